Source: an optimization exercise on an open RTL-to-GDS flow (aim: small area, a short achievable clock period and few clock cycles). Production flows keep margins and buffers that such runs may drop.
At most, simulation tests tie the RTL to the original design; equivalence was not proved.
Order is by start time. A run may have started before the one above it ended, and the first run may already hold edits.
Not every run is shown, and edits may drop behaviour that the tests do not exercise.
Only the layout flow was run in runs 2 to 6, 9, 11 and 21 to 23; the RTL was not checked for function there.
No activity file was given, so power comes from the tool's default toggle rates.

--- flow/design.v ---
module cpu(input clk, reset, input [15:0] i_mem_rddata, output logic o_mem_rd, o_mem_wr, output logic [15:0] o_mem_addr, o_mem_wrdata);
	logic ld_pc, pc_inc, ldpc7, Ain, Gin, AddSub, ldnz, ld_ir, ld_addr, ld_data, done;
	logic Gout, pcout, out8, s8out, s11out, wr, n, z;
	logic [15:0] buswire, wA, wG, wPC, wr0, wr1, wr2, wr3, wr4, wr5, wr6, wr7, sext_imm8, sext_imm11, IR, addr, data, sum;
	logic [7:0] Xreg, Yreg, Rin, Rout;
	logic [12:0] Sel;
	logic [7:0] imm8;
	logic [10:0] imm11;
	logic [4:0] inst;
	enum int unsigned
	{
		INIT,
		T0,
		T1,
		T2,
		T3,
		T4,
		T5,
		T6
	} state, nextstate;
	always @(posedge clk)
		if (reset)
			state <= INIT;
		else
			state <= nextstate;	
	always @(state, done)
	begin
		case (state)
			INIT:
				nextstate = T0;
			T0:  
				nextstate = T1;
			T1: begin
 				if (done) nextstate = T0;
 				else nextstate = T2;
 			end
			T2: 
 			begin
 				if (done) nextstate = T0;
				else nextstate = T3;
			end
	 		T3:  
	 		begin
				if (done) nextstate = T0;
 				else nextstate = T4;
 			end
			T4:  
			begin
 				if (done) nextstate = T0;
 				else nextstate = T5;
 			end
			T5:  
			begin
 				if (done) nextstate = T0;
 				else nextstate = T6;
 			end
 			T6: nextstate = T0;
			default: nextstate = INIT;
		endcase
	end
	always @(*)
	begin
		parameter 
		mv = 5'b0, add = 5'b1, sub = 5'b10, cmp = 5'b11, ld = 5'b100, st = 5'b101, 
		mvi = 5'b10000, addi = 5'b10001, subi = 5'b10010, cmpi = 5'b10011, mvhi = 5'b10110,
		jr = 5'b1000, jzr = 5'b1001, jnr = 5'b1010, callr = 5'b1100, 
		j = 5'b11000, jz = 5'b11001, jn = 5'b11010, call = 5'b11100;
		ld_pc = 0; pc_inc = 0; ldpc7 = 0; out8 = 0; Ain = 0; Gin = 0; AddSub = 0; ldnz = 0; 
		ld_ir = 0; ld_addr = 0; ld_data = 0; done = 0;
		Gout = 0; pcout = 0; s8out = 0; s11out = 0;
		o_mem_rd = 0; o_mem_wr = 0; wr = 0;
		Rin = 0;
		Rout = 0;
		case (state)
			INIT: begin
				ld_addr = 1;
				o_mem_rd = 1;
			end
			T0:  
				begin
					ld_ir = 1;
					pc_inc = 1;  
				end
			T1:
				case (inst)
					mv:
					begin
						Rout = Yreg;
						Rin = Xreg;
						ld_addr = 1;
					end
					add, sub, cmp: begin
						Rout = Xreg;
						Ain = 1;
					end
					ld, st: begin
						Rout = Yreg;
						wr = 1;
						ld_addr = 1;
					end
					mvi: begin
						s8out = 1;
						Rin = Xreg;
						ld_addr = 1;
					end
					addi, subi, cmpi: begin
						Rout = Xreg;
						Ain = 1;
					end
					mvhi: begin
						out8 = 1;
						Rin = Xreg;
						ld_addr = 1;
					end
					jr: begin
						Rout = Xreg;
						ld_pc = 1;
					end
					jzr: begin
						if (z) begin
							Rout = Xreg;
							ld_pc = 1;
						end
						else begin
							ld_addr = 1;
						end
					end
					jnr: begin
						if (n) begin
							Rout = Xreg;
							ld_pc = 1;
						end
						else begin
							ld_addr = 1;
						end					
					end
					callr: begin
						pcout = 1;
						Rin = 8'b10000000;
						ldpc7 = 1;
					end
					j: begin
						s11out = 1;
						Ain = 1;
					end
					jz: begin
						if (z) begin
							s11out = 1;
							Ain = 1;
						end
						else begin
							ld_addr = 1;
						end
					end
					jn: begin
						if (n) begin
							s11out = 1;
							Ain = 1;
						end
						else begin
							ld_addr = 1;
						end					
					end
					call: begin
						pcout = 1;
						Rin = 8'b10000000;
						ldpc7 = 1;
					end
					default: ;
			   endcase
			T2:
				case (inst)
					mv, mvi, mvhi:
					begin
						done = 1;
						o_mem_rd = 1;
					end
					add: begin
						Rout = Yreg;
						Gin = 1;
					end
					sub, cmp: begin
						Rout = Yreg;
						Gin = 1;
						AddSub = 1;
					end
					ld: begin
						o_mem_rd = 1;
					end
					st: begin
						Rout = Xreg;
						wr = 1;
						ld_data = 1;
					end
					addi: begin
						s8out = 1;
						Gin = 1;
					end
					subi, cmpi: begin
						s8out = 1;
						Gin = 1;
						AddSub = 1;	
					end
					jr: begin
						ld_addr = 1;
					end
					jzr: begin
						if (z) begin
							ld_addr = 1;
						end
						else begin
							done = 1;
							o_mem_rd = 1;
						end
					end
					jnr: begin
						if (n) begin
							ld_addr = 1;
						end
						else begin
							done = 1;
							o_mem_rd = 1;
						end					
					end
					callr: begin
						Rout = Xreg;
						ld_pc = 1;
					end
					j: begin
						pcout = 1;
						Gin = 1;
					end
					jz: begin
						if (z) begin
							pcout = 1;
							Gin = 1;
						end
						else begin
							done = 1;
							o_mem_rd = 1;
						end
					end
					jn: begin
						if (n) begin
							pcout = 1;
							Gin = 1;
						end
						else begin
							done = 1;
							o_mem_rd = 1;
						end					
					end
					call: begin
						s11out = 1;
						Ain = 1;
					end
					default: ;
			   endcase
			T3:
				case (inst)
					add, sub: begin
						Gout = 1;
						Rin = Xreg;
						ldnz = 1;
						ld_addr = 1;
					end
					cmp: begin
						Gout = 1;
						ldnz = 1;
						ld_addr = 1;
					end
					ld: begin
						Rout = 0;
						Rin = Xreg;
						ld_addr = 1;
					end
					st: begin
						o_mem_wr = 1;
					end
					addi, subi: begin
						Gout = 1;
						Rin = Xreg;
						ldnz = 1;
						ld_addr = 1;
					end
					cmpi: begin
						Gout = 1;
						ldnz = 1;
						ld_addr = 1;
					end
					jr, jzr, jnr: begin
						done = 1;
						o_mem_rd = 1;
					end
					callr: begin
						ld_addr = 1;
					end
					j, jz, jn: begin
						Gout = 1;
						ld_pc = 1;
					end
					call: begin
						pcout = 1;
						Gin = 1;
					end
					default: ;
			   endcase
			T4:
				case (inst)
					add, sub, cmp, ld, addi, subi, cmpi, callr: begin
						done = 1;
						o_mem_rd = 1;
					end
					cmp: begin
						Gout = 1;
						ldnz = 1;
						ld_addr = 1;
					end
					st: begin
						ld_addr = 1;
					end
					j, jz, jn: begin
						ld_addr = 1;
					end
					call: begin
						Gout = 1;
						ld_pc = 1;
					end
					default: ;
			   endcase
			T5:
				case (inst)
					st, j, jz, jn: begin
						done = 1;
						o_mem_rd = 1;
					end
					call: begin
						ld_addr = 1;
					end
					default: ;
			   endcase
			T6:
				case (inst)
					call: begin
						done = 1;
						o_mem_rd = 1;
					end
					default: ;
			   endcase
			default: ;
		endcase
	end
	assign inst = IR[4:0];
	assign imm8 = IR[15:8];
	assign imm11 = IR[15:5];
	dec3to8 decX (IR[7:5], 1'b1, Xreg);
	dec3to8 decY (IR[10:8], 1'b1, Yreg);
	regn IRreg (i_mem_rddata, ld_ir, clk, IR);	
	genpurp r0 (buswire, Rin[0], out8, 1'b0, clk, reset, wr0);
	genpurp r1 (buswire, Rin[1], out8, 1'b0, clk, reset, wr1);
	genpurp r2 (buswire, Rin[2], out8, 1'b0, clk, reset, wr2);
	genpurp r3 (buswire, Rin[3], out8, 1'b0, clk, reset, wr3);
	genpurp r4 (buswire, Rin[4], out8, 1'b0, clk, reset, wr4);
	genpurp r5 (buswire, Rin[5], out8, 1'b0, clk, reset, wr5);
	genpurp r6 (buswire, Rin[6], out8, 1'b0, clk, reset, wr6);
	genpurp r7 (buswire, Rin[7], out8, ldpc7, clk, reset, wr7);  
	pc_count pc(buswire, reset, clk, ld_pc, pc_inc, wPC);
	regn rA (buswire, Ain, clk, wA);
	regn rG (sum, Gin, clk, wG);
	regn raddr (addr, ld_addr, clk, o_mem_addr);
	regn rdata (data, ld_data, clk, o_mem_wrdata);
	always @(posedge clk) begin
	 	if (reset) begin
	 		n = 0;
	 		z = 0;
	 	end
	 	if (ldnz) begin
	 		n = buswire[15];
	 		z = (buswire == 16'b0) ? 1 : 0;
	 	end
	end
	always @(AddSub or wA or buswire)
		begin
		if (!AddSub)
			sum = wA + buswire;
	    else
			sum = wA - buswire;
		end
	assign addr = (wr) ? buswire : wPC;
	assign data = (wr) ? buswire : 16'b0;
	assign Sel = {Rout, Gout, pcout, out8, s8out, s11out};
	always @(*)
	begin
		if (Sel == 13'b1000000000000)
			buswire = wr7;
   	else if (Sel == 13'b100000000000)
			buswire = wr6;
		else if (Sel == 13'b10000000000)
			buswire = wr5;
		else if (Sel == 13'b1000000000)
			buswire = wr4;
		else if (Sel == 13'b100000000)
			buswire = wr3;
		else if (Sel == 10'b10000000)
			buswire = wr2;
		else if (Sel == 10'b1000000)
			buswire = wr1;
		else if (Sel == 10'b100000)
			buswire = wr0;
		else if (Sel == 10'b10000)
			buswire = wG;
		else if (Sel == 10'b1000)
			buswire = wPC;
		else if (Sel == 10'b100)
			buswire = {imm8, 8'b0};  
		else if (Sel == 10'b10)
			buswire = {{8{imm8[7]}}, imm8};  
		else if (Sel == 10'b1)
			buswire = 2*{{4{imm11[10]}}, imm11};  
   		else buswire = i_mem_rddata;
	end
endmodule
module dec3to8(input [2:0] in, input enable, output logic [7:0] Y);
	always @(in or enable)
	begin
		if (enable)
			case (in)
				3'b000: Y = 8'b1;
	   	   		3'b001: Y = 8'b10;
				3'b010: Y = 8'b100;
				3'b011: Y = 8'b1000;
				3'b100: Y = 8'b10000;
				3'b101: Y = 8'b100000;
				3'b110: Y = 8'b1000000;
				3'b111: Y = 8'b10000000;
			endcase
		else 
			Y = 8'b0;
	end
endmodule
module genpurp(input [15:0] R, input Rin, out8, ldpc7, clk, reset, output logic [15:0] Q);
	always @(posedge clk)
	 	if (reset)
	 		Q <= 16'b0;
	 	else if (out8 & Rin)
			Q <= Q + R;
		else if (Rin) 
			Q <= R;  
		else if (ldpc7)
			Q <= R;  
endmodule
module pc_count(input [15:0] R, input reset, Clock, ld_pc, pc_inc, output logic [15:0] Q);
	always @(posedge Clock)
	 	if (reset)
			Q <= 16'b0;
		else if (ld_pc)
			Q <= R;
		else if (pc_inc)
			Q <= Q + 2'b10;  
endmodule
module regn(R, Rin, Clock, Q);
	parameter n = 16;
	input [n-1:0] R;
	input Rin, Clock;
	output [n-1:0] Q;
	reg [n-1:0] Q;
	always @(posedge Clock)
	 	if (Rin)
			Q <= R;
endmodule
--- flow/run.sh ---
#!/bin/bash
# synth_recipe.tcl (not shown) runs the flow's synth.tcl, then flattens the netlist and writes it again
# the make line also repeats each setting of config.mk as NAME=value (left out here)
make -C /OpenROAD-flow-scripts/flow DESIGN_CONFIG=/design/flow/config.mk WORK_HOME=/design/flow/orfs CLKGATE_MAP_FILE= SYNTH_SCRIPT=/design/flow/synth_recipe.tcl finish
--- flow/config.mk ---
export PLATFORM = sky130hd
export DESIGN_NAME = cpu
export DESIGN_NICKNAME = cpu
export VERILOG_FILES = /design/flow/design.v
export SDC_FILE = /design/flow/constraint.sdc
export NUM_CORES = 4
export LEC_CHECK = 0
export CAP_MARGIN = 20
export CORE_MARGIN = 2
export CORE_UTILIZATION = 40
export SLEW_MARGIN = 20
--- flow/constraint.sdc ---
create_clock -name core_clock -period 7.5 [get_ports {clk}]
set_input_delay 1.5000 -clock core_clock [delete_from_list [all_inputs] [get_ports {clk}]]
set_output_delay 1.5000 -clock core_clock [all_outputs]
set_load 0.01 [all_outputs]
==> results_dict.tcl, run 1 <==
set metrics [dict create \
    drt-total-wl_um 66490 \
    worst_setup_slack_final_ns 0.2752 \
    edff_count_synth 82 \
    area_delta_synth_final_pct 14.44 \
    synthesis_warnings 5 \
    cts.reportedPaths.clkPinSlew_ns 0.06 \
    worst-endpoint-required_ns 7.95 \
    dpl.cell_count 2836 \
    synthesis.nets 2381 \
    finalSetupTns_ns 0 \
    vias_per_cell 6.176 \
    worst_pin_slew_ns 1.270 \
    number_of_iterations_in_the_first_detailed_routing_pass 6 \
    status "no timing/DRC/antenna violations" \
    final.period_utilization_pct 96.33 \
    leakage_nw 8.214 \
    h-tree-depth 1 \
    floorplan.io_pins 52 \
    post_syn_area_per_cell_um2 8.350 \
    initial_antenna_violation_count 0 \
    hold_path.class "reg -> reg" \
    max-clock-path-buffers 3 \
    syn_inst 2215 \
    fin_worst_skew_ns 0.01076 \
    hold_viol_final 0 \
    fp-row-count 78 \
    first_global_vias 17099 \
    placed_area_mm2 0.01998 \
    netlist-cell-type-count 110 \
    cap_violations 0 \
    dp.final_hpwl_um 50380 \
    vias 17954 \
    fin_util_pct 46.54 \
    worst_hold_slack_ns 0.4841 \
    grt_setup_unrepaired "no" \
    final-instance-count-excl-fill 2907 \
    routedWlPerCell_um 22.87 \
    finalWorstPathRequiredPeriod_ns 7.225 \
    fill_cells 4480 \
    tritoncts.num_buffers 30 \
    number_of_antenna_violating_nets_in_the_routed_design 0 \
    fin_total_pwr_mw 4.124 \
    synth_seq_area_share_pct 31.28 \
    final_max_slew_viol_count 0 \
    clock-root-buffer "clkbuf_16" \
    gp_routability_congestion 1.023 \
    post_route_design_area_mm2 0.02117 \
    cp-end-kind "flip-flop" \
    drt-initial-drc-count 1799 \
    io_buffers 51 \
    dominantRegCellSynth "dfxtp_1" \
    async_flop_share_pct 0 \
    drc 0 \
    grt_first_pass_wirelength_um 101600 \
    dieArea_mm2 0.04797 \
    final_net_count 2449 \
    clock.fmax_mhz 138.4 \
    chipWidth_um 219.0 \
    height_of_the_chip_um 219.0 \
    critPathArrivalTime_ns 7.68 \
    finalSetupViolCount 0 \
    number_of_antenna_cells_inserted 0 \
    crit_type "reg -> reg" \
    synthesis.area_mm2 0.01850 \
    timing.max_slew.rel_slack_pct 13.14 \
    drive_gt1_share_pct 10.14 \
    clock_sinks 248 \
    placement.setup.worst_slack_ns -0.1633 \
    groute.usage.overall_pct 27.46 \
    grt_max_degree 56 \
    cts_tree "yes" \
    total_of_hold_buffers_inserted_after_clock_tree_synthesis 0 \
    synth_seq_cells 248 \
    floorplan.core_area_mm2 0.04548 \
    worst_skew_pair.late_latency_ns 0.58 \
    effective_utilization_at_floorplan_pct 40.67 \
    startpoint_type "flip-flop" \
    max_vdd_drop_v 0.0001756 \
    power_density_mw_per_mm2 194.8 \
    overflow 0 \
    crit_fanout 19 \
]
-- where the power goes --
group          total, mW  internal (mW)  switching (mW)
Combinational       1.03          0.390           0.643
Sequential          1.50           1.46          0.0464
Clock               1.59          0.955           0.632
-- flip-flops by register name (all words and copies together), names as in the netlist, named ones only --
name     cells
IRreg.Q     16
state        3
r5.Q        16
z            1
r6.Q        16
r3.Q        16
r1.Q        16
pc.Q        16
rdata.Q     16
rA.Q        16
r2.Q        16
raddr.Q     16
r0.Q        16
Xreg         8
n            1
rG.Q        16
r7.Q        16
Yreg         8
r4.Q        16
-- Yosys cell counts, types with 17 or more instances --
cell,instances,area (um2)
a311oi_1,25,219.0
ha_1,139,1739
o21bai_1,33,247.7
nand4_1,26,162.7
a211oi_1,77,578.1
xnor2_1,114,998.5
buf_2,22,110.1
nand3_1,31,155.2
a21oi_1,165,825.8
nor2_1,305,1145
inv_1,67,251.5
and2_1,17,106.4
edfxtp_1,82,2462
mux2i_1,18,180.2
a221oi_1,18,157.7
clkbuf_1,81,304.0
nand2_1,182,683.2
xor2_1,27,236.5
nor3_1,84,420.4
a2111oi_0,20,175.2
o21ai_0,78,390.4
dfxtp_1,166,3323
o21a_1,22,165.2
a21o_1,37,277.8
o211ai_1,35,262.8
o22ai_1,31,193.9
a31oi_1,29,181.4
-- cells by family (layout without fill, tap and decap cells) --
group                      count (synthesis)  count (layout)  share of synthesized area, %
adders and majority gates                148             148                         10.38
DFF                                      248             248                         31.28
xor gates and xnor gates                 142             142                         6.765
buffers and inverters                    198             290                         4.458
AOI/OAI and AO/OA                        699             699                         26.84
muxes                                     22              22                         1.218
and+or+nand+nor                          758             758                         19.06
-- worst max-delay path, cell delays in order, from the launching register on --
cell and delay [ns]:
edfxtp_1 0.53, buf_4 0.22, and4bb_1 0.25, nand3_1 0.21, o31a_1 0.45, mux2i_1 0.16, a2111oi_1 0.90, buf_4 0.23
a221oi_1 0.07, o21ai_0 0.23, a21o_1 0.28, and2_1 0.37, buf_12 0.21, ha_1 0.24, inv_1 0.10, o21bai_1 0.10
a21oi_1 0.28, nor2b_1 0.08, o21a_1 0.20, o31a_1 0.28, o41ai_1 0.32, buf_4 0.19, o21a_1 0.16, o21ai_0 0.28
nor3_1 0.24, a2111oi_0 0.10, a2111oi_0 0.41
-- routing by layer --
layer,vias to the layer above,GRT usage (%),wire length [um]
li1,8392,-,-
met5,-,0,0
met3,156,3.299,5121
met4,0,9.324,2470
met2,773,44.97,30060
met1,8633,37.41,28830
-- repair_timing --
action	CTS	global route
buffers inserted	0	15
resized for setup	0	7
endpoints found under the setup margin	0	13
-- path summary, 6_finish.rpt --
check                        start                     to  slack (ns)  cells after the start
max reg2reg   IRreg.Q[3]$_DFFE_PP_  r5.Q[15]$_SDFFE_PP0P_        0.28                     26
min reg2reg  r6.Q[11]$_SDFFE_PP0P_  r6.Q[11]$_SDFFE_PP0P_        0.48                      2
min          r6.Q[11]$_SDFFE_PP0P_  r6.Q[11]$_SDFFE_PP0P_        0.48                      2
max           IRreg.Q[3]$_DFFE_PP_  r5.Q[15]$_SDFFE_PP0P_        0.28                     26
-- layout by cell type, fill, tap and decap left out, drive strengths merged, types with 32 or more instances in the layout --
| cell | synthesis | layout |
|---|---|---|
| clkdlybuf4s50 | 0 | 50 |
| buf | 44 | 111 |
| a211oi | 79 | 79 |
| edfxtp | 82 | 82 |
| a31oi | 32 | 32 |
| o211ai | 37 | 37 |
| o21ai | 84 | 84 |
| a21o | 37 | 37 |
| clkbuf | 81 | 34 |
| nor2 | 313 | 313 |
| ha | 139 | 139 |
| o21bai | 33 | 33 |
| nor3 | 84 | 84 |
| nand2 | 183 | 183 |
| dfxtp | 166 | 166 |
| inv | 71 | 71 |
| xnor2 | 114 | 114 |
| o22ai | 32 | 32 |
| a21oi | 168 | 168 |
-- final cells by class --
type                            count  area (um2)  area share, %
Tap cell                          600       750.7          3.547
Inverter                           73       275.3          1.301
Timing Repair Buffer              161        1346          6.361
Sequential cell                   248        5786          27.34
Clock inverter                     22       262.8          1.241
Multi-Input combinational cell   1769       11960          56.50
Clock buffer                       34       787.0          3.718
Testbench counts, summed over its fixed seeds: cycles 249,582.
==> run 2, diff against run 1 <==
==> flow/design.v (replaced) <==
module cpu(input clk, reset, input [15:0] i_mem_rddata, output logic o_mem_rd, o_mem_wr, output logic [15:0] o_mem_addr, o_mem_wrdata);
	logic [15:0] r0, r1, r2, r3, r4, r5, r6, r7;
	logic n, z;
	logic [15:0] IR;      
	logic v;              
	logic s;              
	logic ldp;            
	logic [2:0] ldx;      
	logic [15:1] P;       
	wire [4:0] op = IR[4:0];
	wire [2:0] X = IR[7:5];
	wire [2:0] Y = IR[10:8];
	wire [7:0] imm8 = IR[15:8];
	wire [10:0] imm11 = IR[15:5];
	logic [15:0] rx, ry;
	always @(*) begin
		case (X)
			3'd0: rx = r0; 3'd1: rx = r1; 3'd2: rx = r2; 3'd3: rx = r3;
			3'd4: rx = r4; 3'd5: rx = r5; 3'd6: rx = r6; default: rx = r7;
		endcase
		case (Y)
			3'd0: ry = r0; 3'd1: ry = r1; 3'd2: ry = r2; 3'd3: ry = r3;
			3'd4: ry = r4; 3'd5: ry = r5; 3'd6: ry = r6; default: ry = r7;
		endcase
	end
	wire ex = v & ~s;
	wire jmp   = op[3];
	wire ldst  = ~op[4] & ~op[3] & op[2];
	wire isst  = op[0];
	wire mvhi  = op[4] & op[2];
	wire alu   = ~op[3] & ~ldst;
	wire domov = ~op[1] & ~op[0] & ~mvhi;           
	wire dosub = op[1] & ~mvhi;                     
	wire aluw  = alu & ~(op[1] & op[0]);            
	wire aluf  = alu & ~domov & ~mvhi;              
	wire link  = jmp & op[2];                       
	wire cond  = (~op[1] & ~op[0]) | (op[0] & z) | (op[1] & n);
	wire dacc = ex & ldst;
	wire tk   = ex & jmp & cond;
	logic [15:0] b;
	always @(*) begin
		if (~op[4]) b = ry;
		else if (op[2]) b = {imm8, 8'b0};
		else b = {{8{imm8[7]}}, imm8};
	end
	wire [15:0] a = domov ? 16'b0 : rx;
	wire [15:0] res = a + (dosub ? ~b : b) + {15'b0, dosub};
	wire [15:1] tgt = op[4] ? (P + {{4{imm11[10]}}, imm11}) :
	                  ((op[2] & (X == 3'd7)) ? P : rx[15:1]);
	wire [15:1] faddr = tk ? tgt : (P + {14'b0, ~s | v});
	always @(*) begin
		o_mem_wr = dacc & isst;
		o_mem_rd = ~o_mem_wr;
		o_mem_addr = dacc ? ry : {faddr, 1'b0};
		o_mem_wrdata = rx;
	end
	wire hit = (ry[15:1] == P);
	logic [15:0] wd;
	logic [2:0] wi;
	logic we;
	always @(*) begin
		if (ldp) begin
			wd = i_mem_rddata; wi = ldx; we = 1'b1;
		end else if (link) begin
			wd = {P, 1'b0}; wi = 3'd7; we = ex;
		end else begin
			wd = res; wi = X; we = ex & aluw;
		end
	end
	wire [15:0] wdr = reset ? 16'b0 : wd;
	wire [7:0] wen = {8{reset}} | ({7'b0, we} << wi);
	always @(posedge clk) begin
		if (wen[0]) r0 <= wdr;
		if (wen[1]) r1 <= wdr;
		if (wen[2]) r2 <= wdr;
		if (wen[3]) r3 <= wdr;
		if (wen[4]) r4 <= wdr;
		if (wen[5]) r5 <= wdr;
		if (wen[6]) r6 <= wdr;
		if (wen[7]) r7 <= wdr;
	end
	always @(posedge clk) begin
		if (reset) begin
			n <= 1'b0;
			z <= 1'b0;
		end else if (ex & aluf) begin
			n <= res[15];
			z <= (res == 16'b0);
		end
	end
	always @(posedge clk) begin
		if (reset) begin
			s <= 1'b1;
			v <= 1'b0;
			ldp <= 1'b0;
			P <= 15'b0;
		end else begin
			s <= dacc;
			v <= s ? v : ~(tk | (dacc & isst & hit));
			ldp <= dacc & ~isst;
			if (~dacc) P <= faddr;
		end
	end
	always @(posedge clk) begin
		if (~s) IR <= i_mem_rddata;
		ldx <= X;
	end
endmodule
==> run 2 against run 1 <==
Against the previous run: critical path type is now reg -> out; via count decreased by 48%; setup slack improved by 1.2 ns; largest power group is now sequential cells; total power decreased by 23%; critical endpoint is now o_mem_addr[13]; non-clock buffer count decreased by 88.
==> results_dict.tcl, run 2 <==
set metrics [dict create \
    status "no timing/DRC/antenna violations" \
    synth_seq_area_share_pct 44.57 \
    cp-end-kind "output pin" \
    power_density_mw_per_mm2 263.2 \
    finalSetupViolCount 0 \
    worst_hold_slack_ns 0.4975 \
    dominantRegCellSynth "edfxtp_1" \
    grt_first_pass_wirelength_um 55180 \
    cap_violations 0 \
    grt_setup_unrepaired "no" \
    adder_cell_share_of_the_synthesized_area_pct 3.869 \
    worst_skew_pair.late_latency_ns 0.45 \
    edff_count_synth 144 \
    finalSetupTns_ns 0 \
    fp-row-count 59 \
    drt-initial-drc-count 1296 \
    commonest_non_fill_non_tap_cell_in_the_layout "edfxtp_1" \
    chipWidth_um 167.8 \
    number_of_antenna_cells_inserted 0 \
    hold_viol_final 0 \
    post_synth_top_area_share_pct 40.28 \
    commonest_cells_after_routing_fill_and_taps_aside "edfxtp_1 (144), nand2_1 (121), nor2_1 (115), a21oi_1 (88), o21ai_0 (76)" \
    max-clock-path-buffers 2 \
    post-synth-top-count-cell "edfxtp_1" \
    synthesis_warnings 1 \
    cts_tree "yes" \
    synthesis.area_mm2 0.01074 \
    netlist-cell-type-count 71 \
    worst_pin_slew_ns 1.097 \
    drive_gt1_share_pct 8.399 \
    postCtsSetupBuffers 0 \
    initial_antenna_violation_count 0 \
    yosysTopAreaCell "edfxtp_1" \
    gp_routability_congestion 0.9955 \
    h-tree-depth 4 \
    largest_family_of_logic_cells_by_synthesized_area "compound AO/OA/AOI/OAI gates" \
    effective_utilization_at_floorplan_pct 40.96 \
    fin_worst_skew_ns 0.01857 \
    io_buffers 51 \
    syn_inst 1119 \
    placement.setup.worst_slack_ns 1.534 \
    final_max_slew_viol_count 0 \
    post_syn_area_per_cell_um2 9.594 \
    fin_util_pct 46.13 \
    first_global_vias 8782 \
    cts_repair_resize_count 0 \
    vias 9262 \
    dpl.cell_count 1443 \
    floorplan.io_pins 52 \
    number_of_iterations_in_the_first_detailed_routing_pass 6 \
    grt_max_degree 49 \
    worst_setup_slack_final_ns 1.428 \
    number_of_antenna_violating_nets_in_the_routed_design 0 \
    crit_fanout 7 \
    synth_seq_cells 167 \
    groute.usage.overall_pct 26.25 \
    final_net_count 1180 \
    floorplan.core_area_mm2 0.02621 \
    async_flop_share_pct 0 \
    final-instance-count-excl-fill 1478 \
    post_synth_main_area_contributors "edfxtp_1 (40%), dfxtp_1 (4.3%), nand2_1 (4.2%)" \
    timing.max_slew.rel_slack_pct 26.87 \
    critPathArrivalTime_ns 4.57 \
    synth_compound_gate_area_share_pct 18.90 \
    max_vdd_drop_v 0.0001590 \
    simple_gate_fraction_of_synth_area_pct 14.87 \
    vias_per_cell 6.267 \
    drc 0 \
    area_delta_synth_final_pct 12.60 \
    cts.reportedPaths.clkPinSlew_ns 0.07 \
    leakage_nw 4.565 \
    startpoint_type "flip-flop" \
    synth_xor_area_share_pct 4.977 \
    routedWlPerCell_um 24.87 \
    clock.fmax_mhz 164.7 \
    overflow 0 \
    post_synth_mux_area_share_pct 8.380 \
    dp.final_hpwl_um 25630 \
    finalWorstPathRequiredPeriod_ns 6.072 \
    worst-endpoint-required_ns 6.00 \
    clock-root-buffer "clkbuf_16" \
    drt-total-wl_um 36770 \
    final.period_utilization_pct 80.96 \
    synth_commonest_cells "edfxtp_1 (144), nand2_1 (121), nor2_1 (115)" \
    hold_path.class "reg -> reg" \
    crit_type "reg -> out" \
    clock_sinks 167 \
    synthesis.nets 1169 \
    height_of_the_chip_um 167.8 \
    dieArea_mm2 0.02817 \
    tritoncts.num_buffers 17 \
    total_of_hold_buffers_inserted_after_clock_tree_synthesis 0 \
]
==> run 2: cell count changes after synthesis, moves of 26 or more <==
cell | previous run | this run
nor2_1 | 305 | 115
dfxtp_1 | 166 | 23
ha_1 | 139 | 30
xnor2_1 | 114 | 32
a21oi_1 | 165 | 88
nor3_1 | 84 | 19
edfxtp_1 | 82 | 144
nand2_1 | 182 | 121
a211oi_1 | 77 | 19
inv_1 | 67 | 36
o21bai_1 | 33 | 2
clkbuf_1 | 81 | 55
==> run 2: path summary, 6_finish.rpt <==
path / start / end / slack, ns / cells past startpoint
min reg2reg: z$_SDFFE_PP0P_ / z$_SDFFE_PP0P_ / 0.50 / 2
min: z$_SDFFE_PP0P_ / z$_SDFFE_PP0P_ / 0.50 / 2
max: IR[6]$_DFFE_PN_ / o_mem_addr[13] / 1.43 / 13
max reg2reg: IR[8]$_DFFE_PN_ / r7[13]$_DFFE_PP_ / 1.61 / 17
==> run 2: where the power goes <==
group          switching [mW]  leakage (nW)  total, mW  internal [mW]
combinational           0.597          2.62      0.965          0.368
sequential             0.0990          1.65       1.32           1.22
clock                   0.424         0.286      0.898          0.475
total                    1.12          4.56       3.18           2.06
==> run 2: routing by layer <==
layer  vias to the layer above  wire length [um]  track usage, %
li1                       4149                 -               -
met1                      4464             15420           36.15
met2                       557             16150           39.29
met3                        92              3471           5.853
met4                         0              1718           12.67
met5                         -                 0               0
==> run 2: logic make-up after synthesis <==
logic type	after synthesis
compound gates	320
xor+xnor	61
fa+ha+maj	32
buf+inv	119
flops	167
mux	68
simple gates	352
==> run 2: cell type report <==
type	count	area, um2
Timing Repair Buffer	73	675.6
Multi-Input combinational cell	833	5475
Clock buffer	18	429.2
Inverter	38	142.6
Sequential cell	167	4785
Clock inverter	14	161.4
Tap cell	335	419.2
Fill cell	2435	14120
==> run 2: critical path: stages (launching register included) <==
cell and delay [ns]:
edfxtp_1 0.36, clkinv_1 0.49, fa_1 0.63, nor2b_1 0.17, o21ai_0 0.12, a21oi_1 0.18
o21ai_0 0.19, a21oi_1 0.30, o2111ai_1 0.18, a31oi_1 0.26, xor2_1 0.24, a211oi_1 0.10
o21ai_0 0.32, clkdlybuf4s50_1 0.60
==> run 2: per-stage QoR <==
| stage | power (mW) | cell area [um2] |
|---|---|---|
| finish | 3.182 | 12090 |
| global route | 3.313 | 12090 |
| CTS | 3.158 | 12070 |
| detailed placement | 2.264 | 11480 |
| global placement | 2.267 | 11480 |
| floorplan | 1.913 | 10740 |
==> run 3, diff against run 2 <==
--- a/flow/config.mk
+++ b/flow/config.mk
@@ -6,6 +6,8 @@
 export NUM_CORES = 4
 export LEC_CHECK = 0
+export ABC_AREA = 1
 export CAP_MARGIN = 20
 export CORE_MARGIN = 2
 export CORE_UTILIZATION = 40
+export SETUP_SLACK_MARGIN = 3.5
 export SLEW_MARGIN = 20
==> run 3 against run 2 <==
Against the previous run: via count increased by 18%; register-to-register slack better by 1.2 ns; die area shrank 3.2%; design area rose by 16%; still clean; critical path type unchanged; routed wire length up 17%; sequential share of layout area fell by 5.6 points; non-clock buffer count increased by 166; area after synthesis decreased by 3.3%; global-route usage up 4.7 points; synthesized cell count grew 7.5%; total power up 1.4%.
==> results_dict.tcl, run 3 <==
set metrics [dict create \
    post-synth-top-count-cell "inv_1" \
    async_flop_share_pct 0 \
    vias_per_cell 6.190 \
    hold_path.class "reg -> reg" \
    cts_tree "yes" \
    crit-reg2reg-launch "IR[5]$_DFFE_PN_" \
    status "no timing/DRC/antenna violations" \
    post_synth_main_area_contributors "edfxtp_1 (42%), inv_1 (5.9%), nand2_1 (5.4%)" \
    syn_inst 1203 \
    synth_seq_area_share_pct 46.08 \
    worst_pin_slew_ns 1.106 \
    leakage_nw 5.842 \
    grt_setup_unrepaired "yes" \
    clock-root-buffer "clkbuf_16" \
    fin_worst_skew_ns 0.01623 \
    dpl.cell_count 1554 \
    synthesis.nets 1253 \
    vias 10906 \
    fin_total_pwr_mw 3.227 \
    worst-endpoint-required_ns 6.00 \
    routedWlPerCell_um 24.48 \
    clock_sinks 167 \
    timing.max_slew.rel_slack_pct 26.20 \
    drt-total-wl_um 43130 \
    commonest_non_fill_non_tap_cell_in_the_layout "buf_4" \
    worst_skew_pair.late_latency_ns 0.45 \
    power.internal_mw 2.023 \
    h-tree-depth 4 \
    gp_routability_congestion 1.018 \
    p_sw_share_pct 37.30 \
    finalSetupViolCount 0 \
    placed_area_mm2 0.01124 \
    final_net_count 1469 \
    hold_viol_final 0 \
    finalSetupTns_ns 0 \
    fp-row-count 58 \
    crit_path_max_cell_delay_ns 0.43 \
    p_switching_mw 1.204 \
    finalWorstPathRequiredPeriod_ns 4.695 \
    worst_hold_path_startpoint "z$_SDFFE_PP0P_" \
    crit_path_cell_chain "ha_2, inv_2, fa_2, inv_2, nand3_2, nand2_2, a21oi_4, o21bai_4, a21boi_2, o21ai_2, nand4_1, nand3_1, nand2_1, o21ai_2, nand2_2, a21boi_2, buf_2" \
    post_route_design_area_mm2 0.01408 \
    dominantRegCellSynth "edfxtp_1" \
    drc 0 \
    placement.setup.worst_slack_ns 2.408 \
    fin_util_pct 55.60 \
    clock.fmax_mhz 213.0 \
    post_synth_top_area_share_pct 41.65 \
    power_density_mw_per_mm2 229.2 \
    final.period_utilization_pct 62.60 \
    cap_violations 0 \
    worst_setup_slack_final_ns 2.805 \
    crit_slowest_cell "edfxtp_1" \
    crit_type "reg -> out" \
    final-instance-count-excl-fill 1762 \
    chipWidth_um 165.1 \
    edff_count_synth 144 \
    synth_seq_cells 167 \
    cp-end-kind "output pin" \
    tritoncts.num_buffers 17 \
    timing.reg2reg.worst_path_depth 33 \
    combinational_share_of_power_pct 34.0 \
    max-clock-path-buffers 2 \
    startpoint_type "flip-flop" \
    netlist-cell-type-count 52 \
    first_global_vias 10099 \
    drive_gt1_share_pct 31.22 \
    number_of_iterations_in_the_first_detailed_routing_pass 7 \
    drt-initial-drc-count 1427 \
    floorplan.io_pins 52 \
    pwr-share-clk_pct 27.1 \
    hold_depth 2 \
    io_buffers 51 \
    yosysTopAreaCell "edfxtp_1" \
    effective_utilization_at_floorplan_pct 40.99 \
    final_max_slew_viol_count 0 \
    worstHoldEndpoint "z$_SDFFE_PP0P_" \
    grt_max_degree 34 \
    number_of_antenna_cells_inserted 0 \
    dieArea_mm2 0.02726 \
    commonest_cells_after_routing_fill_and_taps_aside "buf_4 (157), inv_1 (152), edfxtp_1 (144), nand2_1 (142), a21oi_1 (84)" \
    critPathArrivalTime_ns 3.19 \
    initial_antenna_violation_count 0 \
    floorplan.core_area_mm2 0.02533 \
    synthesis.area_mm2 0.01038 \
    max_vdd_drop_v 0.0001770 \
    crit_fanout 4 \
    area_delta_synth_final_pct 35.62 \
    post_syn_area_per_cell_um2 8.630 \
    overflow 0 \
    synthesis_warnings 1 \
    synth_commonest_cells "inv_1 (162), nand2_1 (150), edfxtp_1 (144)" \
    regToRegEndpoint "P[15]$_SDFFE_PP0N_" \
    power.share.sequential_pct 38.9 \
    worst_hold_slack_ns 0.4770 \
    groute.usage.overall_pct 30.95 \
    grt_first_pass_wirelength_um 61620 \
    height_of_the_chip_um 165.1 \
    dp.final_hpwl_um 28100 \
    cts.reportedPaths.clkPinSlew_ns 0.08 \
    rrSetupSlack_ns 2.83 \
    number_of_antenna_violating_nets_in_the_routed_design 0 \
]
run 3: critical path, delay by kind of cell, from the launching register on:
kind,cells,cell delay (ns)
flip-flops,1,0.43
adder cells (fa/ha/maj),2,0.57
buffers and inverters,3,0.28
AND/OR/NAND/NOR,6,0.62
AO/OA/AOI/OAI,6,0.86
run 3: power groups by stage:
stage	registers [mW]	logic, mW	clock network (mW)
final	1.26	1.10	0.875
after global routing	1.27	1.16	0.910
after CTS	1.25	0.954	0.877
after detailed placement	1.27	0.846	0
after global placement	1.27	0.850	0
after floorplan	1.24	0.536	0
run 3: worst max path at each step:
stage / start / endpoint / depth (start not counted)
3_3_place_gp: IR[5]$_DFFE_PN_ / o_mem_addr[15] / 17
6_report: IR[5]$_DFFE_PN_ / o_mem_addr[15] / 17
4_1_cts: IR[5]$_DFFE_PN_ / o_mem_addr[15] / 17
2_1_floorplan: IR[5]$_DFFE_PN_ / o_mem_addr[15] / 16
3_5_place_dp: IR[8]$_DFFE_PN_ / r6[14]$_DFFE_PP_ / 19
5_1_grt: IR[5]$_DFFE_PN_ / o_mem_addr[15] / 17
run 3: kinds of logic after synthesis:
| group | Yosys count | synth area share [%] |
|---|---|---|
| simple gates | 351 | 15.92 |
| compound gates | 385 | 21.73 |
| xor+xnor | 42 | 3.543 |
| fa+ha+maj | 32 | 4.001 |
| flops | 167 | 46.08 |
| buf+inv | 226 | 8.725 |
run 3: cell type report:
class,instances,area [um2]
multi-input combinational,812,5533
fill,2234,11250
timing repair buffer,239,2032
clock buffer,19,432.9
tap,330,412.9
inverter,180,732.0
clock inverter,13,137.6
sequential,167,4791
timing repair inverter,2,10.01
run 3: repair_timing:
action                                  CTS  global route
cloned                                    3             1
buffers inserted                        126            46
resized for setup                       206           140
pin swaps                                33            46
endpoints found under the setup margin  175           149
hold buffers                              0             0
run 3: per-layer routing:
layer	global-route usage (%)	vias to the layer above	wire, um	share of wire, %
met1	40.34	5238	16560	38
met3	7.093	177	4866	11
met5	0	-	0	0
met4	14.51	0	2581	6.0
li1	-	4714	-	-
met2	48.88	777	19120	44
==> run 4, diff against run 3 <==
--- a/flow/config.mk
+++ b/flow/config.mk
@@ -10,4 +10,3 @@
 export CORE_MARGIN = 2
 export CORE_UTILIZATION = 40
-export SETUP_SLACK_MARGIN = 3.5
 export SLEW_MARGIN = 20
==> run 4 against run 3 <==
Against the previous run: still clean on timing, DRC and antenna; first-iteration DRC count shrank 7.8%; routed wire length is 10% lower; fmax fell by 16%; clock-buffer cell count down 1; critical path depth decreased by 4; worst hold slack gained 0.0078 ns; register-to-register slack worse by 0.81 ns; design area is 16% lower; sequential power barely moved.
==> results_dict.tcl, run 4 <==
set metrics [dict create \
    critPathBufInv 2 \
    worst_setup_slack_final_ns 1.932 \
    edff_count_synth 144 \
    post-synth-top-count-cell "inv_1" \
    finalWorstPathRequiredPeriod_ns 5.568 \
    cts_tree "yes" \
    worst_pin_slew_ns 1.080 \
    floorplan.core_area_mm2 0.02533 \
    clock-root-buffer "clkbuf_16" \
    overflow 0 \
    dieArea_mm2 0.02726 \
    placement.setup.worst_slack_ns 2.309 \
    tritoncts.num_buffers 17 \
    leakage_nw 4.692 \
    multi_input_comb_area_mm2 0.004726 \
    number_of_antenna_violating_nets_in_the_routed_design 0 \
    post_synth_top_area_share_pct 41.65 \
    synth_seq_area_share_pct 46.08 \
    chipWidth_um 165.1 \
    dominantRegCellSynth "edfxtp_1" \
    final_max_slew_viol_count 0 \
    worst_skew_pair.late_latency_ns 0.44 \
    cell_class_contributing_the_biggest_share_of_worst_path_delay "compound AO/OA/AOI/OAI gates" \
    vias_per_cell 6.005 \
    yosysTopAreaCell "edfxtp_1" \
    synth_commonest_cells "inv_1 (162), nand2_1 (150), edfxtp_1 (144)" \
    rrSetupSlack_ns 2.02 \
    first_global_vias 8990 \
    commonest_non_fill_non_tap_cell_in_the_layout "inv_1" \
    synth_seq_cells 167 \
    grt_setup_unrepaired "no" \
    worst_path_most_repeated_cell "o21ai_0" \
    post_synth_main_area_contributors "edfxtp_1 (42%), inv_1 (5.9%), nand2_1 (5.4%)" \
    fin_total_pwr_mw 3.008 \
    final.period_utilization_pct 74.24 \
    crit_path_cell_chain "ha_1, a21oi_1, o21ai_0, inv_1, o21ai_0, a21boi_0, o21ai_0, a21oi_1, o21ai_0, nand3_1, nand2_1, o21ai_0, clkdlybuf4s50_1" \
    total_of_hold_buffers_inserted_after_clock_tree_synthesis 0 \
    dp.final_hpwl_um 27900 \
    clock_sinks 167 \
    number_of_antenna_cells_inserted 0 \
    final-seq-area_mm2 0.004785 \
    worst_hold_slack_ns 0.4848 \
    timing.max_slew.rel_slack_pct 27.67 \
    effective_utilization_at_floorplan_pct 40.99 \
    async_flop_share_pct 0 \
    power_density_mw_per_mm2 255.1 \
    grt_first_pass_wirelength_um 56140 \
    cap_violations 0 \
    netlist-cell-type-count 52 \
    synthesis.area_mm2 0.01038 \
    fin_worst_skew_ns 0.01257 \
    syn_inst 1203 \
    fill_cells 2422 \
    startpoint_type "flip-flop" \
    postCtsSetupBuffers 0 \
    fp-row-count 58 \
    post_syn_area_per_cell_um2 8.630 \
    floorplan.io_pins 52 \
    grt_max_degree 33 \
    synthesis.nets 1253 \
    io_buffers 51 \
    crit_path_max_cell_delay_ns 0.60 \
    hold_viol_final 0 \
    drc 0 \
    h-tree-depth 4 \
    drt-initial-drc-count 1316 \
    critPathArrivalTime_ns 4.07 \
    status "no timing/DRC/antenna violations" \
    hold_path.class "reg -> reg" \
    vias 9512 \
    cts_repair_resize_count 0 \
    area_delta_synth_final_pct 13.57 \
    crit_fanout 10 \
    gp_routability_congestion 0.9952 \
    crit_slowest_cell "edfxtp_1" \
    finalSetupTns_ns 0 \
    max-clock-path-buffers 2 \
    initial_antenna_violation_count 0 \
    worst-endpoint-required_ns 6.00 \
    cts.reportedPaths.clkPinSlew_ns 0.08 \
    synthesis_warnings 1 \
    commonest_cells_after_routing_fill_and_taps_aside "inv_1 (162), nand2_1 (150), edfxtp_1 (144), a21oi_1 (109), o21ai_0 (90)" \
    routedWlPerCell_um 24.42 \
    groute.usage.overall_pct 28.53 \
    clock.fmax_mhz 179.6 \
    max_vdd_drop_v 0.0001616 \
    drt-total-wl_um 38680 \
    cp-end-kind "output pin" \
    number_of_iterations_in_the_first_detailed_routing_pass 8 \
    finalSetupViolCount 0 \
    drive_gt1_share_pct 8.931 \
    crit_type "reg -> out" \
    fin_util_pct 46.56 \
    height_of_the_chip_um 165.1 \
    final_net_count 1291 \
]
[run 4: cell types whose count changed in the layout (fill, tap and decap cells not counted), moves of 15 or more]
cell | previous run | this run
buf_4 | 157 | 14
o21ai_0 | 50 | 90
clkdlybuf4s50_1 | 19 | 51
a21oi_1 | 84 | 109
o21ai_2 | 32 | 8
buf_6 | 21 | 0
a21oi_2 | 21 | 1
buf_2 | 15 | 0
[run 4: cells by family (layout without fill, tap and decap cells)]
| logic type | Yosys count | count (layout) | share of synthesized area [%] |
|---|---|---|---|
| compound gates | 385 | 385 | 21.73 |
| xor+xnor | 42 | 42 | 3.543 |
| fa+ha+maj | 32 | 32 | 4.001 |
| buf+inv | 226 | 277 | 8.725 |
| flops | 167 | 167 | 46.08 |
| simple gates | 351 | 351 | 15.92 |
[run 4: routing by layer]
metal | track usage (%) | wire, um | vias to the layer above
li1 | - | - | 4339
met5 | 0 | 0 | -
met2 | 45.00 | 17360 | 583
met1 | 38.61 | 16020 | 4492
met3 | 4.795 | 3524 | 98
met4 | 12.73 | 1776 | 0
[run 4: final timing paths]
kind / start / end / depth (start not counted)
max: IR[7]$_DFFE_PN_ / o_mem_addr[12] / 13
max reg2reg: IR[9]$_DFFE_PN_ / r3[14]$_DFFE_PP_ / 19
min: z$_SDFFE_PP0P_ / z$_SDFFE_PP0P_ / 2
min reg2reg: z$_SDFFE_PP0P_ / z$_SDFFE_PP0P_ / 2
[run 4: worst min-delay path: cells and delay by family, from the launching register on]
family	cells	cell delay (ns)
flip-flops	1	0.32
AND/OR/NAND/NOR	1	0.06
AO/OA/AOI/OAI	1	0.05
[run 4: area by class of cell]
cell class                      count  share of cell area, %
Sequential cell                   167                  40.58
Multi-Input combinational cell    810                  40.08
Inverter                          180                  5.730
Timing Repair Buffer               65                  5.221
Clock buffer                       18                  3.640
Tap cell                          330                  3.502
Clock inverter                     14                  1.252
[run 4: metrics by stage]
stage | std cells | instance area, um2
floorplan | 1203 | 10380
global placement | 1552 | 11210
detailed placement | 1552 | 11210
CTS | 1584 | 11790
global route | 1584 | 11790
finish | 1584 | 11790
[run 4: where the power goes]
part | total [mW] | internal [mW] | switching [mW]
Sequential | 1.25 | 1.19 | 0.0649
Combinational | 0.884 | 0.271 | 0.613
Clock | 0.873 | 0.445 | 0.428
Total | 3.01 | 1.90 | 1.11
==> run 5, diff against run 4 <==
==> flow/design.v (replaced) <==
module cpu(input clk, reset, input [15:0] i_mem_rddata, output logic o_mem_rd, o_mem_wr, output logic [15:0] o_mem_addr, o_mem_wrdata);
	logic [15:0] r0, r1, r2, r3, r4, r5, r6, r7;
	logic n, z;
	logic [15:0] A;       
	logic wr;             
	logic [15:0] wd;      
	logic ldc;            
	logic av;             
	logic [15:1] L;       
	logic lw;             
	logic [2:0] ldx;      
	wire [15:0] I = i_mem_rddata;
	wire [4:0] op = I[4:0];
	wire [2:0] X = I[7:5];
	wire [2:0] Y = I[10:8];
	wire [7:0] imm8 = I[15:8];
	wire [10:0] imm11 = I[15:5];
	logic [15:0] rx, ry;
	always @(*) begin
		case (X)
			3'd0: rx = r0; 3'd1: rx = r1; 3'd2: rx = r2; 3'd3: rx = r3;
			3'd4: rx = r4; 3'd5: rx = r5; 3'd6: rx = r6; default: rx = r7;
		endcase
		case (Y)
			3'd0: ry = r0; 3'd1: ry = r1; 3'd2: ry = r2; 3'd3: ry = r3;
			3'd4: ry = r4; 3'd5: ry = r5; 3'd6: ry = r6; default: ry = r7;
		endcase
	end
	wire jmp   = op[3];
	wire ldst  = ~op[4] & ~op[3] & op[2];
	wire isst  = op[0];
	wire mvhi  = op[4] & op[2];
	wire alu   = ~op[3] & ~ldst;
	wire domov = ~op[1] & ~op[0] & ~mvhi;           
	wire dosub = op[1] & ~mvhi;                     
	wire aluw  = alu & ~(op[1] & op[0]);            
	wire aluf  = alu & ~domov & ~mvhi;              
	wire link  = jmp & op[2];                       
	wire cond  = (~op[1] & ~op[0]) | (op[0] & z) | (op[1] & n);
	wire xrel  = ~(op[4] & op[3]);                  
	wire yrel  = ~op[4] & ~op[3];                   
	wire haz  = (ldc & ((xrel & (X == ldx)) | (yrel & (Y == ldx)) | (link & (ldx == 3'd7))))
	          | (wr & (A[15:1] == L));
	wire ex   = av & ~haz;
	wire dacc = ex & ldst;
	wire tk   = ex & jmp & cond;
	logic [15:0] b;
	always @(*) begin
		if (~op[4]) b = ry;
		else if (op[2]) b = {imm8, 8'b0};
		else b = {{8{imm8[7]}}, imm8};
	end
	wire [15:0] a = domov ? 16'b0 : rx;
	wire [15:0] res = a + (dosub ? ~b : b) + {15'b0, dosub};
	wire now_data = wr | ldc;
	wire [15:1] inc = (now_data ? L : A[15:1]) + 15'd1;   
	wire [15:1] pc2 = now_data ? inc : A[15:1];           
	wire [15:1] tgt = op[4] ? (L + {{4{imm11[10]}}, imm11} + 15'd1) :
	                  ((op[2] & (X == 3'd7)) ? pc2 : rx[15:1]);
	logic [15:0] A_n;
	always @(*) begin
		if (av & haz) A_n = {L, 1'b0};
		else if (dacc) A_n = ry;
		else if (tk) A_n = {tgt, 1'b0};
		else A_n = {inc, 1'b0};
	end
	always @(*) begin
		o_mem_addr = A;
		o_mem_wr = wr;
		o_mem_rd = ~wr;
		o_mem_wrdata = wd;
	end
	logic [15:0] wdat;
	logic [2:0] wi;
	logic we;
	always @(*) begin
		if (lw) begin
			wdat = I; wi = ldx; we = 1'b1;
		end else if (link) begin
			wdat = {pc2, 1'b0}; wi = 3'd7; we = ex;
		end else begin
			wdat = res; wi = X; we = ex & aluw;
		end
	end
	wire [15:0] wdr = reset ? 16'b0 : wdat;
	wire [7:0] wen = {8{reset}} | ({7'b0, we} << wi);
	always @(posedge clk) begin
		if (wen[0]) r0 <= wdr;
		if (wen[1]) r1 <= wdr;
		if (wen[2]) r2 <= wdr;
		if (wen[3]) r3 <= wdr;
		if (wen[4]) r4 <= wdr;
		if (wen[5]) r5 <= wdr;
		if (wen[6]) r6 <= wdr;
		if (wen[7]) r7 <= wdr;
	end
	always @(posedge clk) begin
		if (reset) begin
			n <= 1'b0;
			z <= 1'b0;
		end else if (ex & aluf) begin
			n <= res[15];
			z <= (res == 16'b0);
		end
	end
	always @(posedge clk) begin
		if (reset) begin
			A <= 16'b0;
			wr <= 1'b0;
			ldc <= 1'b0;
			av <= 1'b0;
			lw <= 1'b0;
		end else begin
			A <= A_n;
			wr <= dacc & isst;
			ldc <= dacc & ~isst;
			av <= ~now_data & ~tk;
			lw <= ldc;
		end
	end
	always @(posedge clk) begin
		wd <= rx;
		if (~now_data) L <= A[15:1];
		if (dacc) ldx <= X;
	end
endmodule
==> run 5 against run 4 <==
Against the previous run: still clean on timing, DRC and antenna; global-route usage fell by 0.16 points; clock skew rose by 0.0012 ns; total power rose by 12%; routed wire length rose by 11%; worst hold slack got worse by 0.0052 ns; first-iteration DRC count fell by 2.7%; sequential share of layout area fell by 2.3 points.
==> results_dict.tcl, run 5 <==
set metrics [dict create \
    io_buffers 51 \
    dominantRegCellSynth "edfxtp_1" \
    cts_tree "yes" \
    synthesis.area_mm2 0.01137 \
    gp_routability_congestion 0.9325 \
    critPathArrivalTime_ns 6.54 \
    drt-initial-drc-count 1280 \
    synth_commonest_cells "nand2_1 (222), inv_1 (167), edfxtp_1 (131)" \
    cts_repair_resize_count 0 \
    postCtsSetupBuffers 0 \
    grt_first_pass_wirelength_um 63550 \
    worst_pin_slew_ns 1.029 \
    groute.usage.overall_pct 28.37 \
    final.period_utilization_pct 85.21 \
    fin_worst_skew_ns 0.01373 \
    commonest_non_fill_non_tap_cell_in_the_layout "nand2_1" \
    drc 0 \
    h-tree-depth 4 \
    synthesis_warnings 1 \
    clock-root-buffer "clkbuf_16" \
    leakage_nw 5.336 \
    effective_utilization_at_floorplan_pct 40.82 \
    timing.max_slew.rel_slack_pct 31.17 \
    drive_gt1_share_pct 11.40 \
    vias 10743 \
    initial_antenna_violation_count 0 \
    synth_seq_area_share_pct 43.93 \
    final-instance-count-excl-fill 1817 \
    yosysTopAreaCell "edfxtp_1" \
    dpl.cell_count 1785 \
    finalSetupViolCount 0 \
    post-synth-top-count-cell "nand2_1" \
    area_delta_synth_final_pct 14.62 \
    grt_max_degree 34 \
    height_of_the_chip_um 172.6 \
    dp.final_hpwl_um 31470 \
    drt-total-wl_um 43050 \
    worst_hold_slack_ns 0.4796 \
    floorplan.io_pins 52 \
    post_syn_area_per_cell_um2 8.306 \
    fill_cells 2761 \
    power_density_mw_per_mm2 257.7 \
    dieArea_mm2 0.02979 \
    netlist-cell-type-count 57 \
    fp-row-count 61 \
    floorplan.core_area_mm2 0.02786 \
    grt_setup_unrepaired "no" \
    first_global_vias 10281 \
    cap_violations 0 \
    finalSetupTns_ns 0 \
    final_max_slew_viol_count 0 \
    routedWlPerCell_um 23.69 \
    final_net_count 1475 \
    max_vdd_drop_v 0.0001590 \
    tritoncts.num_buffers 17 \
    syn_inst 1369 \
    crit_type "in -> reg" \
    commonest_cells_after_routing_fill_and_taps_aside "nand2_1 (222), inv_1 (167), edfxtp_1 (131), o21ai_0 (112), a21oi_1 (107)" \
    startpoint_type "input pin" \
    cp-end-kind "flip-flop" \
    total_of_hold_buffers_inserted_after_clock_tree_synthesis 0 \
    fin_util_pct 46.79 \
    overflow 0 \
    hold_path.class "reg -> reg" \
    edff_count_synth 131 \
    cts.reportedPaths.clkPinSlew_ns 0.08 \
    clock.fmax_mhz 156.5 \
    post_synth_main_area_contributors "edfxtp_1 (35%), dfxtp_1 (9.3%), nand2_1 (7.3%)" \
    clock_sinks 184 \
    max-clock-path-buffers 2 \
    crit_fanout 9 \
    number_of_iterations_in_the_first_detailed_routing_pass 6 \
    worst-endpoint-required_ns 7.65 \
    worst_skew_pair.late_latency_ns 0.45 \
    hold_viol_final 0 \
    async_flop_share_pct 0 \
    number_of_antenna_violating_nets_in_the_routed_design 0 \
    chipWidth_um 172.6 \
    vias_per_cell 5.912 \
    synthesis.nets 1418 \
    post_synth_top_area_share_pct 34.60 \
    status "no timing/DRC/antenna violations" \
    finalWorstPathRequiredPeriod_ns 6.390 \
    synth_seq_cells 184 \
    number_of_antenna_cells_inserted 0 \
]
run 5: changes by cell type in the layout (fill, tap and decap cells not counted), sizes merged, moves of 7 or more:
cell / delta
o211ai: -11
edfxtp: -13
a221oi: +15
nor2: +30
xnor2: +7
nand4: +7
nand2: +91
xor2: -7
o21ai: +35
dfxtp: +30
o22ai: -36
buf: +21
inv: +7
run 5: cells by family after synthesis:
| logic type | share of synthesized area [%] |
|---|---|
| AO/OA/AOI/OAI | 20.83 |
| XOR/XNOR | 3.235 |
| adder cells (fa/ha/maj) | 3.543 |
| buffers and inverters | 8.550 |
| flip-flops | 43.93 |
| AND/OR/NAND/NOR | 19.92 |
run 5: metal layers:
metal | GRT usage, % | part of all wire, %
met4 | 16.20 | 6.2
met3 | 4.573 | 8.4
met5 | 0 | 0
met1 | 36.21 | 40
met2 | 45.82 | 45
run 5: final timing paths:
path / start / end / slack (ns) / cells after the start
setup / recovery: i_mem_rddata[8] / r7[12]$_DFFE_PP_ / 1.11 / 21
hold / removal: ldc$_SDFF_PP0_ / lw$_SDFF_PP0_ / 0.48 / 2
hold reg to reg: ldc$_SDFF_PP0_ / lw$_SDFF_PP0_ / 0.48 / 2
setup reg to reg: r5[2]$_DFFE_PP_ / r7[12]$_DFFE_PP_ / 3.35 / 19
run 5: power breakdown:
| group | internal, mW | switching (mW) | total (mW) | leakage [nW] |
|---|---|---|---|---|
| Clock | 0.471 | 0.527 | 0.998 | 0.308 |
| Combinational | 0.314 | 0.670 | 0.985 | 3.25 |
| Sequential | 1.30 | 0.0798 | 1.38 | 1.77 |
run 5: critical path: stages:
cell and delay, ns:
clkdlybuf4s50_1 0.71, inv_1 0.19, nand3_1 0.44, inv_1 0.29, a21oi_1 0.19, o221ai_1 0.13, o32ai_1 0.48, o21ai_0 0.17
xor2_1 0.17, ha_1 0.38, nand2_1 0.06, o21ai_0 0.36, nand2_1 0.09, nand2_1 0.09, nand2_1 0.06, nand2_1 0.06
a21oi_1 0.08, or2_2 0.29, nand3_1 0.09, a31oi_1 0.10, a21oi_1 0.57
run 5: cell type report:
type | instances | area [um2] | share of cell area [%]
Inverter | 187 | 719.4 | 5.520
Tap cell | 378 | 473.0 | 3.629
Clock buffer | 17 | 425.4 | 3.264
Timing Repair Buffer | 86 | 773.2 | 5.933
Sequential cell | 184 | 4995 | 38.32
Multi-Input combinational cell | 950 | 5430 | 41.66
Clock inverter | 15 | 217.7 | 1.670
run 5: through the flow:
stage	instance area, um2	setup slack [ns]	total power [mW]
6_report	13030	1.110	3.359
4_1_cts	13030	1.272	3.338
2_1_floorplan	11370	2.428	1.962
5_1_grt	13030	0.8141	3.486
3_3_place_gp	12390	0.9096	2.358
3_5_place_dp	12390	0.8034	2.350
==> run 6, diff against run 5 <==
--- a/flow/config.mk
+++ b/flow/config.mk
@@ -10,3 +10,4 @@
 export CORE_MARGIN = 2
 export CORE_UTILIZATION = 40
+export SETUP_SLACK_MARGIN = 4.0
 export SLEW_MARGIN = 20
==> run 6 against run 5 <==
Against the previous run: largest cell class unchanged; total power grew 19%; critical path type unchanged; still clean; sequential power is essentially flat; first-iteration DRC count grew 30%; via count grew 11%.
==> results_dict.tcl, run 6 <==
set metrics [dict create \
    status "no timing/DRC/antenna violations" \
    io_buffers 51 \
    clock-root-buffer "clkbuf_16" \
    clock.fmax_mhz 212.3 \
    hold_path.class "reg -> reg" \
    timing.reg2reg.worst_path_depth 21 \
    number_of_iterations_in_the_first_detailed_routing_pass 8 \
    grt_first_pass_wirelength_um 71250 \
    pwr-share-clk_pct 25.2 \
    combinational_share_of_power_pct 40.1 \
    dominantRegCellSynth "edfxtp_1" \
    tritoncts.num_buffers 17 \
    startpoint_type "input pin" \
    rrSetupSlack_ns 3.98 \
    met1Wirelength_um 18240 \
    synth_seq_area_share_pct 43.93 \
    floorplan.core_area_mm2 0.02786 \
    synth_seq_cells 184 \
    dp.final_hpwl_um 31490 \
    clock_sinks 184 \
    fill_cells 2376 \
    hold_depth 2 \
    synthesis.nets 1418 \
    dieArea_mm2 0.02979 \
    drt-total-wl_um 49810 \
    critPathBufInv 6 \
    fin_worst_skew_ns 0.01633 \
    cell_class_contributing_the_biggest_share_of_worst_path_delay "compound AO/OA/AOI/OAI gates" \
    crit_type "in -> reg" \
    floorplan.io_pins 52 \
    grt_setup_unrepaired "yes" \
    p_sw_share_pct 38.89 \
    cts.reportedPaths.clkPinSlew_ns 0.09 \
    final_max_slew_viol_count 0 \
    edff_count_synth 131 \
    crit-reg2reg-launch "r6[2]$_DFFE_PP_" \
    first_global_vias 11522 \
    timing.max_slew.rel_slack_pct 32.00 \
    met2_length_um 22350 \
    post_synth_top_area_share_pct 34.60 \
    placement.setup.worst_slack_ns 0.9635 \
    syn_inst 1369 \
    post_route_design_area_mm2 0.01624 \
    power.internal_mw 2.436 \
    h-tree-depth 4 \
    finalSetupTns_ns 0 \
    post-synth-top-count-cell "nand2_1" \
    cp-end-kind "flip-flop" \
    synth_commonest_cells "nand2_1 (222), inv_1 (167), edfxtp_1 (131)" \
    number_of_antenna_cells_inserted 0 \
    overflow 0 \
    groute.usage.overall_pct 31.72 \
    total_of_hold_buffers_inserted_after_clock_tree_synthesis 0 \
    dr.max_layer_used "met4" \
    routedWlPerCell_um 25.14 \
    finalSetupViolCount 0 \
    worstSetupStartpoint "i_mem_rddata[8]" \
    power_density_mw_per_mm2 245.4 \
    final-seq-area_mm2 0.004995 \
    fp-row-count 61 \
    drt-initial-drc-count 1664 \
    drive_gt1_share_pct 34.37 \
    finalWorstPathRequiredPeriod_ns 4.710 \
    max-clock-path-buffers 2 \
    commonest_cells_after_routing_fill_and_taps_aside "nand2_1 (182), inv_1 (148), buf_4 (136), edfxtp_1 (131), nor2_1 (85)" \
    worst-path-stages 25 \
    effective_utilization_at_floorplan_pct 40.82 \
    drc 0 \
    number_of_antenna_violating_nets_in_the_routed_design 0 \
    async_flop_share_pct 0 \
    p_switching_mw 1.550 \
    post_syn_area_per_cell_um2 8.306 \
    power.share.sequential_pct 34.8 \
    height_of_the_chip_um 172.6 \
    commonest_non_fill_non_tap_cell_in_the_layout "nand2_1" \
    leakage_nw 6.513 \
    vias 11954 \
    initial_antenna_violation_count 0 \
    gp_routability_congestion 0.9625 \
    cap_violations 0 \
    worst_path_most_repeated_cell "nand2_2" \
    synthesis_warnings 1 \
    worst_pin_slew_ns 1.019 \
    worst-endpoint-required_ns 7.70 \
    vias_per_cell 6.034 \
    crit_fanout 8 \
    crit_path_max_cell_delay_ns 0.33 \
    netlist-cell-type-count 57 \
    placed_area_mm2 0.01246 \
    hold_viol_final 0 \
    critPathArrivalTime_ns 4.91 \
    worst_skew_pair.late_latency_ns 0.45 \
    grt_max_degree 31 \
    synthesis.area_mm2 0.01137 \
    worst_setup_slack_final_ns 2.790 \
    final.period_utilization_pct 62.79 \
    yosysTopAreaCell "edfxtp_1" \
    chipWidth_um 172.6 \
    post_synth_main_area_contributors "edfxtp_1 (35%), dfxtp_1 (9.3%), nand2_1 (7.3%)" \
    route.met3.wl_um 5390 \
    cts_tree "yes" \
    final_net_count 1639 \
    crit_slowest_cell "a2111oi_4" \
    max_vdd_drop_v 0.0001675 \
    multi_input_comb_area_mm2 0.006835 \
    worst_hold_path_startpoint "L[12]$_DFF_P_" \
    area_delta_synth_final_pct 42.84 \
]
-- run 6: cell counts after synthesis --
No cell type changed its count.
-- run 6: path summary, 6_finish.rpt --
| check | endpoint |
|---|---|
| setup / recovery | r0[12]$_DFFE_PP_ |
| hold / removal | A[12]$_SDFF_PP0_ |
| hold reg to reg | A[12]$_SDFF_PP0_ |
| setup reg to reg | r0[12]$_DFFE_PP_ |
-- run 6: power groups by stage --
stage	registers [mW]	clock network, mW	logic, mW
floorplan	1.38	0	0.613
global placement	1.40	0	0.967
detailed placement	1.40	0	0.964
CTS	1.38	1.00	1.34
global route	1.40	1.04	1.67
finish	1.39	1.00	1.60
-- run 6: layout make-up --
| type | instances | share of cell area [%] |
|---|---|---|
| tap | 378 | 2.912 |
| clock buffer | 17 | 2.619 |
| inverter | 187 | 5.131 |
| sequential | 184 | 30.75 |
| timing repair buffer | 244 | 15.00 |
| multi-input combinational | 952 | 42.08 |
| clock inverter | 15 | 1.340 |
| timing repair inverter | 4 | 0.1618 |
-- run 6: worst min-delay path, stage by stage, from the launching register on --
cell     delay [ns]
dfxtp_1        0.34
nand2_1        0.07
a21oi_1        0.06
-- run 6: layer usage --
metal / global-route usage, % / vias to the layer above
met3: 6.948 / 256
met4: 18.30 / 0
met5: 0 / -
met2: 50.82 / 843
met1: 39.58 / 5623
li1: - / 5232
-- run 6: cells by family after synthesis --
family	share of synthesized area, %
DFF	43.93
xor gates and xnor gates	3.235
and+or+nand+nor	19.92
adders and majority gates	3.543
buffers and inverters	8.550
AOI/OAI and AO/OA	20.83
-- run 6: timing repair --
item                                   4_1_cts  5_1_grt
setup endpoints to repair                  284      273
endpoints found under the hold margin        0        0
gates cloned                                 4        3
setup buffers                              135       38
gates resized for setup                    261      158
pin swaps                                   83       84
-- run 6: through the flow --
stage	hold slack, ns	total power [mW]	util [%]	cells
3_5_place_dp	0.4628	2.359	44.74	1769
4_1_cts	0.5040	3.727	55.15	1940
3_3_place_gp	0.4607	2.363	44.74	1769
6_report	0.5045	3.985	58.30	1981
5_1_grt	0.5258	4.108	58.30	1981
2_1_floorplan	0.4489	1.992	-	1369
==> run 7, diff against run 6 <==
==> flow/design.v (replaced) <==
module cpu(input clk, reset, input [15:0] i_mem_rddata, output logic o_mem_rd, o_mem_wr, output logic [15:0] o_mem_addr, o_mem_wrdata);
	logic [15:0] r0, r1, r2, r3, r4, r5, r6, r7;
	logic n, z;
	logic [15:0] A;       
	logic wr;             
	logic ldc;            
	logic av;             
	logic [15:1] L;       
	logic lw;             
	logic [2:0] ldx;      
	logic [15:0] opA, opB;
	logic ecin, ewe, efl;
	logic [2:0] ed;
	wire [15:0] I = i_mem_rddata;
	wire [4:0] op = I[4:0];
	wire [2:0] X = I[7:5];
	wire [2:0] Y = I[10:8];
	wire [7:0] imm8 = I[15:8];
	wire [10:0] imm11 = I[15:5];
	wire [15:0] res = opA + opB + {15'b0, ecin};
	wire res_z = (opA[0] ^ opB[0]) == ecin &&
	             ((opA[15:1] ^ opB[15:1]) == (opA[14:0] | opB[14:0]));
	wire n_e = efl ? res[15] : n;
	wire z_e = efl ? res_z : z;
	wire [15:0] wdr = reset ? 16'b0 : res;
	wire [7:0] wen = {8{reset}} | ({7'b0, ewe} << ed);
	always @(posedge clk) begin
		if (wen[0]) r0 <= wdr;
		if (wen[1]) r1 <= wdr;
		if (wen[2]) r2 <= wdr;
		if (wen[3]) r3 <= wdr;
		if (wen[4]) r4 <= wdr;
		if (wen[5]) r5 <= wdr;
		if (wen[6]) r6 <= wdr;
		if (wen[7]) r7 <= wdr;
	end
	always @(posedge clk) begin
		if (reset) begin
			n <= 1'b0;
			z <= 1'b0;
		end else begin
			n <= n_e;
			z <= z_e;
		end
	end
	logic [15:0] rxf, ryf;
	always @(*) begin
		case (X)
			3'd0: rxf = r0; 3'd1: rxf = r1; 3'd2: rxf = r2; 3'd3: rxf = r3;
			3'd4: rxf = r4; 3'd5: rxf = r5; 3'd6: rxf = r6; default: rxf = r7;
		endcase
		case (Y)
			3'd0: ryf = r0; 3'd1: ryf = r1; 3'd2: ryf = r2; 3'd3: ryf = r3;
			3'd4: ryf = r4; 3'd5: ryf = r5; 3'd6: ryf = r6; default: ryf = r7;
		endcase
	end
	wire [15:0] rx = (ewe && ed == X) ? res : rxf;
	wire [15:0] ry = (ewe && ed == Y) ? res : ryf;
	wire jmp   = op[3];
	wire ldst  = ~op[4] & ~op[3] & op[2];
	wire isst  = op[0];
	wire mvhi  = op[4] & op[2];
	wire alu   = ~op[3] & ~ldst;
	wire domov = ~op[1] & ~op[0] & ~mvhi;           
	wire dosub = op[1] & ~mvhi;                     
	wire aluw  = alu & ~(op[1] & op[0]);            
	wire aluf  = alu & ~domov & ~mvhi;              
	wire link  = jmp & op[2];                       
	wire cond  = (~op[1] & ~op[0]) | (op[0] & z_e) | (op[1] & n_e);
	wire xrel  = ~(op[4] & op[3]);                  
	wire yrel  = ~op[4] & ~op[3];                   
	wire haz  = (ldc & ((xrel & (X == ldx)) | (yrel & (Y == ldx)) | (link & (ldx == 3'd7))))
	          | (wr & (A[15:1] == L));
	wire ex   = av & ~haz;
	wire dacc = ex & ldst;
	wire tk   = ex & jmp & cond;
	wire now_data = wr | ldc;
	wire [15:1] inc = (now_data ? L : A[15:1]) + 15'd1;   
	wire [15:1] pc2 = now_data ? inc : A[15:1];           
	wire [15:1] tgt = op[4] ? (L + {{4{imm11[10]}}, imm11} + 15'd1) :
	                  ((op[2] & (X == 3'd7)) ? pc2 : rx[15:1]);
	logic [15:0] A_n;
	always @(*) begin
		if (av & haz) A_n = {L, 1'b0};
		else if (dacc) A_n = ry;
		else if (tk) A_n = {tgt, 1'b0};
		else A_n = {inc, 1'b0};
	end
	logic [15:0] b;
	always @(*) begin
		if (~op[4]) b = ry;
		else if (op[2]) b = {imm8, 8'b0};
		else b = {{8{imm8[7]}}, imm8};
	end
	always @(posedge clk) begin
		if (lw) begin
			opA <= 16'b0;
			opB <= I;
			ecin <= 1'b0;
			ed <= ldx;
		end else if (link) begin
			opA <= {pc2, 1'b0};
			opB <= 16'b0;
			ecin <= 1'b0;
			ed <= 3'd7;
		end else begin
			opA <= domov ? 16'b0 : rx;
			opB <= dosub ? ~b : b;
			ecin <= dosub;
			ed <= X;
		end
	end
	always @(posedge clk) begin
		if (reset) begin
			A <= 16'b0;
			wr <= 1'b0;
			ldc <= 1'b0;
			av <= 1'b0;
			lw <= 1'b0;
			ewe <= 1'b0;
			efl <= 1'b0;
		end else begin
			A <= A_n;
			wr <= dacc & isst;
			ldc <= dacc & ~isst;
			av <= ~now_data & ~tk;
			lw <= ldc;
			ewe <= lw | (ex & (aluw | link));
			efl <= ex & aluf;
		end
	end
	always @(posedge clk) begin
		if (~now_data) L <= A[15:1];
		if (dacc) ldx <= X;
	end
	always @(*) begin
		o_mem_addr = A;
		o_mem_wr = wr;
		o_mem_rd = ~wr;
		o_mem_wrdata = opA;
	end
endmodule
--- a/flow/config.mk
+++ b/flow/config.mk
@@ -10,4 +10,4 @@
 export CORE_MARGIN = 2
 export CORE_UTILIZATION = 40
-export SETUP_SLACK_MARGIN = 4.0
+export SETUP_SLACK_MARGIN = 3.5
 export SLEW_MARGIN = 20
==> run 7 against run 6 <==
Against the previous run: worst hold slack got worse by 0.026 ns; final cell count increased by 9.7%; routed wire length decreased by 4.9%.
==> results_dict.tcl, run 7 <==
set metrics [dict create \
    status "no timing/DRC/antenna violations" \
    edff_count_synth 131 \
    cap_violations 0 \
    p_sw_share_pct 34.82 \
    synth_seq_cells 206 \
    fin_util_pct 46.29 \
    synthesis.nets 1743 \
    combinational_share_of_power_pct 27.1 \
    area_delta_synth_final_pct 13.33 \
    drt-initial-drc-count 1593 \
    dr.max_layer_used "met4" \
    initial_antenna_violation_count 0 \
    effective_utilization_at_floorplan_pct 40.84 \
    synth_compound_gate_area_share_pct 15.60 \
    async_flop_share_pct 0 \
    yosysTopAreaCell "edfxtp_1" \
    met2_length_um 20080 \
    syn_inst 1678 \
    final_max_slew_viol_count 0 \
    drive_gt1_share_pct 9.891 \
    worst-endpoint-required_ns 7.91 \
    worst-path-stages 12 \
    crit_type "in -> reg" \
    clock-root-buffer "clkbuf_16" \
    post_syn_area_per_cell_um2 7.740 \
    floorplan.io_pins 52 \
    groute.usage.overall_pct 27.77 \
    io_buffers 51 \
    dpl.cell_count 2128 \
    power_density_mw_per_mm2 247.1 \
    synth_seq_area_share_pct 41.85 \
    critPathArrivalTime_ns 4.33 \
    final-instance-count-excl-fill 2174 \
    commonest_cells_after_routing_fill_and_taps_aside "nand2_1 (357), inv_1 (226), nor2_1 (149), nand3_1 (131), edfxtp_1 (131)" \
    height_of_the_chip_um 184.2 \
    pwr-share-clk_pct 31.1 \
    post-synth-top-count-cell "nand2_1" \
    crit_fanout 14 \
    crit_path_max_cell_delay_ns 0.60 \
    max_vdd_drop_v 0.0001790 \
    power.share.sequential_pct 41.8 \
    adder_cell_share_of_the_synthesized_area_pct 4.701 \
    clock.fmax_mhz 255.4 \
    cts_tree "yes" \
    grt_first_pass_wirelength_um 70470 \
    crit_path_cell_chain "clkdlybuf4s15_1, inv_2, nand2_1, inv_2, nand2_1, o21ai_0, nor2_1, o2111ai_1, a22oi_1, nor2_1, nor2_1, a21oi_1" \
    dieArea_mm2 0.03393 \
    p_switching_mw 1.266 \
    largest_family_of_logic_cells_by_synthesized_area "simple AND/OR/NAND/NOR gates" \
    critPathBufInv 3 \
    commonest_non_fill_non_tap_cell_in_the_layout "nand2_1" \
    routedWlPerCell_um 21.80 \
    final.period_utilization_pct 52.21 \
    synth_xor_area_share_pct 2.351 \
    finalWorstPathRequiredPeriod_ns 3.915 \
    placed_area_mm2 0.01390 \
    drt-total-wl_um 47390 \
    post_synth_top_area_share_pct 30.29 \
    crit-reg2reg-launch "opA[0]$_SDFF_PP0_" \
    post_route_design_area_mm2 0.01472 \
    cts.reportedPaths.clkPinSlew_ns 0.06 \
    regToRegEndpoint "opB[6]$_DFF_P_" \
    max-clock-path-buffers 3 \
    route.met3.wl_um 5069 \
    vias_per_cell 5.701 \
    netlist-cell-type-count 59 \
    overflow 0 \
    timing.max_slew.rel_slack_pct 33.80 \
    final_net_count 1786 \
    critPathCapture "A[3]$_SDFF_PP0_" \
    synthesis_warnings 1 \
    fp-row-count 65 \
    worst_skew_pair.late_latency_ns 0.54 \
    timing.reg2reg.worst_path_depth 14 \
    cell_class_contributing_the_biggest_share_of_worst_path_delay "buffers and inverters" \
    worst_pin_slew_ns 0.9917 \
    cp-end-kind "flip-flop" \
    hold_path.class "reg -> reg" \
    synthesis.area_mm2 0.01299 \
    post_synth_main_area_contributors "edfxtp_1 (30%), dfxtp_1 (12%), nand2_1 (10%)" \
    worstSetupStartpoint "i_mem_rddata[10]" \
    rrSetupSlack_ns 4.33 \
    post_synth_mux_area_share_pct 0 \
    power.internal_mw 2.371 \
    grt_max_degree 36 \
    crit_slowest_cell "clkdlybuf4s15_1" \
    h-tree-depth 1 \
    dp.final_hpwl_um 34910 \
    worst_path_most_repeated_cell "nor2_1" \
    finalSetupTns_ns 0 \
    fin_worst_skew_ns 0.01279 \
    finalSetupViolCount 0 \
    vias 12395 \
    hold_viol_final 0 \
    drc 0 \
    number_of_antenna_violating_nets_in_the_routed_design 0 \
    chipWidth_um 184.2 \
    met1Wirelength_um 20910 \
    number_of_antenna_cells_inserted 0 \
    floorplan.core_area_mm2 0.03180 \
    dominantRegCellSynth "edfxtp_1" \
    number_of_iterations_in_the_first_detailed_routing_pass 8 \
    grt_setup_unrepaired "yes" \
    clock_sinks 206 \
    synth_commonest_cells "nand2_1 (360), inv_1 (227), nor2_1 (153)" \
    simple_gate_fraction_of_synth_area_pct 26.18 \
    gp_routability_congestion 0.9540 \
    startpoint_type "input pin" \
    tritoncts.num_buffers 24 \
    first_global_vias 11613 \
    leakage_nw 6.350 \
]
## run 7: logic make-up (layout without fill, tap and decap cells)
family,count (synthesis),count (layout)
simple gates,754,754
fa+ha+maj,47,47
compound gates,338,338
buf+inv,299,360
flops,206,206
xor+xnor,34,34
## run 7: final cells by class
class	count	area (um2)
fillers	3192	17080
multi-input cells	1173	6425
flip-flops and latches	206	5435
inverters	250	952.2
clock buffers	33	654.4
repair buffers	66	616.8
well taps	435	544.3
clock inverters	11	91.34
## run 7: worst min path at each step
| stage | slack [ns] | depth (start not counted) | start | end |
|---|---|---|---|---|
| after CTS | 0.48 | 2 | z$_SDFF_PP0_ | z$_SDFF_PP0_ |
| final | 0.48 | 2 | z$_SDFF_PP0_ | z$_SDFF_PP0_ |
| after global placement | 0.46 | 2 | z$_SDFF_PP0_ | z$_SDFF_PP0_ |
| after floorplan | 0.45 | 2 | z$_SDFF_PP0_ | z$_SDFF_PP0_ |
| after global routing | 0.49 | 2 | z$_SDFF_PP0_ | z$_SDFF_PP0_ |
| after detailed placement | 0.47 | 2 | z$_SDFF_PP0_ | z$_SDFF_PP0_ |
## run 7: repair_timing
action	4_1_cts	5_1_grt
setup buffers	2	0
hold endpoints to repair	0	0
pin swaps	2	0
gates resized for setup	17	12
hold buffers	0	0
setup endpoints to repair	40	23
## run 7: worst register-to-register path, stage by stage, from the launching register on
cell	delay, ns
dfxtp_1	0.46
fa_1	0.27
inv_1	0.06
fa_1	0.41
inv_1	0.08
nand3_1	0.06
nand2_1	0.22
nand2_1	0.09
nand2_1	0.15
xor2_1	0.40
nor2_1	0.09
a31oi_1	0.33
o21ai_0	0.17
a22oi_1	0.16
o21ai_0	0.11
## run 7: metrics by stage
| step | power, mW | hold slack [ns] | setup slack (ns) |
|---|---|---|---|
| after global routing | 3.784 | 0.4928 | 3.478 |
| after CTS | 3.614 | 0.4780 | 3.497 |
| after detailed placement | 2.488 | 0.4670 | 2.299 |
| after floorplan | 2.115 | 0.4511 | 4.269 |
| after global placement | 2.482 | 0.4619 | 2.348 |
| final | 3.637 | 0.4790 | 3.585 |
## run 7: power groups by stage
| stage | registers [mW] | logic (mW) | clock network [mW] |
|---|---|---|---|
| 6_report | 1.52 | 0.986 | 1.13 |
| 5_1_grt | 1.54 | 1.06 | 1.19 |
| 4_1_cts | 1.52 | 0.956 | 1.14 |
| 3_5_place_dp | 1.54 | 0.948 | 0 |
| 3_3_place_gp | 1.54 | 0.943 | 0 |
| 2_1_floorplan | 1.51 | 0.604 | 0 |
## run 7: per-layer routing
layer,global-route usage (%),vias to the layer above
met1,40.70,5843
met2,41.45,725
met3,5.295,105
met4,8.064,0
li1,-,5722
met5,0,-
Testbench counts for the RTL of run 7, summed over its fixed seeds: cycles 75,890.
==> run 8, diff against run 7 <==
--- a/flow/config.mk
+++ b/flow/config.mk
@@ -10,4 +10,4 @@
 export CORE_MARGIN = 2
 export CORE_UTILIZATION = 40
-export SETUP_SLACK_MARGIN = 3.5
+export SETUP_SLACK_MARGIN = 4.2
 export SLEW_MARGIN = 20
==> run 8 against run 7 <==
Against the previous run: setup slack improved by 0.62 ns; non-clock buffer count increased by 19; largest power group unchanged; first-iteration DRC count decreased by 1.9%; area after synthesis unchanged; clock power about the same; final cell count increased by 0.92%; largest cell class unchanged; core utilization increased by 1.5 points.
==> results_dict.tcl, run 8 <==
set metrics [dict create \
    height_of_the_chip_um 184.2 \
    grt_setup_unrepaired "yes" \
    startpoint_type "input pin" \
    cp-end-kind "flip-flop" \
    first_global_vias 11779 \
    h-tree-depth 1 \
    drc 0 \
    vias 12519 \
    fp-row-count 65 \
    gp_routability_congestion 0.9540 \
    cts_tree "yes" \
    status "no timing/DRC/antenna violations" \
    effective_utilization_at_floorplan_pct 40.84 \
    groute.usage.overall_pct 28.08 \
    final.period_utilization_pct 43.98 \
    floorplan.core_area_mm2 0.03180 \
    hold_path.class "reg -> reg" \
    finalSetupTns_ns 0 \
    worst_hold_slack_ns 0.4817 \
    syn_inst 1678 \
    grt_util_met3_pct 5.829 \
    synth_commonest_cells "nand2_1 (360), inv_1 (227), nor2_1 (153)" \
    synth_seq_cells 206 \
    critPathArrivalTime_ns 3.76 \
    max_vdd_drop_v 0.0001789 \
    final_net_count 1806 \
    cap_violations 0 \
    post-synth-top-count-cell "nand2_1" \
    overflow 0 \
    leakage_nw 6.499 \
    synth_xor_area_share_pct 2.351 \
    number_of_antenna_cells_inserted 0 \
    cts.reportedPaths.clkPinSlew_ns 0.06 \
    dominantRegCellSynth "edfxtp_1" \
    commonest_cells_after_routing_fill_and_taps_aside "nand2_1 (352), inv_1 (219), nor2_1 (144), edfxtp_1 (131), nand3_1 (129)" \
    number_of_antenna_violating_nets_in_the_routed_design 0 \
    crit_fanout 11 \
    number_of_iterations_in_the_first_detailed_routing_pass 6 \
    edff_count_synth 131 \
    worst_pin_slew_ns 0.9919 \
    clock.fmax_mhz 303.2 \
    grt_most_used_layer "met2" \
    post_synth_top_area_share_pct 30.29 \
    simple_gate_fraction_of_synth_area_pct 26.18 \
    drt-total-wl_um 48310 \
    finalWorstPathRequiredPeriod_ns 3.299 \
    routedWlPerCell_um 22.02 \
    chipWidth_um 184.2 \
    largest_family_of_logic_cells_by_synthesized_area "simple AND/OR/NAND/NOR gates" \
    post_syn_area_per_cell_um2 7.740 \
    clock_sinks 206 \
    max-clock-path-buffers 3 \
    area_delta_synth_final_pct 16.97 \
    synthesis_warnings 1 \
    fill_cells 3146 \
    crit_type "in -> reg" \
    timing.max_slew.rel_slack_pct 33.78 \
    use_met2_pct 41.81 \
    fin_worst_skew_ns 0.02019 \
    worst-endpoint-required_ns 7.96 \
    power_density_mw_per_mm2 242.1 \
    io_buffers 51 \
    met1_track_demand_over_resource_pct 40.92 \
    grt_first_pass_wirelength_um 71270 \
    grt_max_degree 36 \
    netlist-cell-type-count 59 \
    dp.final_hpwl_um 34910 \
    drt-initial-drc-count 1563 \
    synthesis.nets 1743 \
    fin_util_pct 47.77 \
    final_max_slew_viol_count 0 \
    worst_skew_pair.late_latency_ns 0.54 \
    hold_viol_final 0 \
    commonest_non_fill_non_tap_cell_in_the_layout "nand2_1" \
    drive_gt1_share_pct 13.25 \
    rrSetupSlack_ns 4.35 \
    finalSetupViolCount 0 \
    total_of_hold_buffers_inserted_after_clock_tree_synthesis 0 \
    clock-root-buffer "clkbuf_16" \
    floorplan.io_pins 52 \
    post_synth_main_area_contributors "edfxtp_1 (30%), dfxtp_1 (12%), nand2_1 (10%)" \
    initial_antenna_violation_count 0 \
    vias_per_cell 5.706 \
    adder_cell_share_of_the_synthesized_area_pct 4.701 \
    synthesis.area_mm2 0.01299 \
    yosysTopAreaCell "edfxtp_1" \
    tritoncts.num_buffers 24 \
    post_synth_mux_area_share_pct 0 \
    dieArea_mm2 0.03393 \
    async_flop_share_pct 0 \
    synth_compound_gate_area_share_pct 15.60 \
    synth_seq_area_share_pct 41.85 \
]
## run 8: cell counts after synthesis
No cell type changed its count.
## run 8: repair_timing
| action | CTS | global route |
|---|---|---|
| cloned | 2 | 0 |
| resized for setup | 92 | 50 |
| pin swaps | 4 | 3 |
| buffers inserted | 10 | 10 |
| setup endpoints to repair | 55 | 35 |
## run 8: kinds of logic (layout without fill, tap and decap cells)
| group | after synthesis | count (layout) |
|---|---|---|
| compound gates | 338 | 338 |
| xor+xnor | 34 | 34 |
| fa+ha+maj | 47 | 47 |
| buf+inv | 299 | 380 |
| flops | 206 | 206 |
| simple gates | 754 | 754 |
## run 8: report_power, final
part	switching (mW)	internal (mW)
sequential	0.101	1.42
clock	0.490	0.645
combinational	0.698	0.325
total	1.29	2.39
## run 8: path summary, 6_finish.rpt
path	startpoint	to	depth (start not counted)
hold / removal	z$_SDFF_PP0_	z$_SDFF_PP0_	2
setup / recovery	i_mem_rddata[9]	opB[7]$_DFF_P_	12
hold reg to reg	z$_SDFF_PP0_	z$_SDFF_PP0_	2
setup reg to reg	opA[0]$_SDFF_PP0_	opB[6]$_DFF_P_	14
## run 8: routing by layer
layer,share of wire [%],vias up
li1,-,5771
met1,44,5923
met2,43,718
met3,11,107
met4,2.8,0
met5,0,-
## run 8: stage by stage
stage               std cells  power [mW]  worst slack [ns]  cell area, um2
finish                   2194       3.677             4.201           15190
global route             2194       3.822             4.127           15190
CTS                      2184       3.631             4.153           14970
detailed placement       2128       2.488             2.299           13900
global placement         2128       2.482             2.348           13890
floorplan                1678       2.115             4.269           12990
## run 8: layout make-up
type	count	area, um2	area share, %
clock buffer	33	654.4	4.308
clock inverter	11	91.34	0.6013
inverter	250	999.7	6.581
multi-input combinational	1173	6674	43.93
sequential	206	5435	35.78
tap	435	544.3	3.583
timing repair buffer	85	788.3	5.189
timing repair inverter	1	3.754	0.02471
## run 8: critical path, cell delays in order
cell and delay (ns):
clkbuf_4 0.25, inv_2 0.15, nand3_1 0.10, buf_4 0.25
inv_1 0.20, nand2_1 0.10, o21ai_0 0.10, nor4_2 0.39
a22oi_1 0.20, o21ai_0 0.29, a22oi_1 0.11, o21ai_1 0.12
==> run 9, diff against run 8 <==
--- a/flow/design.v
+++ b/flow/design.v
@@ -18,7 +18,28 @@
 	wire [7:0] imm8 = I[15:8];
 	wire [10:0] imm11 = I[15:5];
-	wire [15:0] res = opA + opB + {15'b0, ecin};
-	wire res_z = (opA[0] ^ opB[0]) == ecin &&
-	             ((opA[15:1] ^ opB[15:1]) == (opA[14:0] | opB[14:0]));
+	function automatic [15:0] bkadd(input [15:0] x, input [15:0] y, input c0);
+		logic [15:0] g, p, G, P;
+		integer i, s;
+		begin
+			g = x & y;
+			p = x ^ y;
+			G = g;
+			P = p;
+			G[0] = g[0] | (p[0] & c0);
+			for (s = 1; s < 16; s = s * 2)
+				for (i = 2*s-1; i < 16; i = i + 2*s) begin
+					G[i] = G[i] | (P[i] & G[i-s]);
+					P[i] = P[i] & P[i-s];
+				end
+			for (s = 4; s >= 1; s = s / 2)
+				for (i = 3*s-1; i < 16; i = i + 2*s) begin
+					G[i] = G[i] | (P[i] & G[i-s]);
+					P[i] = P[i] & P[i-s];
+				end
+			bkadd = p ^ {G[14:0], c0};
+		end
+	endfunction
+	wire [15:0] res = bkadd(opA, opB ^ {16{ecin}}, ecin);
+	wire res_z = (res == 16'b0);
 	wire n_e = efl ? res[15] : n;
 	wire z_e = efl ? res_z : z;
@@ -76,5 +97,6 @@
 	wire tk   = ex & jmp & cond;
 	wire now_data = wr | ldc;
-	wire [15:1] inc = (now_data ? L : A[15:1]) + 15'd1;   
+	wire [15:0] incw = bkadd({1'b0, now_data ? L : A[15:1]}, 16'b0, 1'b1);
+	wire [15:1] inc = incw[14:0];                          
 	wire [15:1] pc2 = now_data ? inc : A[15:1];           
 	wire [15:1] tgt = op[4] ? (L + {{4{imm11[10]}}, imm11} + 15'd1) :
@@ -106,5 +128,5 @@
 		end else begin
 			opA <= domov ? 16'b0 : rx;
-			opB <= dosub ? ~b : b;
+			opB <= b;
 			ecin <= dosub;
 			ed <= X;
--- a/flow/config.mk
+++ b/flow/config.mk
@@ -10,4 +10,4 @@
 export CORE_MARGIN = 2
 export CORE_UTILIZATION = 40
-export SETUP_SLACK_MARGIN = 4.2
+export SETUP_SLACK_MARGIN = 4.6
 export SLEW_MARGIN = 20
==> run 9 against run 8 <==
Against the previous run: flip-flop and latch count is the same; highest routed layer unchanged; still clean on timing, DRC and antenna; combinational power grew 25%; first-iteration DRC count shrank 8.2%; core utilization grew 4.8 points; critical path depth grew 6; via count shrank 5.0%; final cell count shrank 8.8%; area after synthesis shrank 7.9%.
==> results_dict.tcl, run 9 <==
set metrics [dict create \
    syn_inst 1456 \
    drt-total-wl_um 46880 \
    grt_setup_unrepaired "yes" \
    pwr-share-clk_pct 28.7 \
    final-seq-area_mm2 0.005461 \
    commonest_cells_after_routing_fill_and_taps_aside "nand2_1 (214), inv_1 (180), nor2_1 (144), edfxtp_1 (131), a21oi_1 (91)" \
    fp-row-count 63 \
    synthesis_warnings 1 \
    io_buffers 51 \
    worst_pin_slew_ns 0.6886 \
    p_switching_mw 1.407 \
    post_route_design_area_mm2 0.01555 \
    edff_count_synth 131 \
    synthesis.area_mm2 0.01197 \
    multi_input_comb_area_mm2 0.006260 \
    routedWlPerCell_um 23.44 \
    critPathArrivalTime_ns 4.30 \
    synth_commonest_cells "nand2_1 (235), inv_1 (195), nor2_1 (160)" \
    tritoncts.num_buffers 24 \
    power.share.sequential_pct 39.6 \
    finalSetupViolCount 0 \
    async_flop_share_pct 0 \
    drt-initial-drc-count 1435 \
    chipWidth_um 177.0 \
    post_synth_top_area_share_pct 32.88 \
    number_of_antenna_cells_inserted 0 \
    cp-end-kind "flip-flop" \
    crit_fanout 6 \
    dieArea_mm2 0.03131 \
    worst-endpoint-required_ns 7.92 \
    hold_path.class "reg -> reg" \
    groute.usage.overall_pct 29.49 \
    crit_path_cell_chain "buf_8, xor2_1, ha_1, a21oi_2, nand2_2, buf_4, fa_1, xor2_4, nor3_1, nand3_2, o21bai_4, nand2_2, nand2_4, nand2_8, inv_6, nand3_1, nand3_1, a21oi_1" \
    finalWorstPathRequiredPeriod_ns 3.877 \
    max_vdd_drop_v 0.0001580 \
    number_of_iterations_in_the_first_detailed_routing_pass 6 \
    dp.final_hpwl_um 31670 \
    vias_per_cell 5.948 \
    grt_first_pass_wirelength_um 69200 \
    status "no timing/DRC/antenna violations" \
    max-clock-path-buffers 3 \
    timing.max_slew.rel_slack_pct 54.05 \
    placed_area_mm2 0.01286 \
    cap_violations 0 \
    crit_path_max_cell_delay_ns 0.48 \
    fin_total_pwr_mw 4.037 \
    p_sw_share_pct 34.84 \
    commonest_non_fill_non_tap_cell_in_the_layout "nand2_1" \
    final_net_count 1652 \
    netlist-cell-type-count 57 \
    cts_tree "yes" \
    final_max_slew_viol_count 0 \
    overflow 0 \
    vias 11896 \
    floorplan.io_pins 52 \
    synth_seq_cells 206 \
    initial_antenna_violation_count 0 \
    power_density_mw_per_mm2 259.6 \
    startpoint_type "flip-flop" \
    number_of_antenna_violating_nets_in_the_routed_design 0 \
    leakage_nw 6.630 \
    worst_skew_pair.late_latency_ns 0.53 \
    effective_utilization_at_floorplan_pct 40.48 \
    combinational_share_of_power_pct 31.7 \
    hold_viol_final 0 \
    clock-root-buffer "clkbuf_16" \
    first_global_vias 11304 \
    crit_slowest_cell "fa_1" \
    height_of_the_chip_um 177.0 \
    finalSetupTns_ns 0 \
    post_synth_main_area_contributors "edfxtp_1 (33%), dfxtp_1 (13%), nand2_1 (7.4%)" \
    post-synth-top-count-cell "nand2_1" \
    fill_cells 2735 \
    cts.reportedPaths.clkPinSlew_ns 0.06 \
    power.internal_mw 2.631 \
    yosysTopAreaCell "edfxtp_1" \
    clock_sinks 206 \
    post_syn_area_per_cell_um2 8.218 \
    floorplan.core_area_mm2 0.02956 \
    final.period_utilization_pct 51.70 \
    fin_worst_skew_ns 0.01417 \
    total_of_hold_buffers_inserted_after_clock_tree_synthesis 0 \
    synthesis.nets 1516 \
    drive_gt1_share_pct 22.24 \
    area_delta_synth_final_pct 29.97 \
    clock.fmax_mhz 257.9 \
    h-tree-depth 1 \
    dominantRegCellSynth "edfxtp_1" \
    grt_max_degree 31 \
    synth_seq_area_share_pct 45.43 \
    gp_routability_congestion 1.002 \
    crit_type "reg -> reg" \
    drc 0 \
]
==> run 9: changes by cell type in the layout (fill, tap and decap cells not counted), moves of 27 or more <==
cell,before,now
buf_4,30,76
clkdlybuf4s50_1,37,10
dlygate4sd2_1,5,32
inv_1,219,180
nand2_1,352,214
nand3_1,129,60
==> run 9: worst paths after layout <==
check	startpoint	to	slack, ns	cells past startpoint
max reg2reg	ecin$_SDFF_PP0_	A[2]$_SDFF_PP0_	3.62	18
min reg2reg	n$_SDFF_PP0_	n$_SDFF_PP0_	0.50	2
max	ecin$_SDFF_PP0_	A[2]$_SDFF_PP0_	3.62	18
min	n$_SDFF_PP0_	n$_SDFF_PP0_	0.50	2
==> run 9: logic make-up after synthesis <==
| group | after synthesis | synth area share [%] |
|---|---|---|
| flops | 206 | 45.43 |
| fa+ha+maj | 42 | 4.957 |
| xor+xnor | 43 | 3.273 |
| buf+inv | 268 | 9.254 |
| mux | 1 | 0.09411 |
| simple gates | 527 | 18.89 |
| compound gates | 369 | 18.11 |
==> run 9: what timing repair did <==
item	CTS	global route
gates resized for setup	239	99
buffers inserted	61	30
hold endpoints to repair	0	0
endpoints found under the setup margin	321	188
pin swaps	31	54
cloned	8	1
==> run 9: per-layer routing <==
layer	routed length (um)	vias to the layer above	share of wire, %	track usage, %
met5	0	-	0	0
met4	2379	0	5.1	12.43
met3	4737	176	10	4.918
met2	20670	820	44	45.96
met1	19090	5660	41	40.56
li1	-	5240	-	-
==> run 9: power groups by stage <==
| stage | logic (mW) | registers, mW | clock network, mW |
|---|---|---|---|
| 3_5_place_dp | 0.954 | 1.61 | 0 |
| 4_1_cts | 1.13 | 1.59 | 1.17 |
| 6_report | 1.28 | 1.60 | 1.16 |
| 3_3_place_gp | 0.948 | 1.61 | 0 |
| 2_1_floorplan | 0.607 | 1.58 | 0 |
| 5_1_grt | 1.36 | 1.62 | 1.21 |
==> run 9: worst max-delay path: cells and delay by family (launching register included) <==
family / cells / cell delay [ns]
AO/OA/AOI/OAI: 3 / 0.40
XOR/XNOR: 2 / 0.41
adder cells (fa/ha/maj): 2 / 0.77
buffers and inverters: 3 / 0.44
flip-flops: 1 / 0.43
AND/OR/NAND/NOR: 8 / 1.30
==> run 9: layout make-up <==
cell class | count | area share (%)
Timing Repair inverter | 5 | 0.2896
Inverter | 209 | 5.648
Clock inverter | 9 | 0.6034
Sequential cell | 206 | 35.12
Timing Repair Buffer | 162 | 10.68
Tap cell | 390 | 3.138
Clock buffer | 35 | 4.264
Multi-Input combinational cell | 984 | 40.25
==> run 9: metrics by stage <==
stage          hold WS, ns  std cells  util [%]  setup slack, ns
2_1_floorplan       0.4501       1456         -            3.915
3_3_place_gp        0.4960       1856     43.50            2.540
3_5_place_dp        0.4955       1856     43.50            2.516
4_1_cts             0.5093       1969     50.37            3.698
5_1_grt             0.5239       2000     52.61            3.468
6_report            0.5021       2000     52.61            3.623
==> run 10, diff against run 9 <==
--- a/flow/design.v
+++ b/flow/design.v
@@ -4,4 +4,5 @@
 	logic [15:0] A;       
 	logic wr;             
+	logic rd;             
 	logic ldc;            
 	logic av;             
@@ -40,6 +41,7 @@
 		end
 	endfunction
-	wire [15:0] res = bkadd(opA, opB ^ {16{ecin}}, ecin);
-	wire res_z = (res == 16'b0);
+	wire [15:0] res = opA + opB + {15'b0, ecin};
+	wire res_z = (opA[0] ^ opB[0]) == ecin &&
+	             ((opA[15:1] ^ opB[15:1]) == (opA[14:0] | opB[14:0]));
 	wire n_e = efl ? res[15] : n;
 	wire z_e = efl ? res_z : z;
@@ -128,5 +130,5 @@
 		end else begin
 			opA <= domov ? 16'b0 : rx;
-			opB <= b;
+			opB <= dosub ? ~b : b;
 			ecin <= dosub;
 			ed <= X;
@@ -137,4 +139,5 @@
 			A <= 16'b0;
 			wr <= 1'b0;
+			rd <= 1'b1;
 			ldc <= 1'b0;
 			av <= 1'b0;
@@ -145,4 +148,5 @@
 			A <= A_n;
 			wr <= dacc & isst;
+			rd <= ~(dacc & isst);
 			ldc <= dacc & ~isst;
 			av <= ~now_data & ~tk;
@@ -159,5 +163,5 @@
 		o_mem_addr = A;
 		o_mem_wr = wr;
-		o_mem_rd = ~wr;
+		o_mem_rd = rd;
 		o_mem_wrdata = opA;
 	end
--- a/flow/config.mk
+++ b/flow/config.mk
@@ -10,4 +10,4 @@
 export CORE_MARGIN = 2
 export CORE_UTILIZATION = 40
-export SETUP_SLACK_MARGIN = 4.6
+export SETUP_SLACK_MARGIN = 4.5
 export SLEW_MARGIN = 20
==> run 10 against run 9 <==
Against the previous run: clock power about the same; die area increased by 4.9%; sequential power decreased by 3%; register-to-register slack improved by 0.94 ns; critical path depth decreased by 7; flip-flop and latch count increased by 1; clock skew increased by 0.022 ns; fmax increased by 29%; sequential share of layout area about the same; worst hold slack got worse by 0.020 ns; via count increased by 7.8%; setup slack improved by 0.87 ns; critical endpoint is now opB[6]$_DFF_P_; largest power group unchanged; highest routed layer is now met5.
==> results_dict.tcl, run 10 <==
set metrics [dict create \
    status "no timing/DRC/antenna violations" \
    post_route_design_area_mm2 0.01559 \
    clock.fmax_mhz 333.0 \
    max-clock-path-buffers 3 \
    routedWlPerCell_um 23.96 \
    vias 12823 \
    drc 0 \
    clock_sinks 207 \
    effective_utilization_at_floorplan_pct 40.86 \
    grt_max_degree 31 \
    worst-endpoint-required_ns 7.92 \
    regToRegEndpoint "A[13]$_SDFF_PP0_" \
    leakage_nw 6.803 \
    clock-root-buffer "clkbuf_16" \
    cp-end-kind "flip-flop" \
    worstHoldEndpoint "z$_SDFF_PP0_" \
    max_vdd_drop_v 0.0001740 \
    power_density_mw_per_mm2 243.9 \
    area_delta_synth_final_pct 24.12 \
    height_of_the_chip_um 181.2 \
    placement.setup.worst_slack_ns 2.475 \
    post-synth-top-count-cell "nand2_1" \
    number_of_antenna_cells_inserted 0 \
    worst_pin_slew_ns 0.9208 \
    crit_type "in -> reg" \
    p_sw_share_pct 35.60 \
    dpl.cell_count 2030 \
    cap_violations 0 \
    placed_area_mm2 0.01354 \
    dominantRegCellSynth "edfxtp_1" \
    finalWorstPathRequiredPeriod_ns 3.003 \
    power.share.sequential_pct 40.8 \
    yosysTopAreaCell "edfxtp_1" \
    chipWidth_um 181.2 \
    crit_fanout 8 \
    edff_count_synth 131 \
    startpoint_type "input pin" \
    grt_first_pass_wirelength_um 74980 \
    drive_gt1_share_pct 17.26 \
    pwr-share-clk_pct 30.1 \
    vias_per_cell 5.961 \
    floorplan.io_pins 52 \
    worst_skew_pair.late_latency_ns 0.55 \
    fin_total_pwr_mw 3.803 \
    fp-row-count 64 \
    commonest_non_fill_non_tap_cell_in_the_layout "nand2_1" \
    post_syn_area_per_cell_um2 7.789 \
    hold_path.class "reg -> reg" \
    finalSetupTns_ns 0 \
    number_of_antenna_violating_nets_in_the_routed_design 0 \
    initial_antenna_violation_count 2 \
    number_of_iterations_in_the_first_detailed_routing_pass 6 \
    io_buffers 51 \
    hold_depth 2 \
    final-instance-count-excl-fill 2151 \
    crit_path_max_cell_delay_ns 0.26 \
    crit_slowest_cell "a22oi_1" \
    final.period_utilization_pct 40.04 \
    worst_setup_slack_final_ns 4.497 \
    drt-initial-drc-count 1805 \
    final_net_count 1809 \
    gp_routability_congestion 0.9766 \
    groute.usage.overall_pct 30.32 \
    timing.reg2reg.worst_path_depth 19 \
    dieArea_mm2 0.03284 \
    synthesis.nets 1684 \
    crit_path_cell_chain "buf_6, nand2_2, nor2_4, clkinvlp_4, buf_4, o22ai_1, nor4_1, a22oi_1, o21ai_0, a22oi_1, o21ai_0" \
    tritoncts.num_buffers 24 \
    critPathArrivalTime_ns 3.43 \
    synth_commonest_cells "nand2_1 (358), inv_1 (223), nor2_1 (145)" \
    dp.final_hpwl_um 36380 \
    hold_viol_final 0 \
    netlist-cell-type-count 52 \
    commonest_cells_after_routing_fill_and_taps_aside "nand2_1 (345), inv_1 (203), nor2_1 (137), edfxtp_1 (131), a21oi_1 (102)" \
    synth_seq_area_share_pct 43.42 \
    synth_seq_cells 207 \
    fin_worst_skew_ns 0.03577 \
    grt_setup_unrepaired "yes" \
    timing.max_slew.rel_slack_pct 38.18 \
    cts.reportedPaths.clkPinSlew_ns 0.06 \
    synthesis.area_mm2 0.01256 \
    worst_hold_path_startpoint "z$_SDFF_PP0_" \
    p_switching_mw 1.354 \
    async_flop_share_pct 0 \
    cts_tree "yes" \
    post_synth_top_area_share_pct 31.31 \
    finalSetupViolCount 0 \
    combinational_share_of_power_pct 29.1 \
    final_max_slew_viol_count 0 \
    post_synth_main_area_contributors "edfxtp_1 (31%), dfxtp_1 (12%), nand2_1 (11%)" \
    drt-total-wl_um 51540 \
    first_global_vias 12026 \
    synthesis_warnings 1 \
    power.internal_mw 2.449 \
    h-tree-depth 1 \
    overflow 0 \
    rrSetupSlack_ns 4.56 \
    syn_inst 1613 \
    floorplan.core_area_mm2 0.03075 \
    total_of_hold_buffers_inserted_after_clock_tree_synthesis 0 \
    crit-reg2reg-launch "ldc$_SDFF_PP0_" \
]
==> run 10: cell types whose count changed after synthesis, moves of 9 or more <==
cell / change
a21oi_1: +10
ha_1: +17
inv_1: +28
nand2_1: +123
nand3_1: +18
nor2_1: -15
o21ai_0: -20
o21ai_1: +9
o221ai_1: +10
o22ai_1: -11
xor2_1: -14
==> run 10: final cells by class <==
type	instances	area (um2)
fill	3020	15160
multi-input combinational	1115	6465
sequential	207	5483
timing repair buffer	144	1353
inverter	242	1010
clock buffer	34	665.6
tap	396	495.5
clock inverter	9	95.09
timing repair inverter	4	27.53
==> run 10: logic make-up (layout without fill, tap and decap cells) <==
logic type,count (synthesis),after routing,share of synthesized area (%)
flops,207,207,43.42
buf+inv,292,433,9.172
simple gates,660,661,22.14
fa+ha+maj,53,53,5.458
xor+xnor,35,35,2.500
compound gates,366,366,17.31
==> run 10: layer usage <==
layer	track usage [%]	part of all wire, %
met1	42.62	42
met2	45.76	42
met3	6.773	12
met4	10.93	3.9
met5	0	0.021
==> run 10: power groups by stage <==
stage / clock, mW / sequential (mW) / combinational, mW
floorplan: 0 / 1.53 / 0.617
CTS: 1.15 / 1.55 / 1.03
global placement: 0 / 1.57 / 0.993
global route: 1.19 / 1.56 / 1.19
detailed placement: 0 / 1.57 / 0.995
finish: 1.14 / 1.55 / 1.11
==> run 10: stage by stage <==
step / utilization (%) / hold slack [ns]
floorplan: - / 0.4511
global placement: 44.03 / 0.4747
detailed placement: 44.03 / 0.4737
CTS: 48.59 / 0.4863
global route: 50.71 / 0.5358
finish: 50.71 / 0.4817
==> run 10: timing repair <==
item	in CTS	in global routing
gates resized for setup	184	68
pin swaps	3	18
gates cloned	5	2
setup buffers	23	48
endpoints found under the setup margin	204	73
==> run 10: how the worst max path moves through the flow <==
| stage | start | endpoint | depth (start not counted) | slack (ns) |
|---|---|---|---|---|
| 5_1_grt | ldc$_SDFF_PP0_ | A[14]$_SDFF_PP0_ | 20 | 4.35 |
| 4_1_cts | i_mem_rddata[6] | A[13]$_SDFF_PP0_ | 15 | 4.49 |
| 6_report | i_mem_rddata[8] | opB[6]$_DFF_P_ | 11 | 4.50 |
| 3_3_place_gp | i_mem_rddata[2] | A[13]$_SDFF_PP0_ | 14 | 2.40 |
| 2_1_floorplan | i_mem_rddata[5] | A[15]$_SDFF_PP0_ | 17 | 4.29 |
| 3_5_place_dp | i_mem_rddata[2] | A[13]$_SDFF_PP0_ | 14 | 2.47 |
==> run 10: worst max-delay path: cells and delay by family <==
kind / cells / cell delay, ns
simple gates: 3 / 0.46
compound gates: 5 / 0.85
buf+inv: 3 / 0.58
Testbench counts for the RTL of run 10, summed over its fixed seeds: cycles 75,890.
==> run 11, diff against run 10 <==
--- a/flow/design.v
+++ b/flow/design.v
@@ -41,7 +41,8 @@
 		end
 	endfunction
-	wire [15:0] res = opA + opB + {15'b0, ecin};
-	wire res_z = (opA[0] ^ opB[0]) == ecin &&
-	             ((opA[15:1] ^ opB[15:1]) == (opA[14:0] | opB[14:0]));
+	wire [15:0] opBx = opB ^ {16{ecin}};
+	wire [15:0] res = opA + opBx + {15'b0, ecin};
+	wire res_z = (opA[0] ^ opBx[0]) == ecin &&
+	             ((opA[15:1] ^ opBx[15:1]) == (opA[14:0] | opBx[14:0]));
 	wire n_e = efl ? res[15] : n;
 	wire z_e = efl ? res_z : z;
@@ -130,5 +131,5 @@
 		end else begin
 			opA <= domov ? 16'b0 : rx;
-			opB <= dosub ? ~b : b;
+			opB <= b;
 			ecin <= dosub;
 			ed <= X;
==> run 11 against run 10 <==
Against the previous run: setup slack lost 0.028 ns; routed wire length shrank 2.6%; critical path type unchanged; non-clock buffer count grew 17; register-to-register slack is essentially flat; area after synthesis grew 1.1%; still clean on timing, DRC and antenna; largest power group unchanged; clock skew shrank 0.0099 ns; final cell count grew 0.51%.
==> results_dict.tcl, run 11 <==
set metrics [dict create \
    status "no timing/DRC/antenna violations" \
    initial_antenna_violation_count 0 \
    finalSetupTns_ns 0 \
    adder_cell_share_of_the_synthesized_area_pct 5.240 \
    final.period_utilization_pct 40.41 \
    floorplan.io_pins 52 \
    worst_setup_slack_final_ns 4.469 \
    critPathArrivalTime_ns 3.44 \
    post-synth-top-count-cell "nand2_1" \
    post_synth_mux_area_share_pct 0 \
    drc 0 \
    synth_seq_cells 207 \
    effective_utilization_at_floorplan_pct 40.46 \
    final-instance-count-excl-fill 2162 \
    crit_fanout 7 \
    grt_setup_unrepaired "yes" \
    worst_pin_slew_ns 0.9721 \
    drive_gt1_share_pct 20.91 \
    drt-initial-drc-count 1818 \
    synthesis.nets 1680 \
    async_flop_share_pct 0 \
    vias_per_cell 5.877 \
    floorplan.core_area_mm2 0.03139 \
    dpl.cell_count 2020 \
    fp-row-count 65 \
    synth_xor_area_share_pct 3.103 \
    routedWlPerCell_um 23.23 \
    chipWidth_um 182.2 \
    overflow 0 \
    total_of_hold_buffers_inserted_after_clock_tree_synthesis 0 \
    post_synth_main_area_contributors "edfxtp_1 (31%), dfxtp_1 (12%), nand2_1 (8.9%)" \
    post_syn_area_per_cell_um2 7.890 \
    drt-total-wl_um 50220 \
    synth_commonest_cells "nand2_1 (301), inv_1 (251), edfxtp_1 (131), o21ai_0 (131), nor2_1 (127)" \
    final_max_slew_viol_count 0 \
    number_of_iterations_in_the_first_detailed_routing_pass 7 \
    synthesis.area_mm2 0.01270 \
    largest_family_of_logic_cells_by_synthesized_area "simple AND/OR/NAND/NOR gates" \
    dieArea_mm2 0.03320 \
    clock-root-buffer "clkbuf_16" \
    height_of_the_chip_um 182.2 \
    post_synth_top_area_share_pct 30.97 \
    final_net_count 1814 \
    hold_path.class "reg -> reg" \
    netlist-cell-type-count 57 \
    number_of_antenna_cells_inserted 0 \
    worst-endpoint-required_ns 7.91 \
    timing.max_slew.rel_slack_pct 35.12 \
    cp-end-kind "flip-flop" \
    commonest_cells_after_routing_fill_and_taps_aside "nand2_1 (283), inv_1 (229), edfxtp_1 (131), nor2_1 (121), o21ai_0 (98)" \
    crit_type "in -> reg" \
    syn_inst 1610 \
    first_global_vias 11768 \
    grt_first_pass_wirelength_um 73490 \
    worst_hold_slack_ns 0.4891 \
    max_vdd_drop_v 0.0001957 \
    cts.reportedPaths.clkPinSlew_ns 0.06 \
    vias 12707 \
    cap_violations 0 \
    yosysTopAreaCell "edfxtp_1" \
    synthesis_warnings 1 \
    leakage_nw 6.946 \
    finalWorstPathRequiredPeriod_ns 3.031 \
    clock.fmax_mhz 330.0 \
    worst_skew_pair.late_latency_ns 0.55 \
    number_of_antenna_violating_nets_in_the_routed_design 0 \
    dominantRegCellSynth "edfxtp_1" \
    simple_gate_fraction_of_synth_area_pct 20.53 \
    fin_util_pct 51.34 \
    io_buffers 51 \
    commonest_non_fill_non_tap_cell_in_the_layout "nand2_1" \
    dp.final_hpwl_um 34560 \
    power_density_mw_per_mm2 249.7 \
    gp_routability_congestion 1.046 \
    tritoncts.num_buffers 23 \
    edff_count_synth 131 \
    synth_seq_area_share_pct 42.95 \
    placement.setup.worst_slack_ns 1.990 \
    fin_worst_skew_ns 0.02586 \
    area_delta_synth_final_pct 26.89 \
    hold_viol_final 0 \
    groute.usage.overall_pct 29.28 \
    h-tree-depth 1 \
    cts_tree "yes" \
    startpoint_type "input pin" \
    clock_sinks 207 \
    max-clock-path-buffers 3 \
    finalSetupViolCount 0 \
    synth_compound_gate_area_share_pct 18.11 \
    grt_max_degree 33 \
    fill_cells 2992 \
]
[run 11: changes by cell type after synthesis, moves of 18 or more]
cell     before  now
nand2_1     358  301
o21ai_0      92  131
inv_1       223  251
o21ai_1      23    2
o22ai_1      50   69
nor2_1      145  127
[run 11: kinds of logic after synthesis]
logic type | Yosys count
simple gates | 601
compound gates | 390
buf+inv | 315
flops | 207
fa+ha+maj | 52
xor+xnor | 45
[run 11: what timing repair did]
item,4_1_cts,5_1_grt
setup endpoints to repair,307,158
gates resized for setup,187,124
cloned,5,3
pin swaps,15,34
setup buffers,57,36
[run 11: worst max-delay path: stages]
cell	delay [ns]
clkdlybuf4s50_1	0.59
nor2_1	0.35
nand2_1	0.16
nand2_1	0.15
nor2_4	0.09
inv_1	0.20
a21oi_1	0.06
or2_2	0.32
[run 11: metal layers]
layer  up-vias  wire length (um)  GRT usage, %
li1       5742                 -             -
met1      5978             20240         39.65
met2       804             21990         45.83
met3       183              4857         4.111
met4         0              3135         14.94
met5         -                 0             0
[run 11: worst paths after layout]
path                   endpoint            start  cells after the start  slack (ns)
max          opA[15]$_SDFF_PP0_  i_mem_rddata[1]                      8        4.47
min reg2reg        z$_SDFF_PP0_     z$_SDFF_PP0_                      2        0.49
max reg2reg    A[12]$_SDFF_PP0_   ldc$_SDFF_PP0_                     19        4.57
min                z$_SDFF_PP0_     z$_SDFF_PP0_                      2        0.49
[run 11: final cells by class]
| type | count | area (um2) | share of cell area, % |
|---|---|---|---|
| multi-input cells | 1093 | 6797 | 42.17 |
| repair inverters | 1 | 7.507 | 0.04658 |
| well taps | 402 | 503.0 | 3.121 |
| repair buffers | 161 | 1545 | 9.587 |
| inverters | 257 | 1060 | 6.575 |
| clock inverters | 6 | 53.80 | 0.3338 |
| clock buffers | 35 | 670.6 | 4.161 |
| flip-flops and latches | 207 | 5482 | 34.01 |
[run 11: where the power goes]
part           switching (mW)  internal [mW]  total (mW)
Combinational           0.881          0.450        1.33
Sequential              0.117           1.47        1.59
Clock                   0.484          0.621        1.10
[run 11: metrics by stage]
step           cell area (um2)  power (mW)
6_report                 16120       4.025
5_1_grt                  16120       4.190
4_1_cts                  15280       3.897
3_5_place_dp             13560       2.733
3_3_place_gp             13560       2.729
2_1_floorplan            12770       2.293
==> run 12, diff against run 11 <==
--- a/flow/design.v
+++ b/flow/design.v
@@ -41,8 +41,7 @@
 		end
 	endfunction
-	wire [15:0] opBx = opB ^ {16{ecin}};
-	wire [15:0] res = opA + opBx + {15'b0, ecin};
-	wire res_z = (opA[0] ^ opBx[0]) == ecin &&
-	             ((opA[15:1] ^ opBx[15:1]) == (opA[14:0] | opBx[14:0]));
+	wire [15:0] res = opA + opB + {15'b0, ecin};
+	wire res_z = (opA[0] ^ opB[0]) == ecin &&
+	             ((opA[15:1] ^ opB[15:1]) == (opA[14:0] | opB[14:0]));
 	wire n_e = efl ? res[15] : n;
 	wire z_e = efl ? res_z : z;
@@ -131,5 +130,5 @@
 		end else begin
 			opA <= domov ? 16'b0 : rx;
-			opB <= b;
+			opB <= dosub ? ~b : b;
 			ecin <= dosub;
 			ed <= X;
==> flow/flow/run.sh (new file) <==
#!/bin/bash
# The standard layout, with one change: Yosys's ABC step maps the logic with
# flow/abc.script (area-oriented mapping) instead of ORFS's abc_area.script.
# Everything before ABC (including flip-flop mapping) and after it is the
# standard synthesis, so the registers keep their names and cell types.
set -euo pipefail
W=$PWD
cat > "$W/synth_abc.tcl" <<EOT
proc abc {args} {
  set i [lsearch \$args -script]
  lset args [expr {\$i + 1}] $W/flow/abc.script
  yosys abc {*}\$args
}
source $W/synth_recipe.tcl
EOT
bash "$W/standard.sh" SYNTH_SCRIPT="$W/synth_abc.tcl" finish > "$W/standard.log" 2>&1
==> flow/flow/abc.script (new file) <==
strash
dch
map -a
topo
stime -c
==> flow/standard.sh (new file) <==
#!/bin/bash
# synth_recipe.tcl (not shown) runs the flow's synth.tcl, then flattens the netlist and writes it again
# the make line also repeats each setting of config.mk as NAME=value (left out here)
make -C /OpenROAD-flow-scripts/flow DESIGN_CONFIG=/design/flow/config.mk WORK_HOME=/design/flow/orfs CLKGATE_MAP_FILE= SYNTH_SCRIPT=/design/flow/synth_recipe.tcl "${@:-finish}"
removed: flow/run.sh
==> run 12 against run 11 <==
Against the previous run: area after synthesis is 11% lower; flip-flop and latch count stayed put; critical path type unchanged; synthesized cell count is 21% lower; critical path depth is 12 higher; routed wire length is 9.8% lower; fmax is 9.0% lower; die area is 11% lower.
==> results_dict.tcl, run 12 <==
set metrics [dict create \
    final.period_utilization_pct 44.42 \
    effective_utilization_at_floorplan_pct 40.69 \
    adder_cell_share_of_the_synthesized_area_pct 6.049 \
    edff_count_synth 131 \
    p_sw_share_pct 34.77 \
    post_route_design_area_mm2 0.01595 \
    final_max_slew_viol_count 0 \
    chipWidth_um 172.3 \
    synth_seq_cells 207 \
    post-synth-top-count-cell "clkinv_1" \
    grt_first_pass_wirelength_um 65960 \
    fp-row-count 61 \
    commonest_non_fill_non_tap_cell_in_the_layout "nand2_1" \
    commonest_cells_after_routing_fill_and_taps_aside "nand2_1 (155), clkinv_1 (141), edfxtp_1 (131), buf_4 (110), a21oi_1 (101)" \
    critPathBufInv 4 \
    cap_violations 0 \
    drt-initial-drc-count 1688 \
    post_synth_top_area_share_pct 34.70 \
    critPathArrivalTime_ns 3.73 \
    yosysTopAreaCell "edfxtp_1" \
    leakage_nw 6.100 \
    fin_worst_skew_ns 0.01407 \
    post_synth_mux_area_share_pct 0.08830 \
    p_switching_mw 1.390 \
    floorplan.core_area_mm2 0.02786 \
    crit_path_max_cell_delay_ns 0.36 \
    grt_max_degree 34 \
    clock_sinks 207 \
    grt_setup_unrepaired "yes" \
    pwr-share-clk_pct 30.1 \
    netlist-cell-type-count 36 \
    dominantRegCellSynth "edfxtp_1" \
    finalWorstPathRequiredPeriod_ns 3.332 \
    synthesis_warnings 1 \
    vias_per_cell 6.141 \
    worst_pin_slew_ns 0.7920 \
    worst_skew_pair.late_latency_ns 0.54 \
    max-clock-path-buffers 3 \
    number_of_antenna_violating_nets_in_the_routed_design 0 \
    hold_path.class "reg -> reg" \
    cts_tree "yes" \
    drt-total-wl_um 45310 \
    number_of_antenna_cells_inserted 0 \
    initial_antenna_violation_count 0 \
    synthesis.area_mm2 0.01134 \
    power_density_mw_per_mm2 250.6 \
    h-tree-depth 1 \
    placed_area_mm2 0.01274 \
    fin_total_pwr_mw 3.998 \
    routedWlPerCell_um 24.09 \
    syn_inst 1269 \
    simple_gate_fraction_of_synth_area_pct 12.76 \
    finalSetupTns_ns 0 \
    async_flop_share_pct 0 \
    crit_fanout 3 \
    cts.reportedPaths.clkPinSlew_ns 0.06 \
    gp_routability_congestion 0.9123 \
    hold_viol_final 0 \
    number_of_iterations_in_the_first_detailed_routing_pass 6 \
    timing.max_slew.rel_slack_pct 47.00 \
    clock-root-buffer "clkbuf_16" \
    drive_gt1_share_pct 29.08 \
    crit_path_cell_chain "buf_12, clkinv_16, ha_4, clkinv_4, fa_2, a21oi_4, o21bai_1, nand3_1, nand2_2, nand3_2, nand2_2, nand3_2, nand2_4, a41oi_2, buf_4, a21oi_2, a21oi_1, o21ai_1, o21ai_1, a21oi_1" \
    synth_xor_area_share_pct 3.400 \
    groute.usage.overall_pct 29.78 \
    io_buffers 51 \
    fin_util_pct 57.27 \
    max_vdd_drop_v 0.0002517 \
    cell_class_contributing_the_biggest_share_of_worst_path_delay "compound AO/OA/AOI/OAI gates" \
    crit_slowest_cell "fa_2" \
    height_of_the_chip_um 172.3 \
    power.share.sequential_pct 39.3 \
    synth_commonest_cells "clkinv_1 (186), nand2_1 (172), edfxtp_1 (131)" \
    vias 11552 \
    floorplan.io_pins 52 \
    area_delta_synth_final_pct 40.74 \
    drc 0 \
    worst_hold_slack_ns 0.4886 \
    tritoncts.num_buffers 24 \
    cp-end-kind "flip-flop" \
    post_syn_area_per_cell_um2 8.933 \
    startpoint_type "input pin" \
    synth_seq_area_share_pct 48.12 \
    crit_type "in -> reg" \
    fill_cells 2338 \
    post_synth_main_area_contributors "edfxtp_1 (35%), dfxtp_1 (13%), clkinv_1 (6.2%)" \
    dieArea_mm2 0.02970 \
    synth_compound_gate_area_share_pct 23.42 \
    largest_family_of_logic_cells_by_synthesized_area "compound AO/OA/AOI/OAI gates" \
    final_net_count 1556 \
    dp.final_hpwl_um 29140 \
    status "no timing/DRC/antenna violations" \
    power.internal_mw 2.608 \
    overflow 0 \
    worst-endpoint-required_ns 7.90 \
    finalSetupViolCount 0 \
    synthesis.nets 1340 \
    combinational_share_of_power_pct 30.6 \
    clock.fmax_mhz 300.1 \
    first_global_vias 10695 \
]
[run 12: cell count changes in the layout (fill, tap and decap cells not counted), sizes merged, moves of 13 or more]
cell | previous run | this run
clkinvlp | 17 | 4
nand3 | 112 | 23
a22oi | 6 | 52
o22ai | 69 | 46
nand2 | 314 | 174
nor2 | 133 | 114
clkbuf | 37 | 24
inv | 240 | 17
buf | 116 | 143
a221oi | 7 | 28
clkinv | 7 | 184
o221ai | 4 | 24
o21ai | 137 | 108
[run 12: worst min-delay path, stage by stage, from the launching register on]
cell      delay, ns
dfxtp_2        0.36
clkinv_1       0.05
nor2_1         0.03
[run 12: per-layer routing]
layer	vias up	global-route usage [%]	wire length (um)
li1	5100	-	-
met5	-	0	0
met4	0	13.04	1942
met1	5581	42.58	18610
met3	131	5.539	5020
met2	740	43.93	19730
[run 12: timing repair]
item | CTS | global route
hold buffers | 0 | 0
pin swaps | 65 | 51
buffers inserted | 86 | 33
cloned | 5 | 0
endpoints found under the setup margin | 240 | 207
gates resized for setup | 285 | 143
[run 12: layout make-up]
type                       count  area [um2]  area share, %
clock inverter                20       202.7          1.270
inverter                     186       942.2          5.905
sequential                   207        5494          34.44
multi-input combinational    879        6464          40.51
tap                          378       473.0          2.964
timing repair buffer         185        1757          11.01
clock buffer                  24       600.6          3.764
timing repair inverter         2       21.27         0.1333
[run 12: path summary, 6_finish.rpt]
path                     start                to  slack, ns  cells after the start
max            i_mem_rddata[5]  A[15]$_SDFF_PP0_       4.17                     20
min             ldc$_SDFF_PP0_     lw$_SDFF_PP0_       0.49                      2
max reg2reg  opA[4]$_SDFF_PP0_   A[2]$_SDFF_PP0_       4.28                     18
min reg2reg     ldc$_SDFF_PP0_     lw$_SDFF_PP0_       0.49                      2
[run 12: stage by stage]
step | std cells | worst slack (ns)
global route | 1881 | 4.089
floorplan | 1269 | 4.017
detailed placement | 1713 | 2.034
CTS | 1848 | 4.156
finish | 1881 | 4.168
global placement | 1713 | 2.047
[run 12: power groups by stage]
stage	logic, mW	registers [mW]	clock network [mW]
detailed placement	0.878	1.58	0
finish	1.22	1.57	1.20
global route	1.29	1.59	1.26
floorplan	0.541	1.55	0
global placement	0.878	1.58	0
CTS	1.06	1.56	1.20
[run 12: cells by family (layout without fill, tap and decap cells)]
logic type               after synthesis  count (layout)
adder cells (fa/ha/maj)               53              53
AND/OR/NAND/NOR                      353             356
AO/OA/AOI/OAI                        425             425
multiplexers                           1               1
buffers and inverters                186             417
XOR/XNOR                              44              44
flip-flops                           207             207
Testbench counts for the RTL of run 12, summed over its fixed seeds: cycles 75,890.
==> run 13, diff against run 12 <==
==> flow/run.sh (new file) <==
#!/bin/bash
# synth_recipe.tcl (not shown) runs the flow's synth.tcl, then flattens the netlist and writes it again
# the make line also repeats each setting of config.mk as NAME=value (left out here)
make -C /OpenROAD-flow-scripts/flow DESIGN_CONFIG=/design/flow/config.mk WORK_HOME=/design/flow/orfs CLKGATE_MAP_FILE= SYNTH_SCRIPT=/design/flow/synth_recipe.tcl finish
--- a/flow/config.mk
+++ b/flow/config.mk
@@ -10,4 +10,4 @@
 export CORE_MARGIN = 2
 export CORE_UTILIZATION = 40
-export SETUP_SLACK_MARGIN = 4.5
+export SETUP_SLACK_MARGIN = 4.35
 export SLEW_MARGIN = 20
removed: flow/flow/run.sh
removed: flow/flow/abc.script
removed: flow/standard.sh
==> run 13 against run 12 <==
Against the previous run: still clean; setup slack better by 0.19 ns; fmax is 6.1% higher; first-iteration DRC count is 13% higher; global-route usage is 0.42 points higher; total power is 3.1% lower; final cell count is 14% higher; combinational power is 9.8% lower; critical path type unchanged.
==> results_dict.tcl, run 13 <==
set metrics [dict create \
    hold_viol_final 0 \
    groute.usage.overall_pct 30.21 \
    worst_skew_pair.late_latency_ns 0.55 \
    floorplan.core_area_mm2 0.03075 \
    finalSetupTns_ns 0 \
    clock_sinks 207 \
    placement.setup.worst_slack_ns 2.442 \
    area_delta_synth_final_pct 23.40 \
    drc 0 \
    crit_path_max_cell_delay_ns 0.25 \
    dp.final_hpwl_um 35850 \
    first_global_vias 11935 \
    drive_gt1_share_pct 15.63 \
    tritoncts.num_buffers 24 \
    gp_routability_congestion 0.9654 \
    p_sw_share_pct 34.95 \
    io_buffers 51 \
    post_syn_area_per_cell_um2 7.789 \
    final_max_slew_viol_count 0 \
    worst_pin_slew_ns 0.8858 \
    netlist-cell-type-count 52 \
    height_of_the_chip_um 181.2 \
    dieArea_mm2 0.03284 \
    fin_total_pwr_mw 3.875 \
    post_synth_top_area_share_pct 31.31 \
    clock-root-buffer "clkbuf_16" \
    floorplan.io_pins 52 \
    worst_setup_slack_final_ns 4.359 \
    vias_per_cell 5.993 \
    commonest_non_fill_non_tap_cell_in_the_layout "nand2_1" \
    dominantRegCellSynth "edfxtp_1" \
    cts.reportedPaths.clkPinSlew_ns 0.06 \
    fin_worst_skew_ns 0.03386 \
    synthesis.nets 1684 \
    synth_commonest_cells "nand2_1 (358), inv_1 (223), nor2_1 (145)" \
    grt_first_pass_wirelength_um 74480 \
    async_flop_share_pct 0 \
    drt-initial-drc-count 1912 \
    grt_max_degree 31 \
    startpoint_type "input pin" \
    effective_utilization_at_floorplan_pct 40.86 \
    number_of_antenna_cells_inserted 0 \
    crit_slowest_cell "clkdlybuf4s15_2" \
    leakage_nw 6.662 \
    crit_fanout 21 \
    post-synth-top-count-cell "nand2_1" \
    synthesis.area_mm2 0.01256 \
    final.period_utilization_pct 41.88 \
    finalSetupViolCount 0 \
    timing.max_slew.rel_slack_pct 40.52 \
    cp-end-kind "flip-flop" \
    drt-total-wl_um 50480 \
    edff_count_synth 131 \
    synthesis_warnings 1 \
    critPathArrivalTime_ns 3.60 \
    routedWlPerCell_um 23.63 \
    overflow 0 \
    yosysTopAreaCell "edfxtp_1" \
    power.internal_mw 2.521 \
    fin_util_pct 50.42 \
    cap_violations 0 \
    chipWidth_um 181.2 \
    synth_seq_area_share_pct 43.42 \
    power.share.sequential_pct 40.0 \
    syn_inst 1613 \
    number_of_antenna_violating_nets_in_the_routed_design 0 \
    initial_antenna_violation_count 1 \
    post_synth_main_area_contributors "edfxtp_1 (31%), dfxtp_1 (12%), nand2_1 (11%)" \
    max-clock-path-buffers 3 \
    clock.fmax_mhz 318.4 \
    finalWorstPathRequiredPeriod_ns 3.141 \
    p_switching_mw 1.354 \
    number_of_iterations_in_the_first_detailed_routing_pass 6 \
    power_density_mw_per_mm2 249.9 \
    max_vdd_drop_v 0.0002047 \
    status "no timing/DRC/antenna violations" \
    pwr-share-clk_pct 31.5 \
    synth_seq_cells 207 \
    fp-row-count 64 \
    commonest_cells_after_routing_fill_and_taps_aside "nand2_1 (347), inv_1 (211), nor2_1 (138), edfxtp_1 (131), a21oi_1 (101)" \
    final_net_count 1794 \
    h-tree-depth 1 \
    crit_path_cell_chain "clkdlybuf4s15_2, buf_12, inv_16, nand2_2, a21oi_2, nand3_1, nand3_2, nand2_1, nand2_2, inv_2, nand3_4, buf_12, inv_4, a21oi_4, nand2_1, a21oi_1" \
    grt_setup_unrepaired "yes" \
    crit_type "in -> reg" \
    worst-endpoint-required_ns 7.96 \
    combinational_share_of_power_pct 28.5 \
    hold_path.class "reg -> reg" \
    cts_tree "yes" \
    vias 12800 \
]
[run 13: critical path: cells and delay by family]
kind / cells / cell delay [ns]
and+or+nand+nor: 7 / 0.65
AOI/OAI and AO/OA: 3 / 0.49
buffers and inverters: 6 / 0.90
[run 13: path summary, 6_finish.rpt]
path,from,endpoint,slack [ns],cells past startpoint
worst max-delay path,i_mem_rddata[4],A[13]$_SDFF_PP0_,4.36,16
worst min-delay path,z$_SDFF_PP0_,z$_SDFF_PP0_,0.49,2
worst max register to register,opA[0]$_SDFF_PP0_,r3[8]$_DFFE_PP_,4.40,12
worst min register to register,z$_SDFF_PP0_,z$_SDFF_PP0_,0.49,2
[run 13: cell type report]
class	instances	area, um2
Timing Repair inverter	3	23.77
Sequential cell	207	5461
Multi-Input combinational cell	1115	6436
Fill cell	2960	15250
Tap cell	396	495.5
Clock inverter	15	182.7
Inverter	242	1005
Clock buffer	28	645.6
Timing Repair Buffer	130	1254
[run 13: per-stage QoR]
stage / hold slack [ns] / instance area, um2 / cells
6_report: 0.4882 / 15500 / 2136
5_1_grt: 0.5187 / 15500 / 2136
4_1_cts: 0.4907 / 15190 / 2117
3_5_place_dp: 0.4777 / 13560 / 2032
3_3_place_gp: 0.4734 / 13560 / 2032
2_1_floorplan: 0.4511 / 12630 / 1613
[run 13: repair_timing]
action | CTS | global route
resized for setup | 144 | 55
pin swaps | 12 | 6
cloned | 5 | 1
setup endpoints to repair | 152 | 57
hold buffers | 0 | 0
buffers inserted | 37 | 18
[run 13: cells by family (layout without fill, tap and decap cells)]
logic type,after synthesis,in the layout,share of synthesized area [%]
adder cells (fa/ha/maj),53,53,5.458
AO/OA/AOI/OAI,366,366,17.31
flip-flops,207,207,43.42
buffers and inverters,292,418,9.172
XOR/XNOR,35,35,2.500
AND/OR/NAND/NOR,660,661,22.14
[run 13: metal layers]
layer  part of all wire [%]  global-route usage, %  routed length (um)  up-vias
met4                    4.5                  12.16                2281        2
met1                     40                  42.26               20360     6017
met3                     13                  7.357                6490      169
met5                  0.036                      0                  18        -
met2                     42                  44.75               21330      949
li1                       -                      -                   -     5663
[run 13: power by group through the flow]
stage | combinational, mW | clock [mW] | sequential [mW]
after floorplan | 0.616 | 0 | 1.53
final | 1.10 | 1.22 | 1.55
after global placement | 0.985 | 0 | 1.57
after detailed placement | 0.986 | 0 | 1.57
after global routing | 1.19 | 1.28 | 1.57
after CTS | 1.04 | 1.23 | 1.55
==> run 14, diff against run 13 <==
--- a/flow/config.mk
+++ b/flow/config.mk
@@ -10,4 +10,6 @@
 export CORE_MARGIN = 2
 export CORE_UTILIZATION = 40
-export SETUP_SLACK_MARGIN = 4.35
+export CTS_CLUSTER_DIAMETER = 60
+export CTS_CLUSTER_SIZE = 30
+export SETUP_SLACK_MARGIN = 4.5
 export SLEW_MARGIN = 20
==> run 14 against run 13 <==
Against the previous run: setup slack better by 0.14 ns; first-iteration DRC count down 3.1%; critical path type unchanged; non-clock buffer count rose by 26; largest cell class unchanged; core utilization is 0.94 points higher; die area unchanged; area after synthesis is the same; routed wire length grew 2.4%; sequential power is essentially flat; synthesized cell count did not move; worst hold slack worse by 0.0049 ns.
==> results_dict.tcl, run 14 <==
set metrics [dict create \
    area_delta_synth_final_pct 25.69 \
    worst_skew_pair.late_latency_ns 0.56 \
    number_of_iterations_in_the_first_detailed_routing_pass 6 \
    crit_fanout 10 \
    synth_seq_cells 207 \
    timing.max_slew.rel_slack_pct 36.30 \
    drc 0 \
    synth_commonest_cells "nand2_1 (358), inv_1 (223), nor2_1 (145)" \
    pwr-share-clk_pct 31.1 \
    synthesis.nets 1684 \
    floorplan.core_area_mm2 0.03075 \
    groute.usage.overall_pct 30.15 \
    max_vdd_drop_v 0.0001720 \
    clock.fmax_mhz 333.0 \
    grt_setup_unrepaired "yes" \
    vias_per_cell 6.011 \
    hold_viol_final 0 \
    post_synth_mux_area_share_pct 0 \
    critPathArrivalTime_ns 3.41 \
    cap_violations 0 \
    async_flop_share_pct 0 \
    effective_utilization_at_floorplan_pct 40.86 \
    worst_path_most_repeated_cell "nand2_1" \
    worst_hold_slack_ns 0.4833 \
    worst-endpoint-required_ns 7.90 \
    yosysTopAreaCell "edfxtp_1" \
    final_net_count 1820 \
    routedWlPerCell_um 23.91 \
    commonest_non_fill_non_tap_cell_in_the_layout "nand2_1" \
    drive_gt1_share_pct 18.70 \
    edff_count_synth 131 \
    crit-reg2reg-launch "wr$_SDFF_PP0_" \
    chipWidth_um 181.2 \
    cts_tree "yes" \
    post-synth-top-count-cell "nand2_1" \
    overflow 0 \
    netlist-cell-type-count 52 \
    cell_class_contributing_the_biggest_share_of_worst_path_delay "simple AND/OR/NAND/NOR gates" \
    drt-initial-drc-count 1852 \
    gp_routability_congestion 0.9766 \
    synth_xor_area_share_pct 2.500 \
    post_synth_top_area_share_pct 31.31 \
    clock_sinks 207 \
    synthesis.area_mm2 0.01256 \
    max-clock-path-buffers 3 \
    finalSetupViolCount 0 \
    synthesis_warnings 1 \
    synth_compound_gate_area_share_pct 17.31 \
    worst_hold_path_startpoint "z$_SDFF_PP0_" \
    post_synth_main_area_contributors "edfxtp_1 (31%), dfxtp_1 (12%), nand2_1 (11%)" \
    post_syn_area_per_cell_um2 7.789 \
    io_buffers 51 \
    finalSetupTns_ns 0 \
    dominantRegCellSynth "edfxtp_1" \
    crit_slowest_cell "a221oi_2" \
    syn_inst 1613 \
    status "no timing/DRC/antenna violations" \
    final_max_slew_viol_count 0 \
    hold_path.class "reg -> reg" \
    first_global_vias 11982 \
    worstSetupStartpoint "i_mem_rddata[6]" \
    dieArea_mm2 0.03284 \
    finalWorstPathRequiredPeriod_ns 3.003 \
    cp-end-kind "flip-flop" \
    grt_max_degree 31 \
    number_of_antenna_violating_nets_in_the_routed_design 0 \
    combinational_share_of_power_pct 28.9 \
    clock-root-buffer "clkbuf_16" \
    height_of_the_chip_um 181.2 \
    h-tree-depth 1 \
    critPathBufInv 5 \
    leakage_nw 6.924 \
    floorplan.io_pins 52 \
    worst_pin_slew_ns 0.9488 \
    crit_path_cell_chain "buf_8, inv_4, nand3_1, buf_6, clkinvlp_4, buf_4, a221oi_2, nand2_1, nand2_1, nand3_1, nand2_1, nand2_1, nand2_1, nand3_1, nand2_1, a21oi_1" \
    fin_worst_skew_ns 0.04405 \
    synth_seq_area_share_pct 43.42 \
    p_sw_share_pct 37.07 \
    number_of_antenna_cells_inserted 0 \
    largest_family_of_logic_cells_by_synthesized_area "simple AND/OR/NAND/NOR gates" \
    fill_cells 2993 \
    fp-row-count 64 \
    power_density_mw_per_mm2 245.3 \
    tritoncts.num_buffers 23 \
    simple_gate_fraction_of_synth_area_pct 22.14 \
    p_switching_mw 1.436 \
    crit_type "in -> reg" \
    vias 12990 \
    drt-total-wl_um 51680 \
    dp.final_hpwl_um 36380 \
    crit_path_max_cell_delay_ns 0.23 \
    startpoint_type "input pin" \
    adder_cell_share_of_the_synthesized_area_pct 5.458 \
    final.period_utilization_pct 40.04 \
    initial_antenna_violation_count 2 \
    power.internal_mw 2.437 \
    cts.reportedPaths.clkPinSlew_ns 0.07 \
    power.share.sequential_pct 40.1 \
    commonest_cells_after_routing_fill_and_taps_aside "nand2_1 (344), inv_1 (203), nor2_1 (136), edfxtp_1 (131), a21oi_1 (103)" \
    grt_first_pass_wirelength_um 74710 \
]
-- run 14: stage by stage --
stage                     cell area (um2)  worst slack (ns)  total power, mW  util [%]  instances
after detailed placement            13540             2.475            2.561     44.03       2030
after CTS                           14940             4.475            3.783     48.60       2094
after global placement              13540             2.399            2.560     44.03       2030
final                               15790             4.497            3.873     51.36       2161
after floorplan                     12630             4.286            2.143         -       1613
after global routing                15790             4.366            4.021     51.36       2161
-- run 14: cell families after synthesis --
| group | count (synthesis) |
|---|---|
| DFF | 207 |
| xor gates and xnor gates | 35 |
| buffers and inverters | 292 |
| AOI/OAI and AO/OA | 366 |
| adders and majority gates | 53 |
| and+or+nand+nor | 660 |
-- run 14: timing repair --
item / 4_1_cts / 5_1_grt
pin swaps: 3 / 28
hold buffers: 0 / 0
buffers inserted: 18 / 64
cloned: 5 / 3
gates resized for setup: 187 / 81
endpoints found under the setup margin: 207 / 82
endpoints found under the hold margin: 0 / 0
-- run 14: path summary, 6_finish.rpt --
| kind | slack (ns) | cells after the start | to |
|---|---|---|---|
| max | 4.50 | 16 | A[13]$_SDFF_PP0_ |
| min | 0.48 | 2 | z$_SDFF_PP0_ |
| max reg2reg | 4.55 | 20 | A[14]$_SDFF_PP0_ |
| min reg2reg | 0.48 | 2 | z$_SDFF_PP0_ |
-- run 14: per-layer routing --
layer / global-route usage [%] / wire length [um] / part of all wire, %
met5: 0 / 0 / 0
met4: 10.57 / 2059 / 4.0
met3: 6.329 / 6554 / 13
met2: 45.70 / 22050 / 43
met1: 42.60 / 21010 / 41
-- run 14: layout make-up --
| class | count | area, um2 | share of cell area (%) |
|---|---|---|---|
| timing repair buffer | 156 | 1424 | 9.017 |
| multi-input combinational | 1116 | 6558 | 41.53 |
| tap | 396 | 495.5 | 3.138 |
| sequential | 207 | 5484 | 34.73 |
| clock buffer | 25 | 583.1 | 3.692 |
| timing repair inverter | 3 | 18.77 | 0.1188 |
| clock inverter | 16 | 212.7 | 1.347 |
| inverter | 242 | 1016 | 6.434 |
-- run 14: worst reg2reg max path: cells and delay by family, from the launching register on --
kind | cells | cell delay (ns)
and+or+nand+nor | 9 | 0.96
AOI/OAI and AO/OA | 5 | 0.52
adders and majority gates | 2 | 0.45
DFF | 1 | 0.41
buffers and inverters | 3 | 0.31
xor gates and xnor gates | 1 | 0.16
-- run 14: power by group through the flow --
stage	registers (mW)	logic, mW	clock network [mW]
after floorplan	1.53	0.617	0
after global placement	1.57	0.993	0
after detailed placement	1.57	0.995	0
after CTS	1.54	1.03	1.21
after global routing	1.56	1.20	1.25
final	1.55	1.12	1.20
==> run 15, diff against run 14 <==
--- a/flow/config.mk
+++ b/flow/config.mk
@@ -10,6 +10,5 @@
 export CORE_MARGIN = 2
 export CORE_UTILIZATION = 40
-export CTS_CLUSTER_DIAMETER = 60
-export CTS_CLUSTER_SIZE = 30
 export SETUP_SLACK_MARGIN = 4.5
 export SLEW_MARGIN = 20
+export TNS_END_PERCENT = 0
==> run 15 against run 14 <==
Against the previous run: setup slack worse by 0.055 ns; area after synthesis stayed put; clock-buffer cell count increased by 2; core utilization is 0.68 points lower; clock skew down 0.013 ns; final cell count down 0.69%; combinational power about the same; critical path depth down 15; sequential power about the same.
==> results_dict.tcl, run 15 <==
set metrics [dict create \
    status "no timing/DRC/antenna violations" \
    io_buffers 51 \
    drive_gt1_share_pct 16.64 \
    synthesis_warnings 1 \
    first_global_vias 11713 \
    cp-end-kind "output pin" \
    placement.setup.worst_slack_ns 2.355 \
    netlist-cell-type-count 52 \
    dieArea_mm2 0.03284 \
    effective_utilization_at_floorplan_pct 40.86 \
    power_density_mw_per_mm2 251.2 \
    worst-endpoint-required_ns 6.00 \
    crit_slowest_cell "clkdlybuf4s50_1" \
    crit_path_max_cell_delay_ns 0.58 \
    regToRegEndpoint "A[14]$_SDFF_PP0_" \
    number_of_antenna_violating_nets_in_the_routed_design 0 \
    vias_per_cell 5.866 \
    drc 0 \
    worst_skew_pair.late_latency_ns 0.56 \
    chipWidth_um 181.2 \
    critPathArrivalTime_ns 1.56 \
    crit_path_cell_chain "clkdlybuf4s50_1" \
    gp_routability_congestion 0.9729 \
    clock_sinks 207 \
    clock.fmax_mhz 327.0 \
    timing.reg2reg.worst_path_depth 19 \
    floorplan.core_area_mm2 0.03075 \
    tritoncts.num_buffers 24 \
    area_delta_synth_final_pct 24.02 \
    critPathBufInv 1 \
    finalWorstPathRequiredPeriod_ns 3.058 \
    yosysTopAreaCell "edfxtp_1" \
    crit-reg2reg-launch "ldc$_SDFF_PP0_" \
    groute.usage.overall_pct 28.88 \
    dominantRegCellSynth "edfxtp_1" \
    rrSetupSlack_ns 4.64 \
    overflow 0 \
    critPathCapture "o_mem_wrdata[6]" \
    cts.reportedPaths.clkPinSlew_ns 0.06 \
    final-instance-count-excl-fill 2146 \
    total_of_hold_buffers_inserted_after_clock_tree_synthesis 0 \
    final_net_count 1804 \
    grt_max_degree 31 \
    max-clock-path-buffers 3 \
    fin_util_pct 50.67 \
    worst_pin_slew_ns 1.011 \
    drt-total-wl_um 48650 \
    synth_commonest_cells "nand2_1 (358), inv_1 (223), nor2_1 (145)" \
    grt_first_pass_wirelength_um 72170 \
    post_synth_main_area_contributors "edfxtp_1 (31%), dfxtp_1 (12%), nand2_1 (11%)" \
    commonest_cells_after_routing_fill_and_taps_aside "nand2_1 (344), inv_1 (210), nor2_1 (137), edfxtp_1 (131), a21oi_1 (103)" \
    post-synth-top-count-cell "nand2_1" \
    leakage_nw 6.670 \
    cell_class_contributing_the_biggest_share_of_worst_path_delay "buffers and inverters" \
    startpoint_type "flip-flop" \
    fill_cells 2943 \
    hold_path.class "reg -> reg" \
    floorplan.io_pins 52 \
    worst-path-stages 1 \
    dp.final_hpwl_um 34730 \
    fp-row-count 64 \
    drt-initial-drc-count 1862 \
    grt_setup_unrepaired "yes" \
    worst_setup_slack_final_ns 4.442 \
    finalSetupTns_ns 0 \
    cts_tree "yes" \
    clock-root-buffer "clkbuf_16" \
    finalSetupViolCount 0 \
    hold_viol_final 0 \
    vias 12589 \
    crit_fanout 3 \
    cap_violations 0 \
    timing.max_slew.rel_slack_pct 32.59 \
    synth_seq_cells 207 \
    synthesis.area_mm2 0.01256 \
    height_of_the_chip_um 181.2 \
    final_max_slew_viol_count 0 \
    final.period_utilization_pct 40.77 \
    synth_seq_area_share_pct 43.42 \
    max_vdd_drop_v 0.0001869 \
    routedWlPerCell_um 22.67 \
    fin_worst_skew_ns 0.03134 \
    h-tree-depth 1 \
    commonest_non_fill_non_tap_cell_in_the_layout "nand2_1" \
    post_syn_area_per_cell_um2 7.789 \
    syn_inst 1613 \
    async_flop_share_pct 0 \
    worstSetupStartpoint "opA[6]$_SDFF_PP0_" \
    initial_antenna_violation_count 1 \
    edff_count_synth 131 \
    dpl.cell_count 2030 \
    post_synth_top_area_share_pct 31.31 \
    number_of_iterations_in_the_first_detailed_routing_pass 6 \
    crit_type "reg -> out" \
    synthesis.nets 1684 \
]
==> run 15: worst min-delay path by stage <==
stage	startpoint	end	slack, ns	cells after the start
5_1_grt	z$_SDFF_PP0_	z$_SDFF_PP0_	0.52	2
4_1_cts	z$_SDFF_PP0_	z$_SDFF_PP0_	0.49	2
6_report	z$_SDFF_PP0_	z$_SDFF_PP0_	0.49	2
3_3_place_gp	z$_SDFF_PP0_	z$_SDFF_PP0_	0.47	2
3_5_place_dp	z$_SDFF_PP0_	z$_SDFF_PP0_	0.48	2
2_1_floorplan	z$_SDFF_PP0_	z$_SDFF_PP0_	0.45	2
==> run 15: power by group <==
| group | switching, mW | total [mW] | internal, mW |
|---|---|---|---|
| sequential | 0.114 | 1.55 | 1.43 |
| clock | 0.502 | 1.28 | 0.773 |
| combinational | 0.726 | 1.09 | 0.368 |
==> run 15: repair_timing <==
action	CTS	global route
setup buffers	12	58
setup endpoints to repair	197	213
resized for setup	74	156
pin swaps	2	25
cloned	3	0
==> run 15: per-stage QoR <==
step	hold slack, ns	instance area, um2	total power, mW
after detailed placement	0.4814	13540	2.532
after CTS	0.4932	14640	3.803
after floorplan	0.4511	12610	2.141
after global routing	0.5188	15580	4.068
final	0.4877	15580	3.914
after global placement	0.4742	13540	2.531
==> run 15: layout make-up <==
cell class              count  area [um2]  share of cell area, %
clock inverters            15       232.7                  1.494
flip-flops and latches    207        5466                  35.08
repair buffers            141        1255                  8.054
multi-input cells        1115        6481                  41.60
diodes                      1       2.502                0.01606
repair inverters            2       15.01                0.09636
inverters                 242        1011                  6.488
clock buffers              27       621.8                  3.991
well taps                 396       495.5                  3.180
==> run 15: layer usage <==
layer  routed length [um]  part of all wire (%)  up-vias  global-route usage [%]
met1                20250                    42     5923                   40.47
li1                     -                     -     5700                       -
met3                 5520                    11      151                   5.866
met2                20850                    43      815                   43.52
met4                 2037                   4.2        0                   11.77
met5                    0                     0        -                       0
==> run 15: kinds of logic (layout without fill, tap and decap cells) <==
| logic type | Yosys count | in the layout | synth area share (%) |
|---|---|---|---|
| buffers and inverters | 292 | 427 | 9.172 |
| AOI/OAI and AO/OA | 366 | 366 | 17.31 |
| adders and majority gates | 53 | 53 | 5.458 |
| other | 0 | 1 | 0 |
| DFF | 207 | 207 | 43.42 |
| xor gates and xnor gates | 35 | 35 | 2.500 |
| and+or+nand+nor | 660 | 661 | 22.14 |
==> run 15: worst register-to-register path: cells and delay by family (launching register included) <==
kind | cells | cell delay, ns
compound gates | 5 | 0.60
flops | 1 | 0.38
simple gates | 9 | 0.93
buf+inv | 2 | 0.23
fa+ha+maj | 2 | 0.42
xor+xnor | 1 | 0.16
==> run 16, diff against run 15 <==
--- a/flow/config.mk
+++ b/flow/config.mk
@@ -10,5 +10,5 @@
 export CORE_MARGIN = 2
 export CORE_UTILIZATION = 40
+export CTS_BUF_LIST = sky130_fd_sc_hd__clkbuf_4 sky130_fd_sc_hd__clkbuf_8
 export SETUP_SLACK_MARGIN = 4.5
 export SLEW_MARGIN = 20
-export TNS_END_PERCENT = 0
==> run 16 against run 15 <==
Against the previous run: sequential share of layout area grew 0.22 points; clock skew grew 0.014 ns; critical path depth rose by 10; combinational power is essentially flat; still clean on timing, DRC and antenna; global-route usage rose by 1.2 points; critical path type is now in -> reg; die area is the same; routed wire length grew 5.9%; area after synthesis unchanged; fmax up 0.41%; flip-flop and latch count did not move; final cell count up 0.79%; worst hold slack worse by 0.0068 ns.
==> results_dict.tcl, run 16 <==
set metrics [dict create \
    status "no timing/DRC/antenna violations" \
    grt_first_pass_wirelength_um 74540 \
    async_flop_share_pct 0 \
    cts.reportedPaths.clkPinSlew_ns 0.06 \
    groute.usage.overall_pct 30.11 \
    post_syn_area_per_cell_um2 7.789 \
    dominantRegCellSynth "edfxtp_1" \
    crit_type "in -> reg" \
    tritoncts.num_buffers 37 \
    clock_sinks 207 \
    first_global_vias 12023 \
    worstHoldEndpoint "z$_SDFF_PP0_" \
    worst_hold_slack_ns 0.4809 \
    final-instance-count-excl-fill 2163 \
    fill_cells 3051 \
    chipWidth_um 181.2 \
    worst_hold_path_startpoint "z$_SDFF_PP0_" \
    netlist-cell-type-count 52 \
    finalSetupViolCount 0 \
    number_of_antenna_violating_nets_in_the_routed_design 0 \
    clock-root-buffer "clkbuf_8" \
    effective_utilization_at_floorplan_pct 40.86 \
    timing.reg2reg.worst_path_depth 13 \
    timing.max_slew.rel_slack_pct 40.93 \
    io_buffers 51 \
    cell_class_contributing_the_biggest_share_of_worst_path_delay "compound AO/OA/AOI/OAI gates" \
    synthesis_warnings 1 \
    vias_per_cell 5.965 \
    worst-endpoint-required_ns 7.94 \
    dpl.cell_count 2030 \
    crit_path_max_cell_delay_ns 0.25 \
    cap_violations 0 \
    h-tree-depth 2 \
    final_max_slew_viol_count 0 \
    post_synth_top_area_share_pct 31.31 \
    dp.final_hpwl_um 36380 \
    finalWorstPathRequiredPeriod_ns 3.046 \
    number_of_antenna_cells_inserted 0 \
    regToRegEndpoint "opB[6]$_DFF_P_" \
    vias 12903 \
    synthesis.area_mm2 0.01256 \
    overflow 0 \
    hold_depth 2 \
    crit-reg2reg-launch "opA[0]$_SDFF_PP0_" \
    max_vdd_drop_v 0.0001388 \
    fin_worst_skew_ns 0.04566 \
    number_of_iterations_in_the_first_detailed_routing_pass 8 \
    drt-initial-drc-count 1838 \
    area_delta_synth_final_pct 23.51 \
    synth_commonest_cells "nand2_1 (358), inv_1 (223), nor2_1 (145)" \
    critPathArrivalTime_ns 3.48 \
    crit_fanout 8 \
    fp-row-count 64 \
    drc 0 \
    cp-end-kind "flip-flop" \
    grt_setup_unrepaired "yes" \
    hold_viol_final 0 \
    commonest_non_fill_non_tap_cell_in_the_layout "nand2_1" \
    post-synth-top-count-cell "nand2_1" \
    final.period_utilization_pct 40.61 \
    worst_skew_pair.late_latency_ns 0.56 \
    floorplan.io_pins 52 \
    yosysTopAreaCell "edfxtp_1" \
    crit_path_cell_chain "buf_4, nand2_2, nor2_4, clkinvlp_4, buf_4, o22ai_1, nor4_1, a22oi_1, o21ai_0, a22oi_1, o21ai_0" \
    routedWlPerCell_um 23.82 \
    crit_slowest_cell "a22oi_1" \
    power_density_mw_per_mm2 241.9 \
    cts_tree "yes" \
    critPathBufInv 3 \
    floorplan.core_area_mm2 0.03075 \
    synth_seq_cells 207 \
    leakage_nw 6.782 \
    hold_path.class "reg -> reg" \
    grt_max_degree 36 \
    final_net_count 1811 \
    dieArea_mm2 0.03284 \
    clock.fmax_mhz 328.3 \
    post_synth_main_area_contributors "edfxtp_1 (31%), dfxtp_1 (12%), nand2_1 (11%)" \
    rrSetupSlack_ns 4.45 \
    drive_gt1_share_pct 17.77 \
    drt-total-wl_um 51530 \
    placed_area_mm2 0.01354 \
    commonest_cells_after_routing_fill_and_taps_aside "nand2_1 (345), inv_1 (204), nor2_1 (136), edfxtp_1 (131), a21oi_1 (103)" \
    syn_inst 1613 \
    synth_seq_area_share_pct 43.42 \
    startpoint_type "input pin" \
    max-clock-path-buffers 3 \
    height_of_the_chip_um 181.2 \
    gp_routability_congestion 0.9766 \
    post_route_design_area_mm2 0.01552 \
    finalSetupTns_ns 0 \
    synthesis.nets 1684 \
    worst_pin_slew_ns 0.8797 \
    initial_antenna_violation_count 4 \
    edff_count_synth 131 \
]
## run 16: cell counts after synthesis
Identical to the previous run, type by type.
## run 16: where the power goes
part / switching, mW / internal [mW]
clock network: 0.507 / 0.599
logic: 0.747 / 0.350
registers: 0.118 / 1.43
## run 16: layer usage
layer	track usage [%]	share of wire (%)
met5	0	0.049
met3	5.684	12
met4	11.28	3.9
met2	45.32	43
met1	42.93	42
## run 16: what timing repair did
item / in CTS / in global routing
hold buffers: 0 / 0
pin swaps: 2 / 20
cloned: 4 / 4
endpoints found under the setup margin: 210 / 67
resized for setup: 182 / 84
setup buffers: 16 / 43
## run 16: layout make-up
type,instances,area (um2),area share [%]
repair inverters,4,27.53,0.1774
well taps,396,495.5,3.193
inverters,242,1006,6.483
clock inverters,15,113.9,0.7338
repair buffers,133,1226,7.902
flip-flops and latches,207,5478,35.30
multi-input cells,1115,6525,42.05
clock buffers,51,645.6,4.161
## run 16: tightest hold or removal path, stage by stage, from the launching register on
cell	delay, ns
dfxtp_1	0.30
nand2_1	0.07
a21oi_1	0.06
## run 16: how the worst max path moves through the flow
| stage | start | endpoint | slack, ns | cells past startpoint |
|---|---|---|---|---|
| finish | i_mem_rddata[8] | opB[6]$_DFF_P_ | 4.45 | 11 |
| global route | i_mem_rddata[8] | opB[6]$_DFF_P_ | 4.42 | 11 |
| CTS | i_mem_rddata[9] | A[12]$_SDFF_PP0_ | 4.48 | 12 |
| detailed placement | i_mem_rddata[2] | A[13]$_SDFF_PP0_ | 2.47 | 14 |
| global placement | i_mem_rddata[2] | A[13]$_SDFF_PP0_ | 2.40 | 14 |
| floorplan | i_mem_rddata[5] | A[15]$_SDFF_PP0_ | 4.29 | 17 |
## run 16: cell families (layout without fill, tap and decap cells)
logic type | after synthesis | count (layout) | synth area share, %
fa+ha+maj | 53 | 53 | 5.458
simple gates | 660 | 661 | 22.14
flops | 207 | 207 | 43.42
buf+inv | 292 | 445 | 9.172
compound gates | 366 | 366 | 17.31
xor+xnor | 35 | 35 | 2.500
## run 16: per-stage QoR
step | util [%] | worst slack (ns) | power [mW]
global placement | 44.03 | 2.399 | 2.560
floorplan | - | 4.286 | 2.143
CTS | 48.15 | 4.478 | 3.674
detailed placement | 44.03 | 2.475 | 2.561
finish | 50.46 | 4.454 | 3.753
global route | 50.46 | 4.421 | 3.901
==> run 17, diff against run 16 <==
--- a/flow/config.mk
+++ b/flow/config.mk
@@ -10,5 +10,5 @@
 export CORE_MARGIN = 2
 export CORE_UTILIZATION = 40
-export CTS_BUF_LIST = sky130_fd_sc_hd__clkbuf_4 sky130_fd_sc_hd__clkbuf_8
+export CTS_BUF_LIST = sky130_fd_sc_hd__clkbuf_8
 export SETUP_SLACK_MARGIN = 4.5
 export SLEW_MARGIN = 20
==> run 17 against run 16 <==
Against the previous run: final cell count unchanged; synthesized cell count unchanged; area after synthesis stayed put; design area down 0.22%; total power is 1.2% lower; critical endpoint unchanged; largest cell class unchanged.
==> results_dict.tcl, run 17 <==
set metrics [dict create \
    worst_skew_pair.late_latency_ns 0.57 \
    commonest_cells_after_routing_fill_and_taps_aside "nand2_1 (345), inv_1 (213), nor2_1 (136), edfxtp_1 (131), a21oi_1 (103)" \
    clock-root-buffer "clkbuf_8" \
    worst_setup_slack_final_ns 4.421 \
    floorplan.core_area_mm2 0.03075 \
    dieArea_mm2 0.03284 \
    async_flop_share_pct 0 \
    crit-reg2reg-launch "opA[0]$_SDFF_PP0_" \
    groute.usage.overall_pct 30.12 \
    critPathArrivalTime_ns 3.52 \
    routedWlPerCell_um 23.84 \
    gp_routability_congestion 0.9766 \
    post_synth_main_area_contributors "edfxtp_1 (31%), dfxtp_1 (12%), nand2_1 (11%)" \
    placement.setup.worst_slack_ns 2.475 \
    final_net_count 1811 \
    tritoncts.num_buffers 37 \
    chipWidth_um 181.2 \
    timing.reg2reg.worst_path_depth 13 \
    max_vdd_drop_v 0.0001382 \
    final-seq-area_mm2 0.005478 \
    synthesis_warnings 1 \
    dpl.cell_count 2030 \
    cts.reportedPaths.clkPinSlew_ns 0.06 \
    first_global_vias 12027 \
    cts_tree "yes" \
    timing.max_slew.rel_slack_pct 38.76 \
    synth_seq_cells 207 \
    area_delta_synth_final_pct 23.24 \
    grt_max_degree 36 \
    height_of_the_chip_um 181.2 \
    power_density_mw_per_mm2 239.5 \
    worst_pin_slew_ns 0.9121 \
    final_max_slew_viol_count 0 \
    status "no timing/DRC/antenna violations" \
    drive_gt1_share_pct 17.26 \
    overflow 0 \
    post_synth_top_area_share_pct 31.31 \
    startpoint_type "input pin" \
    multi_input_comb_area_mm2 0.006525 \
    final-instance-count-excl-fill 2163 \
    post_syn_area_per_cell_um2 7.789 \
    syn_inst 1613 \
    io_buffers 51 \
    vias 12901 \
    hold_path.class "reg -> reg" \
    number_of_antenna_cells_inserted 0 \
    dominantRegCellSynth "edfxtp_1" \
    synth_seq_area_share_pct 43.42 \
    initial_antenna_violation_count 4 \
    cap_violations 0 \
    vias_per_cell 5.964 \
    commonest_non_fill_non_tap_cell_in_the_layout "nand2_1" \
    h-tree-depth 2 \
    effective_utilization_at_floorplan_pct 40.86 \
    leakage_nw 6.789 \
    max-clock-path-buffers 3 \
    drc 0 \
    finalWorstPathRequiredPeriod_ns 3.079 \
    dp.final_hpwl_um 36380 \
    total_of_hold_buffers_inserted_after_clock_tree_synthesis 0 \
    finalSetupTns_ns 0 \
    finalSetupViolCount 0 \
    clock.fmax_mhz 324.8 \
    floorplan.io_pins 52 \
    worstSetupStartpoint "i_mem_rddata[8]" \
    netlist-cell-type-count 52 \
    synthesis.nets 1684 \
    yosysTopAreaCell "edfxtp_1" \
    regToRegEndpoint "opB[6]$_DFF_P_" \
    post-synth-top-count-cell "nand2_1" \
    rrSetupSlack_ns 4.47 \
    clock_sinks 207 \
    critPathCapture "opB[6]$_DFF_P_" \
    number_of_antenna_violating_nets_in_the_routed_design 0 \
    crit_fanout 8 \
    worst-endpoint-required_ns 7.94 \
    fin_worst_skew_ns 0.05053 \
    grt_first_pass_wirelength_um 74550 \
    drt-total-wl_um 51580 \
    cp-end-kind "flip-flop" \
    crit_type "in -> reg" \
    edff_count_synth 131 \
    final.period_utilization_pct 41.06 \
    grt_setup_unrepaired "yes" \
    fill_cells 3056 \
    synthesis.area_mm2 0.01256 \
    fp-row-count 64 \
    drt-initial-drc-count 1742 \
    hold_viol_final 0 \
    number_of_iterations_in_the_first_detailed_routing_pass 7 \
    synth_commonest_cells "nand2_1 (358), inv_1 (223), nor2_1 (145)" \
]
-- run 17: worst min path at each step --
| stage | start | endpoint | slack [ns] | depth (start not counted) |
|---|---|---|---|---|
| 2_1_floorplan | z$_SDFF_PP0_ | z$_SDFF_PP0_ | 0.45 | 2 |
| 3_5_place_dp | z$_SDFF_PP0_ | z$_SDFF_PP0_ | 0.47 | 2 |
| 5_1_grt | z$_SDFF_PP0_ | z$_SDFF_PP0_ | 0.54 | 2 |
| 4_1_cts | z$_SDFF_PP0_ | z$_SDFF_PP0_ | 0.49 | 2 |
| 3_3_place_gp | z$_SDFF_PP0_ | z$_SDFF_PP0_ | 0.47 | 2 |
| 6_report | z$_SDFF_PP0_ | z$_SDFF_PP0_ | 0.48 | 2 |
-- run 17: worst max-delay path, cell delays in order --
cell and delay (ns):
buf_4 0.22, nand2_2 0.15, nor2_4 0.25, clkinvlp_4 0.25, buf_4 0.20, o22ai_1 0.16, nor4_1 0.08, a22oi_1 0.25
o21ai_0 0.15, a22oi_1 0.16, o21ai_0 0.12
-- run 17: per-stage QoR --
step | instance area, um2 | util, % | hold slack, ns | power (mW)
finish | 15480 | 50.35 | 0.4810 | 3.708
global route | 15480 | 50.35 | 0.5351 | 3.857
CTS | 14770 | 48.04 | 0.4863 | 3.630
detailed placement | 13540 | 44.03 | 0.4737 | 2.561
global placement | 13540 | 44.03 | 0.4747 | 2.560
floorplan | 12630 | - | 0.4511 | 2.143
-- run 17: cells by family (layout without fill, tap and decap cells) --
group                      after synthesis  after routing  synth area share (%)
and+or+nand+nor                        660            661                 22.14
DFF                                    207            207                 43.42
xor gates and xnor gates                35             35                 2.500
buffers and inverters                  292            445                 9.172
AOI/OAI and AO/OA                      366            366                 17.31
adders and majority gates               53             53                 5.458
-- run 17: final cells by class --
| class | instances | share of cell area [%] |
|---|---|---|
| inverters | 242 | 6.497 |
| repair buffers | 133 | 7.919 |
| repair inverters | 4 | 0.1778 |
| flip-flops and latches | 207 | 35.38 |
| multi-input cells | 1115 | 42.14 |
| clock buffers | 42 | 3.733 |
| clock inverters | 24 | 0.9535 |
| well taps | 396 | 3.200 |
-- run 17: routing by layer --
layer	share of wire [%]	up-vias	GRT usage [%]
met5	0.056	-	0
met4	4.0	4	11.28
met3	13	176	5.684
met2	42	914	45.33
met1	41	6095	42.93
li1	-	5712	-
-- run 17: repair_timing --
action | CTS | global route
gates cloned | 4 | 4
gates resized for setup | 182 | 84
setup endpoints to repair | 210 | 67
pin swaps | 2 | 20
buffers inserted | 16 | 43
-- run 17: report_power, final --
| part | leakage, nW | internal (mW) | switching (mW) |
|---|---|---|---|
| clock | 0.410 | 0.554 | 0.507 |
| sequential | 1.97 | 1.43 | 0.118 |
| combinational | 4.41 | 0.350 | 0.746 |
| total | 6.79 | 2.34 | 1.37 |
==> run 18, diff against run 17 <==
--- a/flow/config.mk
+++ b/flow/config.mk
@@ -9,6 +9,6 @@
 export CAP_MARGIN = 20
 export CORE_MARGIN = 2
-export CORE_UTILIZATION = 40
-export CTS_BUF_LIST = sky130_fd_sc_hd__clkbuf_8
+export CORE_UTILIZATION = 45
+export PLACE_DENSITY = 0.75
 export SETUP_SLACK_MARGIN = 4.5
 export SLEW_MARGIN = 20
==> run 18 against run 17 <==
Against the previous run: still clean; non-clock buffer count is 22 higher; fmax increased by 0.98%; clock-buffer cell count down 16; routed wire length fell by 4.7%; flip-flop and latch count stayed put; first-iteration DRC count rose by 44%; sequential share of layout area shrank 0.67 points; clock power rose by 14%; synthesized cell count unchanged; area after synthesis is the same; critical path depth grew 3; design area is 1.9% higher; critical path type unchanged; critical endpoint is now opB[9]$_DFF_P_.
==> results_dict.tcl, run 18 <==
set metrics [dict create \
    io_buffers 51 \
    status "no timing/DRC/antenna violations" \
    grt_util_met3_pct 7.819 \
    finalSetupViolCount 0 \
    dpl.cell_count 2009 \
    initial_antenna_violation_count 1 \
    grt_most_used_layer "met2" \
    fin_worst_skew_ns 0.02792 \
    netlist-cell-type-count 52 \
    vias 13062 \
    grt_first_pass_wirelength_um 71180 \
    grt_max_degree 31 \
    height_of_the_chip_um 171.1 \
    crit_type "in -> reg" \
    startpoint_type "input pin" \
    post_synth_top_area_share_pct 31.31 \
    commonest_cells_after_routing_fill_and_taps_aside "nand2_1 (341), inv_1 (206), nor2_1 (136), edfxtp_1 (131), a21oi_1 (102)" \
    leakage_nw 6.967 \
    tritoncts.num_buffers 23 \
    final.period_utilization_pct 40.66 \
    number_of_iterations_in_the_first_detailed_routing_pass 9 \
    drt-initial-drc-count 2510 \
    clock.fmax_mhz 328.0 \
    h-tree-depth 1 \
    syn_inst 1613 \
    drive_gt1_share_pct 18.08 \
    crit_fanout 8 \
    number_of_antenna_cells_inserted 0 \
    floorplan.io_pins 52 \
    fin_util_pct 57.09 \
    crit_path_max_cell_delay_ns 0.21 \
    synthesis_warnings 1 \
    overflow 0 \
    power_density_mw_per_mm2 245.1 \
    dp.final_hpwl_um 34030 \
    worst-endpoint-required_ns 7.87 \
    drc 0 \
    cts_tree "yes" \
    p_switching_mw 1.343 \
    clock_sinks 207 \
    p_sw_share_pct 34.72 \
    hold_path.class "reg -> reg" \
    use_met2_pct 48.42 \
    grt_setup_unrepaired "yes" \
    met1_track_demand_over_resource_pct 44.34 \
    synth_commonest_cells "nand2_1 (358), inv_1 (223), nor2_1 (145)" \
    timing.max_slew.rel_slack_pct 33.68 \
    crit_path_cell_chain "buf_4, nor2_1, nand2_4, clkinvlp_4, nand2_1, nand2_1, nor2_1, o2111ai_1, o21ai_1, nand2_1, o21ai_2, a21oi_1, nand2_1, o221ai_1" \
    post_route_design_area_mm2 0.01577 \
    commonest_non_fill_non_tap_cell_in_the_layout "nand2_1" \
    cts.reportedPaths.clkPinSlew_ns 0.06 \
    synth_seq_cells 207 \
    chipWidth_um 171.1 \
    yosysTopAreaCell "edfxtp_1" \
    critPathArrivalTime_ns 3.42 \
    worst_skew_pair.late_latency_ns 0.54 \
    post_syn_area_per_cell_um2 7.789 \
    final_max_slew_viol_count 0 \
    placed_area_mm2 0.01349 \
    fp-row-count 61 \
    first_global_vias 11882 \
    hold_viol_final 0 \
    synth_seq_area_share_pct 43.42 \
    effective_utilization_at_floorplan_pct 45.47 \
    post-synth-top-count-cell "nand2_1" \
    number_of_antenna_violating_nets_in_the_routed_design 0 \
    post_synth_main_area_contributors "edfxtp_1 (31%), dfxtp_1 (12%), nand2_1 (11%)" \
    gp_routability_congestion 1.015 \
    worst_pin_slew_ns 0.9947 \
    finalSetupTns_ns 0 \
    max-clock-path-buffers 3 \
    dieArea_mm2 0.02927 \
    cp-end-kind "flip-flop" \
    pwr-share-clk_pct 31.4 \
    routedWlPerCell_um 22.95 \
    power.internal_mw 2.524 \
    worst_hold_slack_ns 0.4768 \
    groute.usage.overall_pct 32.50 \
    finalWorstPathRequiredPeriod_ns 3.049 \
    clock-root-buffer "clkbuf_16" \
    combinational_share_of_power_pct 28.6 \
    synthesis.nets 1684 \
    drt-total-wl_um 49160 \
    worst_path_most_repeated_cell "nand2_1" \
    edff_count_synth 131 \
    vias_per_cell 6.098 \
    final-instance-count-excl-fill 2142 \
    power.share.sequential_pct 40.0 \
    synthesis.area_mm2 0.01256 \
    async_flop_share_pct 0 \
    final_net_count 1819 \
    floorplan.core_area_mm2 0.02763 \
    dominantRegCellSynth "edfxtp_1" \
    crit_slowest_cell "buf_4" \
    cap_violations 0 \
    area_delta_synth_final_pct 25.56 \
    max_vdd_drop_v 0.0002038 \
]
[run 18: changes by cell type in the layout (fill, tap and decap cells not counted), moves of 5 or more]
cell and change:
inv_2 -5, clkdlybuf4s50_1 +12, clkbuf_8 -40, buf_6 +5
inv_1 -7, buf_4 +20, clkbuf_16 +22, dlygate4sd2_1 -20
dlymetal6s2s_1 +8
[run 18: logic make-up after synthesis]
| family | count (synthesis) | synth area share, % |
|---|---|---|
| AND/OR/NAND/NOR | 660 | 22.14 |
| buffers and inverters | 292 | 9.172 |
| XOR/XNOR | 35 | 2.500 |
| adder cells (fa/ha/maj) | 53 | 5.458 |
| flip-flops | 207 | 43.42 |
| AO/OA/AOI/OAI | 366 | 17.31 |
[run 18: layout make-up]
cell class	count	area, um2
clock buffer	26	608.1
clock inverter	15	196.4
fill	2462	11860
inverter	242	1021
multi-input combinational	1115	6539
sequential	207	5475
tap	378	473.0
timing repair buffer	155	1433
timing repair inverter	4	28.78
[run 18: worst paths after layout]
| check | startpoint | to | slack [ns] | cells after the start |
|---|---|---|---|---|
| hold reg to reg | z$_SDFF_PP0_ | z$_SDFF_PP0_ | 0.48 | 2 |
| setup / recovery | i_mem_rddata[8] | opB[9]$_DFF_P_ | 4.45 | 14 |
| hold / removal | z$_SDFF_PP0_ | z$_SDFF_PP0_ | 0.48 | 2 |
| setup reg to reg | opA[2]$_SDFF_PP0_ | r7[15]$_DFFE_PP_ | 4.61 | 9 |
[run 18: routing by layer]
metal	vias to the layer above	share of wire [%]	routed length, um
li1	5727	-	-
met5	-	0	0
met3	235	14	7028
met2	1077	43	20900
met4	0	5.6	2754
met1	6023	38	18470
[run 18: stage by stage]
step,power (mW),setup slack [ns]
finish,3.866,4.451
CTS,3.768,4.462
global placement,2.511,2.522
global route,3.995,4.411
floorplan,2.143,4.286
detailed placement,2.525,2.548
[run 18: power groups by stage]
stage / combinational [mW] / clock [mW] / sequential, mW
finish: 1.11 / 1.21 / 1.55
global route: 1.18 / 1.26 / 1.56
CTS: 1.01 / 1.21 / 1.54
detailed placement: 0.965 / 0 / 1.56
global placement: 0.954 / 0 / 1.56
floorplan: 0.617 / 0 / 1.53
[run 18: repair_timing]
item / in CTS / in global routing
endpoints found under the setup margin: 196 / 93
setup buffers: 37 / 47
hold buffers: 0 / 0
cloned: 5 / 3
pin swaps: 6 / 15
resized for setup: 169 / 89
[run 18: worst max-delay path: cells and delay by family]
kind,cells,cell delay [ns]
AOI/OAI and AO/OA,5,0.70
buffers and inverters,2,0.42
and+or+nand+nor,7,0.78
==> run 19, diff against run 18 <==
--- a/flow/design.v
+++ b/flow/design.v
@@ -7,5 +7,5 @@
 	logic ldc;            
 	logic av;             
-	logic [15:1] L;       
+	logic nd;             
 	logic lw;             
 	logic [2:0] ldx;      
@@ -94,13 +94,14 @@
 	wire yrel  = ~op[4] & ~op[3];                   
 	wire haz  = (ldc & ((xrel & (X == ldx)) | (yrel & (Y == ldx)) | (link & (ldx == 3'd7))))
-	          | (wr & (A[15:1] == L));
+	          | (wr & (A[8:1] == L[8:1]));    
 	wire ex   = av & ~haz;
 	wire dacc = ex & ldst;
 	wire tk   = ex & jmp & cond;
-	wire now_data = wr | ldc;
+	wire now_data = nd;
+	wire [15:1] L = opB[15:1];
 	wire [15:0] incw = bkadd({1'b0, now_data ? L : A[15:1]}, 16'b0, 1'b1);
 	wire [15:1] inc = incw[14:0];                          
 	wire [15:1] pc2 = now_data ? inc : A[15:1];           
-	wire [15:1] tgt = op[4] ? (L + {{4{imm11[10]}}, imm11} + 15'd1) :
+	wire [15:1] tgt = op[4] ? ((now_data ? L : A[15:1]) + {{4{imm11[10]}}, imm11} + {14'b0, now_data}) :
 	                  ((op[2] & (X == 3'd7)) ? pc2 : rx[15:1]);
 	logic [15:0] A_n;
@@ -113,5 +114,6 @@
 	logic [15:0] b;
 	always @(*) begin
-		if (~op[4]) b = ry;
+		if (ldst) b = {now_data ? L : A[15:1], 1'b0};    
+		else if (~op[4]) b = ry;
 		else if (op[2]) b = {imm8, 8'b0};
 		else b = {{8{imm8[7]}}, imm8};
@@ -139,4 +141,5 @@
 			A <= 16'b0;
 			wr <= 1'b0;
+			nd <= 1'b0;
 			rd <= 1'b1;
 			ldc <= 1'b0;
@@ -148,4 +151,5 @@
 			A <= A_n;
 			wr <= dacc & isst;
+			nd <= dacc;
 			rd <= ~(dacc & isst);
 			ldc <= dacc & ~isst;
@@ -157,5 +161,4 @@
 	end
 	always @(posedge clk) begin
-		if (~now_data) L <= A[15:1];
 		if (dacc) ldx <= X;
 	end
--- a/flow/config.mk
+++ b/flow/config.mk
@@ -9,6 +9,5 @@
 export CAP_MARGIN = 20
 export CORE_MARGIN = 2
-export CORE_UTILIZATION = 45
-export PLACE_DENSITY = 0.75
+export CORE_UTILIZATION = 40
 export SETUP_SLACK_MARGIN = 4.5
 export SLEW_MARGIN = 20
==> run 19 against run 18 <==
Against the previous run: area after synthesis fell by 0.69%; critical endpoint is now A[13]$_SDFF_PP0_; final cell count rose by 0.28%; sequential power fell by 6%; non-clock buffer count rose by 6; routed wire length rose by 5.4%; global-route usage fell by 1.5 points; register-to-register slack got worse by 0.11 ns; still clean; total power fell by 7.9%; worst hold slack got worse by 0.036 ns.
==> results_dict.tcl, run 19 <==
set metrics [dict create \
    finalSetupTns_ns 0 \
    final_net_count 1810 \
    clock.fmax_mhz 329.4 \
    final.period_utilization_pct 40.48 \
    leakage_nw 6.637 \
    adder_cell_share_of_the_synthesized_area_pct 5.556 \
    timing.reg2reg.worst_path_depth 10 \
    crit_type "in -> reg" \
    critPathBufInv 3 \
    worst-path-stages 13 \
    cap_violations 0 \
    hold_depth 2 \
    crit_fanout 5 \
    synth_seq_cells 193 \
    fp-row-count 64 \
    worst_skew_pair.late_latency_ns 0.46 \
    chipWidth_um 180.6 \
    status "no timing/DRC/antenna violations" \
    overflow 0 \
    clock-root-buffer "clkbuf_16" \
    post_synth_mux_area_share_pct 0 \
    hold_viol_final 0 \
    finalWorstPathRequiredPeriod_ns 3.036 \
    fin_worst_skew_ns 0.01422 \
    crit_path_cell_chain "buf_12, inv_12, fa_2, fa_2, inv_2, nand3_2, nand3_4, a31o_4, nand2_1, nand2_1, o21ai_1, o21ai_1, a21oi_1" \
    number_of_antenna_cells_inserted 0 \
    cts_tree "yes" \
    initial_antenna_violation_count 0 \
    placed_area_mm2 0.01333 \
    synthesis_warnings 1 \
    post_synth_top_area_share_pct 31.53 \
    finalSetupViolCount 0 \
    fill_cells 2987 \
    floorplan.core_area_mm2 0.03067 \
    vias_per_cell 5.872 \
    synth_xor_area_share_pct 2.316 \
    groute.usage.overall_pct 30.97 \
    worst_setup_slack_final_ns 4.464 \
    netlist-cell-type-count 53 \
    tritoncts.num_buffers 17 \
    placement.setup.worst_slack_ns 2.625 \
    number_of_antenna_violating_nets_in_the_routed_design 0 \
    regToRegEndpoint "r3[6]$_DFFE_PP_" \
    synth_compound_gate_area_share_pct 17.89 \
    final_max_slew_viol_count 0 \
    startpoint_type "input pin" \
    simple_gate_fraction_of_synth_area_pct 23.15 \
    critPathArrivalTime_ns 3.37 \
    power_density_mw_per_mm2 229.4 \
    first_global_vias 11999 \
    crit_path_max_cell_delay_ns 0.41 \
    vias 12612 \
    syn_inst 1614 \
    fin_util_pct 50.63 \
    dieArea_mm2 0.03262 \
    synthesis.area_mm2 0.01248 \
    cp-end-kind "flip-flop" \
    synthesis.nets 1685 \
    rrSetupSlack_ns 4.50 \
    routedWlPerCell_um 24.12 \
    post_route_design_area_mm2 0.01553 \
    drive_gt1_share_pct 19.52 \
    async_flop_share_pct 0 \
    post-synth-top-count-cell "nand2_1" \
    crit_slowest_cell "fa_2" \
    drt-total-wl_um 51820 \
    gp_routability_congestion 1.011 \
    io_buffers 51 \
    drt-initial-drc-count 1852 \
    cts.reportedPaths.clkPinSlew_ns 0.08 \
    commonest_cells_after_routing_fill_and_taps_aside "nand2_1 (328), inv_1 (203), edfxtp_1 (131), nor2_1 (118)" \
    effective_utilization_at_floorplan_pct 40.68 \
    hold_path.class "reg -> reg" \
    dp.final_hpwl_um 36280 \
    height_of_the_chip_um 180.6 \
    edff_count_synth 131 \
    max-clock-path-buffers 2 \
    worst_pin_slew_ns 0.7908 \
    grt_first_pass_wirelength_um 75730 \
    timing.max_slew.rel_slack_pct 47.21 \
    dominantRegCellSynth "edfxtp_1" \
    total_of_hold_buffers_inserted_after_clock_tree_synthesis 0 \
    max_vdd_drop_v 0.0001980 \
    h-tree-depth 4 \
    synth_seq_area_share_pct 41.48 \
    crit-reg2reg-launch "opA[0]$_SDFF_PP0_" \
    number_of_iterations_in_the_first_detailed_routing_pass 6 \
    synth_commonest_cells "nand2_1 (345), inv_1 (221), edfxtp_1 (131)" \
    post_syn_area_per_cell_um2 7.730 \
    grt_max_degree 30 \
    floorplan.io_pins 52 \
    post_synth_main_area_contributors "edfxtp_1 (32%), nand2_1 (10%), dfxtp_1 (9.9%)" \
    drc 0 \
    worstSetupStartpoint "i_mem_rddata[5]" \
    yosysTopAreaCell "edfxtp_1" \
    cell_class_contributing_the_biggest_share_of_worst_path_delay "adder cells" \
    grt_setup_unrepaired "yes" \
    fin_total_pwr_mw 3.562 \
    worst-endpoint-required_ns 7.84 \
    clock_sinks 193 \
    largest_family_of_logic_cells_by_synthesized_area "simple AND/OR/NAND/NOR gates" \
    critPathCapture "A[13]$_SDFF_PP0_" \
    area_delta_synth_final_pct 24.46 \
    commonest_non_fill_non_tap_cell_in_the_layout "nand2_1" \
]
==> run 19: cell types whose count changed after synthesis, moves of 7 or more <==
cell and change:
nand2_1 -13, o21ai_0 +18, nand3_1 +11, buf_2 -7, nor2_1 -18, xnor2_1 -10
xor2_1 +9, dfxtp_1 -14, and2_1 +8
==> run 19: cell families (layout without fill, tap and decap cells) <==
kind of cell | Yosys count | count (layout)
adder cells (fa/ha/maj) | 53 | 53
XOR/XNOR | 33 | 33
AND/OR/NAND/NOR | 662 | 663
flip-flops | 193 | 193
AO/OA/AOI/OAI | 378 | 378
buffers and inverters | 295 | 432
==> run 19: report_power, final <==
group	total [mW]	internal [mW]	switching (mW)
clock	0.957	0.478	0.479
combinational	1.14	0.378	0.762
sequential	1.46	1.35	0.115
==> run 19: worst register-to-register path, delay by kind of cell, from the launching register on <==
kind / cells / cell delay, ns
xor+xnor: 1 / 0.48
buf+inv: 2 / 0.18
fa+ha+maj: 2 / 0.61
flops: 1 / 0.39
simple gates: 5 / 1.04
==> run 19: how the worst min path moves through the flow <==
stage	startpoint	slack [ns]	end
global placement	ldc$_SDFF_PP0_	0.42	lw$_SDFF_PP0_
finish	ldc$_SDFF_PP0_	0.44	lw$_SDFF_PP0_
CTS	ldc$_SDFF_PP0_	0.44	lw$_SDFF_PP0_
detailed placement	ldc$_SDFF_PP0_	0.41	lw$_SDFF_PP0_
global route	ldc$_SDFF_PP0_	0.48	lw$_SDFF_PP0_
floorplan	ldc$_SDFF_PP0_	0.40	lw$_SDFF_PP0_
==> run 19: repair_timing <==
action,CTS,global route
pin swaps,16,42
hold endpoints to repair,0,0
gates cloned,4,2
setup endpoints to repair,204,46
buffers inserted,49,41
resized for setup,173,117
==> run 19: final cells by class <==
class	count	area (um2)	area share (%)
multi-input cells	1127	6729	43.33
flip-flops and latches	193	5185	33.39
repair buffers	161	1489	9.588
inverters	237	1021	6.575
well taps	396	495.5	3.191
clock buffers	18	429.2	2.764
clock inverters	14	170.2	1.096
repair inverters	2	10.01	0.06446
==> run 19: layer usage <==
| metal | up-vias | track usage [%] | part of all wire (%) |
|---|---|---|---|
| met5 | - | 0 | 0 |
| met4 | 0 | 19.58 | 7.7 |
| met3 | 200 | 5.558 | 9.1 |
| met2 | 775 | 48.81 | 45 |
| met1 | 5928 | 39.34 | 38 |
| li1 | 5709 | - | - |
==> run 19: per-stage QoR <==
step | cells | hold WS (ns)
floorplan | 1614 | 0.4031
global placement | 2020 | 0.4172
detailed placement | 2020 | 0.4115
CTS | 2105 | 0.4407
global route | 2148 | 0.4821
finish | 2148 | 0.4407
Testbench counts for the RTL of run 19, summed over its fixed seeds: cycles 75,905.
==> run 20, diff against run 19 <==
--- a/flow/config.mk
+++ b/flow/config.mk
@@ -10,4 +10,4 @@
 export CORE_MARGIN = 2
 export CORE_UTILIZATION = 40
-export SETUP_SLACK_MARGIN = 4.5
+export SETUP_SLACK_MARGIN = 4.6
 export SLEW_MARGIN = 20
==> run 20 against run 19 <==
Against the previous run: still clean on timing, DRC and antenna; core utilization increased by 1.5 points; flip-flop and latch count stayed put; clock power decreased by 3.4%; setup slack worse by 0.21 ns; register-to-register slack better by 0.07 ns; critical path depth down 3; synthesized cell count unchanged; non-clock buffer count grew 16; via count is 2.2% higher; critical endpoint is now opB[6]$_DFF_P_; largest cell class unchanged; largest power group unchanged.
==> results_dict.tcl, run 20 <==
set metrics [dict create \
    status "no timing/DRC/antenna violations" \
    synth_commonest_cells "nand2_1 (345), inv_1 (221), edfxtp_1 (131)" \
    synthesis.nets 1685 \
    gp_routability_congestion 0.9753 \
    syn_inst 1614 \
    hold_path.class "reg -> reg" \
    h-tree-depth 4 \
    async_flop_share_pct 0 \
    grt_first_pass_wirelength_um 75380 \
    post_syn_area_per_cell_um2 7.730 \
    final-seq-area_mm2 0.005205 \
    yosysTopAreaCell "edfxtp_1" \
    first_global_vias 12042 \
    fin_worst_skew_ns 0.02762 \
    dieArea_mm2 0.03262 \
    vias_per_cell 5.942 \
    cts.reportedPaths.clkPinSlew_ns 0.08 \
    commonest_cells_after_routing_fill_and_taps_aside "nand2_1 (322), inv_1 (200), edfxtp_1 (131), nor2_1 (116), buf_4 (100)" \
    number_of_iterations_in_the_first_detailed_routing_pass 8 \
    crit_fanout 11 \
    vias 12894 \
    fill_cells 2862 \
    timing.max_slew.rel_slack_pct 47.36 \
    finalSetupViolCount 0 \
    startpoint_type "input pin" \
    leakage_nw 6.895 \
    cap_violations 0 \
    final_max_slew_viol_count 0 \
    post_synth_main_area_contributors "edfxtp_1 (32%), nand2_1 (10%), dfxtp_1 (9.9%)" \
    floorplan.io_pins 52 \
    effective_utilization_at_floorplan_pct 40.68 \
    drc 0 \
    critPathArrivalTime_ns 3.57 \
    floorplan.core_area_mm2 0.03067 \
    multi_input_comb_area_mm2 0.006910 \
    worst_skew_pair.late_latency_ns 0.47 \
    routedWlPerCell_um 24.27 \
    final.period_utilization_pct 43.23 \
    io_buffers 51 \
    max_vdd_drop_v 0.0001521 \
    clock_sinks 193 \
    synth_seq_area_share_pct 41.48 \
    chipWidth_um 180.6 \
    drive_gt1_share_pct 23.00 \
    fin_total_pwr_mw 3.568 \
    tritoncts.num_buffers 17 \
    initial_antenna_violation_count 0 \
    post_synth_top_area_share_pct 31.53 \
    worst-endpoint-required_ns 7.83 \
    hold_viol_final 0 \
    grt_max_degree 30 \
    crit_type "in -> reg" \
    overflow 0 \
    groute.usage.overall_pct 30.76 \
    max-clock-path-buffers 2 \
    grt_setup_unrepaired "yes" \
    area_delta_synth_final_pct 28.09 \
    commonest_non_fill_non_tap_cell_in_the_layout "nand2_1" \
    finalSetupTns_ns 0 \
    cp-end-kind "flip-flop" \
    cts_tree "yes" \
    number_of_antenna_violating_nets_in_the_routed_design 0 \
    clock-root-buffer "clkbuf_16" \
    height_of_the_chip_um 180.6 \
    clock.fmax_mhz 308.4 \
    post-synth-top-count-cell "nand2_1" \
    worst_pin_slew_ns 0.7885 \
    dp.final_hpwl_um 35570 \
    final_net_count 1832 \
    total_of_hold_buffers_inserted_after_clock_tree_synthesis 0 \
    synthesis_warnings 1 \
    power_density_mw_per_mm2 223.3 \
    drt-total-wl_um 52680 \
    finalWorstPathRequiredPeriod_ns 3.242 \
    drt-initial-drc-count 1669 \
    number_of_antenna_cells_inserted 0 \
    dominantRegCellSynth "edfxtp_1" \
    edff_count_synth 131 \
    synth_seq_cells 193 \
    netlist-cell-type-count 53 \
    fp-row-count 64 \
    synthesis.area_mm2 0.01248 \
]
[run 20: kinds of logic after synthesis]
family	count (synthesis)	synth area share, %
AOI/OAI and AO/OA	378	17.89
buffers and inverters	295	9.607
and+or+nand+nor	662	23.15
DFF	193	41.48
adders and majority gates	53	5.556
xor gates and xnor gates	33	2.317
[run 20: worst paths after layout]
| path | end | slack [ns] | cells after the start | start |
|---|---|---|---|---|
| worst max-delay path | opB[6]$_DFF_P_ | 4.26 | 10 | i_mem_rddata[9] |
| worst min-delay path | lw$_SDFF_PP0_ | 0.44 | 2 | ldc$_SDFF_PP0_ |
| worst max register to register | r0[6]$_DFFE_PP_ | 4.57 | 10 | opB[0]$_DFF_P_ |
| worst min register to register | lw$_SDFF_PP0_ | 0.44 | 2 | ldc$_SDFF_PP0_ |
[run 20: metrics by stage]
stage / hold WS [ns] / instance area, um2 / util, % / std cells / setup WS (ns)
finish: 0.4437 / 15980 / 52.11 / 2170 / 4.258
global placement: 0.4216 / 13400 / 43.70 / 2015 / 2.569
CTS: 0.4309 / 15020 / 48.98 / 2109 / 4.488
global route: 0.4884 / 15980 / 52.11 / 2170 / 4.295
floorplan: 0.4031 / 12640 / - / 1614 / 4.410
detailed placement: 0.4241 / 13400 / 43.70 / 2015 / 2.459
[run 20: power breakdown]
group	total [mW]	switching [mW]	internal (mW)
clock network	0.924	0.479	0.445
logic	1.18	0.787	0.394
registers	1.46	0.111	1.35
[run 20: critical path, cell delays in order]
cell and delay (ns):
buf_16 0.14, xor2_1 0.54, a21oi_2 0.09, and2_4 0.24, a21oi_1 0.25, o2111ai_1 0.31
o21ai_2 0.21, o21bai_1 0.11, nand3_1 0.08, o211ai_1 0.09
[run 20: cell type report]
class	instances	area share [%]
Timing Repair Buffer	177	10.92
Timing Repair inverter	4	0.1722
Sequential cell	193	32.57
Tap cell	396	3.100
Clock buffer	18	2.685
Clock inverter	14	0.8612
Inverter	237	6.451
Multi-Input combinational cell	1131	43.24
[run 20: what timing repair did]
item                       CTS  global route
resized for setup          221           152
setup endpoints to repair  233           181
pin swaps                   19            63
hold endpoints to repair     0             0
cloned                       7             6
buffers inserted            55            55
[run 20: routing by layer]
layer  track usage, %  vias up  routed length (um)
li1                 -     5752                   -
met1            38.89     6037               19760
met2            48.69      846               23380
met3            5.457      259                5454
met4            19.52        0                4084
met5                0        -                   0
==> run 21, diff against run 20 <==
--- a/flow/design.v
+++ b/flow/design.v
@@ -41,5 +41,5 @@
 		end
 	endfunction
-	wire [15:0] res = opA + opB + {15'b0, ecin};
+	wire [15:0] res = bkadd(opA, opB, ecin);
 	wire res_z = (opA[0] ^ opB[0]) == ecin &&
 	             ((opA[15:1] ^ opB[15:1]) == (opA[14:0] | opB[14:0]));
--- a/flow/config.mk
+++ b/flow/config.mk
@@ -10,4 +10,4 @@
 export CORE_MARGIN = 2
 export CORE_UTILIZATION = 40
-export SETUP_SLACK_MARGIN = 4.6
+export SETUP_SLACK_MARGIN = 4.5
 export SLEW_MARGIN = 20
==> run 21 against run 20 <==
Against the previous run: setup slack got worse by 0.28 ns; sequential share of layout area barely moved; critical path depth up 12; combinational power grew about 10%; register-to-register slack lost 0.60 ns; clock skew is 0.014 ns lower; sequential power is essentially flat; critical endpoint is now A[8]$_SDFF_PP0_; largest power group unchanged.
==> results_dict.tcl, run 21 <==
set metrics [dict create \
    initial_antenna_violation_count 0 \
    drt-total-wl_um 50630 \
    height_of_the_chip_um 179.7 \
    multi_input_comb_area_mm2 0.006965 \
    clock.fmax_mhz 283.5 \
    drive_gt1_share_pct 20.87 \
    max_vdd_drop_v 0.0001611 \
    commonest_cells_after_routing_fill_and_taps_aside "nand2_1 (312), inv_1 (198), edfxtp_1 (131), nor2_1 (125), a21oi_1 (103)" \
    grt_util_met3_pct 5.450 \
    worst_path_most_repeated_cell "inv_2" \
    crit_type "reg -> reg" \
    finalSetupViolCount 0 \
    area_delta_synth_final_pct 28.94 \
    synth_seq_area_share_pct 41.90 \
    status "no timing/DRC/antenna violations" \
    synthesis.nets 1668 \
    synth_commonest_cells "nand2_1 (331), inv_1 (216), nor2_1 (143)" \
    hold_viol_final 0 \
    fin_worst_skew_ns 0.01368 \
    finalSetupTns_ns 0 \
    cts_tree "yes" \
    groute.usage.overall_pct 30.13 \
    number_of_iterations_in_the_first_detailed_routing_pass 9 \
    edff_count_synth 131 \
    post_synth_main_area_contributors "edfxtp_1 (32%), nand2_1 (10%), dfxtp_1 (10%)" \
    leakage_nw 6.792 \
    effective_utilization_at_floorplan_pct 40.48 \
    tritoncts.num_buffers 17 \
    power_density_mw_per_mm2 232.6 \
    crit_path_max_cell_delay_ns 0.38 \
    commonest_non_fill_non_tap_cell_in_the_layout "nand2_1" \
    drc 0 \
    drt-initial-drc-count 1789 \
    overflow 0 \
    gp_routability_congestion 0.9853 \
    worst_skew_pair.late_latency_ns 0.45 \
    routedWlPerCell_um 23.82 \
    crit_slowest_cell "fa_2" \
    vias 12572 \
    synthesis_warnings 1 \
    cap_violations 0 \
    worst_setup_slack_final_ns 3.973 \
    met1_track_demand_over_resource_pct 38.94 \
    io_buffers 51 \
    final_max_slew_viol_count 0 \
    chipWidth_um 179.7 \
    synthesis.area_mm2 0.01235 \
    dominantRegCellSynth "edfxtp_1" \
    dp.final_hpwl_um 34560 \
    async_flop_share_pct 0 \
    timing.max_slew.rel_slack_pct 49.31 \
    clock-root-buffer "clkbuf_16" \
    floorplan.core_area_mm2 0.03051 \
    yosysTopAreaCell "edfxtp_1" \
    cp-end-kind "flip-flop" \
    placement.setup.worst_slack_ns 2.628 \
    grt_setup_unrepaired "yes" \
    netlist-cell-type-count 53 \
    final.period_utilization_pct 47.03 \
    clock_sinks 193 \
    first_global_vias 11745 \
    crit_path_cell_chain "fa_2, inv_2, fa_2, inv_2, a31oi_4, inv_2, a21boi_2, inv_2, a221o_1, a31oi_2, fa_2, xnor2_4, o21ai_2, nand2_1, nand2_1, inv_2, nand2_4, buf_12, nand2_8, a21oi_1, o21ai_1, a21oi_1" \
    grt_first_pass_wirelength_um 73420 \
    grt_most_used_layer "met2" \
    hold_path.class "reg -> reg" \
    h-tree-depth 4 \
    cts.reportedPaths.clkPinSlew_ns 0.08 \
    post-synth-top-count-cell "nand2_1" \
    final-instance-count-excl-fill 2126 \
    syn_inst 1592 \
    floorplan.io_pins 52 \
    dpl.cell_count 2004 \
    post_syn_area_per_cell_um2 7.758 \
    finalWorstPathRequiredPeriod_ns 3.527 \
    synth_seq_cells 193 \
    vias_per_cell 5.913 \
    final_net_count 1793 \
    crit_fanout 4 \
    number_of_antenna_cells_inserted 0 \
    fp-row-count 64 \
    post_synth_top_area_share_pct 31.85 \
    fill_cells 2834 \
    max-clock-path-buffers 2 \
    use_met2_pct 46.93 \
    fin_total_pwr_mw 3.704 \
    worst-endpoint-required_ns 7.87 \
    final-seq-area_mm2 0.005194 \
    worst_hold_slack_ns 0.4732 \
    critPathArrivalTime_ns 3.90 \
    dieArea_mm2 0.03230 \
    number_of_antenna_violating_nets_in_the_routed_design 0 \
    worst_pin_slew_ns 0.7575 \
    grt_max_degree 33 \
    startpoint_type "flip-flop" \
]
==> run 21: cell count changes in the layout (fill, tap and decap cells not counted), moves of 12 or more <==
cell	delta
clkdlybuf4s50_1	+26
a21oi_1	+12
o21ai_1	-14
dlygate4sd2_1	-17
clkinvlp_4	-12
buf_4	-33
==> run 21: per-layer routing <==
layer	wire length [um]	up-vias
met3	4700	203
met4	3601	0
met1	19930	5925
met2	22410	838
met5	0	-
li1	-	5606
==> run 21: repair_timing <==
action / 4_1_cts / 5_1_grt
buffers inserted: 38 / 38
pin swaps: 37 / 46
endpoints found under the hold margin: 0 / 0
gates resized for setup: 205 / 139
endpoints found under the setup margin: 236 / 171
cloned: 10 / 4
hold buffers: 0 / 0
==> run 21: final timing paths <==
path	startpoint	endpoint	slack, ns	cells after the start
hold / removal	ldc$_SDFF_PP0_	lw$_SDFF_PP0_	0.47	2
setup reg to reg	ecin$_SDFF_PP0_	A[8]$_SDFF_PP0_	3.97	22
hold reg to reg	ldc$_SDFF_PP0_	lw$_SDFF_PP0_	0.47	2
setup / recovery	ecin$_SDFF_PP0_	A[8]$_SDFF_PP0_	3.97	22
==> run 21: layout make-up <==
cell class / count / area share (%)
clock buffer: 17 / 2.671
clock inverter: 15 / 1.029
inverter: 236 / 6.325
multi-input combinational: 1111 / 43.74
sequential: 193 / 32.61
tap: 396 / 3.111
timing repair buffer: 152 / 10.10
timing repair inverter: 6 / 0.4164
==> run 21: kinds of logic after synthesis <==
group | synth area share, %
and+or+nand+nor | 22.39
AOI/OAI and AO/OA | 17.03
buffers and inverters | 9.786
DFF | 41.90
adders and majority gates | 6.544
xor gates and xnor gates | 2.269
muxes | 0.08105
==> run 21: worst max-delay path: cells and delay by family, from the launching register on <==
family / cells / cell delay [ns]
AOI/OAI and AO/OA: 8 / 1.41
xor gates and xnor gates: 1 / 0.09
adders and majority gates: 3 / 0.88
buffers and inverters: 6 / 0.41
DFF: 1 / 0.33
and+or+nand+nor: 4 / 0.33
==> run 21: report_power, final <==
group          internal [mW]  switching [mW]
Combinational          0.471           0.827
Sequential              1.36          0.0998
Clock                  0.477           0.467
==> run 21: per-stage QoR <==
step | utilization, % | cell area (um2)
floorplan | - | 12450
global placement | 43.59 | 13300
detailed placement | 43.59 | 13300
CTS | 49.47 | 15090
global route | 52.20 | 15930
finish | 52.20 | 15930
==> run 22, diff against run 21 <==
--- a/flow/design.v
+++ b/flow/design.v
@@ -11,6 +11,6 @@
 	logic [2:0] ldx;      
 	logic [15:0] opA, opB;
-	logic ecin, ewe, efl;
-	logic [2:0] ed;
+	logic ecin, efl;
+	logic [7:0] edh;      
 	wire [15:0] I = i_mem_rddata;
 	wire [4:0] op = I[4:0];
@@ -41,5 +41,5 @@
 		end
 	endfunction
-	wire [15:0] res = bkadd(opA, opB, ecin);
+	wire [15:0] res = opA + opB + {15'b0, ecin};
 	wire res_z = (opA[0] ^ opB[0]) == ecin &&
 	             ((opA[15:1] ^ opB[15:1]) == (opA[14:0] | opB[14:0]));
@@ -47,5 +47,5 @@
 	wire z_e = efl ? res_z : z;
 	wire [15:0] wdr = reset ? 16'b0 : res;
-	wire [7:0] wen = {8{reset}} | ({7'b0, ewe} << ed);
+	wire [7:0] wen = {8{reset}} | edh;
 	always @(posedge clk) begin
 		if (wen[0]) r0 <= wdr;
@@ -78,6 +78,8 @@
 		endcase
 	end
-	wire [15:0] rx = (ewe && ed == X) ? res : rxf;
-	wire [15:0] ry = (ewe && ed == Y) ? res : ryf;
+	wire [7:0] xh = 8'b1 << X;
+	wire [7:0] yh = 8'b1 << Y;
+	wire [15:0] rx = |(edh & xh) ? res : rxf;
+	wire [15:0] ry = |(edh & yh) ? res : ryf;
 	wire jmp   = op[3];
 	wire ldst  = ~op[4] & ~op[3] & op[2];
@@ -124,15 +126,12 @@
 			opB <= I;
 			ecin <= 1'b0;
-			ed <= ldx;
 		end else if (link) begin
 			opA <= {pc2, 1'b0};
 			opB <= 16'b0;
 			ecin <= 1'b0;
-			ed <= 3'd7;
 		end else begin
 			opA <= domov ? 16'b0 : rx;
 			opB <= dosub ? ~b : b;
 			ecin <= dosub;
-			ed <= X;
 		end
 	end
@@ -146,5 +145,5 @@
 			av <= 1'b0;
 			lw <= 1'b0;
-			ewe <= 1'b0;
+			edh <= 8'b0;
 			efl <= 1'b0;
 		end else begin
@@ -156,5 +155,5 @@
 			av <= ~now_data & ~tk;
 			lw <= ldc;
-			ewe <= lw | (ex & (aluw | link));
+			edh <= {8{lw | (ex & (aluw | link))}} & (8'b1 << (lw ? ldx : (link ? 3'd7 : X)));
 			efl <= ex & aluf;
 		end
==> run 22 against run 21 <==
Against the previous run: combinational power down 9%; sequential power is essentially flat; critical path type is now in -> reg; flip-flop and latch count grew 4; final cell count rose by 5.1%; clock power grew 4.3%; clock-buffer cell count unchanged; synthesized cell count up 5.7%; largest power group unchanged; still clean on timing, DRC and antenna.
==> results_dict.tcl, run 22 <==
set metrics [dict create \
    status "no timing/DRC/antenna violations" \
    yosysTopAreaCell "edfxtp_1" \
    max_vdd_drop_v 0.0002636 \
    max-clock-path-buffers 2 \
    first_global_vias 12231 \
    clock-root-buffer "clkbuf_16" \
    effective_utilization_at_floorplan_pct 40.47 \
    startpoint_type "input pin" \
    adder_cell_share_of_the_synthesized_area_pct 5.457 \
    grt_setup_unrepaired "yes" \
    height_of_the_chip_um 182.2 \
    synth_compound_gate_area_share_pct 16.36 \
    dieArea_mm2 0.03320 \
    synthesis.nets 1754 \
    initial_antenna_violation_count 0 \
    final.period_utilization_pct 41.98 \
    total_of_hold_buffers_inserted_after_clock_tree_synthesis 0 \
    h-tree-depth 4 \
    io_buffers 51 \
    floorplan.io_pins 52 \
    largest_family_of_logic_cells_by_synthesized_area "simple AND/OR/NAND/NOR gates" \
    crit_fanout 4 \
    post_synth_top_area_share_pct 30.97 \
    drt-total-wl_um 52820 \
    async_flop_share_pct 0 \
    crit_path_max_cell_delay_ns 0.43 \
    drt-initial-drc-count 1626 \
    fill_cells 2960 \
    commonest_cells_after_routing_fill_and_taps_aside "nand2_1 (399), inv_1 (213), edfxtp_1 (131), nor2_1 (121), nand3_1 (110)" \
    fin_worst_skew_ns 0.01418 \
    post_syn_area_per_cell_um2 7.548 \
    post_synth_main_area_contributors "edfxtp_1 (31%), nand2_1 (13%), dfxtp_1 (10%)" \
    grt_max_degree 32 \
    final_max_slew_viol_count 0 \
    simple_gate_fraction_of_synth_area_pct 25.21 \
    crit_path_cell_chain "buf_12, inv_12, fa_2, fa_2, o21ai_4, a21boi_2, inv_2, buf_6, nand3_2, nand2_2, o21ai_2, a21oi_2, o21ai_1, a21oi_1" \
    synth_commonest_cells "nand2_1 (424), inv_1 (230), nor2_1 (134)" \
    clock_sinks 197 \
    power_density_mw_per_mm2 225.3 \
    hold_viol_final 0 \
    cp-end-kind "flip-flop" \
    finalWorstPathRequiredPeriod_ns 3.148 \
    leakage_nw 6.931 \
    worst_pin_slew_ns 0.8368 \
    timing.max_slew.rel_slack_pct 44.21 \
    post_synth_mux_area_share_pct 0 \
    synth_xor_area_share_pct 1.793 \
    hold_depth 2 \
    dp.final_hpwl_um 35380 \
    cts_tree "yes" \
    gp_routability_congestion 0.9929 \
    netlist-cell-type-count 54 \
    drc 0 \
    number_of_antenna_violating_nets_in_the_routed_design 0 \
    area_delta_synth_final_pct 27.23 \
    crit_type "in -> reg" \
    fp-row-count 65 \
    overflow 0 \
    synth_seq_area_share_pct 41.37 \
    tritoncts.num_buffers 17 \
    syn_inst 1683 \
    edff_count_synth 131 \
    worst_hold_slack_ns 0.4333 \
    finalSetupTns_ns 0 \
    synthesis.area_mm2 0.01270 \
    commonest_non_fill_non_tap_cell_in_the_layout "nand2_1" \
    number_of_antenna_cells_inserted 0 \
    crit_slowest_cell "fa_2" \
    routedWlPerCell_um 23.64 \
    synth_seq_cells 197 \
    floorplan.core_area_mm2 0.03139 \
    worst_path_most_repeated_cell "fa_2" \
    post-synth-top-count-cell "nand2_1" \
    worst_skew_pair.late_latency_ns 0.46 \
    synthesis_warnings 1 \
    worst-endpoint-required_ns 7.89 \
    critPathArrivalTime_ns 3.54 \
    final_net_count 1890 \
    cap_violations 0 \
    clock.fmax_mhz 317.6 \
    number_of_iterations_in_the_first_detailed_routing_pass 8 \
    grt_first_pass_wirelength_um 76210 \
    vias_per_cell 5.943 \
    cts.reportedPaths.clkPinSlew_ns 0.08 \
    chipWidth_um 182.2 \
    timing.reg2reg.worst_path_depth 19 \
    hold_path.class "reg -> reg" \
    vias 13277 \
    finalSetupViolCount 0 \
    dominantRegCellSynth "edfxtp_1" \
    groute.usage.overall_pct 30.98 \
    drive_gt1_share_pct 20.03 \
]
run 22: cell types whose count changed in the layout (fill, tap and decap cells not counted), sizes merged, moves of 7 or more:
cell | previous run | this run
o21ai | 121 | 109
xor2 | 17 | 10
fa | 11 | 4
buf | 100 | 119
nor2 | 152 | 134
clkinvlp | 7 | 18
nand3 | 119 | 132
nand2 | 342 | 440
a22oi | 11 | 3
o22ai | 48 | 73
run 22: power breakdown:
part           switching (mW)  internal, mW  leakage (nW)  total [mW]
clock                   0.500         0.485         0.299       0.985
sequential              0.103          1.37          1.88        1.47
combinational           0.792         0.391          4.75        1.18
run 22: routing by layer:
layer	routed length, um	track usage (%)	up-vias
met2	23250	49.07	902
met1	20710	40.47	6244
met3	5579	6.146	211
met5	0	0	-
met4	3275	15.55	0
li1	-	-	5920
run 22: final timing paths:
path	to	from	slack, ns
setup / recovery	A[11]$_SDFF_PP0_	i_mem_rddata[5]	4.35
hold / removal	lw$_SDFF_PP0_	ldc$_SDFF_PP0_	0.43
setup reg to reg	A[14]$_SDFF_PP0_	nd$_SDFF_PP0_	4.49
hold reg to reg	lw$_SDFF_PP0_	ldc$_SDFF_PP0_	0.43
run 22: cell families after synthesis:
kind of cell,Yosys count
AO/OA/AOI/OAI,353
XOR/XNOR,26
AND/OR/NAND/NOR,752
buffers and inverters,302
adder cells (fa/ha/maj),53
flip-flops,197
run 22: final cells by class:
cell class,count,area [um2],area share (%)
clock inverter,15,206.4,1.277
timing repair buffer,167,1772,10.96
clock buffer,17,425.4,2.632
multi-input combinational,1185,6895,42.66
tap,402,503.0,3.112
timing repair inverter,6,45.04,0.2787
sequential,197,5270,32.61
inverter,245,1046,6.472
run 22: per-stage QoR:
stage | cells | instance area [um2] | power [mW] | util (%) | setup slack [ns]
2_1_floorplan | 1683 | 12770 | 2.091 | - | 4.073
3_3_place_gp | 2088 | 13520 | 2.495 | 43.06 | 2.253
3_5_place_dp | 2088 | 13520 | 2.500 | 43.06 | 2.298
4_1_cts | 2193 | 15460 | 3.547 | 49.25 | 4.363
5_1_grt | 2234 | 16160 | 3.777 | 51.49 | 4.272
6_report | 2234 | 16160 | 3.641 | 51.49 | 4.352
run 22: repair_timing:
action / in CTS / in global routing
gates resized for setup: 204 / 103
setup buffers: 66 / 37
gates cloned: 7 / 4
endpoints found under the setup margin: 197 / 189
pin swaps: 26 / 40
run 22: worst max-delay path: cells and delay by family:
kind | cells | cell delay [ns]
buffers and inverters | 4 | 0.33
AND/OR/NAND/NOR | 2 | 0.15
adder cells (fa/ha/maj) | 2 | 0.79
AO/OA/AOI/OAI | 6 | 0.76
==> run 23, diff against run 22 <==
--- a/flow/design.v
+++ b/flow/design.v
@@ -11,6 +11,6 @@
 	logic [2:0] ldx;      
 	logic [15:0] opA, opB;
-	logic ecin, efl;
-	logic [7:0] edh;      
+	logic ecin, ewe, efl;
+	logic [2:0] ed;
 	wire [15:0] I = i_mem_rddata;
 	wire [4:0] op = I[4:0];
@@ -47,5 +47,5 @@
 	wire z_e = efl ? res_z : z;
 	wire [15:0] wdr = reset ? 16'b0 : res;
-	wire [7:0] wen = {8{reset}} | edh;
+	wire [7:0] wen = {8{reset}} | ({7'b0, ewe} << ed);
 	always @(posedge clk) begin
 		if (wen[0]) r0 <= wdr;
@@ -78,8 +78,6 @@
 		endcase
 	end
-	wire [7:0] xh = 8'b1 << X;
-	wire [7:0] yh = 8'b1 << Y;
-	wire [15:0] rx = |(edh & xh) ? res : rxf;
-	wire [15:0] ry = |(edh & yh) ? res : ryf;
+	wire [15:0] rx = (ewe && ed == X) ? res : rxf;
+	wire [15:0] ry = (ewe && ed == Y) ? res : ryf;
 	wire jmp   = op[3];
 	wire ldst  = ~op[4] & ~op[3] & op[2];
@@ -96,14 +94,17 @@
 	wire yrel  = ~op[4] & ~op[3];                   
 	wire haz  = (ldc & ((xrel & (X == ldx)) | (yrel & (Y == ldx)) | (link & (ldx == 3'd7))))
-	          | (wr & (A[8:1] == L[8:1]));    
+	          | (wr & (incA[8:1] == opB[8:1]));    
 	wire ex   = av & ~haz;
 	wire dacc = ex & ldst;
 	wire tk   = ex & jmp & cond;
 	wire now_data = nd;
-	wire [15:1] L = opB[15:1];
-	wire [15:0] incw = bkadd({1'b0, now_data ? L : A[15:1]}, 16'b0, 1'b1);
-	wire [15:1] inc = incw[14:0];                          
-	wire [15:1] pc2 = now_data ? inc : A[15:1];           
-	wire [15:1] tgt = op[4] ? ((now_data ? L : A[15:1]) + {{4{imm11[10]}}, imm11} + {14'b0, now_data}) :
+	wire [15:1] N = opB[15:1];
+	wire [15:0] incw = bkadd({1'b0, A[15:1]}, 16'b0, 1'b1);
+	wire [15:1] incA = incw[14:0];
+	wire [15:0] decw = bkadd({1'b0, N}, 16'h7fff, 1'b0);
+	wire [15:1] L = decw[14:0];                            
+	wire [15:1] seq = now_data ? N : incA;                
+	wire [15:1] pc2 = now_data ? N : A[15:1];             
+	wire [15:1] tgt = op[4] ? (pc2 + {{4{imm11[10]}}, imm11}) :
 	                  ((op[2] & (X == 3'd7)) ? pc2 : rx[15:1]);
 	logic [15:0] A_n;
@@ -112,9 +113,9 @@
 		else if (dacc) A_n = ry;
 		else if (tk) A_n = {tgt, 1'b0};
-		else A_n = {inc, 1'b0};
+		else A_n = {seq, 1'b0};
 	end
 	logic [15:0] b;
 	always @(*) begin
-		if (ldst) b = {now_data ? L : A[15:1], 1'b0};    
+		if (ldst) b = {seq, 1'b0};    
 		else if (~op[4]) b = ry;
 		else if (op[2]) b = {imm8, 8'b0};
@@ -126,12 +127,15 @@
 			opB <= I;
 			ecin <= 1'b0;
+			ed <= ldx;
 		end else if (link) begin
 			opA <= {pc2, 1'b0};
 			opB <= 16'b0;
 			ecin <= 1'b0;
+			ed <= 3'd7;
 		end else begin
 			opA <= domov ? 16'b0 : rx;
 			opB <= dosub ? ~b : b;
 			ecin <= dosub;
+			ed <= X;
 		end
 	end
@@ -145,5 +149,5 @@
 			av <= 1'b0;
 			lw <= 1'b0;
-			edh <= 8'b0;
+			ewe <= 1'b0;
 			efl <= 1'b0;
 		end else begin
@@ -155,5 +159,5 @@
 			av <= ~now_data & ~tk;
 			lw <= ldc;
-			edh <= {8{lw | (ex & (aluw | link))}} & (8'b1 << (lw ? ldx : (link ? 3'd7 : X)));
+			ewe <= lw | (ex & (aluw | link));
 			efl <= ex & aluf;
 		end
==> run 23 against run 22 <==
Against the previous run: fmax rose by 4.3%; routed wire length fell by 0.37%; area after synthesis rose by 3.1%; synthesized cell count rose by 5.1%; first-iteration DRC count rose by 1.5%; critical endpoint is now A[7]$_SDFF_PP0_.
==> results_dict.tcl, run 23 <==
set metrics [dict create \
    grt_first_pass_wirelength_um 75530 \
    max-clock-path-buffers 2 \
    height_of_the_chip_um 184.9 \
    tritoncts.num_buffers 17 \
    largest_family_of_logic_cells_by_synthesized_area "simple AND/OR/NAND/NOR gates" \
    first_global_vias 12212 \
    dpl.cell_count 2231 \
    cp-end-kind "flip-flop" \
    leakage_nw 7.045 \
    overflow 0 \
    worst-endpoint-required_ns 7.83 \
    dieArea_mm2 0.03419 \
    adder_cell_share_of_the_synthesized_area_pct 5.907 \
    finalSetupViolCount 0 \
    edff_count_synth 131 \
    groute.usage.overall_pct 30.31 \
    commonest_cells_after_routing_fill_and_taps_aside "nand2_1 (389), inv_1 (215), nor2_1 (181), edfxtp_1 (131), nand3_1 (123)" \
    synth_seq_cells 193 \
    area_delta_synth_final_pct 24.12 \
    synthesis.area_mm2 0.01309 \
    max_vdd_drop_v 0.0001699 \
    dominantRegCellSynth "edfxtp_1" \
    drive_gt1_share_pct 19.47 \
    worst_pin_slew_ns 0.7912 \
    post_synth_top_area_share_pct 30.05 \
    clock_sinks 193 \
    crit_fanout 13 \
    hold_path.class "reg -> reg" \
    synthesis.nets 1847 \
    status "no timing/DRC/antenna violations" \
    vias_per_cell 5.582 \
    critPathArrivalTime_ns 3.35 \
    grt_util_met3_pct 4.738 \
    synth_commonest_cells "nand2_1 (412), inv_1 (234), nor2_1 (197)" \
    routedWlPerCell_um 22.47 \
    clock-root-buffer "clkbuf_16" \
    crit_type "in -> reg" \
    post_route_design_area_mm2 0.01625 \
    finalSetupTns_ns 0 \
    drc 0 \
    final_net_count 1965 \
    io_buffers 51 \
    gp_routability_congestion 0.9797 \
    cts_tree "yes" \
    post-synth-top-count-cell "nand2_1" \
    netlist-cell-type-count 52 \
    grt_most_used_layer "met2" \
    syn_inst 1769 \
    cap_violations 0 \
    floorplan.core_area_mm2 0.03237 \
    initial_antenna_violation_count 0 \
    fin_worst_skew_ns 0.01415 \
    post_synth_mux_area_share_pct 0 \
    number_of_antenna_violating_nets_in_the_routed_design 0 \
    cts.reportedPaths.clkPinSlew_ns 0.08 \
    clock.fmax_mhz 331.4 \
    grt_setup_unrepaired "yes" \
    fp-row-count 66 \
    effective_utilization_at_floorplan_pct 40.44 \
    met1_track_demand_over_resource_pct 37.53 \
    final_max_slew_viol_count 0 \
    final.period_utilization_pct 40.23 \
    floorplan.io_pins 52 \
    finalWorstPathRequiredPeriod_ns 3.018 \
    drt-total-wl_um 52620 \
    use_met2_pct 50.73 \
    async_flop_share_pct 0 \
    hold_depth 2 \
    dp.final_hpwl_um 37790 \
    yosysTopAreaCell "edfxtp_1" \
    timing.reg2reg.worst_path_depth 22 \
    synth_seq_area_share_pct 39.53 \
    drt-initial-drc-count 1650 \
    hold_viol_final 0 \
    chipWidth_um 184.9 \
    h-tree-depth 4 \
    grt_max_degree 27 \
    final-instance-count-excl-fill 2342 \
    synthesis_warnings 1 \
    startpoint_type "input pin" \
    timing.max_slew.rel_slack_pct 46.69 \
    fill_cells 3244 \
    post_synth_main_area_contributors "edfxtp_1 (30%), nand2_1 (12%), dfxtp_1 (9.5%)" \
    worst_skew_pair.late_latency_ns 0.46 \
    post_syn_area_per_cell_um2 7.400 \
    synth_compound_gate_area_share_pct 13.97 \
    commonest_non_fill_non_tap_cell_in_the_layout "nand2_1" \
    simple_gate_fraction_of_synth_area_pct 28.99 \
    synth_xor_area_share_pct 2.265 \
    power_density_mw_per_mm2 226.7 \
    number_of_antenna_cells_inserted 0 \
    number_of_iterations_in_the_first_detailed_routing_pass 6 \
    vias 13072 \
    placed_area_mm2 0.01406 \
]
==> run 23: cell families after synthesis <==
group | Yosys count
buf+inv | 304
compound gates | 323
simple gates | 856
xor+xnor | 33
fa+ha+maj | 60
flops | 193
==> run 23: final timing paths <==
| check | from | end | slack [ns] |
|---|---|---|---|
| worst max-delay path | i_mem_rddata[8] | A[7]$_SDFF_PP0_ | 4.48 |
| worst min-delay path | z$_SDFF_PP0_ | z$_SDFF_PP0_ | 0.50 |
| worst max register to register | nd$_SDFF_PP0_ | A[11]$_SDFF_PP0_ | 4.59 |
| worst min register to register | z$_SDFF_PP0_ | z$_SDFF_PP0_ | 0.50 |
==> run 23: critical path, cell delays in order <==
cell        delay [ns]
buf_12            0.14
nor2_2            0.09
nand2_4           0.13
clkinvlp_4        0.25
nand2_1           0.12
o21ai_0           0.09
nor4_1            0.41
nand2_1           0.18
a31oi_2           0.33
a21oi_2           0.09
==> run 23: through the flow <==
step | worst slack [ns] | hold WS, ns | utilization, % | power [mW]
floorplan | 4.400 | 0.4031 | - | 2.136
global placement | 2.231 | 0.4847 | 43.43 | 2.568
detailed placement | 2.228 | 0.4918 | 43.43 | 2.573
CTS | 4.443 | 0.5034 | 47.73 | 3.597
global route | 4.451 | 0.5515 | 50.20 | 3.845
finish | 4.482 | 0.4997 | 50.20 | 3.684
==> run 23: area by class of cell <==
class	count	area (um2)	share of cell area, %
Multi-Input combinational cell	1274	7360	45.29
Timing Repair inverter	5	30.03	0.1848
Timing Repair Buffer	145	1466	9.024
Inverter	251	1030	6.337
Sequential cell	193	5192	31.96
Clock inverter	14	188.9	1.163
Tap cell	442	553.0	3.403
Clock buffer	18	429.2	2.641
==> run 23: per-layer routing <==
layer,share of wire (%),vias to the layer above
met4,5.7,0
met2,47,737
li1,-,6094
met1,39,6065
met5,0,-
met3,8.1,176
==> run 23: power by group <==
part / internal, mW / switching [mW]
registers: 1.35 / 0.112
clock network: 0.510 / 0.476
logic: 0.414 / 0.822
total: 2.27 / 1.41
==> run 23: repair_timing <==
action | in CTS | in global routing
hold buffers | 0 | 0
gates resized for setup | 155 | 135
gates cloned | 6 | 6
setup buffers | 32 | 35
pin swaps | 15 | 33
setup endpoints to repair | 187 | 80
==> run 24, diff against run 23 <==
--- a/flow/design.v
+++ b/flow/design.v
@@ -94,17 +94,14 @@
 	wire yrel  = ~op[4] & ~op[3];                   
 	wire haz  = (ldc & ((xrel & (X == ldx)) | (yrel & (Y == ldx)) | (link & (ldx == 3'd7))))
-	          | (wr & (incA[8:1] == opB[8:1]));    
+	          | (wr & (A[8:1] == L[8:1]));    
 	wire ex   = av & ~haz;
 	wire dacc = ex & ldst;
 	wire tk   = ex & jmp & cond;
 	wire now_data = nd;
-	wire [15:1] N = opB[15:1];
-	wire [15:0] incw = bkadd({1'b0, A[15:1]}, 16'b0, 1'b1);
-	wire [15:1] incA = incw[14:0];
-	wire [15:0] decw = bkadd({1'b0, N}, 16'h7fff, 1'b0);
-	wire [15:1] L = decw[14:0];                            
-	wire [15:1] seq = now_data ? N : incA;                
-	wire [15:1] pc2 = now_data ? N : A[15:1];             
-	wire [15:1] tgt = op[4] ? (pc2 + {{4{imm11[10]}}, imm11}) :
+	wire [15:1] L = opB[15:1];
+	wire [15:0] incw = bkadd({1'b0, now_data ? L : A[15:1]}, 16'b0, 1'b1);
+	wire [15:1] inc = incw[14:0];                          
+	wire [15:1] pc2 = now_data ? inc : A[15:1];           
+	wire [15:1] tgt = op[4] ? ((now_data ? L : A[15:1]) + {{4{imm11[10]}}, imm11} + {14'b0, now_data}) :
 	                  ((op[2] & (X == 3'd7)) ? pc2 : rx[15:1]);
 	logic [15:0] A_n;
@@ -113,9 +110,9 @@
 		else if (dacc) A_n = ry;
 		else if (tk) A_n = {tgt, 1'b0};
-		else A_n = {seq, 1'b0};
+		else A_n = {inc, 1'b0};
 	end
 	logic [15:0] b;
 	always @(*) begin
-		if (ldst) b = {seq, 1'b0};    
+		if (ldst) b = {now_data ? L : A[15:1], 1'b0};    
 		else if (~op[4]) b = ry;
 		else if (op[2]) b = {imm8, 8'b0};
--- a/flow/config.mk
+++ b/flow/config.mk
@@ -10,4 +10,4 @@
 export CORE_MARGIN = 2
 export CORE_UTILIZATION = 40
-export SETUP_SLACK_MARGIN = 4.5
+export SETUP_SLACK_MARGIN = 4.55
 export SLEW_MARGIN = 20
==> run 24 against run 23 <==
Against the previous run: highest routed layer unchanged; critical endpoint is now A[9]$_SDFF_PP0_; final cell count is 8.5% lower; still clean; non-clock buffer count is 6 higher; synthesized cell count is 8.8% lower.
==> results_dict.tcl, run 24 <==
set metrics [dict create \
    status "no timing/DRC/antenna violations" \
    worst_pin_slew_ns 0.7846 \
    hold_depth 2 \
    final_max_slew_viol_count 0 \
    routedWlPerCell_um 24.37 \
    clock.fmax_mhz 333.6 \
    area_delta_synth_final_pct 27.57 \
    worst_setup_slack_final_ns 4.502 \
    finalSetupTns_ns 0 \
    worst_skew_pair.late_latency_ns 0.46 \
    chipWidth_um 180.6 \
    route.met3.wl_um 4739 \
    synthesis.area_mm2 0.01248 \
    regToRegEndpoint "r3[6]$_DFFE_PP_" \
    final_net_count 1802 \
    startpoint_type "input pin" \
    hold_viol_final 0 \
    overflow 0 \
    clock_sinks 193 \
    synth_seq_area_share_pct 41.48 \
    drt-initial-drc-count 1682 \
    height_of_the_chip_um 180.6 \
    worst_hold_path_startpoint "ldc$_SDFF_PP0_" \
    grt_setup_unrepaired "yes" \
    vias_per_cell 5.921 \
    number_of_iterations_in_the_first_detailed_routing_pass 6 \
    grt_first_pass_wirelength_um 76190 \
    met1Wirelength_um 19990 \
    vias 12683 \
    drc 0 \
    synth_commonest_cells "nand2_1 (345), inv_1 (221), edfxtp_1 (131)" \
    dp.final_hpwl_um 35680 \
    final.period_utilization_pct 39.97 \
    groute.usage.overall_pct 31.17 \
    synthesis_warnings 1 \
    floorplan.io_pins 52 \
    dpl.cell_count 2017 \
    floorplan.core_area_mm2 0.03067 \
    number_of_antenna_violating_nets_in_the_routed_design 0 \
    clock-root-buffer "clkbuf_16" \
    placement.setup.worst_slack_ns 2.637 \
    met2_length_um 23660 \
    critPathArrivalTime_ns 3.39 \
    cp-end-kind "flip-flop" \
    post_syn_area_per_cell_um2 7.730 \
    h-tree-depth 4 \
    rrSetupSlack_ns 4.65 \
    tritoncts.num_buffers 17 \
    io_buffers 51 \
    netlist-cell-type-count 53 \
    worstSetupStartpoint "i_mem_rddata[5]" \
    synth_seq_cells 193 \
    cts_tree "yes" \
    placed_area_mm2 0.01332 \
    gp_routability_congestion 0.9882 \
    synthesis.nets 1685 \
    finalWorstPathRequiredPeriod_ns 2.998 \
    fp-row-count 64 \
    max-clock-path-buffers 2 \
    fill_cells 2883 \
    crit_type "in -> reg" \
    cts.reportedPaths.clkPinSlew_ns 0.08 \
    crit-reg2reg-launch "opB[3]$_DFF_P_" \
    commonest_non_fill_non_tap_cell_in_the_layout "nand2_1" \
    post_synth_main_area_contributors "edfxtp_1 (32%), nand2_1 (10%), dfxtp_1 (9.9%)" \
    cap_violations 0 \
    async_flop_share_pct 0 \
    timing.max_slew.rel_slack_pct 47.62 \
    timing.reg2reg.worst_path_depth 9 \
    leakage_nw 6.737 \
    yosysTopAreaCell "edfxtp_1" \
    dr.max_layer_used "met4" \
    syn_inst 1614 \
    dieArea_mm2 0.03262 \
    final-instance-count-excl-fill 2142 \
    drt-total-wl_um 52190 \
    edff_count_synth 131 \
    hold_path.class "reg -> reg" \
    worst-endpoint-required_ns 7.89 \
    grt_max_degree 30 \
    max_vdd_drop_v 0.0001558 \
    dominantRegCellSynth "edfxtp_1" \
    commonest_cells_after_routing_fill_and_taps_aside "nand2_1 (321), inv_1 (203), edfxtp_1 (131), nor2_1 (114), nand3_1 (87)" \
    power_density_mw_per_mm2 228.9 \
    drive_gt1_share_pct 21.85 \
    initial_antenna_violation_count 0 \
    total_of_hold_buffers_inserted_after_clock_tree_synthesis 0 \
    finalSetupViolCount 0 \
    post_synth_top_area_share_pct 31.53 \
    crit_fanout 5 \
    post-synth-top-count-cell "nand2_1" \
    fin_util_pct 51.90 \
    post_route_design_area_mm2 0.01592 \
    first_global_vias 11994 \
    effective_utilization_at_floorplan_pct 40.68 \
    fin_worst_skew_ns 0.02543 \
    critPathCapture "A[9]$_SDFF_PP0_" \
]
-- run 24: cell count changes in the layout (fill, tap and decap cells not counted), moves of 15 or more --
| cell | before | now |
|---|---|---|
| o21ai_1 | 18 | 33 |
| nand2_1 | 389 | 321 |
| o21ai_0 | 92 | 71 |
| nor2_1 | 181 | 114 |
| nand3_1 | 123 | 87 |
| o21ai_2 | 3 | 18 |
-- run 24: stage by stage --
stage / hold WS [ns] / power, mW
3_3_place_gp: 0.4299 / 2.463
3_5_place_dp: 0.4185 / 2.463
5_1_grt: 0.4630 / 3.780
2_1_floorplan: 0.4031 / 2.055
6_report: 0.4428 / 3.644
4_1_cts: 0.4322 / 3.550
-- run 24: worst min path at each step --
stage               endpoint  slack [ns]
2_1_floorplan  lw$_SDFF_PP0_        0.40
3_3_place_gp   lw$_SDFF_PP0_        0.43
3_5_place_dp   lw$_SDFF_PP0_        0.42
4_1_cts        lw$_SDFF_PP0_        0.43
5_1_grt        lw$_SDFF_PP0_        0.46
6_report       lw$_SDFF_PP0_        0.44
-- run 24: cells by family after synthesis --
group	synth area share, %
buffers and inverters	9.607
AOI/OAI and AO/OA	17.89
xor gates and xnor gates	2.317
adders and majority gates	5.556
DFF	41.48
and+or+nand+nor	23.15
-- run 24: critical path, stage by stage --
cell and delay [ns]:
buf_12 0.10, inv_12 0.03, fa_2 0.35, fa_2 0.40, inv_2 0.10, a21oi_2 0.07
o21bai_1 0.16, o21ai_1 0.11, a21oi_2 0.22, a21oi_2 0.05, nand2_1 0.07, nand2_1 0.06
a21oi_2 0.14
-- run 24: cell type report --
type / instances / area, um2 / share of cell area, %
timing repair inverter: 2 / 10.01 / 0.06289
tap: 396 / 495.5 / 3.113
clock inverter: 15 / 221.5 / 1.391
inverter: 237 / 1037 / 6.517
clock buffer: 17 / 425.4 / 2.673
antenna: 2 / 5.005 / 0.03144
sequential: 193 / 5190 / 32.61
timing repair buffer: 151 / 1551 / 9.748
multi-input combinational: 1129 / 6980 / 43.86
-- run 24: where the power goes --
group          leakage, nW  switching (mW)  total [mW]  internal [mW]
Sequential            1.85           0.110        1.46           1.35
Clock                0.309           0.532        1.01          0.474
Combinational         4.58           0.787        1.18          0.391
Total                 6.74            1.43        3.64           2.21
-- run 24: per-layer routing --
layer	GRT usage (%)	up-vias
met3	5.881	217
li1	-	5702
met1	38.87	5950
met2	50.31	814
met5	0	-
met4	18.52	0
-- run 24: repair_timing --
item,4_1_cts,5_1_grt
hold endpoints to repair,0,0
cloned,6,1
setup buffers,61,23
pin swaps,33,51
resized for setup,243,134
setup endpoints to repair,208,130
Testbench counts for the RTL of run 24, summed over its fixed seeds: cycles 75,905.
==> run 25, diff against run 24 <==
==> flow/flow/run.sh (new file) <==
#!/bin/bash
# The standard layout (standard synthesis and ORFS steps), with one change:
# the buffers that ORFS puts on every input and output port are
# sky130_fd_sc_hd__buf_4 instead of the cell buffer_ports picks by itself
# (a slow delay cell here).
set -euo pipefail
W=$PWD
bash "$W/standard.sh" BUFFER_PORTS_ARGS="-buffer_cell sky130_fd_sc_hd__buf_4" finish > "$W/standard.log" 2>&1
==> flow/standard.sh (new file) <==
#!/bin/bash
# synth_recipe.tcl (not shown) runs the flow's synth.tcl, then flattens the netlist and writes it again
# the make line also repeats each setting of config.mk as NAME=value (left out here)
make -C /OpenROAD-flow-scripts/flow DESIGN_CONFIG=/design/flow/config.mk WORK_HOME=/design/flow/orfs CLKGATE_MAP_FILE= SYNTH_SCRIPT=/design/flow/synth_recipe.tcl "${@:-finish}"
removed: flow/run.sh
==> run 25 against run 24 <==
Against the previous run: via count up 0.25%; fmax decreased by 0.72%; routed wire length about the same.
==> results_dict.tcl, run 25 <==
set metrics [dict create \
    post_synth_top_area_share_pct 31.53 \
    height_of_the_chip_um 180.6 \
    groute.usage.overall_pct 30.83 \
    power_density_mw_per_mm2 230.0 \
    commonest_cells_after_routing_fill_and_taps_aside "nand2_1 (328), inv_1 (205), edfxtp_1 (131), buf_4 (125), nor2_1 (114)" \
    synthesis.area_mm2 0.01248 \
    leakage_nw 6.745 \
    vias_per_cell 5.928 \
    fill_cells 2862 \
    post-synth-top-count-cell "nand2_1" \
    post_syn_area_per_cell_um2 7.730 \
    power.internal_mw 2.219 \
    drt-total-wl_um 52210 \
    io_buffers 51 \
    multi_input_comb_area_mm2 0.006858 \
    worst_pin_slew_ns 1.180 \
    rrSetupSlack_ns 4.56 \
    yosysTopAreaCell "edfxtp_1" \
    area_delta_synth_final_pct 25.80 \
    commonest_non_fill_non_tap_cell_in_the_layout "nand2_1" \
    clock.fmax_mhz 331.2 \
    tritoncts.num_buffers 17 \
    grt_first_pass_wirelength_um 74840 \
    fin_worst_skew_ns 0.01864 \
    worst_skew_pair.late_latency_ns 0.47 \
    critPathArrivalTime_ns 3.42 \
    clock_sinks 193 \
    status "no timing/DRC/antenna violations" \
    number_of_antenna_cells_inserted 0 \
    max-clock-path-buffers 2 \
    grt_setup_unrepaired "yes" \
    cts.reportedPaths.clkPinSlew_ns 0.09 \
    regToRegEndpoint "opB[14]$_DFF_P_" \
    fin_util_pct 51.18 \
    floorplan.io_pins 52 \
    post_synth_main_area_contributors "edfxtp_1 (32%), nand2_1 (10%), dfxtp_1 (9.9%)" \
    crit_path_cell_chain "buf_12, inv_12, fa_2, fa_2, inv_2, a21oi_2, o21bai_1, o21ai_1, a21oi_2, a21oi_2, nand2_1, nand2_1, a21oi_2" \
    number_of_antenna_violating_nets_in_the_routed_design 0 \
    max_vdd_drop_v 0.0001524 \
    vias 12715 \
    floorplan.core_area_mm2 0.03067 \
    dieArea_mm2 0.03262 \
    total_of_hold_buffers_inserted_after_clock_tree_synthesis 0 \
    number_of_iterations_in_the_first_detailed_routing_pass 8 \
    dp.final_hpwl_um 35460 \
    cts_tree "yes" \
    synth_commonest_cells "nand2_1 (345), inv_1 (221), edfxtp_1 (131)" \
    hold_viol_final 0 \
    cp-end-kind "flip-flop" \
    synthesis.nets 1685 \
    power.share.sequential_pct 40.3 \
    hold_depth 2 \
    routedWlPerCell_um 24.34 \
    crit_slowest_cell "fa_2" \
    final.period_utilization_pct 40.26 \
    chipWidth_um 180.6 \
    crit_type "in -> reg" \
    worstHoldEndpoint "lw$_SDFF_PP0_" \
    fp-row-count 64 \
    worst_hold_path_startpoint "ldc$_SDFF_PP0_" \
    hold_path.class "reg -> reg" \
    final_max_slew_viol_count 0 \
    startpoint_type "input pin" \
    first_global_vias 11798 \
    overflow 0 \
    netlist-cell-type-count 53 \
    effective_utilization_at_floorplan_pct 40.68 \
    h-tree-depth 4 \
    drc 0 \
    grt_max_degree 34 \
    cap_violations 0 \
    finalSetupViolCount 0 \
    edff_count_synth 131 \
    syn_inst 1614 \
    dominantRegCellSynth "edfxtp_1" \
    drt-initial-drc-count 1515 \
    timing.max_slew.rel_slack_pct 21.36 \
    async_flop_share_pct 0 \
    worst-endpoint-required_ns 7.90 \
    gp_routability_congestion 0.9490 \
    finalWorstPathRequiredPeriod_ns 3.019 \
    p_switching_mw 1.391 \
    drive_gt1_share_pct 22.93 \
    final_net_count 1807 \
    crit-reg2reg-launch "opA[0]$_SDFF_PP0_" \
    combinational_share_of_power_pct 32.0 \
    synthesis_warnings 1 \
    synth_seq_area_share_pct 41.48 \
    initial_antenna_violation_count 0 \
    finalSetupTns_ns 0 \
    crit_fanout 4 \
    crit_path_max_cell_delay_ns 0.41 \
    pwr-share-clk_pct 27.7 \
    p_sw_share_pct 38.52 \
    synth_seq_cells 193 \
    clock-root-buffer "clkbuf_16" \
    timing.reg2reg.worst_path_depth 19 \
    worst_path_most_repeated_cell "a21oi_2" \
    final-seq-area_mm2 0.005180 \
]
[run 25: changes by cell type in the layout (fill, tap and decap cells not counted), moves of 6 or more]
cell             change
buf_6                -9
buf_4               +57
nand2_1              +7
dfxtp_1              +8
inv_4                +6
clkdlybuf4s50_1     -30
dfxtp_2              -8
[run 25: through the flow]
stage	worst slack [ns]	std cells	hold WS, ns	cell area [um2]	total power [mW]
floorplan	4.410	1614	0.4031	12520	2.055
global placement	2.917	2013	0.4246	13160	2.444
detailed placement	2.929	2013	0.4252	13160	2.446
CTS	4.455	2104	0.4378	14810	3.492
global route	4.384	2145	0.4648	15700	3.741
finish	4.481	2145	0.4466	15700	3.610
[run 25: logic make-up after synthesis]
group | count (synthesis) | synth area share (%)
buffers and inverters | 295 | 9.607
flip-flops | 193 | 41.48
AO/OA/AOI/OAI | 378 | 17.89
AND/OR/NAND/NOR | 662 | 23.15
adder cells (fa/ha/maj) | 53 | 5.556
XOR/XNOR | 33 | 2.317
[run 25: worst max-delay path by stage]
| stage | cells past startpoint | start | to | slack, ns |
|---|---|---|---|---|
| after floorplan | 14 | i_mem_rddata[5] | A[15]$_SDFF_PP0_ | 4.41 |
| after global placement | 11 | i_mem_rddata[10] | opB[5]$_DFF_P_ | 2.92 |
| after detailed placement | 11 | i_mem_rddata[10] | opB[5]$_DFF_P_ | 2.93 |
| after CTS | 15 | i_mem_rddata[5] | A[15]$_SDFF_PP0_ | 4.46 |
| after global routing | 19 | opA[0]$_SDFF_PP0_ | opB[14]$_DFF_P_ | 4.38 |
| final | 13 | i_mem_rddata[5] | A[9]$_SDFF_PP0_ | 4.48 |
[run 25: power groups by stage]
stage / sequential, mW / clock (mW) / combinational (mW)
6_report: 1.46 / 1.00 / 1.15
4_1_cts: 1.45 / 0.998 / 1.04
3_5_place_dp: 1.47 / 0 / 0.974
3_3_place_gp: 1.47 / 0 / 0.974
2_1_floorplan: 1.44 / 0 / 0.615
5_1_grt: 1.47 / 1.04 / 1.23
[run 25: what timing repair did]
| item | CTS | global route |
|---|---|---|
| gates cloned | 4 | 3 |
| endpoints found under the setup margin | 64 | 80 |
| setup buffers | 55 | 38 |
| endpoints found under the hold margin | 0 | 0 |
| pin swaps | 30 | 65 |
| gates resized for setup | 131 | 123 |
[run 25: worst max-delay path: cells and delay by family]
family	cells	cell delay [ns]
AND/OR/NAND/NOR	2	0.13
buffers and inverters	3	0.24
AO/OA/AOI/OAI	6	0.78
adder cells (fa/ha/maj)	2	0.78
[run 25: metal layers]
metal | up-vias | wire (um) | GRT usage (%)
met5 | - | 0 | 0
met3 | 209 | 4784 | 5.295
met1 | 5971 | 19880 | 38.76
met4 | 0 | 3964 | 19.29
met2 | 829 | 23580 | 49.31
li1 | 5706 | - | -
[run 25: final cells by class]
type / instances / share of cell area, %
Timing Repair Buffer: 156 / 9.470
Tap cell: 396 / 3.157
Inverter: 237 / 6.473
Clock inverter: 15 / 1.419
Clock buffer: 17 / 2.710
Multi-Input combinational cell: 1129 / 43.69
Sequential cell: 193 / 33.00
Timing Repair inverter: 2 / 0.07971
==> run 26, diff against run 25 <==
==> flow/run.sh (new file) <==
#!/bin/bash
# synth_recipe.tcl (not shown) runs the flow's synth.tcl, then flattens the netlist and writes it again
# the make line also repeats each setting of config.mk as NAME=value (left out here)
make -C /OpenROAD-flow-scripts/flow DESIGN_CONFIG=/design/flow/config.mk WORK_HOME=/design/flow/orfs CLKGATE_MAP_FILE= SYNTH_SCRIPT=/design/flow/synth_recipe.tcl finish
--- a/flow/config.mk
+++ b/flow/config.mk
@@ -10,4 +10,5 @@
 export CORE_MARGIN = 2
 export CORE_UTILIZATION = 40
-export SETUP_SLACK_MARGIN = 4.55
+export GPL_ROUTABILITY_DRIVEN = 0
+export SETUP_SLACK_MARGIN = 4.5
 export SLEW_MARGIN = 20
removed: flow/flow/run.sh
removed: flow/standard.sh
==> run 26 against run 25 <==
Against the previous run: setup slack got worse by 0.10 ns; largest power group unchanged; final cell count fell by 0.37%; critical endpoint is now opB[12]$_DFF_P_; routed wire length fell by 4.2%; non-clock buffer count fell by 9; combinational power about the same; die area unchanged; register-to-register slack about the same; largest cell class unchanged; synthesized cell count is the same; sequential power hardly changed; flip-flop and latch count unchanged; highest routed layer unchanged.
==> results_dict.tcl, run 26 <==
set metrics [dict create \
    status "no timing/DRC/antenna violations" \
    synth_xor_area_share_pct 2.316 \
    number_of_antenna_violating_nets_in_the_routed_design 0 \
    hold_path.class "reg -> reg" \
    fin_worst_skew_ns 0.01615 \
    first_global_vias 12001 \
    simple_gate_fraction_of_synth_area_pct 23.15 \
    effective_utilization_at_floorplan_pct 40.68 \
    largest_family_of_logic_cells_by_synthesized_area "simple AND/OR/NAND/NOR gates" \
    cts_tree "yes" \
    overflow 0 \
    post_synth_main_area_contributors "edfxtp_1 (32%), nand2_1 (10%), dfxtp_1 (9.9%)" \
    synth_seq_cells 193 \
    post-synth-top-count-cell "nand2_1" \
    floorplan.core_area_mm2 0.03067 \
    initial_antenna_violation_count 1 \
    final_net_count 1798 \
    adder_cell_share_of_the_synthesized_area_pct 5.556 \
    grt_first_pass_wirelength_um 73780 \
    crit_fanout 14 \
    worst_pin_slew_ns 0.7857 \
    edff_count_synth 131 \
    fill_cells 2905 \
    synthesis.area_mm2 0.01248 \
    clock.fmax_mhz 320.6 \
    post_syn_area_per_cell_um2 7.730 \
    placed_area_mm2 0.01331 \
    multi_input_comb_area_mm2 0.006703 \
    yosysTopAreaCell "edfxtp_1" \
    crit_slowest_cell "o21ai_2" \
    startpoint_type "input pin" \
    fp-row-count 64 \
    number_of_iterations_in_the_first_detailed_routing_pass 6 \
    post_synth_mux_area_share_pct 0 \
    height_of_the_chip_um 180.6 \
    leakage_nw 6.541 \
    dp.final_hpwl_um 33740 \
    io_buffers 51 \
    post_synth_top_area_share_pct 31.53 \
    cts.reportedPaths.clkPinSlew_ns 0.08 \
    post_route_design_area_mm2 0.01545 \
    drive_gt1_share_pct 19.02 \
    finalSetupViolCount 0 \
    dieArea_mm2 0.03262 \
    worst_path_most_repeated_cell "nand2_1" \
    final-instance-count-excl-fill 2137 \
    grt_setup_unrepaired "yes" \
    final-seq-area_mm2 0.005186 \
    crit_path_cell_chain "buf_6, buf_12, inv_16, nand2_8, clkinvlp_4, buf_4, a22o_1, nor2_1, a22oi_1, o21ai_2, nand2_1, nand3_1, nand2_1, nand2_1, nand3_1" \
    worst-endpoint-required_ns 7.83 \
    drt-total-wl_um 50030 \
    critPathArrivalTime_ns 3.45 \
    finalWorstPathRequiredPeriod_ns 3.119 \
    final.period_utilization_pct 41.59 \
    total_of_hold_buffers_inserted_after_clock_tree_synthesis 0 \
    worst_hold_slack_ns 0.4361 \
    syn_inst 1614 \
    synthesis.nets 1685 \
    synthesis_warnings 1 \
    commonest_non_fill_non_tap_cell_in_the_layout "nand2_1" \
    vias_per_cell 5.910 \
    hold_viol_final 0 \
    vias 12630 \
    groute.usage.overall_pct 29.97 \
    grt_max_degree 30 \
    timing.max_slew.rel_slack_pct 47.55 \
    max_vdd_drop_v 0.0001687 \
    final_max_slew_viol_count 0 \
    synth_seq_area_share_pct 41.48 \
    drc 0 \
    crit_type "in -> reg" \
    clock_sinks 193 \
    floorplan.io_pins 52 \
    netlist-cell-type-count 53 \
    synth_commonest_cells "nand2_1 (345), inv_1 (221), edfxtp_1 (131)" \
    dominantRegCellSynth "edfxtp_1" \
    clock-root-buffer "clkbuf_16" \
    h-tree-depth 4 \
    drt-initial-drc-count 1757 \
    area_delta_synth_final_pct 23.87 \
    crit_path_max_cell_delay_ns 0.32 \
    chipWidth_um 180.6 \
    worst_skew_pair.late_latency_ns 0.46 \
    synth_compound_gate_area_share_pct 17.89 \
    cap_violations 0 \
    cell_class_contributing_the_biggest_share_of_worst_path_delay "buffers and inverters" \
    routedWlPerCell_um 23.41 \
    max-clock-path-buffers 2 \
    commonest_cells_after_routing_fill_and_taps_aside "nand2_1 (327), inv_1 (204), edfxtp_1 (131), nor2_1 (114), a21oi_1 (91)" \
    finalSetupTns_ns 0 \
    cp-end-kind "flip-flop" \
    tritoncts.num_buffers 17 \
    critPathBufInv 5 \
    power_density_mw_per_mm2 229.2 \
    dpl.cell_count 2017 \
    async_flop_share_pct 0 \
]
==> run 26: where the power goes <==
| group | switching (mW) | leakage [nW] | total [mW] | internal, mW |
|---|---|---|---|---|
| Sequential | 0.106 | 1.85 | 1.46 | 1.35 |
| Combinational | 0.759 | 4.40 | 1.13 | 0.371 |
| Clock | 0.476 | 0.293 | 0.958 | 0.481 |
==> run 26: worst reg2reg max path, stage by stage (launching register included) <==
cell and delay, ns:
dfxtp_2 0.48, inv_1 0.21, ha_1 0.42, a21oi_1 0.16, nand2_1 0.12, nand2_1 0.08, nand3_1 0.13, xor2_1 0.50
o21ai_2 0.14, nor2_2 0.16, o22ai_2 0.11, o211ai_1 0.31
==> run 26: stage by stage <==
step                util (%)  setup slack (ns)  total power, mW
global placement       43.40             2.432            2.435
finish                 50.39             4.381            3.543
global route           50.38             4.360            3.684
floorplan                  -             4.410            2.054
detailed placement     43.40             2.319            2.443
CTS                    48.88             4.492            3.458
==> run 26: final timing paths <==
check	from	end	slack, ns	cells past startpoint
max	i_mem_rddata[10]	opB[12]$_DFF_P_	4.38	15
min	ldc$_SDFF_PP0_	lw$_SDFF_PP0_	0.44	2
max reg2reg	opB[2]$_DFF_P_	opB[5]$_DFF_P_	4.57	11
min reg2reg	ldc$_SDFF_PP0_	lw$_SDFF_PP0_	0.44	2
==> run 26: logic make-up after synthesis <==
kind of cell	after synthesis
buf+inv	295
compound gates	378
fa+ha+maj	53
xor+xnor	33
simple gates	662
flops	193
==> run 26: what timing repair did <==
action                                  in CTS  in global routing
gates cloned                                 5                  2
endpoints found under the setup margin     190                231
pin swaps                                   30                 42
resized for setup                          187                 99
buffers inserted                            58                 22
==> run 26: cell type report <==
type | count | share of cell area [%]
tap | 396 | 3.206
multi-input combinational | 1128 | 43.37
clock inverter | 14 | 1.166
timing repair inverter | 3 | 0.09715
sequential | 193 | 33.56
clock buffer | 18 | 2.777
inverter | 237 | 6.550
antenna | 1 | 0.01619
timing repair buffer | 147 | 9.262
==> run 26: layer usage <==
metal  wire length, um  track usage (%)  part of all wire (%)  vias up
met5                 0                0                     0        -
met4              3948            19.00                   7.9        0
met3              4791            5.053                   9.6      211
met2             22160            47.50                    44      844
met1             19130            38.03                    38     5888
li1                  -                -                     -     5687
==> run 27, diff against run 26 <==
--- a/flow/config.mk
+++ b/flow/config.mk
@@ -10,5 +10,6 @@
 export CORE_MARGIN = 2
 export CORE_UTILIZATION = 40
-export GPL_ROUTABILITY_DRIVEN = 0
+export CTS_CLUSTER_DIAMETER = 60
+export CTS_CLUSTER_SIZE = 30
 export SETUP_SLACK_MARGIN = 4.5
 export SLEW_MARGIN = 20
==> run 27 against run 26 <==
Against the previous run: largest power group unchanged; still clean on timing, DRC and antenna; clock power hardly changed; core utilization grew 0.24 points; critical path depth down 2; critical path type unchanged; die area unchanged; worst hold slack better by 0.0046 ns; non-clock buffer count grew 14; first-iteration DRC count rose by 5.4%; clock-buffer cell count stayed put; design area increased by 0.48%; clock skew fell by 0.0019 ns.
==> results_dict.tcl, run 27 <==
set metrics [dict create \
    status "no timing/DRC/antenna violations" \
    max-clock-path-buffers 2 \
    power.internal_mw 2.206 \
    fin_total_pwr_mw 3.562 \
    finalSetupTns_ns 0 \
    vias 12612 \
    overflow 0 \
    post_synth_main_area_contributors "edfxtp_1 (32%), nand2_1 (10%), dfxtp_1 (9.9%)" \
    cts_tree "yes" \
    cts.reportedPaths.clkPinSlew_ns 0.08 \
    cp-end-kind "flip-flop" \
    groute.usage.overall_pct 30.97 \
    p_switching_mw 1.356 \
    cap_violations 0 \
    floorplan.io_pins 52 \
    post_syn_area_per_cell_um2 7.730 \
    grt_max_degree 30 \
    met1Wirelength_um 19950 \
    gp_routability_congestion 1.011 \
    drt-initial-drc-count 1852 \
    commonest_non_fill_non_tap_cell_in_the_layout "nand2_1" \
    met2_length_um 23170 \
    total_of_hold_buffers_inserted_after_clock_tree_synthesis 0 \
    dr.max_layer_used "met4" \
    initial_antenna_violation_count 0 \
    commonest_cells_after_routing_fill_and_taps_aside "nand2_1 (328), inv_1 (203), edfxtp_1 (131), nor2_1 (118)" \
    syn_inst 1614 \
    drc 0 \
    fp-row-count 64 \
    first_global_vias 11999 \
    final-instance-count-excl-fill 2148 \
    worst_pin_slew_ns 0.7908 \
    edff_count_synth 131 \
    synthesis.nets 1685 \
    final.period_utilization_pct 40.48 \
    worst_skew_pair.late_latency_ns 0.46 \
    final_max_slew_viol_count 0 \
    drive_gt1_share_pct 19.52 \
    effective_utilization_at_floorplan_pct 40.68 \
    crit-reg2reg-launch "opA[0]$_SDFF_PP0_" \
    p_sw_share_pct 38.07 \
    floorplan.core_area_mm2 0.03067 \
    combinational_share_of_power_pct 32.0 \
    worst-endpoint-required_ns 7.84 \
    hold_path.class "reg -> reg" \
    crit_type "in -> reg" \
    power_density_mw_per_mm2 229.4 \
    height_of_the_chip_um 180.6 \
    max_vdd_drop_v 0.0001980 \
    dpl.cell_count 2020 \
    clock.fmax_mhz 329.4 \
    power.share.sequential_pct 41.1 \
    dp.final_hpwl_um 36280 \
    drt-total-wl_um 51820 \
    synth_commonest_cells "nand2_1 (345), inv_1 (221), edfxtp_1 (131)" \
    fin_worst_skew_ns 0.01422 \
    worst_setup_slack_final_ns 4.464 \
    dieArea_mm2 0.03262 \
    finalSetupViolCount 0 \
    critPathArrivalTime_ns 3.37 \
    chipWidth_um 180.6 \
    area_delta_synth_final_pct 24.46 \
    worst_hold_path_startpoint "ldc$_SDFF_PP0_" \
    grt_setup_unrepaired "yes" \
    post-synth-top-count-cell "nand2_1" \
    tritoncts.num_buffers 17 \
    vias_per_cell 5.872 \
    final_net_count 1810 \
    number_of_antenna_violating_nets_in_the_routed_design 0 \
    worstSetupStartpoint "i_mem_rddata[5]" \
    number_of_antenna_cells_inserted 0 \
    async_flop_share_pct 0 \
    clock-root-buffer "clkbuf_16" \
    io_buffers 51 \
    grt_first_pass_wirelength_um 75730 \
    dominantRegCellSynth "edfxtp_1" \
    synth_seq_area_share_pct 41.48 \
    leakage_nw 6.637 \
    pwr-share-clk_pct 26.9 \
    worst_hold_slack_ns 0.4407 \
    route.met3.wl_um 4725 \
    synth_seq_cells 193 \
    h-tree-depth 4 \
    synthesis.area_mm2 0.01248 \
    clock_sinks 193 \
    crit_fanout 5 \
    finalWorstPathRequiredPeriod_ns 3.036 \
    synthesis_warnings 1 \
    post_synth_top_area_share_pct 31.53 \
    routedWlPerCell_um 24.12 \
    number_of_iterations_in_the_first_detailed_routing_pass 6 \
    timing.max_slew.rel_slack_pct 47.21 \
    startpoint_type "input pin" \
    placement.setup.worst_slack_ns 2.625 \
    hold_viol_final 0 \
    netlist-cell-type-count 53 \
    yosysTopAreaCell "edfxtp_1" \
]
-- run 27: cell type report --
| cell class | count | area (um2) |
|---|---|---|
| fill | 2987 | 15140 |
| multi-input combinational | 1127 | 6729 |
| sequential | 193 | 5185 |
| timing repair buffer | 161 | 1489 |
| inverter | 237 | 1021 |
| tap | 396 | 495.5 |
| clock buffer | 18 | 429.2 |
| clock inverter | 14 | 170.2 |
| timing repair inverter | 2 | 10.01 |
-- run 27: power groups by stage --
stage	sequential, mW	clock, mW	combinational (mW)
3_5_place_dp	1.48	0	0.994
6_report	1.46	0.957	1.14
2_1_floorplan	1.44	0	0.615
3_3_place_gp	1.48	0	0.994
5_1_grt	1.48	1.00	1.23
4_1_cts	1.46	0.959	1.06
-- run 27: path summary, 6_finish.rpt --
check | slack (ns) | to | cells past startpoint
worst max register to register | 4.50 | r3[6]$_DFFE_PP_ | 10
worst max-delay path | 4.46 | A[13]$_SDFF_PP0_ | 13
worst min-delay path | 0.44 | lw$_SDFF_PP0_ | 2
worst min register to register | 0.44 | lw$_SDFF_PP0_ | 2
-- run 27: cell families after synthesis --
family          share of synthesized area, %
simple gates                           23.15
compound gates                         17.89
buf+inv                                9.607
flops                                  41.48
fa+ha+maj                              5.556
xor+xnor                               2.317
-- run 27: per-stage QoR --
stage | area [um2] | utilization [%]
after floorplan | 12510 | -
after global placement | 13330 | 43.48
after detailed placement | 13330 | 43.48
after CTS | 14830 | 48.36
after global routing | 15530 | 50.63
final | 15530 | 50.63
-- run 27: layer usage --
metal / vias up / global-route usage [%]
met4: 0 / 19.58
met5: - / 0
met1: 5928 / 39.34
met3: 200 / 5.558
li1: 5709 / -
met2: 775 / 48.81
-- run 27: worst max-delay path, cell delays in order --
cell     delay (ns)
buf_12         0.11
inv_12         0.04
fa_2           0.41
fa_2           0.41
inv_2          0.09
nand3_2        0.09
nand3_4        0.12
a31o_4         0.16
nand2_1        0.04
nand2_1        0.05
o21ai_1        0.05
o21ai_1        0.20
a21oi_1        0.09
-- run 27: timing repair --
action,CTS,global route
pin swaps,16,42
setup endpoints to repair,204,46
cloned,4,2
gates resized for setup,173,117
setup buffers,49,41
==> run 28, diff against run 27 <==
--- a/flow/config.mk
+++ b/flow/config.mk
@@ -6,10 +6,8 @@
 export NUM_CORES = 4
 export LEC_CHECK = 0
-export ABC_AREA = 1
+export ABC_AREA = 0
 export CAP_MARGIN = 20
 export CORE_MARGIN = 2
 export CORE_UTILIZATION = 40
-export CTS_CLUSTER_DIAMETER = 60
-export CTS_CLUSTER_SIZE = 30
 export SETUP_SLACK_MARGIN = 4.5
 export SLEW_MARGIN = 20
==> run 28 against run 27 <==
Against the previous run: highest routed layer unchanged; critical endpoint unchanged; clock skew up 0.0086 ns; still clean; synthesized cell count down 21%; combinational power up 27%; first-iteration DRC count down 10%.
==> results_dict.tcl, run 28 <==
set metrics [dict create \
    final.period_utilization_pct 44.37 \
    synthesis.area_mm2 0.01260 \
    crit_path_cell_chain "buf_16, inv_16, fa_2, fa_2, nor2b_4, o2111ai_4, a311oi_2, nor2_1, xor2_1, nor2_1, a211oi_1, nor3_1" \
    clock-root-buffer "clkbuf_16" \
    total_of_hold_buffers_inserted_after_clock_tree_synthesis 0 \
    post_synth_main_area_contributors "edfxtp_1 (31%), dfxtp_1 (9.9%), ha_1 (4.9%)" \
    drt-total-wl_um 51790 \
    groute.usage.overall_pct 30.49 \
    async_flop_share_pct 0 \
    io_buffers 51 \
    startpoint_type "input pin" \
    commonest_cells_after_routing_fill_and_taps_aside "edfxtp_1 (131), buf_4 (109), nand2_1 (101), nor2_1 (72), a21oi_1 (59)" \
    max_vdd_drop_v 0.0001548 \
    finalSetupTns_ns 0 \
    syn_inst 1274 \
    multi_input_comb_area_mm2 0.008112 \
    final-seq-area_mm2 0.005209 \
    number_of_antenna_violating_nets_in_the_routed_design 0 \
    cts.reportedPaths.clkPinSlew_ns 0.09 \
    chipWidth_um 181.5 \
    final_max_slew_viol_count 0 \
    dominantRegCellSynth "edfxtp_1" \
    vias_per_cell 6.570 \
    initial_antenna_violation_count 0 \
    crit_slowest_cell "fa_2" \
    h-tree-depth 4 \
    finalSetupViolCount 0 \
    height_of_the_chip_um 181.5 \
    hold_path.class "reg -> reg" \
    synth_commonest_cells "edfxtp_1 (131), nand2_1 (115), nor2_1 (83)" \
    grt_setup_unrepaired "yes" \
    final_net_count 1493 \
    vias 12029 \
    crit_type "in -> reg" \
    leakage_nw 6.592 \
    grt_max_degree 34 \
    synthesis.nets 1345 \
    fp-row-count 64 \
    drc 0 \
    worst_pin_slew_ns 1.006 \
    area_delta_synth_final_pct 35.85 \
    yosysTopAreaCell "edfxtp_1" \
    cap_violations 0 \
    status "no timing/DRC/antenna violations" \
    worst-endpoint-required_ns 7.86 \
    hold_viol_final 0 \
    effective_utilization_at_floorplan_pct 40.86 \
    synth_seq_area_share_pct 41.08 \
    crit_path_max_cell_delay_ns 0.39 \
    power_density_mw_per_mm2 225.5 \
    fin_worst_skew_ns 0.02281 \
    timing.max_slew.rel_slack_pct 32.45 \
    post_syn_area_per_cell_um2 9.889 \
    number_of_iterations_in_the_first_detailed_routing_pass 9 \
    floorplan.io_pins 52 \
    fill_cells 2582 \
    max-clock-path-buffers 2 \
    synth_seq_cells 193 \
    commonest_non_fill_non_tap_cell_in_the_layout "edfxtp_1" \
    synthesis_warnings 1 \
    first_global_vias 11320 \
    edff_count_synth 131 \
    clock.fmax_mhz 300.5 \
    worst_hold_path_startpoint "n$_SDFF_PP0_" \
    overflow 0 \
    worstSetupStartpoint "i_mem_rddata[5]" \
    floorplan.core_area_mm2 0.03083 \
    gp_routability_congestion 0.9499 \
    critPathArrivalTime_ns 3.69 \
    cp-end-kind "flip-flop" \
    finalWorstPathRequiredPeriod_ns 3.328 \
    routedWlPerCell_um 28.29 \
    clock_sinks 193 \
    dieArea_mm2 0.03293 \
    fin_util_pct 55.52 \
    drive_gt1_share_pct 34.01 \
    post_synth_top_area_share_pct 31.22 \
    crit_fanout 3 \
    tritoncts.num_buffers 17 \
    cts_tree "yes" \
    number_of_antenna_cells_inserted 0 \
    netlist-cell-type-count 92 \
    grt_first_pass_wirelength_um 74660 \
    dp.final_hpwl_um 31640 \
    crit-reg2reg-launch "nd$_SDFF_PP0_" \
    drt-initial-drc-count 1663 \
    post-synth-top-count-cell "edfxtp_1" \
    worst_skew_pair.late_latency_ns 0.46 \
]
[run 28: cell types whose count changed after synthesis, sizes merged, moves of 16 or more]
cell    delta
clkbuf    +16
o22ai     -17
mux2      +18
a21oi     -45
nor2      -52
mux2i     +36
o21ai     -48
nand3     -90
inv      -173
mux4      +23
nor2b     +22
nand2    -243
xnor2     +35
[run 28: kinds of logic after synthesis]
| logic type | Yosys count | synth area share (%) |
|---|---|---|
| DFF | 193 | 41.08 |
| and+or+nand+nor | 343 | 13.08 |
| xor gates and xnor gates | 68 | 4.787 |
| muxes | 77 | 8.611 |
| buffers and inverters | 148 | 5.184 |
| adders and majority gates | 53 | 5.502 |
| AOI/OAI and AO/OA | 392 | 21.76 |
[run 28: path summary, 6_finish.rpt]
| check | to | slack [ns] | cells after the start |
|---|---|---|---|
| worst max-delay path | A[13]$_SDFF_PP0_ | 4.17 | 12 |
| worst min-delay path | n$_SDFF_PP0_ | 0.50 | 2 |
| worst max register to register | A[14]$_SDFF_PP0_ | 4.23 | 18 |
| worst min register to register | n$_SDFF_PP0_ | 0.50 | 2 |
[run 28: repair_timing]
action                     4_1_cts  5_1_grt
gates resized for setup        286      130
hold endpoints to repair         0        0
setup buffers                   77       54
gates cloned                    18        1
setup endpoints to repair      234       83
pin swaps                       48       69
[run 28: where the power goes]
part           total [mW]  switching [mW]  internal, mW
Combinational        1.45           0.825         0.621
Sequential           1.49           0.125          1.36
Clock               0.928           0.480         0.448
[run 28: cell type report]
cell class | count | area share (%)
Clock buffer | 18 | 2.507
Clock inverter | 14 | 0.9431
Inverter | 62 | 1.616
Multi-Input combinational cell | 935 | 47.39
Sequential cell | 193 | 30.43
Tap cell | 396 | 2.895
Timing Repair Buffer | 213 | 14.21
[run 28: worst max-delay path, delay by kind of cell]
kind	cells	cell delay, ns
adders and majority gates	2	0.75
AOI/OAI and AO/OA	3	0.71
and+or+nand+nor	4	0.40
xor gates and xnor gates	1	0.18
buffers and inverters	2	0.13
[run 28: routing by layer]
layer / share of wire [%] / up-vias / global-route usage (%)
met1: 39 / 5874 / 40.37
met4: 5.7 / 0 / 14.54
met5: 0 / - / 0
li1: - / 5143 / -
met3: 10 / 202 / 6.157
met2: 46 / 810 / 47.95
[run 28: through the flow]
stage	instance area [um2]	setup slack, ns	hold WS, ns	std cells	power (mW)
floorplan	12930	3.749	0.4583	1274	2.199
global placement	13380	2.521	0.4698	1649	2.552
detailed placement	13380	2.477	0.4888	1649	2.558
CTS	16100	4.179	0.4984	1776	3.680
global route	17120	4.038	0.5119	1831	3.990
finish	17120	4.172	0.5041	1831	3.860
==> run 29, diff against run 28 <==
--- a/flow/config.mk
+++ b/flow/config.mk
@@ -6,8 +6,8 @@
 export NUM_CORES = 4
 export LEC_CHECK = 0
-export ABC_AREA = 0
+export ABC_AREA = 1
 export CAP_MARGIN = 20
 export CORE_MARGIN = 2
 export CORE_UTILIZATION = 40
-export SETUP_SLACK_MARGIN = 4.5
+export SETUP_SLACK_MARGIN = 4.45
 export SLEW_MARGIN = 20
==> run 29 against run 28 <==
Against the previous run: worst hold slack got worse by 0.074 ns; die area is 0.94% lower; combinational power shrank about 20%; final cell count is 17% higher; largest cell class unchanged; largest power group unchanged; highest routed layer unchanged.
==> results_dict.tcl, run 29 <==
set metrics [dict create \
    grt_max_degree 30 \
    synthesis.area_mm2 0.01248 \
    worst_setup_slack_final_ns 4.421 \
    worst_hold_path_startpoint "ldc$_SDFF_PP0_" \
    drt-total-wl_um 52520 \
    critPathArrivalTime_ns 3.47 \
    dieArea_mm2 0.03262 \
    p_sw_share_pct 37.92 \
    tritoncts.num_buffers 17 \
    vias 12633 \
    largest_family_of_logic_cells_by_synthesized_area "simple AND/OR/NAND/NOR gates" \
    max_vdd_drop_v 0.0001680 \
    power.share.sequential_pct 40.8 \
    gp_routability_congestion 0.9870 \
    async_flop_share_pct 0 \
    overflow 0 \
    max-clock-path-buffers 2 \
    timing.max_slew.rel_slack_pct 45.57 \
    status "no timing/DRC/antenna violations" \
    synth_compound_gate_area_share_pct 17.89 \
    met1_track_demand_over_resource_pct 39.40 \
    use_met2_pct 49.94 \
    worst_skew_pair.late_latency_ns 0.46 \
    crit_slowest_cell "fa_2" \
    synth_xor_area_share_pct 2.316 \
    fp-row-count 64 \
    synthesis.nets 1685 \
    finalSetupViolCount 0 \
    finalWorstPathRequiredPeriod_ns 3.079 \
    critPathBufInv 2 \
    groute.usage.overall_pct 31.23 \
    cap_violations 0 \
    drc 0 \
    dp.final_hpwl_um 36100 \
    area_delta_synth_final_pct 26.27 \
    commonest_non_fill_non_tap_cell_in_the_layout "nand2_1" \
    clock_sinks 193 \
    commonest_cells_after_routing_fill_and_taps_aside "nand2_1 (326), inv_1 (206), edfxtp_1 (131), nor2_1 (115), nand3_1 (89)" \
    synth_seq_cells 193 \
    floorplan.io_pins 52 \
    grt_util_met3_pct 6.164 \
    post_syn_area_per_cell_um2 7.730 \
    drt-initial-drc-count 1700 \
    io_buffers 51 \
    number_of_iterations_in_the_first_detailed_routing_pass 5 \
    worst-endpoint-required_ns 7.89 \
    number_of_antenna_cells_inserted 0 \
    cts_tree "yes" \
    post_synth_top_area_share_pct 31.53 \
    initial_antenna_violation_count 0 \
    clock.fmax_mhz 324.8 \
    post_route_design_area_mm2 0.01576 \
    effective_utilization_at_floorplan_pct 40.68 \
    edff_count_synth 131 \
    dominantRegCellSynth "edfxtp_1" \
    synthesis_warnings 1 \
    cell_class_contributing_the_biggest_share_of_worst_path_delay "compound AO/OA/AOI/OAI gates" \
    cts.reportedPaths.clkPinSlew_ns 0.08 \
    crit_type "in -> reg" \
    synth_seq_area_share_pct 41.48 \
    clock-root-buffer "clkbuf_16" \
    simple_gate_fraction_of_synth_area_pct 23.15 \
    synth_commonest_cells "nand2_1 (345), inv_1 (221), edfxtp_1 (131)" \
    crit_path_cell_chain "buf_12, inv_12, fa_2, fa_2, o21ai_0, o21ai_0, a21oi_2, a21oi_1, nand2_1, o211ai_1, a21oi_2" \
    crit_fanout 6 \
    startpoint_type "input pin" \
    post-synth-top-count-cell "nand2_1" \
    vias_per_cell 5.876 \
    final_net_count 1812 \
    grt_most_used_layer "met2" \
    yosysTopAreaCell "edfxtp_1" \
    p_switching_mw 1.353 \
    fin_total_pwr_mw 3.569 \
    worstSetupStartpoint "i_mem_rddata[5]" \
    pwr-share-clk_pct 26.7 \
    placed_area_mm2 0.01334 \
    routedWlPerCell_um 24.43 \
    cp-end-kind "flip-flop" \
    h-tree-depth 4 \
    netlist-cell-type-count 53 \
    power_density_mw_per_mm2 226.6 \
    placement.setup.worst_slack_ns 2.524 \
    finalSetupTns_ns 0 \
    post_synth_mux_area_share_pct 0 \
    combinational_share_of_power_pct 32.5 \
    number_of_antenna_violating_nets_in_the_routed_design 0 \
    height_of_the_chip_um 180.6 \
    final_max_slew_viol_count 0 \
    total_of_hold_buffers_inserted_after_clock_tree_synthesis 0 \
    leakage_nw 6.674 \
    post_synth_main_area_contributors "edfxtp_1 (32%), nand2_1 (10%), dfxtp_1 (9.9%)" \
    chipWidth_um 180.6 \
    worst_pin_slew_ns 0.8080 \
    syn_inst 1614 \
    power.internal_mw 2.216 \
    floorplan.core_area_mm2 0.03067 \
    adder_cell_share_of_the_synthesized_area_pct 5.556 \
    hold_viol_final 0 \
    hold_path.class "reg -> reg" \
    first_global_vias 11632 \
    crit_path_max_cell_delay_ns 0.46 \
    crit-reg2reg-launch "opA[0]$_SDFF_PP0_" \
    final.period_utilization_pct 41.05 \
    grt_first_pass_wirelength_um 75890 \
    fin_worst_skew_ns 0.01451 \
    grt_setup_unrepaired "yes" \
    drive_gt1_share_pct 20.30 \
]
## run 29: cell count changes after synthesis, sizes merged, moves of 35 or more
cell / before / now
nand3: 22 / 112
mux2i: 36 / 0
nor2: 83 / 135
xnor2: 49 / 14
o21ai: 81 / 129
inv: 62 / 235
a21oi: 75 / 120
nand2: 115 / 358
## run 29: cells by family (layout without fill, tap and decap cells)
| logic type | after synthesis | in the layout |
|---|---|---|
| adders and majority gates | 53 | 53 |
| AOI/OAI and AO/OA | 378 | 378 |
| DFF | 193 | 193 |
| buffers and inverters | 295 | 434 |
| xor gates and xnor gates | 33 | 33 |
| and+or+nand+nor | 662 | 663 |
## run 29: power by group through the flow
| stage | clock network (mW) | registers (mW) | logic (mW) |
|---|---|---|---|
| 2_1_floorplan | 0 | 1.44 | 0.614 |
| 3_3_place_gp | 0 | 1.47 | 0.990 |
| 3_5_place_dp | 0 | 1.48 | 0.992 |
| 4_1_cts | 0.966 | 1.45 | 1.05 |
| 5_1_grt | 1.01 | 1.47 | 1.24 |
| 6_report | 0.954 | 1.46 | 1.16 |
## run 29: repair_timing
action                     4_1_cts  5_1_grt
setup endpoints to repair      186      211
setup buffers                   32       55
pin swaps                       12       47
gates resized for setup        160      139
gates cloned                     5        5
## run 29: layer usage
layer / wire length, um / part of all wire (%)
met5: 0 / 0
met4: 3460 / 6.6
met3: 4863 / 9.3
met2: 23700 / 45
met1: 20500 / 39
## run 29: worst paths after layout
| check | to | slack (ns) | cells after the start |
|---|---|---|---|
| setup / recovery | A[5]$_SDFF_PP0_ | 4.42 | 11 |
| hold / removal | lw$_SDFF_PP0_ | 0.43 | 2 |
| setup reg to reg | r7[6]$_DFFE_PP_ | 4.50 | 10 |
| hold reg to reg | lw$_SDFF_PP0_ | 0.43 | 2 |
## run 29: metrics by stage
step           utilization [%]  std cells  hold WS (ns)
5_1_grt                  51.37       2150        0.4525
6_report                 51.37       2150        0.4304
2_1_floorplan                -       1614        0.4031
4_1_cts                  48.04       2090        0.4301
3_3_place_gp             43.50       2021        0.4197
3_5_place_dp             43.50       2021        0.4178
## run 29: area by class of cell
type                            instances  area (um2)
Timing Repair inverter                  4       30.03
Fill cell                            2863       14910
Clock inverter                         15       185.2
Inverter                              237        1030
Tap cell                              396       495.5
Clock buffer                           17       425.4
Multi-Input combinational cell       1127        6785
Timing Repair Buffer                  161        1624
Sequential cell                       193        5180
## run 29: worst reg2reg max path: stages (launching register included)
cell      delay, ns
dfxtp_2        0.37
fa_1           0.21
inv_1          0.06
fa_1           0.40
nand3b_1       0.17
nand2_1        0.15
nand2_1        0.07
nand2_1        0.14
xor2_1         0.58
inv_1          0.09
nor2_1         0.49
==> run 30, diff against run 29 <==
--- a/flow/config.mk
+++ b/flow/config.mk
@@ -7,7 +7,7 @@
 export LEC_CHECK = 0
 export ABC_AREA = 1
-export CAP_MARGIN = 20
+export CAP_MARGIN = 5
 export CORE_MARGIN = 2
 export CORE_UTILIZATION = 40
-export SETUP_SLACK_MARGIN = 4.45
-export SLEW_MARGIN = 20
+export SETUP_SLACK_MARGIN = 4.5
+export SLEW_MARGIN = 5
==> run 30 against run 29 <==
Against the previous run: still clean; area after synthesis unchanged; clock power hardly changed; core utilization shrank 0.74 points; setup slack better by 0.043 ns; global-route usage decreased by 0.26 points; die area did not move; combinational power about the same; register-to-register slack barely moved; highest routed layer unchanged.
==> results_dict.tcl, run 30 <==
set metrics [dict create \
    cp-end-kind "flip-flop" \
    multi_input_comb_area_mm2 0.006729 \
    groute.usage.overall_pct 30.97 \
    worstHoldEndpoint "lw$_SDFF_PP0_" \
    height_of_the_chip_um 180.6 \
    dpl.cell_count 2020 \
    effective_utilization_at_floorplan_pct 40.68 \
    status "no timing/DRC/antenna violations" \
    dieArea_mm2 0.03262 \
    finalSetupViolCount 0 \
    grt_max_degree 30 \
    hold_viol_final 0 \
    synth_seq_area_share_pct 41.48 \
    cell_class_contributing_the_biggest_share_of_worst_path_delay "adder cells" \
    crit_slowest_cell "fa_2" \
    netlist-cell-type-count 53 \
    leakage_nw 6.637 \
    met1_track_demand_over_resource_pct 39.34 \
    overflow 0 \
    hold_path.class "reg -> reg" \
    power.share.sequential_pct 41.1 \
    chipWidth_um 180.6 \
    post_synth_top_area_share_pct 31.53 \
    fp-row-count 64 \
    clock_sinks 193 \
    final-seq-area_mm2 0.005185 \
    crit_path_cell_chain "buf_12, inv_12, fa_2, fa_2, inv_2, nand3_2, nand3_4, a31o_4, nand2_1, nand2_1, o21ai_1, o21ai_1, a21oi_1" \
    finalWorstPathRequiredPeriod_ns 3.036 \
    initial_antenna_violation_count 0 \
    number_of_antenna_violating_nets_in_the_routed_design 0 \
    gp_routability_congestion 1.011 \
    h-tree-depth 4 \
    synthesis.nets 1685 \
    crit-reg2reg-launch "opA[0]$_SDFF_PP0_" \
    use_met2_pct 48.81 \
    dominantRegCellSynth "edfxtp_1" \
    grt_setup_unrepaired "yes" \
    clock.fmax_mhz 329.4 \
    synthesis.area_mm2 0.01248 \
    synth_commonest_cells "nand2_1 (345), inv_1 (221), edfxtp_1 (131)" \
    drc 0 \
    rrSetupSlack_ns 4.50 \
    drive_gt1_share_pct 19.52 \
    timing.reg2reg.worst_path_depth 10 \
    post_syn_area_per_cell_um2 7.730 \
    syn_inst 1614 \
    timing.max_slew.rel_slack_pct 47.21 \
    edff_count_synth 131 \
    finalSetupTns_ns 0 \
    final_net_count 1810 \
    max-clock-path-buffers 2 \
    crit_fanout 5 \
    critPathArrivalTime_ns 3.37 \
    power_density_mw_per_mm2 229.4 \
    routedWlPerCell_um 24.12 \
    worst_hold_path_startpoint "ldc$_SDFF_PP0_" \
    p_switching_mw 1.356 \
    regToRegEndpoint "r3[6]$_DFFE_PP_" \
    synthesis_warnings 1 \
    combinational_share_of_power_pct 32.0 \
    async_flop_share_pct 0 \
    fill_cells 2987 \
    hold_depth 2 \
    worst_skew_pair.late_latency_ns 0.46 \
    fin_worst_skew_ns 0.01422 \
    tritoncts.num_buffers 17 \
    power.internal_mw 2.206 \
    cts_tree "yes" \
    floorplan.io_pins 52 \
    cap_violations 0 \
    yosysTopAreaCell "edfxtp_1" \
    critPathBufInv 3 \
    pwr-share-clk_pct 26.9 \
    final-instance-count-excl-fill 2148 \
    post_synth_main_area_contributors "edfxtp_1 (32%), nand2_1 (10%), dfxtp_1 (9.9%)" \
    worst_pin_slew_ns 0.7908 \
    area_delta_synth_final_pct 24.46 \
    drt-total-wl_um 51820 \
    vias_per_cell 5.872 \
    cts.reportedPaths.clkPinSlew_ns 0.08 \
    io_buffers 51 \
    total_of_hold_buffers_inserted_after_clock_tree_synthesis 0 \
    synth_seq_cells 193 \
    worst-endpoint-required_ns 7.84 \
    grt_most_used_layer "met2" \
    startpoint_type "input pin" \
    final.period_utilization_pct 40.48 \
    crit_type "in -> reg" \
    number_of_iterations_in_the_first_detailed_routing_pass 6 \
    first_global_vias 11999 \
    drt-initial-drc-count 1852 \
    vias 12612 \
    floorplan.core_area_mm2 0.03067 \
    commonest_non_fill_non_tap_cell_in_the_layout "nand2_1" \
    grt_util_met3_pct 5.558 \
    clock-root-buffer "clkbuf_16" \
    number_of_antenna_cells_inserted 0 \
    final_max_slew_viol_count 0 \
    max_vdd_drop_v 0.0001980 \
    commonest_cells_after_routing_fill_and_taps_aside "nand2_1 (328), inv_1 (203), edfxtp_1 (131), nor2_1 (118)" \
    crit_path_max_cell_delay_ns 0.41 \
    grt_first_pass_wirelength_um 75730 \
    p_sw_share_pct 38.07 \
    dp.final_hpwl_um 36280 \
    post-synth-top-count-cell "nand2_1" \
]
run 30: cell type report:
| type | instances | share of cell area, % |
|---|---|---|
| timing repair inverter | 2 | 0.06446 |
| multi-input combinational | 1127 | 43.33 |
| tap | 396 | 3.191 |
| inverter | 237 | 6.575 |
| clock inverter | 14 | 1.096 |
| sequential | 193 | 33.39 |
| clock buffer | 18 | 2.764 |
| timing repair buffer | 161 | 9.588 |
run 30: worst max path at each step:
| stage | start | depth (start not counted) | slack, ns | to |
|---|---|---|---|---|
| after floorplan | i_mem_rddata[5] | 14 | 4.41 | A[15]$_SDFF_PP0_ |
| after global placement | i_mem_rddata[9] | 12 | 2.59 | opB[13]$_DFF_P_ |
| after detailed placement | i_mem_rddata[9] | 12 | 2.62 | opB[13]$_DFF_P_ |
| after CTS | i_mem_rddata[9] | 12 | 4.47 | opB[13]$_DFF_P_ |
| after global routing | i_mem_rddata[5] | 15 | 4.36 | A[15]$_SDFF_PP0_ |
| final | i_mem_rddata[5] | 13 | 4.46 | A[13]$_SDFF_PP0_ |
run 30: cells by family after synthesis:
family | after synthesis | share of synthesized area [%]
fa+ha+maj | 53 | 5.556
xor+xnor | 33 | 2.317
flops | 193 | 41.48
buf+inv | 295 | 9.607
simple gates | 662 | 23.15
compound gates | 378 | 17.89
run 30: repair_timing:
| action | 4_1_cts | 5_1_grt |
|---|---|---|
| endpoints found under the setup margin | 204 | 46 |
| setup buffers | 49 | 41 |
| pin swaps | 16 | 42 |
| gates cloned | 4 | 2 |
| gates resized for setup | 173 | 117 |
run 30: metal layers:
metal,up-vias,routed length (um)
li1,5709,-
met1,5928,19950
met2,775,23170
met3,200,4725
met4,0,3977
met5,-,0
run 30: metrics by stage:
step	worst slack (ns)	power, mW	instance area (um2)	hold slack, ns	utilization (%)
2_1_floorplan	4.410	2.054	12510	0.4031	-
6_report	4.464	3.562	15530	0.4407	50.63
4_1_cts	4.472	3.474	14830	0.4407	48.36
5_1_grt	4.363	3.706	15530	0.4821	50.63
3_5_place_dp	2.625	2.475	13330	0.4115	43.48
3_3_place_gp	2.587	2.474	13330	0.4172	43.48
run 30: worst min-delay path, stage by stage (launching register included):
cell and delay [ns]:
dfxtp_1 0.33, inv_1 0.05, nor2_1 0.03
run 30: power by group through the flow:
stage	registers [mW]	clock network [mW]	logic, mW
after floorplan	1.44	0	0.615
after global placement	1.48	0	0.994
after CTS	1.46	0.959	1.06
after detailed placement	1.48	0	0.994
final	1.46	0.957	1.14
after global routing	1.48	1.00	1.23

[afterwards: timing with drivers on the ports]
In the flow no input, the clock included, has a driving cell. The finished layouts below were timed again as built, in two steps. Step 1 assumes that a clkbuf_16 drives the clock port and a buf_2 every other input. Step 2 adds t to the input delays and takes it off the output delays; t is the mean of the earliest and latest rising clock arrival at the registers after step 1. Input paths then give back, and output paths get back, about the clock's delay inside the block. Three values: no drivers, after step 1, after step 2; two values: the first two.
| run | t (ns) | setup WS [ns] | worst setup path after step 2 |
|---|---|---|---|
| run 1 | 0.633 | 0.275 / 0.275 / -0.116 | input to register |
| run 2 | 0.486 | 1.428 / 1.380 / 1.608 | register to register |
| run 3 | 0.489 | 2.805 / 2.757 / 2.827 | register to register |
| run 4 | 0.482 | 1.932 / 1.884 / 2.017 | register to register |
| run 5 | 0.490 | 1.110 / 1.130 / 0.640 | input to register |
| run 6 | 0.495 | 2.790 / 2.794 / 2.299 | input to register |
| run 7 | 0.585 | 3.585 / 3.612 / 3.027 | input to register |
| run 8 | 0.584 | 4.201 / 4.224 / 3.640 | input to register |
| run 9 | 0.581 | 3.623 / 3.623 / 3.579 | input to register |
| run 10 | 0.589 | 4.497 / 4.450 / 3.920 | input to register |
| run 11 | 0.588 | 4.469 / 4.461 / 3.873 | input to register |
| run 12 | 0.587 | 4.168 / 4.172 / 3.584 | input to register |
| run 13 | 0.585 | 4.359 / 4.370 / 3.807 | input to register |
| run 14 | 0.593 | 4.497 / 4.482 / 3.906 | input to register |
| run 15 | 0.595 | 4.442 / 4.390 / 3.903 | input to register |
| run 16 | 0.591 | 4.454 / 4.455 / 3.883 | input to register |
| run 17 | 0.589 | 4.421 / 4.440 / 3.850 | input to register |
| run 18 | 0.579 | 4.451 / 4.464 / 3.901 | input to register |
| run 19 | 0.501 | 4.464 / 4.456 / 3.955 | input to register |
| run 20 | 0.509 | 4.258 / 4.225 / 3.716 | input to register |
| run 21 | 0.489 | 3.973 / 3.973 / 3.565 | input to register |
| run 22 | 0.509 | 4.352 / 4.334 / 3.825 | input to register |
| run 23 | 0.499 | 4.482 / 4.457 / 3.972 | input to register |
| run 24 | 0.504 | 4.502 / 4.493 / 3.990 | input to register |
| run 25 | 0.504 | 4.481 / 4.467 / 3.962 | input to register |
| run 26 | 0.502 | 4.381 / 4.396 / 3.894 | input to register |
| run 27 | 0.501 | 4.464 / 4.456 / 3.955 | input to register |
| run 28 | 0.502 | 4.172 / 4.139 / 3.637 | input to register |
| run 29 | 0.502 | 4.421 / 4.412 / 3.910 | input to register |
| run 30 | 0.501 | 4.464 / 4.456 / 3.955 | input to register |
Met with ideal ports but missed after step 2: setup timing in run 1. For run 11, which loses most, drivers alone change the setup slack by -0.008 ns; drivers and shift together by -0.596 ns.
